This design comes from an exercise in tuning for small area, a short achievable clock period and few clock cycles on the open sky130 flow, not from production work.
At most, simulation tests tie the RTL to the original design; equivalence was not proved.
Runs are listed by start time; runs that overlapped did not see each other's results, and the first one shown may already differ from the original design.
The series may have gaps, and a smaller design here may also do less where the tests do not look.
No functional check of the RTL was part of runs 3 to 5.

--- flow/run.sh ---
#!/bin/bash
# synth_recipe.tcl (not shown) runs the flow's synth.tcl, then flattens the netlist and writes it again
# the make line also repeats each setting of config.mk as NAME=value (left out here)
make -C /OpenROAD-flow-scripts/flow DESIGN_CONFIG=/design/flow/config.mk WORK_HOME=/design/flow/orfs CLKGATE_MAP_FILE= SYNTH_SCRIPT=/design/flow/synth_recipe.tcl finish
--- flow/config.mk ---
export PLATFORM = sky130hd
export DESIGN_NAME = SHA1_hash
export DESIGN_NICKNAME = SHA1_hash
export VERILOG_FILES = /design/flow/design.v
export SDC_FILE = /design/flow/constraint.sdc
export NUM_CORES = 4
export LEC_CHECK = 0
export CAP_MARGIN = 50
export CORE_MARGIN = 2
export CORE_UTILIZATION = 40
export SLEW_MARGIN = 50
--- flow/constraint.sdc ---
create_clock -name core_clock -period 8.0 [get_ports {clk}]
set_input_delay 1.6000 -clock core_clock [delete_from_list [all_inputs] [get_ports {clk}]]
set_output_delay 1.6000 -clock core_clock [all_outputs]
set_load 0.01 [all_outputs]
--- flow/design.v ---
module SHA1_hash (       
	clk, 		
	nreset, 	
	start_hash,  
	message_addr,	
	message_size, 	
	hash, 	
	done, 		
        port_A_data_out,
        port_A_addr
	);
input	clk;
input	nreset; 
input	start_hash; 
input 	[31:0] message_addr; 
input	[31:0] message_size; 
output	[159:0] hash; 
input   [31:0] port_A_data_out; 
output  [15:0] port_A_addr;
integer i;  
output	done;  
function [31:0] changeEndian;    
    input [31:0] value;
    changeEndian = {value[7:0], value[15:8], value[23:16], value[31:24]};
endfunction
function [31:0] f1;
	input [31:0] x, y, z;
	f1 = {(x & y) ^ (~x & z)};
endfunction
function [31:0] f2;
	input [31:0] x, y, z;
	f2 = {x ^ y ^ z};
endfunction
function [31:0] f3;
	input [31:0] x, y, z;
	f3 = {(x & y) ^ (x & z) ^ (y & z)};
endfunction
function [31:0] T;
	input [31:0] a, b, c, d;	
	T = {a[30:0],a[31]} ^ {b[30:0],b[31]} ^ {c[30:0],c[31]} ^ {d[30:0],d[31]};
endfunction
reg done;
reg [15:0] port_A_addr;
reg [159:0] hash ;
reg [15:0] addr;
reg [15:0] incr_mess;  
reg [16:0] size;  
reg [3:0] state;  
reg [31:0] A;
reg [31:0] B;
reg [31:0] C; 
reg [31:0] D;
reg [31:0] E;
reg [31:0] w[0:15];  
reg [7:0] count;
reg [1:0] padflag;
wire [31:0] x1,x2,x3,x4;
wire [31:0] hA = hash[159:128] + A;
wire [31:0] hB = hash[127:96] + B;
wire [31:0] hC = hash[95:64] + C;
wire [31:0] hD = hash[63:32] + D;
wire [31:0] hE = hash[31:0] + E;
assign x1 = w[15] + 32'h5a827999;
assign x2 = w[15] + 32'h6ed9eba1;
assign x3 = w[15] + 32'h8f1bbcdc;
assign x4 = w[15] + 32'hca62c1d6;
parameter IDLE=4'b0000, read=4'b0001, buffer=4'b0010, r1=4'b0011;
parameter c1=4'b0100, d1=4'b0101, pad0=4'b0111,pad1=4'b1000;
always @(posedge clk or negedge nreset)
begin
	if(!nreset) begin
		state <= IDLE;
		count <= 0;
		done <= 0;
	end else begin
		case(state)
			IDLE: begin
				if(start_hash) begin  
					incr_mess <= 16'b0;
					addr <= message_addr[15:0];
					port_A_addr <= message_addr[15:0];
					size <= {1'b0, message_size[15:0]};
					done <= 0;
					count <= 0;
					padflag <= 2'b00;
					hash[159:128] <= 32'h67452301;
					hash[127:96] <= 32'hEFCDAB89;
					hash[95:64] <= 32'h98BADCFE;
					hash[63:32] <= 32'h10325476;
					hash[31:0] <= 32'hC3D2E1F0;
					A <= 32'h67452301;
					B <= 32'hEFCDAB89;
					C <= 32'h98BADCFE;
					D <= 32'h10325476;
					E <= 32'hC3D2E1F0;
					state <= read;
				end
			end
			read: begin
				if (size == 0)begin
					count <= 0;
					state <= pad0;
				end	
				else begin	 
					port_A_addr <= addr + (incr_mess);
					incr_mess <= incr_mess + 4;
					count<=0;
					state <= buffer;
				end
			end
			buffer: begin
				state <= r1;
			end
			r1:begin		
				w[count[3:0]] <= changeEndian(port_A_data_out);
				if(count!=15 && ((size>>2) != count))begin
					port_A_addr <= addr + incr_mess;
					incr_mess <= incr_mess + 4;
				end
				if((size>>2) == count)begin
					state <= pad0;
				end else
					state <= c1;				
			end			
		c1:begin
				if (count < 16)
					A <= {A[26:0], A[31:27]} + w[count[3:0]] + f1(B,C,D) + 32'h5a827999 + E; 
				else if (count < 20)
					A <= {A[26:0], A[31:27]} + x1 + f1(B,C,D) + E;
				else if (count < 40)
					A <= {A[26:0], A[31:27]} + x2 + f2(B,C,D) + E; 
				else if (count < 60)
					A <= {A[26:0], A[31:27]} + x3 + f3(B,C,D) + E; 
				else 
					A <= {A[26:0], A[31:27]} + x4 + f2(B,C,D) + E; 
				B <= A;
				C <= {B[1:0], B[31:2]};
				D <= C;
				E <= D;								
				if(count < 15 && padflag==2'b00)begin
					count <= count + 1;
					state <= r1;
				end else if (count < 15 && padflag!=2'b00)begin
					count <= count + 1;
					state <= c1;
				end else if(count==79)begin
					state <= d1;				
				end else begin
					count <= count + 1;
					state <= c1;
					w[15] <= T(w[13],w[8],w[2],w[0]);
					w[14] <= w[15];
					w[13] <= w[14];
					w[12] <= w[13];
					w[11] <= w[12];
					w[10] <= w[11];
					w[9] <= w[10];
					w[8] <= w[9];
					w[7] <= w[8];
					w[6] <= w[7];
					w[5] <= w[6];
					w[4] <= w[5];
					w[3] <= w[4];
					w[2] <= w[3];
					w[1] <= w[2];
					w[0] <= w[1];
				end
			end
			d1:begin
				hash <= {hA, hB, hC, hD, hE};
				A <= hA;
				B <= hB;
				C <= hC;
				D <= hD;
				E <= hE;
				if(padflag == 2'b00)begin
					size <= size - 64;
					state <= read;
				end else if (padflag == 2'b10)begin
					state <= pad1;	
				end else begin
					done <=1;
					state <= IDLE;
				end
			end
			pad0: begin
				if(size[1:0]==1)begin
					w[count[3:0]] <= {w[count[3:0]][31:24] , 24'h800000};
				end else if (size[1:0]==2)begin
					w[count[3:0]] <= {w[count[3:0]][31:16] , 16'h8000};
				end else if (size[1:0]==3)
					w[count[3:0]] <= {w[count[3:0]][31:8] , 8'h80};
				else
					w[count[3:0]] <= 32'h80000000;
				for(i=1;i<14;i=i+1)begin
					if(i > count) 
						w[i] <= 32'h00000000;
				end			
				if(count < 14)begin
					w[14] <= 32'h00000000;
					w[15] <= {13'b0, message_size[15:0], 3'b000};
				end else	if(count == 14) 
					w[15] <= 32'h00000000;					
				if(size > 55)
					padflag <= 2'b10;
				else
					padflag <= 2'b01;
				state<=c1;			
			end	
			pad1: begin
				w[0] <= 32'h00000000;	
				w[1] <= 32'h00000000;
				w[2] <= 32'h00000000;
				w[3] <= 32'h00000000;
				w[4] <= 32'h00000000;
				w[5] <= 32'h00000000;
				w[6] <= 32'h00000000;
				w[7] <= 32'h00000000;
				w[8] <= 32'h00000000;
				w[9] <= 32'h00000000;
				w[10] <= 32'h00000000;
				w[11] <= 32'h00000000;
				w[12] <= 32'h00000000;
				w[13] <= 32'h00000000;
				w[14] <= 32'h00000000;
				w[15] <= {13'b0, message_size[15:0], 3'b000}; 
				count<=0;
				state <= c1;
				padflag <= 2'b11;
			end			
			default: begin
				state <= IDLE;
			end
			endcase
		end
	end
endmodule 
==> flow_summary.json, run 1 <==
{
  "crit_chain": "inv_1 > ha_1 > and3_1 > buf_12 > a22o_1 > a221oi_1 > nand4b_1 > o21ai_0 > fa_1 > inv_1 > ha_1 > ha_1 > inv_1 > fa_1 > nor2b_1 > o31a_1 > o311ai_1 > nand3_1 > o2111ai_1 > nand2_1 > a41oi_1 > xnor2_1 > o221ai_1 > o311ai_1",
  "grt_antenna_before_repair": 6,
  "drtPass1Iterations": 6,
  "yosys_most_used_dff": "edfxtp_1",
  "cts_hold_buf": 0,
  "cts_tree": "yes",
  "num_io_pins": 276,
  "die_x_um": 412,
  "fillers": 15300,
  "hold_viol": 0,
  "rsz0062_at_grt": "false",
  "num_antenna_cells": 0,
  "cts_buffer_depth": 3,
  "grt_usage_pct": 28.7,
  "r2r_end": "A[29]",
  "cts.sinks": 910,
  "path_class": "register to register",
  "synth_top_area_share_pct": 40.4,
  "die_area_um2": 170000,
  "synth-xor-area-share_pct": 5.22,
  "hold_end": "state[3]",
  "yosys.area.top_type": "edfxtp_1",
  "synthSimpleGateAreaFrac_pct": 9.89,
  "nets": 7341,
  "place_congestion": 0.958,
  "synth_area_um2": 66700,
  "r2r_start": "count[1]",
  "top_usage_layer": "met2",
  "use_met1_pct": 39.8,
  "cts_root_buf": "clkbuf_16",
  "core-area_um2": 165000,
  "grt_use_met2_pct": 44.0,
  "post-dp-hpwl_um": 182000,
  "slew_viol_final": 0,
  "rrSetupSlack_ns": 0.87,
  "yosys_warnings": 2,
  "cp_slowest_cell": "and3_1",
  "synth-compound-area-share_pct": 21.0,
  "min_path_cells": 1,
  "grt_use_met3_pct": 5.71,
  "final-setup-viol-count": 0,
  "synth_seq_cells": 910,
  "grt-ovfl-total": 0,
  "rows": 149,
  "die_height_um": 412,
  "worstPathArrival_ns": 7.67,
  "cts_setup_buffers": 0,
  "netlist_instances": 6328,
  "yosys-top-cells-count": "edfxtp_1, nand2_1, inv_1",
  "drive_above_1_share_pct": 7.38,
  "outcome": "finished clean",
  "place_ws_ns": 1.13,
  "required_ns": 8.54,
  "async_flop_share_pct": 1.43,
  "synth.distinct_cells": 93,
  "slew_headroom_pct": 47.1,
  "grt_pass1_wl_um": 359000,
  "crit_fanout": 20,
  "cp_num_buf_inv": 4,
  "clk_pin_slew_ns": 0.07,
  "viasPerCell": 6.31,
  "critical_path.top_delay_family": "compound AO/OA/AOI/OAI gates",
  "yosysMostFrequentCell": "edfxtp_1",
  "fmax_mhz": 140,
  "syn_to_final_growth_pct": 14.1,
  "wl_per_cell_um": 28.5,
  "hp-start": "padflag[0]",
  "worstMarginPinSlew_ns": 0.791,
  "muxShareOfSynthArea_pct": 0.815,
  "startpoint_type": "register",
  "synth_fa_ha_area_share_pct": 16.9,
  "initial_core_util_pct": 40.4,
  "vias": 55500,
  "slowest_delay_ns": 0.69,
  "synth_edf_count": 897,
  "path_depth": 24,
  "synthTopCellsByArea": "edfxtp_1, fa_1, ha_1, a221o_1, nand2_1",
  "fin_worst_skew_ns": 0.0840,
  "drcViolationCount": 0,
  "drv_cap": 0,
  "holdCritPathClass": "register to register",
  "cts_resized": 0,
  "endpoint_kind": "register",
  "drtAntennaViolNets": 0,
  "clk_latency_ns": 0.79,
  "synth_seq_area_share_pct": 40.8,
  "portBuffers": 243,
  "wl_um": 251000,
  "h-tree-depth": 3,
  "fin_ws_ns": 0.872,
  "fin_crit_ns": 7.13,
  "synth_top_family_by_area": "compound AO/OA/AOI/OAI gates",
  "cts_inserted_buffers": 106,
  "drtIter0Drc": 7773,
  "finalCritPeriodShare_pct": 89.1,
  "grt_pass1_vias": 53400,
  "reg2reg_depth": 24,
  "avgSynthCellArea_um2": 10.5,
  "grt_max_degree": 113
}
[routing by layer]
layer / routed length [um] / part of all wire [%] / vias to the layer above
met3: 27300 / 11 / 549
met4: 10600 / 4.2 / 4
met2: 110000 / 44 / 3449
li1: - / - / 23900
met5: 15 / 0.0060 / -
met1: 102000 / 41 / 27500
[metrics by stage]
stage	util, %	setup TNS, ns	instances	hold slack (ns)	instance area, um^2
5_1_grt	46.1	0	8790	0.506	76200
4_1_cts	46.0	0	8785	0.470	76100
3_3_place_gp	43.6	0	8570	0.451	72000
2_1_floorplan	-	-718.28	6328	0.437	66700
3_5_place_dp	43.9	0	8591	0.467	72600
6_report	46.1	0	8790	0.473	76200
[sequential cells by signal, summed over array words and instances (netlist names), 14 cells and up]
name / count
D: 32
port_A_addr: 16
w: 512
incr_mess: 14
C: 32
B: 32
E: 32
addr: 16
size: 17
hash: 160
A: 32
[cell families (layout without fill, tap and decap cells)]
kind of cell / after synthesis / in the layout
AND/OR/NAND/NOR: 1427 / 1427
buffers and inverters: 916 / 1189
flip-flops: 910 / 910
adder cells (fa/ha/maj): 727 / 727
XOR/XNOR: 398 / 398
AO/OA/AOI/OAI: 1899 / 1899
multiplexers: 51 / 51
[cell type report]
cell class / count / area [um^2] / share of cell area, %
multi-input combinational: 4502 / 36500 / 47.9
sequential: 910 / 27300 / 35.8
timing repair buffer: 417 / 4040 / 5.30
tap: 2189 / 2740 / 3.60
clock buffer: 123 / 2720 / 3.57
inverter: 578 / 2170 / 2.85
clock inverter: 71 / 773 / 1.01
[worst max path at each step]
stage,from,to,slack [ns]
after CTS,count[0],A[29],1.03
after global placement,count[0],A[29],1.02
after floorplan,start_hash,A[0],-2.24
after detailed placement,count[1],A[29],1.13
final,count[1],A[29],0.87
after global routing,count[0],A[29],0.72
[cell usage in the layout, fill, tap and decap left out, types with 23 or more instances in the layout]
cell type / count
o21a_1: 60
o211ai_1: 49
buf_4: 135
nand3_1: 80
nor2b_1: 30
a22o_1: 46
and3_1: 51
a31oi_1: 46
nor2_4: 25
ha_1: 434
a21o_1: 189
o22ai_1: 23
or3_1: 31
o21ai_0: 257
xnor2_1: 249
clkbuf_16: 106
nand4_1: 47
a21oi_1: 351
clkdlybuf4s50_1: 243
xor2_1: 149
o21bai_1: 36
nand2_1: 585
a211o_1: 46
a222oi_1: 25
and2_1: 75
mux2_2: 27
edfxtp_1: 897
a221oi_1: 59
a22oi_1: 116
a211oi_1: 36
inv_1: 577
nand2b_1: 52
o31ai_1: 31
mux2i_1: 23
nor2_1: 267
a221o_1: 363
nor3_1: 64
fa_1: 293
[worst reg2reg max path: cells and delay by family, from the launching register on]
family / cells / cell delay (ns)
XOR/XNOR: 1 / 0.16
buffers and inverters: 4 / 0.67
AO/OA/AOI/OAI: 9 / 2.37
flip-flops: 1 / 0.52
adder cells (fa/ha/maj): 5 / 1.80
AND/OR/NAND/NOR: 5 / 1.38
Testbench counts, summed over its fixed seeds: cycles 59,871.
Power of run 1 is not shown: the default activity estimate is doubtful for this run.
==> run 2, diff against run 1 <==
==> flow/design.v (replaced) <==
module SHA1_hash (
	clk,
	nreset,
	start_hash,
	message_addr,
	message_size,
	hash,
	done,
	port_A_data_out,
	port_A_addr
	);
input		clk;
input		nreset;
input		start_hash;
input	[31:0]	message_addr;
input	[31:0]	message_size;
output	[159:0]	hash;
output		done;
input	[31:0]	port_A_data_out;
output	[15:0]	port_A_addr;
localparam [31:0] IV0 = 32'h67452301;
localparam [31:0] IV1 = 32'hEFCDAB89;
localparam [31:0] IV2 = 32'h98BADCFE;
localparam [31:0] IV3 = 32'h10325476;
localparam [31:0] IV4 = 32'hC3D2E1F0;
reg		done;
reg		busy;
reg	[6:0]	tc;		 
reg		init;		 
reg		first;		 
reg		last;		 
reg		pad_done;	 
reg		pad14;		 
reg	[13:0]	dw;		 
reg	[13:0]	waddr;		 
reg	[31:0]	a, bq, cq, q, r;
reg	[31:0]	h0, h1, h2, h3, h4;
reg	[31:0]	w [0:15];
assign port_A_addr = {waddr, 2'b00};
assign hash = {h0, h1, h2, h3, h4};
wire	tc_wrap   = (tc == 7'd82);
wire	rd_word   = (tc >= 7'd79) || (tc <= 7'd11);	 
wire	cap_word  = (tc >= 7'd80) || (tc <= 7'd12);	 
wire	ring_add  = (tc >= 7'd76) && (tc <= 7'd80);
wire	ring_rot  = ring_add || (tc >= 7'd81) || (tc <= 7'd2);
wire	inj_b     = (tc >= 7'd79) && (tc <= 7'd81);
wire	inj_a     = (tc >= 7'd81);
wire	[31:0]	mem_be = {port_A_data_out[7:0], port_A_data_out[15:8],
			  port_A_data_out[23:16], port_A_data_out[31:24]};
wire		dw_zero = (dw == 14'd0);
wire		part  = !pad_done && dw_zero;	 
wire		full  = !pad_done && !dw_zero;
wire		lenw  = (tc == 7'd12) && pad14;	 
wire	[1:0]	rb = message_size[1:0];
wire	[3:0]	keep = full ? 4'b1111 :
		       part ? (rb == 2'd0 ? 4'b0000 : rb == 2'd1 ? 4'b1000 :
			       rb == 2'd2 ? 4'b1100 : 4'b1110) : 4'b0000;
wire	[3:0]	p80  = part ? (rb == 2'd0 ? 4'b1000 : rb == 2'd1 ? 4'b0100 :
			       rb == 2'd2 ? 4'b0010 : 4'b0001) : 4'b0000;
wire	[31:0]	kmask = {{8{keep[3]}}, {8{keep[2]}}, {8{keep[1]}}, {8{keep[0]}}};
wire	[31:0]	pbits = {p80[3], 7'd0, p80[2], 7'd0, p80[1], 7'd0, p80[0], 7'd0} |
			(lenw ? {13'd0, message_size[15:0], 3'd0} : 32'd0);
wire	[31:0]	wmem  = (mem_be & kmask) | pbits;
wire	[31:0]	wx    = w[13] ^ w[8] ^ w[2] ^ w[0];
wire	[31:0]	wnew  = cap_word ? wmem : {wx[30:0], wx[31]};
wire	[31:0]	kc = (tc <= 7'd17 || tc >= 7'd81) ? 32'h5A827999 :
		     (tc <= 7'd37) ? 32'h6ED9EBA1 :
		     (tc <= 7'd57) ? 32'h8F1BBCDC : 32'hCA62C1D6;
wire	f_ch  = (tc <= 7'd18) || (tc >= 7'd82);
wire	f_maj = (tc >= 7'd39) && (tc <= 7'd58);
wire	[31:0]	fb = a, fc = bq, fd = cq;
wire	[31:0]	fv = f_ch  ? ((fb & fc) | (~fb & fd)) :
		     f_maj ? ((fb & fc) | (fb & fd) | (fc & fd)) : (fb ^ fc ^ fd);
wire	[31:0]	r_next = cq + kc + w[15];
wire	[31:0]	q_next = fv + r;
wire	[31:0]	a_round = {a[26:0], a[31:27]} + q;
wire	[31:0]	x_ring = (tc == 7'd79 || tc == 7'd80) ? a :
			 ring_add ? {a[1:0], a[31:2]} : 32'd0;
wire	[31:0]	iv_t = (tc == 7'd76) ? IV4 : (tc == 7'd77) ? IV3 :
		       (tc == 7'd78) ? IV2 : (tc == 7'd79) ? IV1 : IV0;
wire	[31:0]	h_in = (first && ring_add) ? iv_t : h4;
wire	[31:0]	h_sum = h_in + x_ring;
wire	[31:0]	tap_b = init ? ((tc == 7'd79) ? IV4 : (tc == 7'd80) ? IV3 : IV2) : h2;
wire	[31:0]	tap_a = init ? ((tc == 7'd81) ? IV1 : IV0) : h1;
integer i;
always @(posedge clk) begin
	for (i = 0; i < 15; i = i + 1)
		w[i] <= w[i+1];
	w[15] <= wnew;
	r  <= r_next;
	q  <= q_next;
	a  <= inj_a ? tap_a : a_round;
	bq <= inj_b ? tap_b : {a[1:0], a[31:2]};
	cq <= bq;
	if (busy && ring_rot) begin
		h0 <= h_sum;
		h1 <= h0;
		h2 <= h1;
		h3 <= h2;
		h4 <= h3;
	end
end
always @(posedge clk or negedge nreset) begin
	if (!nreset) begin
		busy <= 1'b0;
		done <= 1'b0;
	end else if (!busy) begin
		if (start_hash) begin
			busy <= 1'b1;
			done <= 1'b0;
		end
	end else if (tc == 7'd80 && last && !init) begin
		busy <= 1'b0;
		done <= 1'b1;
	end
end
always @(posedge clk) begin
	if (!busy) begin
		if (start_hash) begin
			tc <= 7'd79;
			init <= 1'b1;
			first <= 1'b1;
			pad_done <= 1'b0;
			dw <= message_size[15:2];
			waddr <= message_addr[15:2];
		end
	end else begin
		tc <= tc_wrap ? 7'd0 : tc + 7'd1;
		if (tc_wrap) begin
			if (init)
				init <= 1'b0;
			else
				first <= 1'b0;
		end
		if (rd_word)
			waddr <= waddr + 14'd1;
		if (cap_word) begin
			dw <= dw - 14'd1;
			if (part)
				pad_done <= 1'b1;
		end
		if (tc == 7'd11)
			pad14 <= pad_done;
		if (tc == 7'd12)
			last <= pad14;
	end
end
endmodule
==> run 2 against run 1 <==
Die area down 51%. Maximum frequency rose by 27%. Sequential share of layout area grew 14 points. Clock skew fell by 0.050 ns. Design area fell by 48%. Routed wire length shrank 67%. Setup slack improved by 1.5 ns. Critical path depth is 6 lower. Register-to-register slack better by 1.5 ns.
==> flow_summary.json, run 2 <==
{
  "outcome": "finished clean",
  "synth-compound-area-share_pct": 13.4,
  "clk_latency_ns": 0.66,
  "vias": 21400,
  "synth_area_um2": 32700,
  "path_class": "register to register",
  "viasPerCell": 5.11,
  "synth_seq_cells": 874,
  "startpoint_type": "register",
  "grt_pass1_vias": 22000,
  "rsz0062_at_grt": "false",
  "synth-xor-area-share_pct": 6.53,
  "synth_top_area_share_pct": 41.1,
  "die_height_um": 290,
  "yosys-top-cells-count": "dfxtp_1, a21oi_1, edfxtp_1",
  "slowest_delay_ns": 0.63,
  "final_common_cell": "dfxtp_1",
  "drtAntennaViolNets": 0,
  "final_cell_mix": "dfxtp_1, clkdlybuf4s50_1, a21oi_1",
  "endpoint_kind": "register",
  "synth_seq_area_share_pct": 59.6,
  "cts_buffer_depth": 3,
  "synth.distinct_cells": 76,
  "required_ns": 8.56,
  "drtIter0Drc": 1142,
  "grt_usage_pct": 19.3,
  "async_flop_share_pct": 0.229,
  "netlist_instances": 2800,
  "die_area_um2": 84100,
  "initial_core_util_pct": 40.5,
  "synth_top_family_by_area": "compound AO/OA/AOI/OAI gates",
  "grt-ovfl-total": 0,
  "yosys_most_used_dff": "dfxtp_1",
  "portBuffers": 239,
  "cts_resized": 0,
  "grt_max_degree": 94,
  "synth_edf_count": 200,
  "drv_cap": 0,
  "grt_pass1_wl_um": 127000,
  "num_io_pins": 276,
  "slew_headroom_pct": 48.7,
  "die_x_um": 290,
  "drcViolationCount": 0,
  "fin_worst_skew_ns": 0.0341,
  "post-dp-hpwl_um": 60600,
  "drtPass1Iterations": 5,
  "synthTopCellsByArea": "dfxtp_1, edfxtp_1, ha_1, xnor2_1, a21oi_1",
  "yosys_warnings": 2,
  "cts.sinks": 874,
  "grt_use_met3_pct": 3.61,
  "worstMarginPinSlew_ns": 0.765,
  "worstPathArrival_ns": 6.17,
  "largest-register": "w",
  "slew_viol_final": 0,
  "drive_above_1_share_pct": 6.50,
  "h-tree-depth": 3,
  "grt_use_met2_pct": 31.5,
  "rows": 104,
  "syn_to_final_growth_pct": 20.7,
  "fmax_mhz": 178,
  "cts_hold_buf": 0,
  "wl_per_cell_um": 19.7,
  "final-setup-viol-count": 0,
  "holdCritPathClass": "register to register",
  "largest_reg_flops": 512,
  "yosysMostFrequentCell": "dfxtp_1",
  "place_congestion": 0.903,
  "fin_crit_ns": 5.62,
  "cp_slowest_cell": "nor2_1",
  "num_antenna_cells": 0,
  "cts_setup_buffers": 0,
  "core-area_um2": 80800,
  "cts_tree": "yes",
  "synth_fa_ha_area_share_pct": 8.95,
  "nets": 3367,
  "clk_pin_slew_ns": 0.06,
  "wl_um": 82700,
  "top_usage_layer": "met2",
  "crit_chain": "nor2_1 > nor2_1 > a211o_1 > nand2_1 > and2_1 > inv_1 > xnor2_1 > ha_1 > a21o_1 > ha_1 > a2111oi_4 > o21ai_2 > a41o_1 > a221oi_4 > nand3_2 > a2111oi_4 > nor3_2 > o311ai_2",
  "yosys.area.top_type": "dfxtp_1",
  "setup_tns_ns": 0,
  "avgSynthCellArea_um2": 11.7,
  "cts_inserted_buffers": 88,
  "finalCritPeriodShare_pct": 70.2,
  "hold_viol": 0,
  "grt_antenna_before_repair": 1,
  "crit_fanout": 12,
  "muxShareOfSynthArea_pct": 1.20,
  "use_met1_pct": 25.7,
  "cts_root_buf": "clkbuf_16",
  "synthSimpleGateAreaFrac_pct": 8.31
}
## run 2: changes by cell type in the layout (fill, tap and decap cells not counted), moves of 119 or more
cell	previous run	this run
edfxtp_1	897	200
dfxtp_1	0	672
inv_1	577	83
nand2_1	585	178
a221o_1	363	3
ha_1	434	151
fa_1	293	52
a21oi_1	351	217
a21o_1	189	60
buf_4	135	16
## run 2: worst max-delay path, delay by kind of cell, from the launching register on
kind                       cells  cell delay [ns]
AOI/OAI and AO/OA              8             2.37
xor gates and xnor gates       1             0.20
adders and majority gates      2             0.45
buffers and inverters          1             0.31
DFF                            1             0.57
and+or+nand+nor                6             1.62
## run 2: metal layers
metal  part of all wire [%]  wire (um)
met1                     46      37800
met2                     46      37800
met3                    5.0       4160
met4                    3.6       2960
met5                      0          0
## run 2: logic make-up after synthesis
kind of cell	after synthesis
other cells	1
flops	874
buf+inv	170
fa+ha+maj	203
xor+xnor	244
mux	39
compound gates	682
simple gates	587
## run 2: cell type report
cell class | count | area, um^2
Multi-Input combinational cell | 1757 | 12700
Tap cell | 1060 | 1330
Inverter | 85 | 319
Clock buffer | 122 | 2560
Clock inverter | 40 | 534
Sequential cell | 874 | 19500
Fill cell | 7140 | 41300
Timing Repair Buffer | 259 | 2580
## run 2: worst paths after layout
path	depth (start not counted)	slack, ns	from	end
worst min register to register	0	0.31	w[6][13]	w[5][13]
min in group asynchronous	1	1.10	nreset	done
worst min-delay path	0	0.31	w[6][13]	w[5][13]
max in group asynchronous	1	6.77	nreset	busy
worst max register to register	18	2.38	tc[1]	r[30]
worst max-delay path	18	2.38	tc[1]	r[30]
## run 2: through the flow
step | setup slack (ns) | util, % | cell area (um^2) | hold slack (ns) | std cells
2_1_floorplan | 1.12 | - | 32700 | 0.310 | 2801
3_3_place_gp | 2.65 | 45.0 | 36300 | 0.310 | 4033
3_5_place_dp | 2.41 | 45.1 | 36400 | 0.312 | 4035
6_report | 2.38 | 48.9 | 39500 | 0.305 | 4197
4_1_cts | 2.39 | 48.9 | 39500 | 0.304 | 4197
5_1_grt | 2.09 | 48.9 | 39500 | 0.300 | 4197
Testbench counts for the RTL of run 2, summed over its fixed seeds: cycles 51,953.
Power of run 2 is not shown: default switching activity piles up to over one toggle a cycle in this logic, so the estimate is an artifact.
==> run 3, diff against run 2 <==
==> flow/design.v (replaced) <==
module SHA1_hash (
	clk,
	nreset,
	start_hash,
	message_addr,
	message_size,
	hash,
	done,
	port_A_data_out,
	port_A_addr
	);
input		clk;
input		nreset;
input		start_hash;
input	[31:0]	message_addr;
input	[31:0]	message_size;
output	[159:0]	hash;
output		done;
input	[31:0]	port_A_data_out;
output	[15:0]	port_A_addr;
localparam [31:0] IV0 = 32'h67452301;
localparam [31:0] IV1 = 32'hEFCDAB89;
localparam [31:0] IV2 = 32'h98BADCFE;
localparam [31:0] IV3 = 32'h10325476;
localparam [31:0] IV4 = 32'hC3D2E1F0;
reg		done;
reg		busy;
reg	[6:0]	tc;		 
reg		init;		 
reg		first;		 
reg		last;		 
reg		pad_done;	 
reg	[13:0]	dw;		 
reg	[13:0]	waddr;		 
reg	[31:0]	a, bq, cq, q, r;
reg	[31:0]	h0, h1, h2, h3, h4;
reg	[31:0]	w [0:15];
reg		rd_r, cap_r, lenw_r;
reg		dwz_r;		 
reg		f_ch_r, f_maj_r;
reg	[1:0]	k_r;
reg	[4:0]	st_r;		 
reg		rot_r;		 
reg		xrot_r, xun_r;	 
reg	[4:0]	hiv_r;		 
reg		injb_r, inja_r;
reg	[2:0]	ivb_r;		 
reg	[1:0]	iva_r;		 
assign port_A_addr = {waddr, 2'b00};
assign hash = {h0, h1, h2, h3, h4};
wire	[6:0]	tcn = start_hash ? 7'd78 : (tc == 7'd81) ? 7'd0 : tc + 7'd1;
wire		initn = start_hash ? 1'b1 : (tc == 7'd81) ? 1'b0 : init;
wire		firstn = start_hash ? 1'b1 : (tc == 7'd81 && !init) ? 1'b0 : first;
always @(posedge clk) begin
	tc      <= tcn;
	init    <= initn;
	first   <= firstn;
	rd_r    <= (tcn >= 7'd78) || (tcn <= 7'd11);
	cap_r   <= (tcn >= 7'd79) || (tcn <= 7'd12);
	f_ch_r  <= (tcn <= 7'd18) || (tcn >= 7'd81);
	f_maj_r <= (tcn >= 7'd39) && (tcn <= 7'd58);
	k_r     <= (tcn <= 7'd17 || tcn >= 7'd80) ? 2'd0 :
		   (tcn <= 7'd37) ? 2'd1 : (tcn <= 7'd57) ? 2'd2 : 2'd3;
	st_r    <= {tcn == 7'd80, tcn == 7'd79, tcn == 7'd78, tcn == 7'd77, tcn == 7'd76};
	rot_r   <= (tcn >= 7'd76) || (tcn <= 7'd3);
	xrot_r  <= (tcn >= 7'd76) && (tcn <= 7'd78);
	xun_r   <= (tcn == 7'd79) || (tcn == 7'd80);
	hiv_r   <= firstn ? {tcn == 7'd80, tcn == 7'd79, tcn == 7'd78, tcn == 7'd77, tcn == 7'd76} : 5'd0;
	injb_r  <= (tcn >= 7'd78) && (tcn <= 7'd80);
	inja_r  <= (tcn >= 7'd80);
	ivb_r   <= initn ? {tcn == 7'd78, tcn == 7'd79, tcn == 7'd80} : 3'd0;
	iva_r   <= initn ? {tcn == 7'd80, tcn == 7'd81} : 2'd0;
end
wire	[31:0]	mem_be = {port_A_data_out[7:0], port_A_data_out[15:8],
			  port_A_data_out[23:16], port_A_data_out[31:24]};
wire		part  = !pad_done && dwz_r;	 
wire		full  = !pad_done && !dwz_r;
wire	[1:0]	rb = message_size[1:0];
wire	[3:0]	keep = full ? 4'b1111 :
		       part ? (rb == 2'd0 ? 4'b0000 : rb == 2'd1 ? 4'b1000 :
			       rb == 2'd2 ? 4'b1100 : 4'b1110) : 4'b0000;
wire	[3:0]	p80  = part ? (rb == 2'd0 ? 4'b1000 : rb == 2'd1 ? 4'b0100 :
			       rb == 2'd2 ? 4'b0010 : 4'b0001) : 4'b0000;
wire	[31:0]	kmask = {{8{keep[3]}}, {8{keep[2]}}, {8{keep[1]}}, {8{keep[0]}}};
wire	[31:0]	pbits = {p80[3], 7'd0, p80[2], 7'd0, p80[1], 7'd0, p80[0], 7'd0} |
			(lenw_r ? {13'd0, message_size[15:0], 3'd0} : 32'd0);
wire	[31:0]	wmem  = (mem_be & kmask) | pbits;
wire	[31:0]	wx    = w[13] ^ w[8] ^ w[2] ^ w[0];
wire	[31:0]	wnew  = cap_r ? wmem : {wx[30:0], wx[31]};
wire	[13:0]	dw_dec = dw - 14'd1;
wire	[13:0]	dwn = start_hash ? message_size[15:2] : cap_r ? dw_dec : dw;
always @(posedge clk) begin
	dw <= dwn;
	dwz_r <= (dwn == 14'd0);
	waddr <= start_hash ? message_addr[15:2] : rd_r ? waddr + 14'd1 : waddr;
	if (start_hash)
		pad_done <= 1'b0;
	else if (cap_r && part)
		pad_done <= 1'b1;
	lenw_r <= (tcn == 7'd12) && pad_done;
	if (start_hash)
		last <= 1'b0;
	else if (lenw_r)
		last <= 1'b1;
end
wire	[31:0]	kc = (k_r == 2'd0) ? 32'h5A827999 : (k_r == 2'd1) ? 32'h6ED9EBA1 :
		     (k_r == 2'd2) ? 32'h8F1BBCDC : 32'hCA62C1D6;
wire	[31:0]	fb = a, fc = bq, fd = cq;
wire	[31:0]	fv = f_ch_r  ? ((fb & fc) | (~fb & fd)) :
		     f_maj_r ? ((fb & fc) | (fb & fd) | (fc & fd)) : (fb ^ fc ^ fd);
wire	[31:0]	r_next = cq + kc + w[15];
wire	[31:0]	q_next = fv + r;
wire	[31:0]	a_round = {a[26:0], a[31:27]} + q;
wire	[31:0]	x_ring = ({32{xun_r}} & a) | ({32{xrot_r}} & {a[1:0], a[31:2]});
wire	[31:0]	h_in = hiv_r[0] ? IV4 : hiv_r[1] ? IV3 : hiv_r[2] ? IV2 :
		       hiv_r[3] ? IV1 : hiv_r[4] ? IV0 : h4;
wire	[31:0]	h_sum = h_in + x_ring;
wire	[31:0]	tap_b = ivb_r[2] ? IV4 : ivb_r[1] ? IV3 : ivb_r[0] ? IV2 : h1;
wire	[31:0]	tap_a = iva_r[1] ? IV1 : iva_r[0] ? IV0 : h0;
integer i;
always @(posedge clk) begin
	for (i = 0; i < 15; i = i + 1)
		w[i] <= w[i+1];
	w[15] <= wnew;
	r  <= r_next;
	q  <= q_next;
	a  <= inja_r ? tap_a : a_round;
	bq <= injb_r ? tap_b : {a[1:0], a[31:2]};
	cq <= bq;
	if (busy && rot_r) begin
		h0 <= h_sum;
		h1 <= h0;
		h2 <= h1;
		h3 <= h2;
		h4 <= h3;
	end
end
always @(posedge clk or negedge nreset) begin
	if (!nreset) begin
		busy <= 1'b0;
		done <= 1'b0;
	end else if (!busy) begin
		if (start_hash) begin
			busy <= 1'b1;
			done <= 1'b0;
		end
	end else if (st_r[4] && last && !init) begin
		busy <= 1'b0;
		done <= 1'b1;
	end
end
endmodule
==> run 3 against run 2 <==
Still clean on timing, DRC and antenna. Synthesized area about the same. Clock skew shrank 0.017 ns. Maximum frequency rose by 18%. Synthesized cell count fell by 1.6%. First-iteration DRC count up 12%. Setup slack better by 0.87 ns. Critical path depth shrank 3. Routed wire length fell by 3.9%. Critical path type unchanged.
==> flow_summary.json, run 3 <==
{
  "outcome": "finished clean",
  "drv_cap": 0,
  "rrSetupSlack_ns": 3.26,
  "portBuffers": 239,
  "synthTopCellsByArea": "dfxtp_1, edfxtp_1, ha_1, xnor2_1, fa_1",
  "rsz0062_at_grt": "false",
  "core-area_um2": 80800,
  "num_antenna_cells": 0,
  "async_flop_share_pct": 0.223,
  "final_cell_mix": "dfxtp_1, clkdlybuf4s50_1, a21oi_1",
  "syn_to_final_growth_pct": 20.4,
  "finalCritPeriodShare_pct": 59.3,
  "nets": 3336,
  "cts_setup_buffers": 0,
  "yosys.area.top_type": "dfxtp_1",
  "grt_pass1_vias": 20900,
  "worstMarginPinSlew_ns": 0.693,
  "startpoint_type": "register",
  "die_x_um": 290,
  "cp_slowest_cell": "dfxtp_1",
  "synth.distinct_cells": 86,
  "synth_top_family_by_area": "compound AO/OA/AOI/OAI gates",
  "slowest_delay_ns": 0.62,
  "die_area_um2": 84100,
  "slew_viol_final": 0,
  "hold_viol": 0,
  "grt-ovfl-total": 0,
  "r2r_start": "k_r[0]",
  "synth_area_um2": 32700,
  "cts_resized": 0,
  "largest-register": "w",
  "initial_core_util_pct": 40.5,
  "rows": 104,
  "cts_buffer_depth": 3,
  "largest_reg_flops": 512,
  "final_common_cell": "dfxtp_1",
  "clk_pin_slew_ns": 0.06,
  "drive_above_1_share_pct": 6.91,
  "synth-xor-area-share_pct": 6.42,
  "synth_seq_cells": 896,
  "viasPerCell": 5.02,
  "grt_antenna_before_repair": 1,
  "die_height_um": 290,
  "cp-startpoint": "k_r[0]",
  "h-tree-depth": 3,
  "crit_chain": "inv_1 > ha_1 > or2_2 > fa_1 > ha_1 > fa_1 > a211oi_1 > o21ai_0 > a31o_2 > a21o_1 > a211oi_1 > or3_1 > a21oi_1 > mux2i_1 > o311ai_0",
  "path_class": "register to register",
  "grt_max_degree": 65,
  "clk_latency_ns": 0.65,
  "drtAntennaViolNets": 0,
  "required_ns": 8.50,
  "vias": 20900,
  "critPathCapture": "r[31]",
  "slew_headroom_pct": 53.8,
  "yosys_warnings": 2,
  "fin_crit_ns": 4.74,
  "synth_edf_count": 174,
  "crit_fanout": 7,
  "drcViolationCount": 0,
  "fmax_mhz": 211,
  "grt_usage_pct": 18.6,
  "final-setup-viol-count": 0,
  "yosys-top-cells-count": "dfxtp_1, a21oi_1, xnor2_1",
  "yosys_most_used_dff": "dfxtp_1",
  "wl_per_cell_um": 19.1,
  "yosysMostFrequentCell": "dfxtp_1",
  "fin_worst_skew_ns": 0.0174,
  "reg2reg_depth": 15,
  "cts.sinks": 896,
  "synth_top_area_share_pct": 44.1,
  "wl_um": 79500,
  "holdCritPathClass": "register to register",
  "num_io_pins": 276,
  "grt_pass1_wl_um": 122000,
  "netlist_instances": 2755,
  "r2r_end": "r[31]",
  "synth_seq_area_share_pct": 60.2,
  "avgSynthCellArea_um2": 11.9,
  "synth_fa_ha_area_share_pct": 9.41,
  "place_congestion": 0.925,
  "post-dp-hpwl_um": 59100,
  "drtPass1Iterations": 6,
  "cts_inserted_buffers": 91,
  "setup_tns_ns": 0,
  "muxShareOfSynthArea_pct": 1.22,
  "synthSimpleGateAreaFrac_pct": 7.95,
  "endpoint_kind": "register",
  "cts_root_buf": "clkbuf_16",
  "cts_tree": "yes",
  "cts_hold_buf": 0,
  "worstPathArrival_ns": 5.24,
  "drtIter0Drc": 1276,
  "synth-compound-area-share_pct": 12.5
}
run 3: cell count changes after synthesis, sizes merged, moves of 13 or more:
cell | previous run | this run
o21a | 32 | 14
o21ai | 149 | 126
nand2b | 16 | 31
o22a | 0 | 16
nand3 | 65 | 35
or2 | 4 | 17
nor2 | 160 | 147
dfxtp | 672 | 720
edfxtp | 200 | 174
nand2 | 179 | 147
inv | 85 | 126
nor3 | 53 | 30
run 3: kinds of logic (layout without fill, tap and decap cells):
logic type               count (synthesis)  after routing
XOR/XNOR                               240            240
flip-flops                             896            896
other                                    1              2
multiplexers                            39             39
buffers and inverters                  201            544
adder cells (fa/ha/maj)                210            210
AO/OA/AOI/OAI                          634            634
AND/OR/NAND/NOR                        534            534
run 3: critical path: cells and delay by family (launching register included):
| kind | cells | cell delay (ns) |
|---|---|---|
| adder cells (fa/ha/maj) | 4 | 1.45 |
| AND/OR/NAND/NOR | 2 | 0.55 |
| multiplexers | 1 | 0.15 |
| AO/OA/AOI/OAI | 7 | 1.66 |
| buffers and inverters | 1 | 0.17 |
| flip-flops | 1 | 0.62 |
run 3: cell type report:
type | count | area (um^2)
fill | 7161 | 41400
clock inverter | 36 | 432
clock buffer | 129 | 2640
timing repair buffer | 253 | 2520
multi-input combinational | 1659 | 12300
sequential | 896 | 19700
inverter | 126 | 473
tap | 1060 | 1330
run 3: metal layers:
layer	up-vias	GRT usage (%)	share of wire [%]
met1	10100	25.2	46
met2	501	30.5	47
met4	2	5.59	2.6
met5	-	0	0.0088
met3	126	3.21	4.6
li1	10200	-	-
run 3: worst min-delay path by stage:
stage	slack, ns	startpoint	endpoint	cells past startpoint
after floorplan	0.31	w[1][0]	w[0][0]	0
after global placement	0.31	w[7][7]	w[6][7]	0
final	0.32	w[14][31]	w[13][31]	0
after CTS	0.32	w[9][4]	w[8][4]	0
after detailed placement	0.31	w[14][24]	w[13][24]	0
after global routing	0.32	w[1][0]	w[0][0]	0
run 3: through the flow:
| stage | hold slack, ns | utilization (%) | cells | worst slack [ns] | cell area (um^2) |
|---|---|---|---|---|---|
| floorplan | 0.310 | - | 2756 | 3.44 | 32700 |
| global placement | 0.311 | 44.9 | 3993 | 3.44 | 36200 |
| detailed placement | 0.312 | 44.9 | 3994 | 3.36 | 36300 |
| CTS | 0.322 | 48.7 | 4159 | 3.30 | 39400 |
| global route | 0.325 | 48.7 | 4159 | 2.98 | 39400 |
| finish | 0.319 | 48.7 | 4159 | 3.26 | 39400 |
Power of run 3 is not shown: the default activity estimate is doubtful for this run.
==> run 4, diff against run 3 <==
--- a/flow/config.mk
+++ b/flow/config.mk
@@ -9,3 +9,4 @@
 export CORE_MARGIN = 2
 export CORE_UTILIZATION = 40
+export SETUP_SLACK_MARGIN = 5
 export SLEW_MARGIN = 50
==> run 4 against run 3 <==
Still clean. Synthesized area stayed put. Clock skew up 0.011 ns. Maximum frequency increased by 29%. Design area rose by 10%. Sequential share of layout area is 4.5 points lower. Setup slack gained 1.1 ns. Clock-buffer cell count fell by 1. Critical path depth is 2 higher. Die area did not move. Core utilization grew 5.1 points. Register-to-register slack improved by 1.1 ns. Global-route usage grew 1.4 points. Critical endpoint is now q[30].
==> flow_summary.json, run 4 <==
{
  "post-dp-hpwl_um": 59100,
  "clk_latency_ns": 0.67,
  "drtIter0Drc": 1464,
  "fin_worst_skew_ns": 0.0282,
  "wl_per_cell_um": 19.7,
  "synth-xor-area-share_pct": 6.42,
  "grt_pass1_vias": 22600,
  "rrSetupSlack_ns": 4.32,
  "place_congestion": 0.883,
  "setup_tns_ns": 0,
  "synth_top_family_by_area": "compound AO/OA/AOI/OAI gates",
  "cts_root_buf": "clkbuf_16",
  "crit_fanout": 4,
  "largest-register": "w",
  "synth-compound-area-share_pct": 12.5,
  "viasPerCell": 5.03,
  "h-tree-depth": 3,
  "reg2reg_depth": 17,
  "initial_core_util_pct": 40.5,
  "fin_crit_ns": 3.68,
  "holdCritPathClass": "register to register",
  "cp-startpoint": "a[0]",
  "grt-ovfl-total": 0,
  "num_antenna_cells": 0,
  "synth.distinct_cells": 86,
  "avgSynthCellArea_um2": 11.9,
  "syn_to_final_growth_pct": 33.0,
  "yosys.area.top_type": "dfxtp_1",
  "synth_top_area_share_pct": 44.1,
  "num_io_pins": 276,
  "muxShareOfSynthArea_pct": 1.22,
  "min_path_cells": 0,
  "fmax_mhz": 271,
  "synth_fa_ha_area_share_pct": 9.41,
  "final_common_cell": "dfxtp_1",
  "drtPass1Iterations": 5,
  "synthTopCellsByArea": "dfxtp_1, edfxtp_1, ha_1, xnor2_1, fa_1",
  "cts_tree": "yes",
  "cts_inserted_buffers": 93,
  "wl_um": 87700,
  "synth_area_um2": 32700,
  "rows": 104,
  "hp-start": "w[11][29]",
  "drcViolationCount": 0,
  "slew_headroom_pct": 54.5,
  "hold_viol": 0,
  "worstMarginPinSlew_ns": 0.683,
  "grt_max_degree": 88,
  "final-setup-viol-count": 0,
  "cts_buffer_depth": 3,
  "netlist_instances": 2755,
  "drv_cap": 0,
  "r2r_end": "q[30]",
  "nets": 3611,
  "outcome": "finished clean",
  "cts_hold_buf": 0,
  "finalCritPeriodShare_pct": 46.1,
  "synth_seq_cells": 896,
  "vias": 22300,
  "synthSimpleGateAreaFrac_pct": 7.95,
  "die_x_um": 290,
  "yosysMostFrequentCell": "dfxtp_1",
  "grt_pass1_wl_um": 131000,
  "yosys_warnings": 2,
  "drtAntennaViolNets": 0,
  "slew_viol_final": 0,
  "synth_seq_area_share_pct": 60.2,
  "drive_above_1_share_pct": 22.7,
  "yosys-top-cells-count": "dfxtp_1, a21oi_1, xnor2_1",
  "worstPathArrival_ns": 4.28,
  "synth_edf_count": 174,
  "grt_usage_pct": 20.0,
  "core-area_um2": 80800,
  "async_flop_share_pct": 0.223,
  "yosys_most_used_dff": "dfxtp_1",
  "path_class": "register to register",
  "grt_antenna_before_repair": 0,
  "clk_pin_slew_ns": 0.06,
  "die_height_um": 290,
  "hold_end": "w[10][29]",
  "startpoint_type": "register",
  "die_area_um2": 84100,
  "endpoint_kind": "register",
  "largest_reg_flops": 512,
  "portBuffers": 239,
  "cts.sinks": 896,
  "final_cell_mix": "dfxtp_1, buf_4, edfxtp_1",
  "r2r_start": "a[0]",
  "rsz0062_at_grt": "true",
  "required_ns": 8.59
}
-- run 4: cell counts after synthesis --
No cell type changed its count.
-- run 4: kinds of logic (layout without fill, tap and decap cells) --
group | after synthesis | count (layout)
AOI/OAI and AO/OA | 634 | 634
xor gates and xnor gates | 240 | 240
adders and majority gates | 210 | 210
buffers and inverters | 201 | 825
DFF | 896 | 896
muxes | 39 | 39
other | 1 | 2
and+or+nand+nor | 534 | 534
-- run 4: stage by stage --
stage / setup WS [ns] / hold WS, ns / utilization (%) / instance area [um^2] / instances
4_1_cts: 4.34 / 0.321 / 52.1 / 42100 / 4365
5_1_grt: 4.18 / 0.319 / 53.8 / 43500 / 4440
6_report: 4.32 / 0.319 / 53.8 / 43500 / 4440
3_5_place_dp: 3.88 / 0.312 / 45.3 / 36600 / 3996
2_1_floorplan: 4.67 / 0.310 / - / 33000 / 2756
3_3_place_gp: 3.57 / 0.310 / 45.2 / 36500 / 3995
-- run 4: layout make-up --
cell class	instances	area, um^2
clock buffers	128	2640
clock inverters	45	561
fillers	6858	37300
inverters	126	488
multi-input cells	1659	13900
flip-flops and latches	896	19800
well taps	1060	1330
repair buffers	526	4820
-- run 4: metal layers --
metal	vias to the layer above	GRT usage [%]	wire length [um]
li1	10700	-	-
met1	11000	26.3	38700
met2	513	34.2	43200
met3	132	2.94	3730
met4	0	5.54	2030
met5	-	0	0
-- run 4: critical path: stages, from the launching register on --
cell	delay, ns
dfxtp_4	0.36
fa_1	0.52
nor2b_1	0.13
a211oi_1	0.05
a21oi_1	0.17
ha_2	0.21
inv_2	0.04
fa_2	0.35
nor2b_1	0.13
o21a_1	0.21
o21ai_4	0.09
a211oi_4	0.34
a221oi_4	0.14
o31ai_4	0.19
buf_6	0.16
a31oi_4	0.11
o31ai_2	0.23
xor2_1	0.17
-- run 4: how the worst max path moves through the flow --
stage                     slack [ns]  cells after the start      to
after floorplan                 4.67                     16   q[30]
after global placement          3.57                     12  h0[30]
after detailed placement        3.88                     12  h0[30]
after CTS                       4.34                     13   r[31]
after global routing            4.18                     17   q[30]
final                           4.32                     17   q[30]
-- run 4: repair_timing --
action | in CTS | in global routing
setup buffers | 194 | 72
cloned | 2 | 3
setup endpoints to repair | 263 | 123
resized for setup | 486 | 204
pin swaps | 121 | 147
Power of run 4 is not shown: the default activity estimate is doubtful for this run.
==> run 5, diff against run 4 <==
--- a/flow/config.mk
+++ b/flow/config.mk
@@ -8,5 +8,5 @@
 export CAP_MARGIN = 50
 export CORE_MARGIN = 2
-export CORE_UTILIZATION = 40
+export CORE_UTILIZATION = 65
 export SETUP_SLACK_MARGIN = 5
 export SLEW_MARGIN = 50
==> run 5 against run 4 <==
Still clean on timing, DRC and antenna. Sequential share of layout area increased by 0.89 points. First-iteration DRC count increased by 44%. Worst hold slack got worse by 0.0080 ns. Routed wire length increased by 8.1%.
==> flow_summary.json, run 5 <==
{
  "wl_um": 94700,
  "place_congestion": 0.964,
  "startpoint_type": "register",
  "crit_fanout": 5,
  "grt_pass1_wl_um": 136000,
  "finalCritPeriodShare_pct": 48.7,
  "core-area_um2": 50000,
  "cts_tree": "yes",
  "critical_path.top_delay_family": "adder cells",
  "drtIter0Drc": 2115,
  "slew_headroom_pct": 56.5,
  "rsz0062_at_grt": "true",
  "required_ns": 8.53,
  "die_height_um": 228,
  "worstPathArrival_ns": 4.43,
  "final_common_cell": "dfxtp_1",
  "hp-start": "w[10][8]",
  "slew_viol_final": 0,
  "drtAntennaViolNets": 0,
  "reg2reg_depth": 15,
  "synth.distinct_cells": 86,
  "avgSynthCellArea_um2": 11.9,
  "die_area_um2": 52100,
  "hold_viol": 0,
  "fillers": 2529,
  "slowest_delay_ns": 0.50,
  "h-tree-depth": 3,
  "clk_latency_ns": 0.67,
  "min_path_cells": 0,
  "synth_edf_count": 174,
  "worstMarginPinSlew_ns": 0.652,
  "largest_reg_flops": 512,
  "drive_above_1_share_pct": 21.5,
  "num_antenna_cells": 0,
  "viasPerCell": 5.93,
  "vias": 23900,
  "cts_hold_buf": 0,
  "fin_worst_skew_ns": 0.0375,
  "synth_seq_cells": 896,
  "synth_top_area_share_pct": 44.1,
  "grt_antenna_before_repair": 1,
  "path_class": "register to register",
  "grt_pass1_vias": 23800,
  "multiInputGateArea_um2": 13800,
  "grt_max_degree": 74,
  "die_x_um": 228,
  "rrSetupSlack_ns": 4.10,
  "whs_ns": 0.311,
  "cts.sinks": 896,
  "cp_slowest_cell": "fa_1",
  "r2r_end": "r[31]",
  "r2r_start": "k_r[0]",
  "cts_root_buf": "clkbuf_16",
  "yosys_warnings": 2,
  "cpMostUsedCell": "inv_1",
  "final_cell_mix": "dfxtp_1, buf_4, edfxtp_1",
  "final-setup-viol-count": 0,
  "cts_inserted_buffers": 86,
  "rows": 82,
  "largest-register": "w",
  "yosysMostFrequentCell": "dfxtp_1",
  "cts_buffer_depth": 3,
  "num_io_pins": 276,
  "async_flop_share_pct": 0.223,
  "setup_tns_ns": 0,
  "synthTopCellsByArea": "dfxtp_1, edfxtp_1, ha_1, xnor2_1, fa_1",
  "netlist_instances": 2755,
  "synth_area_um2": 32700,
  "drcViolationCount": 0,
  "drv_cap": 0,
  "hold_end": "w[9][8]",
  "post-dp-hpwl_um": 55800,
  "yosys_most_used_dff": "dfxtp_1",
  "fmax_mhz": 257,
  "outcome": "finished clean",
  "nets": 3585,
  "synth_seq_area_share_pct": 60.2,
  "grt-ovfl-total": 0,
  "final-seq-area_um2": 19800,
  "grt_usage_pct": 33.9,
  "syn_to_final_growth_pct": 30.4,
  "yosys.area.top_type": "dfxtp_1",
  "drtPass1Iterations": 6,
  "cp_num_buf_inv": 3,
  "clk_pin_slew_ns": 0.06,
  "endpoint_kind": "register",
  "wl_per_cell_um": 23.6,
  "portBuffers": 239,
  "fin_crit_ns": 3.90,
  "crit_chain": "inv_4 > ha_4 > inv_1 > fa_1 > inv_1 > ha_1 > nand2_1 > nor2_1 > a221oi_2 > o21bai_2 > a211oi_4 > or3_4 > a21oi_4 > mux2i_2 > o311ai_2",
  "initial_core_util_pct": 65.5,
  "yosys-top-cells-count": "dfxtp_1, a21oi_1, xnor2_1",
  "holdCritPathClass": "register to register"
}
[run 5: cell counts after synthesis]
Identical to the previous run, type by type.
[run 5: cell families (layout without fill, tap and decap cells)]
| kind of cell | Yosys count | in the layout | synth area share (%) |
|---|---|---|---|
| adders and majority gates | 210 | 210 | 9.41 |
| and+or+nand+nor | 534 | 534 | 7.95 |
| AOI/OAI and AO/OA | 634 | 634 | 12.5 |
| buffers and inverters | 201 | 794 | 2.35 |
| xor gates and xnor gates | 240 | 240 | 6.42 |
| muxes | 39 | 39 | 1.22 |
| other | 1 | 2 | 0.0115 |
| DFF | 896 | 896 | 60.2 |
[run 5: worst reg2reg max path: cells and delay by family, from the launching register on]
family	cells	cell delay, ns
flip-flops	1	0.43
AND/OR/NAND/NOR	3	0.78
buffers and inverters	3	0.22
multiplexers	1	0.25
adder cells (fa/ha/maj)	3	1.23
AO/OA/AOI/OAI	5	0.84
[run 5: through the flow]
stage,utilization (%),std cells,area [um^2],setup slack (ns)
after floorplan,-,2756,33000,4.67
after global placement,72.1,3602,36000,3.93
after detailed placement,72.1,3602,36000,4.05
after CTS,82.8,3946,41400,4.30
after global routing,85.4,4021,42700,4.02
final,85.4,4021,42700,4.10
[run 5: area by class of cell]
cell class	instances	share of cell area [%]
inverter	126	1.13
tap	672	1.97
clock inverter	52	1.92
clock buffer	109	5.50
multi-input combinational	1659	32.4
timing repair buffer	507	10.7
sequential	896	46.4
[run 5: repair_timing]
item | in CTS | in global routing
pin swaps | 131 | 91
resized for setup | 418 | 159
cloned | 1 | 2
endpoints found under the setup margin | 256 | 114
endpoints found under the hold margin | 0 | 0
setup buffers | 182 | 72
[run 5: how the worst max path moves through the flow]
stage / end / depth (start not counted) / slack [ns] / startpoint
floorplan: q[30] / 16 / 4.67 / a[0]
global placement: h0[29] / 11 / 3.93 / hiv_r[0]
detailed placement: q[30] / 16 / 4.05 / a[0]
CTS: r[31] / 13 / 4.30 / k_r[0]
global route: r[31] / 15 / 4.02 / k_r[0]
finish: r[31] / 15 / 4.10 / k_r[0]
[run 5: per-layer routing]
layer  wire (um)  track usage (%)  vias up  part of all wire (%)
met5           0                0        -                     0
met3        6870             5.81      341                   7.2
met4        4510             14.1        0                   4.8
met2       47300             58.7     1163                    50
met1       36100             42.3    11700                    38
li1            -                -    10600                     -
Power of run 5 is left out: the tool's default activity adds up to more than one toggle a clock period on the data nets, which glitch-free logic cannot reach.
==> run 6, diff against run 5 <==
--- a/flow/design.v
+++ b/flow/design.v
@@ -47,4 +47,20 @@
 reg	[2:0]	ivb_r;		 
 reg	[1:0]	iva_r;		 
+function [31:0] add32;
+	input [31:0] x, y;
+	reg [31:0] g, p, p0;
+	integer l, j;
+	begin
+		g = x & y;
+		p = x ^ y;
+		p0 = p;
+		for (l = 1; l < 32; l = l * 2)
+			for (j = 31; j >= l; j = j - 1) begin
+				g[j] = g[j] | (p[j] & g[j-l]);
+				p[j] = p[j] & p[j-l];
+			end
+		add32 = p0 ^ {g[30:0], 1'b0};
+	end
+endfunction
 assign port_A_addr = {waddr, 2'b00};
 assign hash = {h0, h1, h2, h3, h4};
@@ -109,11 +125,13 @@
 wire	[31:0]	fv = f_ch_r  ? ((fb & fc) | (~fb & fd)) :
 		     f_maj_r ? ((fb & fc) | (fb & fd) | (fc & fd)) : (fb ^ fc ^ fd);
-wire	[31:0]	r_next = cq + kc + w[15];
-wire	[31:0]	q_next = fv + r;
-wire	[31:0]	a_round = {a[26:0], a[31:27]} + q;
+wire	[31:0]	r_s = cq ^ kc ^ w[15];
+wire	[31:0]	r_c = (cq & kc) | (cq & w[15]) | (kc & w[15]);
+wire	[31:0]	r_next = add32(r_s, {r_c[30:0], 1'b0});
+wire	[31:0]	q_next = add32(fv, r);
+wire	[31:0]	a_round = add32({a[26:0], a[31:27]}, q);
 wire	[31:0]	x_ring = ({32{xun_r}} & a) | ({32{xrot_r}} & {a[1:0], a[31:2]});
 wire	[31:0]	h_in = hiv_r[0] ? IV4 : hiv_r[1] ? IV3 : hiv_r[2] ? IV2 :
 		       hiv_r[3] ? IV1 : hiv_r[4] ? IV0 : h4;
-wire	[31:0]	h_sum = h_in + x_ring;
+wire	[31:0]	h_sum = add32(h_in, x_ring);
 wire	[31:0]	tap_b = ivb_r[2] ? IV4 : ivb_r[1] ? IV3 : ivb_r[0] ? IV2 : h1;
 wire	[31:0]	tap_a = iva_r[1] ? IV1 : iva_r[0] ? IV0 : h0;
--- a/flow/config.mk
+++ b/flow/config.mk
@@ -8,5 +8,5 @@
 export CAP_MARGIN = 50
 export CORE_MARGIN = 2
-export CORE_UTILIZATION = 65
+export CORE_UTILIZATION = 40
 export SETUP_SLACK_MARGIN = 5
 export SLEW_MARGIN = 50
==> run 6 against run 5 <==
Still clean on timing, DRC and antenna. Routed wire length down 6.6%. Synthesized cell count up 1.7%. Sequential cell count unchanged. Core utilization down 33 points. Global-route usage down 13 points. Design area up 1.0%. Worst hold slack better by 0.0029 ns. Register-to-register slack better by 0.22 ns. First-iteration DRC count down 33%. Maximum frequency up 5.9%. Critical path type unchanged. Critical endpoint is now q[24].
==> flow_summary.json, run 6 <==
{
  "drtIter0Drc": 1407,
  "async_flop_share_pct": 0.223,
  "fin_crit_ns": 3.68,
  "crit_fanout": 4,
  "clk_latency_ns": 0.67,
  "portBuffers": 239,
  "synth_seq_area_share_pct": 59.9,
  "cts.sinks": 896,
  "drv_cap": 0,
  "drtAntennaViolNets": 0,
  "core-area_um2": 81700,
  "cts_tree": "yes",
  "rsz0062_at_grt": "true",
  "startpoint_type": "register",
  "grt_pass1_vias": 23200,
  "place_congestion": 0.904,
  "yosys_warnings": 2,
  "slew_headroom_pct": 56.2,
  "holdCritPathClass": "register to register",
  "h-tree-depth": 3,
  "min_path_cells": 0,
  "nets": 3621,
  "wl_per_cell_um": 19.8,
  "final_cell_mix": "dfxtp_1, buf_4, a21oi_1",
  "yosys.area.top_type": "dfxtp_1",
  "die_x_um": 291,
  "final-setup-viol-count": 0,
  "grt_usage_pct": 20.5,
  "path_class": "register to register",
  "fin_worst_skew_ns": 0.0619,
  "synthTopCellsByArea": "dfxtp_1, edfxtp_1, ha_1, xnor2_1, fa_1",
  "synth.distinct_cells": 80,
  "final_common_cell": "dfxtp_1",
  "cts_buffer_depth": 3,
  "cts_hold_buf": 0,
  "grt-ovfl-total": 0,
  "yosysMostFrequentCell": "dfxtp_1",
  "grt_max_degree": 65,
  "worstMarginPinSlew_ns": 0.655,
  "outcome": "finished clean",
  "rows": 105,
  "wl_um": 88500,
  "worstPathArrival_ns": 4.20,
  "synth_seq_cells": 896,
  "synth_edf_count": 174,
  "largest_reg_flops": 512,
  "num_io_pins": 276,
  "reg2reg_depth": 15,
  "viasPerCell": 5.07,
  "yosys_most_used_dff": "dfxtp_1",
  "cts_inserted_buffers": 91,
  "drcViolationCount": 0,
  "drtPass1Iterations": 5,
  "setup_tns_ns": 0,
  "grt_pass1_wl_um": 135000,
  "initial_core_util_pct": 40.2,
  "yosys-top-cells-count": "dfxtp_1, a21oi_1, xnor2_1",
  "largest-register": "w",
  "slew_viol_final": 0,
  "num_antenna_cells": 0,
  "fmax_mhz": 272,
  "netlist_instances": 2803,
  "post-dp-hpwl_um": 60200,
  "clk_pin_slew_ns": 0.07,
  "required_ns": 8.52,
  "avgSynthCellArea_um2": 11.7,
  "cts_root_buf": "clkbuf_16",
  "syn_to_final_growth_pct": 31.1,
  "stdcell_area_um2": 43100,
  "hold_viol": 0,
  "placedInstanceArea_um2": 36700,
  "drive_above_1_share_pct": 21.7,
  "grt_antenna_before_repair": 2,
  "synth_top_area_share_pct": 43.9,
  "endpoint_kind": "register",
  "vias": 22600,
  "synth_area_um2": 32900,
  "finalCritPeriodShare_pct": 46.0,
  "die_area_um2": 84500,
  "die_height_um": 291
}
-- run 6: cell types whose count changed after synthesis, moves of 6 or more --
cell,change
o21ai_0,+19
o21a_1,+8
a21o_1,-18
xnor2_1,+9
nor2_1,+7
inv_1,+19
a31oi_1,+6
maj3_1,+6
clkbuf_1,+8
nand3_1,+12
o21bai_1,-9
-- run 6: cells by family (layout without fill, tap and decap cells) --
| kind of cell | Yosys count | after routing | synth area share [%] |
|---|---|---|---|
| flops | 896 | 896 | 59.9 |
| compound gates | 634 | 634 | 12.4 |
| simple gates | 550 | 550 | 8.03 |
| xor+xnor | 249 | 249 | 6.64 |
| buf+inv | 227 | 813 | 2.65 |
| fa+ha+maj | 212 | 212 | 9.33 |
| mux | 34 | 34 | 1.05 |
| other cells | 1 | 2 | 0.0114 |
-- run 6: repair_timing --
action                                  CTS  global route
gates resized for setup                 445           227
pin swaps                                90           109
endpoints found under the setup margin  255           120
setup buffers                           176            67
hold endpoints to repair                  0             0
-- run 6: layout make-up --
type	count	area, um^2
Fill cell	6992	38600
Sequential cell	896	19800
Multi-Input combinational cell	1681	13800
Timing Repair Buffer	501	4430
Clock buffer	126	2640
Tap cell	1070	1340
Inverter	145	557
Clock inverter	41	510
-- run 6: per-stage QoR --
step	hold slack (ns)	util [%]	cells	setup slack [ns]
after global placement	0.310	44.9	4047	3.78
after CTS	0.317	51.1	4393	4.15
final	0.314	52.7	4460	4.32
after detailed placement	0.312	45.0	4050	3.97
after floorplan	0.310	-	2804	4.60
after global routing	0.325	52.7	4460	4.15
-- run 6: critical path: stages, from the launching register on --
cell       delay (ns)
dfxtp_4          0.36
fa_1             0.52
nor2b_1          0.19
a211oi_2         0.06
a21oi_2          0.16
ha_1             0.27
nor2b_2          0.16
o31a_1           0.26
o2111ai_1        0.19
nand3_1          0.15
o31a_1           0.33
a221oi_4         0.25
buf_6            0.17
a211oi_4         0.07
a31oi_1          0.23
xnor2_1          0.17
-- run 6: final timing paths --
path | from | to | slack [ns]
worst max-delay path | a[2] | q[24] | 4.32
worst min-delay path | w[10][2] | w[9][2] | 0.31
worst max register to register | a[2] | q[24] | 4.32
worst min register to register | w[10][2] | w[9][2] | 0.31
max in group asynchronous | nreset | done | 6.78
min in group asynchronous | nreset | busy | 1.10
-- run 6: routing by layer --
metal  global-route usage (%)  routed length (um)  vias up
met2                     33.9               41400      686
li1                         -                   -    10800
met5                        0                  12        -
met3                     3.39                4830      157
met4                     6.28                2770        2
met1                     27.5               39400    11000
Testbench counts for the RTL of run 6, summed over its fixed seeds: cycles 51,526.
Power of run 6 is left out for the same reason.
==> run 7, diff against run 6 <==
--- a/flow/config.mk
+++ b/flow/config.mk
@@ -9,4 +9,6 @@
 export CORE_MARGIN = 2
 export CORE_UTILIZATION = 40
+export CTS_CLUSTER_DIAMETER = 100
+export CTS_CLUSTER_SIZE = 30
 export SETUP_SLACK_MARGIN = 5
 export SLEW_MARGIN = 50
==> run 7 against run 6 <==
Sequential share of layout area increased by 2.2 points. Routed wire length shrank 2.0%. Sequential cell count unchanged. Design area decreased by 4.6%. Cell count decreased by 2.4%. Synthesized area did not move. Non-clock buffer count fell by 2. Core utilization is 2.4 points lower. Synthesized cell count did not move. Still clean. Critical path type unchanged. Critical path depth unchanged.
==> flow_summary.json, run 7 <==
{
  "outcome": "finished clean",
  "grt_pass1_vias": 22500,
  "wl_met1_um": 39600,
  "final_cell_mix": "dfxtp_1, buf_4, a21oi_1",
  "synth.distinct_cells": 80,
  "holdCritPathClass": "register to register",
  "cts_root_buf": "clkbuf_16",
  "synth_area_um2": 32900,
  "drive_above_1_share_pct": 18.4,
  "post-dp-hpwl_um": 60200,
  "grt_antenna_before_repair": 0,
  "top_layer_used": "met4",
  "finalCritPeriodShare_pct": 46.3,
  "path_class": "register to register",
  "hold_viol": 0,
  "yosys_most_used_dff": "dfxtp_1",
  "initial_core_util_pct": 40.2,
  "num_io_pins": 276,
  "cts_hold_buf": 0,
  "async_flop_share_pct": 0.223,
  "num_antenna_cells": 0,
  "portBuffers": 239,
  "crit_fanout": 4,
  "syn_to_final_growth_pct": 25.2,
  "drcViolationCount": 0,
  "die_height_um": 291,
  "clk_latency_ns": 0.64,
  "die_area_um2": 84500,
  "rows": 105,
  "clk_pin_slew_ns": 0.11,
  "synth_seq_cells": 896,
  "nets": 3568,
  "drv_cap": 0,
  "final_cells": 4351,
  "dpl.cell_count": 4050,
  "synth_edf_count": 174,
  "grt_usage_pct": 19.9,
  "yosys-top-cells-count": "dfxtp_1, a21oi_1, xnor2_1",
  "synth_top_area_share_pct": 43.9,
  "viasPerCell": 5.09,
  "cts.sinks": 896,
  "place_congestion": 0.904,
  "fin_crit_ns": 3.71,
  "grt_max_degree": 65,
  "vias": 22200,
  "netlist_instances": 2803,
  "endpoint_kind": "register",
  "grt-ovfl-total": 0,
  "avgSynthCellArea_um2": 11.7,
  "yosys_warnings": 2,
  "synth_seq_area_share_pct": 59.9,
  "largest_reg_flops": 512,
  "drtAntennaViolNets": 0,
  "h-tree-depth": 2,
  "yosysMostFrequentCell": "dfxtp_1",
  "synthTopCellsByArea": "dfxtp_1, edfxtp_1, ha_1, xnor2_1, fa_1",
  "dr_wl_met2_um": 40900,
  "slew_headroom_pct": 54.5,
  "grt_pass1_wl_um": 132000,
  "routed-wl-met3_um": 4010,
  "die_x_um": 291,
  "setup_tns_ns": 0,
  "cts_inserted_buffers": 40,
  "largest-register": "w",
  "worstPathArrival_ns": 4.20,
  "required_ns": 8.50,
  "fin_worst_skew_ns": 0.0375,
  "drtPass1Iterations": 5,
  "wl_um": 86700,
  "final_common_cell": "dfxtp_1",
  "cts_tree": "yes",
  "wl_per_cell_um": 19.9,
  "slew_viol_final": 0,
  "core-area_um2": 81700,
  "drtIter0Drc": 1408,
  "final-setup-viol-count": 0,
  "worstMarginPinSlew_ns": 0.679,
  "fmax_mhz": 270,
  "rsz0062_at_grt": "true",
  "startpoint_type": "register",
  "cts_buffer_depth": 3,
  "yosys.area.top_type": "dfxtp_1"
}
## run 7: cell counts after synthesis
Identical to the previous run, type by type.
## run 7: cell families (layout without fill, tap and decap cells)
kind of cell / after synthesis / count (layout) / synth area share [%]
adder cells (fa/ha/maj): 212 / 212 / 9.33
AND/OR/NAND/NOR: 550 / 550 / 8.03
flip-flops: 896 / 896 / 59.9
AO/OA/AOI/OAI: 634 / 634 / 12.4
other: 1 / 2 / 0.0114
XOR/XNOR: 249 / 249 / 6.64
multiplexers: 34 / 34 / 1.05
buffers and inverters: 227 / 704 / 2.65
## run 7: path summary, 6_finish.rpt
check,startpoint,slack [ns],endpoint,cells after the start
worst min-delay path,w[6][27],0.32,w[5][27],0
max in group asynchronous,nreset,6.75,busy,1
min in group asynchronous,nreset,1.14,done,1
worst max register to register,a[2],4.29,q[29],15
worst max-delay path,a[2],4.29,q[29],15
worst min register to register,w[6][27],0.32,w[5][27],0
## run 7: per-stage QoR
| stage | setup WS, ns | util [%] | instance area [um^2] | hold WS [ns] |
|---|---|---|---|---|
| after floorplan | 4.60 | - | 33200 | 0.310 |
| after global placement | 3.78 | 44.9 | 36700 | 0.310 |
| after detailed placement | 3.97 | 45.0 | 36700 | 0.312 |
| after CTS | 4.17 | 48.7 | 39800 | 0.318 |
| after global routing | 4.14 | 50.3 | 41100 | 0.314 |
| final | 4.29 | 50.3 | 41100 | 0.318 |
## run 7: area by class of cell
cell class                 count  area [um^2]
clock inverter                19          278
fill                        7225        40600
tap                         1070         1340
sequential                   896        19800
clock buffer                  41         1000
timing repair buffer         499         4470
inverter                     145          557
multi-input combinational   1681        13700
## run 7: worst max-delay path, stage by stage (launching register included)
cell,delay (ns)
dfxtp_4,0.38
fa_1,0.45
nor2b_2,0.17
a211oi_2,0.19
a21oi_2,0.07
ha_1,0.33
buf_4,0.16
o21ai_4,0.13
o21ai_2,0.10
a2111oi_4,0.47
o31ai_4,0.18
a22o_4,0.28
a211oi_4,0.29
buf_4,0.16
o21ai_2,0.06
xnor2_2,0.16
## run 7: what timing repair did
action                     CTS  global route
setup endpoints to repair  255           104
buffers inserted           169            72
pin swaps                   78           109
hold endpoints to repair     0             0
gates resized for setup    420           178
## run 7: per-layer routing
layer / vias up / track usage, %
met4: 0 / 5.07
met3: 115 / 2.65
met2: 606 / 33.5
li1: 10600 / -
met5: - / 0
met1: 10800 / 27.2
Power of run 7 is left out for the same reason.
==> run 8, diff against run 7 <==
--- a/flow/config.mk
+++ b/flow/config.mk
@@ -9,4 +9,5 @@
 export CORE_MARGIN = 2
 export CORE_UTILIZATION = 40
+export CTS_BUF_LIST = sky130_fd_sc_hd__clkbuf_8 sky130_fd_sc_hd__clkbuf_16
 export CTS_CLUSTER_DIAMETER = 100
 export CTS_CLUSTER_SIZE = 30
==> run 8 against run 7 <==
Synthesized cell count is the same. Critical endpoint unchanged. Sequential cell count is the same. Clock skew is essentially flat. Non-clock buffer count is the same. Clock-buffer cell count shrank 1. Cell count is the same.
==> flow_summary.json, run 8 <==
{
  "outcome": "finished clean",
  "vias": 22200,
  "largest_reg_flops": 512,
  "startpoint_type": "register",
  "r2r_start": "a[2]",
  "hold_viol": 0,
  "viasPerCell": 5.09,
  "required_ns": 8.50,
  "grt_antenna_before_repair": 0,
  "cp-startpoint": "a[2]",
  "synthTopCellsByArea": "dfxtp_1, edfxtp_1, ha_1, xnor2_1, fa_1",
  "routed-wl-met3_um": 4010,
  "r2r_end": "q[29]",
  "syn_to_final_growth_pct": 25.2,
  "slowest_delay_ns": 0.47,
  "core-area_um2": 81700,
  "yosys.area.top_type": "dfxtp_1",
  "rsz0062_at_grt": "true",
  "drtIter0Drc": 1408,
  "num_antenna_cells": 0,
  "crit_fanout": 4,
  "reg2reg_depth": 15,
  "netlist_instances": 2803,
  "cts_hold_buf": 0,
  "synth_seq_cells": 896,
  "crit_chain": "fa_1 > nor2b_2 > a211oi_2 > a21oi_2 > ha_1 > buf_4 > o21ai_4 > o21ai_2 > a2111oi_4 > o31ai_4 > a22o_4 > a211oi_4 > buf_4 > o21ai_2 > xnor2_2",
  "grt_max_degree": 65,
  "grt_usage_pct": 19.9,
  "top_layer_used": "met4",
  "slew_headroom_pct": 54.5,
  "yosys_most_used_dff": "dfxtp_1",
  "yosys_warnings": 2,
  "die_area_um2": 84500,
  "place_congestion": 0.904,
  "nets": 3568,
  "endpoint_kind": "register",
  "largest-register": "w",
  "cts.sinks": 896,
  "fmax_mhz": 270,
  "die_x_um": 291,
  "final_cell_mix": "dfxtp_1, buf_4, a21oi_1",
  "post-route-util_pct": 50.3,
  "grt_pass1_vias": 22500,
  "drcViolationCount": 0,
  "slew_viol_final": 0,
  "setup_tns_ns": 0,
  "synth_area_um2": 32900,
  "avgSynthCellArea_um2": 11.7,
  "rows": 105,
  "synth.distinct_cells": 80,
  "dpl.cell_count": 4050,
  "cts_tree": "yes",
  "die_height_um": 291,
  "final-setup-viol-count": 0,
  "drv_cap": 0,
  "clk_latency_ns": 0.64,
  "h-tree-depth": 2,
  "grt-ovfl-total": 0,
  "fillers": 7225,
  "fin_crit_ns": 3.71,
  "wl_met1_um": 39600,
  "final_cells": 4351,
  "path_class": "register to register",
  "drtAntennaViolNets": 0,
  "dr_wl_met2_um": 40900,
  "clk_pin_slew_ns": 0.11,
  "drive_above_1_share_pct": 18.4,
  "grt_pass1_wl_um": 132000,
  "rrSetupSlack_ns": 4.29,
  "holdCritPathClass": "register to register",
  "post-dp-hpwl_um": 60200,
  "cts_root_buf": "clkbuf_16",
  "finalCritPeriodShare_pct": 46.3,
  "worstMarginPinSlew_ns": 0.679,
  "num_io_pins": 276,
  "synth_edf_count": 174,
  "final_common_cell": "dfxtp_1",
  "cts_buffer_depth": 3,
  "critPathCapture": "q[29]",
  "fin_worst_skew_ns": 0.0375,
  "drtPass1Iterations": 5,
  "whs_ns": 0.318,
  "synth_top_area_share_pct": 43.9,
  "synth_seq_area_share_pct": 59.9,
  "cts_inserted_buffers": 40,
  "worstPathArrival_ns": 4.20,
  "initial_core_util_pct": 40.2,
  "async_flop_share_pct": 0.223,
  "yosysMostFrequentCell": "dfxtp_1",
  "yosys-top-cells-count": "dfxtp_1, a21oi_1, xnor2_1",
  "cp_slowest_cell": "a2111oi_4",
  "wl_um": 86700,
  "wl_per_cell_um": 19.9,
  "portBuffers": 239
}
==> run 8: cell counts after synthesis <==
Identical to the previous run, type by type.
==> run 8: kinds of logic (layout without fill, tap and decap cells) <==
family | count (synthesis) | after routing | synth area share, %
flops | 896 | 896 | 59.9
simple gates | 550 | 550 | 8.03
fa+ha+maj | 212 | 212 | 9.33
compound gates | 634 | 634 | 12.4
buf+inv | 227 | 704 | 2.65
other cells | 1 | 2 | 0.0114
xor+xnor | 249 | 249 | 6.64
mux | 34 | 34 | 1.05
==> run 8: worst min path at each step <==
| stage | start | to | slack, ns | depth (start not counted) |
|---|---|---|---|---|
| 2_1_floorplan | w[1][0] | w[0][0] | 0.31 | 0 |
| 3_3_place_gp | w[14][10] | w[13][10] | 0.31 | 0 |
| 3_5_place_dp | w[1][3] | w[0][3] | 0.31 | 0 |
| 4_1_cts | w[6][27] | w[5][27] | 0.32 | 0 |
| 5_1_grt | w[6][27] | w[5][27] | 0.31 | 0 |
| 6_report | w[6][27] | w[5][27] | 0.32 | 0 |
==> run 8: routing by layer <==
layer	up-vias	global-route usage, %
met5	-	0
met4	0	5.07
met3	115	2.65
met2	608	33.5
met1	10800	27.2
li1	10600	-
==> run 8: repair_timing <==
action / in CTS / in global routing
resized for setup: 420 / 178
setup buffers: 169 / 72
pin swaps: 78 / 109
setup endpoints to repair: 255 / 104
==> run 8: stage by stage <==
stage	instance area [um^2]	setup WS, ns
final	41100	4.29
after global placement	36700	3.78
after detailed placement	36700	3.97
after floorplan	33200	4.60
after global routing	41100	4.14
after CTS	39800	4.17
==> run 8: cell type report <==
class,count,area [um^2],share of cell area [%]
Clock buffer,40,1000,2.43
Clock inverter,20,282,0.684
Inverter,145,557,1.35
Multi-Input combinational cell,1681,13700,33.3
Sequential cell,896,19800,48.1
Tap cell,1070,1340,3.25
Timing Repair Buffer,499,4470,10.9
==> run 8: critical path, delay by kind of cell, from the launching register on <==
| kind | cells | cell delay (ns) |
|---|---|---|
| AO/OA/AOI/OAI | 9 | 1.77 |
| XOR/XNOR | 1 | 0.16 |
| adder cells (fa/ha/maj) | 2 | 0.78 |
| buffers and inverters | 2 | 0.32 |
| flip-flops | 1 | 0.38 |
| AND/OR/NAND/NOR | 1 | 0.17 |
Power of run 8 is left out for the same reason.
==> run 9, diff against run 8 <==
--- a/flow/config.mk
+++ b/flow/config.mk
@@ -9,7 +9,7 @@
 export CORE_MARGIN = 2
 export CORE_UTILIZATION = 40
-export CTS_BUF_LIST = sky130_fd_sc_hd__clkbuf_8 sky130_fd_sc_hd__clkbuf_16
-export CTS_CLUSTER_DIAMETER = 100
-export CTS_CLUSTER_SIZE = 30
+export CTS_BUF_LIST = sky130_fd_sc_hd__clkbuf_8
+export CTS_CLUSTER_DIAMETER = 60
+export CTS_CLUSTER_SIZE = 20
 export SETUP_SLACK_MARGIN = 5
 export SLEW_MARGIN = 50
==> run 9 against run 8 <==
Still clean on timing, DRC and antenna. Via count rose by 1.5%. Routed wire length grew 0.90%. Clock skew is 0.018 ns higher. Critical path type unchanged. Synthesized cell count is the same. Largest cell class unchanged.
==> flow_summary.json, run 9 <==
{
  "outcome": "finished clean",
  "cts_hold_buf": 0,
  "wl_per_cell_um": 19.7,
  "post-dp-hpwl_um": 60200,
  "drive_above_1_share_pct": 25.5,
  "netlist_instances": 2803,
  "synth_edf_count": 174,
  "holdCritPathClass": "register to register",
  "cts_tree": "yes",
  "fin_worst_skew_ns": 0.0554,
  "clk_latency_ns": 0.73,
  "cts_root_buf": "clkbuf_8",
  "core-area_um2": 81700,
  "yosys.area.top_type": "dfxtp_1",
  "final_common_cell": "dfxtp_1",
  "clk_pin_slew_ns": 0.12,
  "finalCritPeriodShare_pct": 46.2,
  "largest_reg_flops": 512,
  "yosys_warnings": 2,
  "place_congestion": 0.904,
  "avgSynthCellArea_um2": 11.7,
  "wl_um": 87500,
  "final-setup-viol-count": 0,
  "die_area_um2": 84500,
  "stdcell_area_um2": 41100,
  "syn_to_final_growth_pct": 24.9,
  "multiInputGateArea_um2": 13700,
  "drtIter0Drc": 1472,
  "path_class": "register to register",
  "synth_seq_cells": 896,
  "viasPerCell": 5.06,
  "placedInstanceArea_um2": 36700,
  "drtPass1Iterations": 5,
  "worstPathArrival_ns": 4.28,
  "drtAntennaViolNets": 0,
  "yosys_most_used_dff": "dfxtp_1",
  "slew_viol_final": 0,
  "synthTopCellsByArea": "dfxtp_1, edfxtp_1, ha_1, xnor2_1, fa_1",
  "required_ns": 8.58,
  "rsz0062_at_grt": "true",
  "fmax_mhz": 270,
  "num_io_pins": 276,
  "h-tree-depth": 3,
  "fin_crit_ns": 3.70,
  "grt_max_degree": 65,
  "cts_inserted_buffers": 73,
  "cts_buffer_depth": 3,
  "cts.sinks": 896,
  "synth_top_area_share_pct": 43.9,
  "rows": 105,
  "drv_cap": 0,
  "nets": 3628,
  "worstMarginPinSlew_ns": 0.663,
  "grt_usage_pct": 20.4,
  "initial_core_util_pct": 40.2,
  "die_height_um": 291,
  "hold_viol": 0,
  "grt_pass1_wl_um": 134000,
  "final_cell_mix": "dfxtp_1, buf_4, a21oi_1",
  "grt_pass1_vias": 23100,
  "die_x_um": 291,
  "fillers": 7237,
  "setup_tns_ns": 0,
  "drcViolationCount": 0,
  "synth_area_um2": 32900,
  "portBuffers": 239,
  "final-seq-area_um2": 19800,
  "synth_seq_area_share_pct": 59.9,
  "endpoint_kind": "register",
  "grt_antenna_before_repair": 1,
  "largest-register": "w",
  "yosys-top-cells-count": "dfxtp_1, a21oi_1, xnor2_1",
  "vias": 22500,
  "startpoint_type": "register",
  "synth.distinct_cells": 80,
  "slew_headroom_pct": 55.7,
  "crit_fanout": 3,
  "grt-ovfl-total": 0,
  "yosysMostFrequentCell": "dfxtp_1",
  "async_flop_share_pct": 0.223
}
-- run 9: cell families (layout without fill, tap and decap cells) --
kind of cell,count (synthesis),in the layout,synth area share [%]
compound gates,634,634,12.4
xor+xnor,249,249,6.64
fa+ha+maj,212,212,9.33
buf+inv,227,792,2.65
flops,896,896,59.9
mux,34,34,1.05
other cells,1,4,0.0114
simple gates,550,550,8.03
-- run 9: layout make-up --
class | instances | share of cell area [%]
antenna | 2 | 0.0122
clock buffer | 75 | 2.51
clock inverter | 46 | 1.58
inverter | 145 | 1.35
multi-input combinational | 1681 | 33.5
sequential | 896 | 48.2
tap | 1070 | 3.26
timing repair buffer | 526 | 9.59
-- run 9: repair_timing --
action,CTS,global route
setup buffers,216,52
endpoints found under the hold margin,0,0
resized for setup,872,135
setup endpoints to repair,255,121
pin swaps,99,89
-- run 9: per-stage QoR --
| stage | worst slack [ns] | hold WS [ns] | util, % | cells |
|---|---|---|---|---|
| final | 4.30 | 0.308 | 50.3 | 4441 |
| after global routing | 4.11 | 0.307 | 50.3 | 4440 |
| after CTS | 4.15 | 0.303 | 49.2 | 4387 |
| after detailed placement | 3.97 | 0.312 | 45.0 | 4050 |
| after global placement | 3.78 | 0.310 | 44.9 | 4047 |
| after floorplan | 4.60 | 0.310 | - | 2804 |
-- run 9: layer usage --
metal  global-route usage [%]  routed length [um]
met5                        0                   0
met4                     6.76                2760
met3                     3.17                4310
met2                     33.6               41000
met1                     27.4               39500
-- run 9: critical path, cell delays in order, from the launching register on --
cell and delay (ns):
dfxtp_4 0.38, fa_1 0.54, mux2i_1 0.08, o21ai_2 0.22, buf_4 0.15, ha_4 0.20
a211oi_4 0.29, o21ai_4 0.09, a2111oi_4 0.46, o31ai_4 0.18, a22o_4 0.28, a211oi_4 0.28
buf_4 0.17, o21ai_2 0.06, xnor2_2 0.17
-- run 9: final timing paths --
| kind | from | cells past startpoint | end | slack (ns) |
|---|---|---|---|---|
| min | w[4][23] | 0 | w[3][23] | 0.31 |
| max reg2reg | a[1] | 14 | q[29] | 4.30 |
| max | a[1] | 14 | q[29] | 4.30 |
| min in group asynchronous | nreset | 1 | busy | 1.05 |
| min reg2reg | w[4][23] | 0 | w[3][23] | 0.31 |
| max in group asynchronous | nreset | 1 | done | 6.82 |
Power of run 9 is left out for the same reason.
==> run 10, diff against run 9 <==
--- a/flow/config.mk
+++ b/flow/config.mk
@@ -11,5 +11,6 @@
 export CTS_BUF_LIST = sky130_fd_sc_hd__clkbuf_8
 export CTS_CLUSTER_DIAMETER = 60
-export CTS_CLUSTER_SIZE = 20
+export CTS_CLUSTER_SIZE = 16
+export PLACE_DENSITY = 0.75
 export SETUP_SLACK_MARGIN = 5
 export SLEW_MARGIN = 50
==> run 10 against run 9 <==
Still clean on timing, DRC and antenna. Sequential share of layout area increased by 1.0 points. Setup slack improved by 0.029 ns. Clock skew increased by 0.0085 ns. First-iteration DRC count increased by 18%. Synthesized area unchanged. Core utilization decreased by 1.1 points. Critical path type unchanged. Highest routed layer is now met5.
==> flow_summary.json, run 10 <==
{
  "outcome": "finished clean",
  "crit_fanout": 4,
  "fin_crit_ns": 3.67,
  "synth_seq_cells": 896,
  "largest_reg_flops": 512,
  "drcViolationCount": 0,
  "reg2reg_depth": 16,
  "rows": 105,
  "die_x_um": 291,
  "num_io_pins": 276,
  "drv_cap": 0,
  "grt-ovfl-total": 0,
  "final-setup-viol-count": 0,
  "cts_root_buf": "clkbuf_8",
  "yosys.area.top_type": "dfxtp_1",
  "cts_tree": "yes",
  "finalCritPeriodShare_pct": 45.9,
  "drive_above_1_share_pct": 23.0,
  "yosys_most_used_dff": "dfxtp_1",
  "initial_core_util_pct": 40.2,
  "post-route-util_pct": 49.2,
  "syn_to_final_growth_pct": 22.3,
  "async_flop_share_pct": 0.223,
  "final_common_cell": "dfxtp_1",
  "hp-start": "w[7][29]",
  "holdCritPathClass": "register to register",
  "yosys-top-cells-count": "dfxtp_1, a21oi_1, xnor2_1",
  "startpoint_type": "register",
  "worstPathArrival_ns": 4.24,
  "clk_pin_slew_ns": 0.10,
  "grt_usage_pct": 18.6,
  "die_area_um2": 84500,
  "synth_area_um2": 32900,
  "netlist_instances": 2803,
  "stdcell_area_um2": 40200,
  "fmax_mhz": 273,
  "cts_inserted_buffers": 72,
  "post-dp-hpwl_um": 55900,
  "grt_antenna_before_repair": 3,
  "grt_pass1_vias": 21600,
  "largest-register": "w",
  "slew_viol_final": 0,
  "rrSetupSlack_ns": 4.33,
  "core-area_um2": 81700,
  "viasPerCell": 5.09,
  "worstMarginPinSlew_ns": 0.710,
  "yosysMostFrequentCell": "dfxtp_1",
  "yosys_warnings": 2,
  "place_congestion": 0.920,
  "cts_hold_buf": 0,
  "nets": 3594,
  "required_ns": 8.57,
  "cp-startpoint": "a[0]",
  "wl_per_cell_um": 18.9,
  "fillers": 7114,
  "synth_seq_area_share_pct": 59.9,
  "grt_pass1_wl_um": 123000,
  "hold_end": "w[6][29]",
  "min_path_cells": 0,
  "portBuffers": 239,
  "placedInstanceArea_um2": 36700,
  "grt_max_degree": 70,
  "rsz0062_at_grt": "true",
  "final_cell_mix": "dfxtp_1, buf_4, a21oi_1",
  "vias": 22400,
  "wl_um": 82900,
  "synth_edf_count": 174,
  "fin_worst_skew_ns": 0.0639,
  "setup_tns_ns": 0,
  "r2r_start": "a[0]",
  "slew_headroom_pct": 52.5,
  "synth_top_area_share_pct": 43.9,
  "cts.sinks": 896,
  "drtIter0Drc": 1741,
  "die_height_um": 291,
  "clk_latency_ns": 0.74,
  "synth.distinct_cells": 80,
  "h-tree-depth": 3,
  "path_class": "register to register",
  "cts_buffer_depth": 3,
  "synthTopCellsByArea": "dfxtp_1, edfxtp_1, ha_1, xnor2_1, fa_1",
  "hold_viol": 0,
  "avgSynthCellArea_um2": 11.7,
  "drtPass1Iterations": 5,
  "endpoint_kind": "register",
  "r2r_end": "q[30]",
  "drtAntennaViolNets": 0
}
[run 10: worst max path at each step]
stage	to	slack, ns	cells after the start
4_1_cts	q[30]	4.24	16
5_1_grt	q[30]	4.19	16
6_report	q[30]	4.33	16
2_1_floorplan	h0[30]	4.60	15
3_3_place_gp	h0[30]	3.85	12
3_5_place_dp	h0[30]	4.03	12
[run 10: final cells by class]
type                            count  area, um^2  area share [%]
Antenna cell                        1        2.50         0.00622
Multi-Input combinational cell   1681       13500            33.6
Clock buffer                       74        1020            2.53
Tap cell                         1070        1340            3.33
Timing Repair Buffer              493        3680            9.16
Clock inverter                     34         269           0.669
Inverter                          145         563            1.40
Sequential cell                   896       19800            49.2
[run 10: kinds of logic (layout without fill, tap and decap cells)]
kind of cell,count (synthesis),count (layout),share of synthesized area (%)
DFF,896,896,59.9
other,1,3,0.0114
adders and majority gates,212,212,9.33
AOI/OAI and AO/OA,634,634,12.4
xor gates and xnor gates,249,249,6.64
buffers and inverters,227,746,2.65
muxes,34,34,1.05
and+or+nand+nor,550,550,8.03
[run 10: stage by stage]
step / hold slack (ns) / cells / worst slack (ns)
after floorplan: 0.310 / 2804 / 4.60
after global placement: 0.310 / 4042 / 3.85
after detailed placement: 0.312 / 4042 / 4.03
after CTS: 0.296 / 4346 / 4.24
after global routing: 0.311 / 4394 / 4.19
final: 0.293 / 4394 / 4.33
[run 10: critical path, cell delays in order, from the launching register on]
cell	delay (ns)
dfxtp_4	0.36
fa_1	0.49
nor2b_4	0.14
a211oi_2	0.18
a21oi_2	0.06
ha_2	0.21
inv_2	0.06
fa_2	0.21
nor2b_2	0.05
o31a_1	0.27
o2111ai_2	0.19
nand3_2	0.11
o31a_1	0.32
a221oi_4	0.41
a21bo_4	0.23
o41ai_4	0.09
xor2_1	0.15
[run 10: layer usage]
metal	global-route usage, %	share of wire (%)	wire [um]	up-vias
met3	3.37	6.0	4980	185
li1	-	-	-	10700
met1	23.4	41	34300	10800
met2	31.6	49	40600	711
met5	0	0.016	13	-
met4	7.78	3.7	3050	2
[run 10: repair_timing]
item,4_1_cts,5_1_grt
pin swaps,79,67
setup endpoints to repair,253,89
buffers inserted,196,47
resized for setup,839,121
Power of run 10 is not shown: the default activity estimate is doubtful for this run.
==> run 11, diff against run 10 <==
==> flow/flow/run.sh (new file) <==
#!/bin/bash
# Layout flow: the standard ORFS layout (standard.sh), unchanged except
# that the ports are buffered with sky130_fd_sc_hd__buf_1 cells (the repair
# steps may still resize them) instead of the buffer the flow picks itself.
# Each step's full output goes to a log file in the work folder.
set -euo pipefail
export BUFFER_PORTS_ARGS="-buffer_cell sky130_fd_sc_hd__buf_1"
bash standard.sh synth > synth.log 2>&1
bash standard.sh finish > layout.log 2>&1
test -f out/final.def
==> flow/standard.sh (new file) <==
#!/bin/bash
# synth_recipe.tcl (not shown) runs the flow's synth.tcl, then flattens the netlist and writes it again
# the make line also repeats each setting of config.mk as NAME=value (left out here)
make -C /OpenROAD-flow-scripts/flow DESIGN_CONFIG=/design/flow/config.mk WORK_HOME=/design/flow/orfs CLKGATE_MAP_FILE= SYNTH_SCRIPT=/design/flow/synth_recipe.tcl "${@:-finish}"
removed: flow/run.sh
==> run 11 against run 10 <==
Design area down 2.8%. Register-to-register slack better by 0.02 ns. Clock-buffer cell count unchanged. Clock skew down 0.020 ns. Global-route usage down 0.52 points. Synthesized cell count unchanged. Synthesized area unchanged. Critical path depth up 1. Cell count down 1.7%. Still clean on timing, DRC and antenna.
==> flow_summary.json, run 11 <==
{
  "outcome": "finished clean",
  "crit_fanout": 6,
  "setup_tns_ns": 0,
  "largest_reg_flops": 512,
  "holdCritPathClass": "register to register",
  "drcViolationCount": 0,
  "nets": 3522,
  "clk_pin_slew_ns": 0.10,
  "rsz0062_at_grt": "true",
  "yosysMostFrequentCell": "dfxtp_1",
  "synth.distinct_cells": 80,
  "slew_viol_final": 0,
  "r2r_start": "k_r[0]",
  "hp-start": "w[10][23]",
  "synth_top_area_share_pct": 43.9,
  "rrSetupSlack_ns": 4.35,
  "yosys.area.top_type": "dfxtp_1",
  "syn_to_final_growth_pct": 18.9,
  "final-setup-viol-count": 0,
  "synth_seq_area_share_pct": 59.9,
  "grt_usage_pct": 18.1,
  "vias": 22000,
  "rows": 105,
  "cts_hold_buf": 0,
  "path_class": "register to register",
  "yosys_most_used_dff": "dfxtp_1",
  "fin_worst_skew_ns": 0.0436,
  "cts_buffer_depth": 3,
  "netlist_instances": 2803,
  "final_cell_mix": "dfxtp_1, buf_1, a21oi_1",
  "grt_pass1_wl_um": 120000,
  "cts_inserted_buffers": 71,
  "worstMarginPinSlew_ns": 0.729,
  "drtPass1Iterations": 8,
  "grt-ovfl-total": 0,
  "cts_tree": "yes",
  "largest-register": "w",
  "drtIter0Drc": 1568,
  "cts_root_buf": "clkbuf_8",
  "place_congestion": 0.914,
  "drive_above_1_share_pct": 16.6,
  "die_x_um": 291,
  "fin_crit_ns": 3.65,
  "synth_edf_count": 174,
  "synthTopCellsByArea": "dfxtp_1, edfxtp_1, ha_1, xnor2_1, fa_1",
  "cts.sinks": 896,
  "grt_max_degree": 84,
  "yosys_warnings": 2,
  "num_antenna_cells": 0,
  "cp-startpoint": "k_r[0]",
  "startpoint_type": "register",
  "drtAntennaViolNets": 0,
  "avgSynthCellArea_um2": 11.7,
  "synth_seq_cells": 896,
  "endpoint_kind": "register",
  "fmax_mhz": 274,
  "wl_um": 80200,
  "post-dp-hpwl_um": 55400,
  "final_common_cell": "dfxtp_1",
  "wl_per_cell_um": 18.6,
  "synth_area_um2": 32900,
  "required_ns": 8.59,
  "grt_pass1_vias": 21200,
  "worstPathArrival_ns": 4.24,
  "hold_viol": 0,
  "grt_antenna_before_repair": 2,
  "die_area_um2": 84500,
  "clk_latency_ns": 0.72,
  "die_height_um": 291,
  "slew_headroom_pct": 51.2,
  "finalCritPeriodShare_pct": 45.6,
  "portBuffers": 239,
  "initial_core_util_pct": 40.2,
  "num_io_pins": 276,
  "yosys-top-cells-count": "dfxtp_1, a21oi_1, xnor2_1",
  "drv_cap": 0,
  "viasPerCell": 5.09,
  "h-tree-depth": 3,
  "async_flop_share_pct": 0.223,
  "core-area_um2": 81700
}
## run 11: cell counts after synthesis
No cell type changed its count.
## run 11: cell type report
| type | count | area [um^2] |
|---|---|---|
| Sequential cell | 896 | 19800 |
| Tap cell | 1070 | 1340 |
| Timing Repair Buffer | 422 | 2470 |
| Inverter | 145 | 561 |
| Clock buffer | 74 | 1020 |
| Fill cell | 7142 | 42600 |
| Clock inverter | 31 | 309 |
| Multi-Input combinational cell | 1681 | 13600 |
## run 11: final timing paths
| path | end | cells after the start |
|---|---|---|
| worst min register to register | w[9][23] | 0 |
| worst max-delay path | r[27] | 17 |
| worst max register to register | r[27] | 17 |
| min in group asynchronous | done | 1 |
| max in group asynchronous | busy | 1 |
| worst min-delay path | w[9][23] | 0 |
## run 11: logic make-up (layout without fill, tap and decap cells)
logic type               Yosys count  in the layout  share of synthesized area [%]
flip-flops                       896            896                           59.9
buffers and inverters            227            672                           2.65
XOR/XNOR                         249            249                           6.64
AND/OR/NAND/NOR                  550            550                           8.03
multiplexers                      34             34                           1.05
other                              1              2                         0.0114
AO/OA/AOI/OAI                    634            634                           12.4
adder cells (fa/ha/maj)          212            212                           9.33
## run 11: stage by stage
step / util, % / setup slack, ns / std cells / hold slack [ns] / cell area (um^2)
floorplan: - / 4.60 / 2804 / 0.310 / 33200
global placement: 43.0 / 3.81 / 4040 / 0.310 / 35100
detailed placement: 43.1 / 3.97 / 4042 / 0.312 / 35200
CTS: 46.6 / 4.29 / 4267 / 0.301 / 38100
global route: 47.8 / 4.23 / 4319 / 0.313 / 39100
finish: 47.8 / 4.35 / 4319 / 0.303 / 39100
## run 11: what timing repair did
action	CTS	global route
endpoints found under the setup margin	117	86
pin swaps	96	72
hold endpoints to repair	0	0
buffers inserted	120	51
gates resized for setup	172	123
## run 11: routing by layer
| layer | share of wire [%] | track usage [%] | wire [um] | up-vias |
|---|---|---|---|---|
| li1 | - | - | - | 10500 |
| met1 | 42 | 23.2 | 33900 | 10700 |
| met2 | 49 | 30.7 | 39300 | 657 |
| met3 | 5.4 | 3.18 | 4340 | 151 |
| met4 | 3.2 | 6.58 | 2570 | 4 |
| met5 | 0.034 | 0 | 27 | - |
## run 11: worst max-delay path, stage by stage, from the launching register on
cell and delay (ns):
dfxtp_4 0.46, inv_6 0.07, ha_4 0.17, nor2_4 0.21
buf_6 0.16, buf_4 0.16, xnor2_1 0.13, ha_1 0.29
nand2_1 0.12, nand2b_1 0.12, nor4_4 0.34, o41ai_4 0.12
a211o_1 0.39, a221oi_4 0.31, buf_4 0.17, o21bai_1 0.06
a21oi_1 0.17, xnor2_1 0.09
Power of run 11 is not shown: default switching activity piles up to over one toggle a cycle in this logic, so the estimate is an artifact.
==> run 12, diff against run 11 <==
--- a/flow/design.v
+++ b/flow/design.v
@@ -56,8 +56,9 @@
 		p0 = p;
 		for (l = 1; l < 32; l = l * 2)
-			for (j = 31; j >= l; j = j - 1) begin
-				g[j] = g[j] | (p[j] & g[j-l]);
-				p[j] = p[j] & p[j-l];
-			end
+			for (j = 0; j < 32; j = j + 1)
+				if (j & l) begin
+					g[j] = g[j] | (p[j] & g[(j & ~(2*l-1)) + l - 1]);
+					p[j] = p[j] & p[(j & ~(2*l-1)) + l - 1];
+				end
 		add32 = p0 ^ {g[30:0], 1'b0};
 	end
==> flow/run.sh (new file) <==
#!/bin/bash
# synth_recipe.tcl (not shown) runs the flow's synth.tcl, then flattens the netlist and writes it again
# the make line also repeats each setting of config.mk as NAME=value (left out here)
make -C /OpenROAD-flow-scripts/flow DESIGN_CONFIG=/design/flow/config.mk WORK_HOME=/design/flow/orfs CLKGATE_MAP_FILE= SYNTH_SCRIPT=/design/flow/synth_recipe.tcl finish
removed: flow/flow/run.sh
removed: flow/standard.sh
==> run 12 against run 11 <==
Sequential cell count did not move. Still clean. Synthesized area fell by 4.8%. Design area fell by 1.5%. Critical path depth fell by 1. First-iteration DRC count rose by 9.1%.
==> flow_summary.json, run 12 <==
{
  "synth_seq_cells": 896,
  "cts_hold_buf": 0,
  "die_x_um": 284,
  "whs_ns": 0.316,
  "drtIter0Drc": 1711,
  "wl_per_cell_um": 18.4,
  "wl_um": 75200,
  "die_area_um2": 80500,
  "synth_top_area_share_pct": 46.1,
  "yosys_warnings": 2,
  "cts_tree": "yes",
  "async_flop_share_pct": 0.223,
  "setup_tns_ns": 0,
  "drive_above_1_share_pct": 21.3,
  "synth_seq_area_share_pct": 62.9,
  "drtPass1Iterations": 5,
  "clk_pin_slew_ns": 0.11,
  "final-setup-viol-count": 0,
  "die_height_um": 284,
  "netlist_instances": 2529,
  "drv_cap": 0,
  "grt_antenna_before_repair": 3,
  "cts_buffer_depth": 3,
  "core-area_um2": 77500,
  "startpoint_type": "register",
  "place_congestion": 0.887,
  "synthTopCellsByArea": "dfxtp_1, edfxtp_1, ha_1, fa_1, xnor2_1",
  "slew_viol_final": 0,
  "required_ns": 8.61,
  "path_class": "register to register",
  "portBuffers": 239,
  "worstMarginPinSlew_ns": 0.711,
  "h-tree-depth": 3,
  "rsz0062_at_grt": "true",
  "initial_core_util_pct": 40.4,
  "slew_headroom_pct": 52.6,
  "yosys-top-cells-count": "dfxtp_1, edfxtp_1, a21oi_1",
  "holdCritPathClass": "register to register",
  "hold_viol": 0,
  "synth_area_um2": 31300,
  "grt-ovfl-total": 0,
  "rows": 102,
  "yosys_most_used_dff": "dfxtp_1",
  "final_common_cell": "dfxtp_1",
  "final_cell_mix": "dfxtp_1, buf_4, edfxtp_1",
  "worstPathArrival_ns": 4.12,
  "synth.distinct_cells": 68,
  "outcome": "finished clean",
  "finalCritPeriodShare_pct": 43.9,
  "grt_pass1_vias": 20000,
  "grt_max_degree": 77,
  "post-dp-hpwl_um": 51400,
  "vias": 20200,
  "nets": 3337,
  "fmax_mhz": 285,
  "crit_fanout": 4,
  "drcViolationCount": 0,
  "grt_pass1_wl_um": 112000,
  "cts_root_buf": "clkbuf_8",
  "num_io_pins": 276,
  "avgSynthCellArea_um2": 12.4,
  "synth_edf_count": 174,
  "endpoint_kind": "register",
  "grt_usage_pct": 17.8,
  "cts_inserted_buffers": 69,
  "clk_latency_ns": 0.69,
  "fillers": 6593,
  "fin_worst_skew_ns": 0.0416,
  "syn_to_final_growth_pct": 23.1,
  "largest-register": "w",
  "yosys.area.top_type": "dfxtp_1",
  "multiInputGateArea_um2": 11800,
  "cts.sinks": 896,
  "viasPerCell": 4.93,
  "drtAntennaViolNets": 0,
  "final-seq-area_um2": 19800,
  "yosysMostFrequentCell": "dfxtp_1",
  "largest_reg_flops": 512,
  "fin_crit_ns": 3.51
}
-- run 12: area by class of cell --
type | count | share of cell area [%]
Clock buffer | 73 | 2.61
Antenna cell | 3 | 0.0195
Inverter | 136 | 1.35
Multi-Input combinational cell | 1435 | 30.6
Sequential cell | 896 | 51.3
Tap cell | 1040 | 3.38
Timing Repair Buffer | 482 | 10.2
Clock inverter | 27 | 0.552
-- run 12: per-layer routing --
metal	global-route usage (%)	vias up	part of all wire [%]	wire, um
met3	3.04	154	5.7	4290
met2	31.1	640	50	37600
li1	-	9624	-	-
met1	22.6	9734	41	31000
met4	5.40	2	3.1	2310
met5	0	-	0.011	8
-- run 12: worst paths after layout --
path	end	from	slack (ns)	depth (start not counted)
setup / recovery	q[22]	a[0]	4.49	16
hold / removal	w[10][21]	w[11][21]	0.32	0
setup reg to reg	q[22]	a[0]	4.49	16
hold reg to reg	w[10][21]	w[11][21]	0.32	0
max in group asynchronous	done	nreset	6.79	1
min in group asynchronous	busy	nreset	1.09	1
-- run 12: per-stage QoR --
| stage | setup WS, ns | instance area, um^2 | utilization [%] | cells |
|---|---|---|---|---|
| after detailed placement | 4.20 | 35000 | 45.2 | 3762 |
| final | 4.49 | 38500 | 49.7 | 4092 |
| after global placement | 4.03 | 35000 | 45.2 | 3762 |
| after floorplan | 4.66 | 31500 | - | 2530 |
| after CTS | 4.53 | 37900 | 48.9 | 4038 |
| after global routing | 4.29 | 38500 | 49.7 | 4091 |
-- run 12: critical path, cell delays in order (launching register included) --
cell and delay [ns]:
dfxtp_4 0.37, fa_1 0.46, nor2b_2 0.16, a211oi_2 0.16
a21oi_1 0.06, ha_1 0.20, inv_1 0.08, fa_2 0.24
nor2b_4 0.06, o2111ai_4 0.21, a21oi_4 0.10, o21ai_4 0.24
buf_4 0.16, a21oi_2 0.06, or4_4 0.51, a31oi_2 0.21
xnor2_1 0.14
-- run 12: kinds of logic after synthesis --
| logic type | after synthesis | synth area share, % |
|---|---|---|
| compound gates | 485 | 9.73 |
| xor+xnor | 211 | 5.91 |
| fa+ha+maj | 218 | 10.6 |
| buf+inv | 199 | 2.41 |
| flops | 896 | 62.9 |
| mux | 36 | 1.18 |
| other cells | 1 | 0.0120 |
| simple gates | 483 | 7.23 |
-- run 12: what timing repair did --
item / 4_1_cts / 5_1_grt
setup buffers: 176 / 51
pin swaps: 90 / 76
hold endpoints to repair: 0 / 0
endpoints found under the setup margin: 260 / 139
gates resized for setup: 600 / 127
Testbench counts for the RTL of run 12, summed over its fixed seeds: cycles 51,526.
Power of run 12 is not shown: the default activity estimate is doubtful for this run.
==> run 13, diff against run 12 <==
==> flow/flow/run.sh (new file) <==
#!/bin/bash
# Layout flow: the standard ORFS layout (standard.sh), unchanged except
# that the ports are buffered with sky130_fd_sc_hd__buf_1 cells (the repair
# steps may still resize them) instead of the buffer the flow picks itself.
# Each step's full output goes to a log file in the work folder.
set -euo pipefail
export BUFFER_PORTS_ARGS="-buffer_cell sky130_fd_sc_hd__buf_1"
bash standard.sh synth > synth.log 2>&1
bash standard.sh finish > layout.log 2>&1
test -f out/final.def
==> flow/standard.sh (new file) <==
#!/bin/bash
# synth_recipe.tcl (not shown) runs the flow's synth.tcl, then flattens the netlist and writes it again
# the make line also repeats each setting of config.mk as NAME=value (left out here)
make -C /OpenROAD-flow-scripts/flow DESIGN_CONFIG=/design/flow/config.mk WORK_HOME=/design/flow/orfs CLKGATE_MAP_FILE= SYNTH_SCRIPT=/design/flow/synth_recipe.tcl "${@:-finish}"
removed: flow/run.sh
==> run 13 against run 12 <==
Still clean on timing, DRC and antenna. Clock-buffer cell count decreased by 1. Design area decreased by 4.8%. Sequential share of layout area increased by 2.6 points.
==> flow_summary.json, run 13 <==
{
  "reg2reg_depth": 12,
  "hold_viol": 0,
  "final_common_cell": "dfxtp_1",
  "fin_ws_ns": 4.43,
  "wl_um": 72200,
  "yosys-top-cells-count": "dfxtp_1, edfxtp_1, a21oi_1",
  "rows": 102,
  "fillers": 6803,
  "required_ns": 8.62,
  "hp-start": "w[7][16]",
  "yosys_most_used_dff": "dfxtp_1",
  "finalCritPeriodShare_pct": 44.6,
  "nets": 3234,
  "largest-register": "w",
  "initial_core_util_pct": 40.4,
  "final-setup-viol-count": 0,
  "crit_chain": "fa_1 > nor2b_1 > a211oi_1 > a21oi_1 > ha_1 > a21o_1 > o21ai_4 > buf_6 > a21oi_2 > or4_4 > a31oi_4 > xnor2_2",
  "core-area_um2": 77500,
  "holdCritPathClass": "register to register",
  "wl_per_cell_um": 18.1,
  "largest_reg_flops": 512,
  "grt_pass1_wl_um": 107000,
  "slew_viol_final": 0,
  "yosys.area.top_type": "dfxtp_1",
  "drtAntennaViolNets": 0,
  "cts_root_buf": "clkbuf_8",
  "endpoint_kind": "register",
  "die_height_um": 284,
  "outcome": "finished clean",
  "synth_seq_area_share_pct": 62.9,
  "avgSynthCellArea_um2": 12.4,
  "fmax_mhz": 280,
  "final_cell_mix": "dfxtp_1, buf_1, edfxtp_1",
  "drtPass1Iterations": 6,
  "clk_latency_ns": 0.71,
  "drv_cap": 0,
  "synth.distinct_cells": 68,
  "slowest_delay_ns": 0.63,
  "clk_pin_slew_ns": 0.10,
  "synth_edf_count": 174,
  "grt-ovfl-total": 0,
  "drive_above_1_share_pct": 14.6,
  "dpl.cell_count": 3765,
  "synth_seq_cells": 896,
  "crit_fanout": 7,
  "drcViolationCount": 0,
  "yosys_warnings": 2,
  "startpoint_type": "register",
  "cts_tree": "yes",
  "cp_slowest_cell": "dfxtp_1",
  "final_cells": 3988,
  "num_io_pins": 276,
  "synthTopCellsByArea": "dfxtp_1, edfxtp_1, ha_1, fa_1, xnor2_1",
  "cts_inserted_buffers": 70,
  "drtIter0Drc": 1421,
  "synth_area_um2": 31300,
  "place_ws_ns": 4.20,
  "synth_top_area_share_pct": 46.1,
  "fin_worst_skew_ns": 0.0383,
  "post-dp-hpwl_um": 50600,
  "path_class": "register to register",
  "worstPathArrival_ns": 4.19,
  "fin_crit_ns": 3.57,
  "slew_headroom_pct": 50.3,
  "min_path_cells": 0,
  "h-tree-depth": 3,
  "yosysMostFrequentCell": "dfxtp_1",
  "cts_hold_buf": 0,
  "syn_to_final_growth_pct": 17.2,
  "async_flop_share_pct": 0.223,
  "cts.sinks": 896,
  "grt_pass1_vias": 19000,
  "worstMarginPinSlew_ns": 0.742,
  "setup_tns_ns": 0,
  "grt_antenna_before_repair": 5,
  "grt_usage_pct": 17.1,
  "rsz0062_at_grt": "true",
  "die_area_um2": 80500,
  "path_depth": 12,
  "cts_buffer_depth": 3,
  "netlist_instances": 2529,
  "portBuffers": 239,
  "vias": 19700,
  "r2r_start": "a[7]",
  "cp-startpoint": "a[7]",
  "cp_num_buf_inv": 1,
  "critical_path.top_delay_family": "compound AO/OA/AOI/OAI gates",
  "grt_max_degree": 65,
  "viasPerCell": 4.94,
  "place_congestion": 0.918,
  "die_x_um": 284
}
run 13: cell types whose count changed in the layout (fill, tap and decap cells not counted), sizes merged:
cell           before  now
clkbuf            103   75
inv               156  157
clkdlybuf4s50      63    0
buf               300  375
clkdlybuf4s15      89    0
bufinv              2    1
clkinv              3    4
run 13: final timing paths:
check | endpoint | slack, ns
max | q[22] | 4.43
min | w[6][16] | 0.32
max reg2reg | q[22] | 4.43
min reg2reg | w[6][16] | 0.32
max in group asynchronous | done | 7.19
min in group asynchronous | busy | 0.68
run 13: kinds of logic (layout without fill, tap and decap cells):
group                      count (synthesis)  count (layout)  share of synthesized area (%)
and+or+nand+nor                          483             483                           7.23
DFF                                      896             896                           62.9
adders and majority gates                218             218                           10.6
buffers and inverters                    199             614                           2.41
other                                      1               5                         0.0120
AOI/OAI and AO/OA                        485             485                           9.73
muxes                                     36              36                           1.18
xor gates and xnor gates                 211             211                           5.91
run 13: final cells by class:
type	instances	area, um^2	share of cell area, %
flip-flops and latches	896	19800	53.9
inverters	136	520	1.42
well taps	1040	1300	3.55
clock buffers	72	991	2.70
multi-input cells	1435	11700	32.0
repair buffers	378	2150	5.88
diodes	3	7.51	0.0205
clock inverters	28	209	0.570
run 13: through the flow:
step	instance area, um^2	utilization [%]	hold WS, ns
final	36700	47.3	0.320
after CTS	36000	46.4	0.321
after global routing	36700	47.3	0.329
after floorplan	31500	-	0.310
after global placement	33500	43.3	0.310
after detailed placement	33600	43.4	0.312
run 13: repair_timing:
action / CTS / global route
setup buffers: 81 / 38
pin swaps: 72 / 56
endpoints found under the hold margin: 0 / 0
gates resized for setup: 130 / 97
cloned: 1 / 0
endpoints found under the setup margin: 106 / 111
run 13: layer usage:
layer,GRT usage [%],vias to the layer above,share of wire (%)
met1,22.0,9487,42
met2,29.0,634,49
met3,3.26,152,6.0
li1,-,9411,-
met4,5.45,2,3.1
met5,0,-,0.0097
Power of run 13 is not shown: the default activity estimate is doubtful for this run.
==> run 14, diff against run 13 <==
--- a/flow/config.mk
+++ b/flow/config.mk
@@ -10,6 +10,6 @@
 export CORE_UTILIZATION = 40
 export CTS_BUF_LIST = sky130_fd_sc_hd__clkbuf_8
-export CTS_CLUSTER_DIAMETER = 60
-export CTS_CLUSTER_SIZE = 16
+export CTS_CLUSTER_DIAMETER = 50
+export CTS_CLUSTER_SIZE = 14
 export PLACE_DENSITY = 0.75
 export SETUP_SLACK_MARGIN = 5
==> run 14 against run 13 <==
Die area stayed put. Setup slack got worse by 0.0036 ns. Routed wire length shrank 1.6%. Worst hold slack better by 0.0030 ns. Clock-buffer cell count rose by 18. Critical path type unchanged. Register-to-register slack hardly changed. Still clean. Sequential share of layout area grew 0.051 points. Non-clock buffer count fell by 28.
==> flow_summary.json, run 14 <==
{
  "synth_top_area_share_pct": 46.1,
  "cts_tree": "yes",
  "avgSynthCellArea_um2": 12.4,
  "multiInputGateArea_um2": 11700,
  "largest_reg_flops": 512,
  "synth_edf_count": 174,
  "yosys_warnings": 2,
  "reg2reg_depth": 17,
  "fin_worst_skew_ns": 0.0368,
  "drtAntennaViolNets": 0,
  "outcome": "finished clean",
  "cpMostUsedCell": "nor2b_4",
  "required_ns": 8.61,
  "drcViolationCount": 0,
  "grt_usage_pct": 16.9,
  "worstPathArrival_ns": 4.19,
  "syn_to_final_growth_pct": 17.1,
  "whs_ns": 0.323,
  "synth_area_um2": 31300,
  "yosys_most_used_dff": "dfxtp_1",
  "portBuffers": 239,
  "path_depth": 17,
  "holdCritPathClass": "register to register",
  "synthTopCellsByArea": "dfxtp_1, edfxtp_1, ha_1, fa_1, xnor2_1",
  "initial_core_util_pct": 40.4,
  "h-tree-depth": 3,
  "fin_crit_ns": 3.57,
  "die_area_um2": 80500,
  "cts.sinks": 896,
  "fillers": 6824,
  "yosys.area.top_type": "dfxtp_1",
  "drv_cap": 0,
  "vias": 19600,
  "min_path_cells": 0,
  "synth_seq_cells": 896,
  "die_x_um": 284,
  "grt_max_degree": 65,
  "clk_pin_slew_ns": 0.10,
  "r2r_start": "a[0]",
  "cts_root_buf": "clkbuf_8",
  "stdcell_area_um2": 36600,
  "finalCritPeriodShare_pct": 44.6,
  "netlist_instances": 2529,
  "yosysMostFrequentCell": "dfxtp_1",
  "rows": 102,
  "final_common_cell": "dfxtp_1",
  "crit_chain": "fa_1 > nor2b_4 > a211oi_2 > a21oi_1 > ha_2 > inv_2 > fa_2 > nor2b_4 > o2111ai_4 > a21oi_4 > o21ai_4 > buf_4 > buf_6 > a21oi_2 > or4_4 > a31oi_4 > xnor2_2",
  "hold_viol": 0,
  "setup_tns_ns": 0,
  "num_io_pins": 276,
  "path_class": "register to register",
  "crit_fanout": 4,
  "synth.distinct_cells": 68,
  "clk_latency_ns": 0.69,
  "cp_num_buf_inv": 3,
  "wl_um": 71000,
  "final_cells": 3979,
  "async_flop_share_pct": 0.223,
  "drtIter0Drc": 1404,
  "cp_slowest_cell": "fa_1",
  "slowest_delay_ns": 0.47,
  "slew_viol_final": 0,
  "rsz0062_at_grt": "true",
  "largest-register": "w",
  "drtPass1Iterations": 6,
  "grt-ovfl-total": 0,
  "cts_buffer_depth": 3,
  "fmax_mhz": 280,
  "final-setup-viol-count": 0,
  "synth_seq_area_share_pct": 62.9,
  "die_height_um": 284,
  "hp-start": "w[7][3]",
  "post-dp-hpwl_um": 50600,
  "worstMarginPinSlew_ns": 0.727,
  "cp-startpoint": "a[0]",
  "drive_above_1_share_pct": 14.3,
  "grt_pass1_vias": 19000,
  "grt_antenna_before_repair": 4,
  "placedInstanceArea_um2": 33600,
  "grt_pass1_wl_um": 106000,
  "wl_per_cell_um": 17.9,
  "nets": 3218,
  "final-seq-area_um2": 19800,
  "slew_headroom_pct": 51.3,
  "final_cell_mix": "dfxtp_1, buf_1, edfxtp_1",
  "cts_inserted_buffers": 81,
  "startpoint_type": "register",
  "viasPerCell": 4.93,
  "dpl.cell_count": 3765,
  "endpoint_kind": "register",
  "core-area_um2": 77500,
  "place_congestion": 0.918,
  "critical_path.top_delay_family": "compound AO/OA/AOI/OAI gates",
  "yosys-top-cells-count": "dfxtp_1, edfxtp_1, a21oi_1"
}
==> run 14: cell counts after synthesis <==
No cell type changed its count.
==> run 14: final cells by class <==
type                       count  share of cell area, %
tap                         1040                   3.55
multi-input combinational   1436                   31.9
inverter                     136                   1.41
timing repair buffer         350                   5.08
antenna                        2                 0.0137
clock inverter                29                  0.727
sequential                   896                   53.9
clock buffer                  90                   3.38
==> run 14: final timing paths <==
kind | to | slack [ns]
worst max-delay path | q[22] | 4.43
worst min-delay path | w[6][3] | 0.32
worst max register to register | q[22] | 4.43
worst min register to register | w[6][3] | 0.32
max in group asynchronous | done | 7.15
min in group asynchronous | busy | 0.71
==> run 14: repair_timing <==
| item | 4_1_cts | 5_1_grt |
|---|---|---|
| pin swaps | 73 | 52 |
| hold buffers | 0 | 0 |
| hold endpoints to repair | 0 | 0 |
| cloned | 1 | 0 |
| buffers inserted | 52 | 40 |
| resized for setup | 120 | 76 |
| setup endpoints to repair | 99 | 90 |
==> run 14: kinds of logic (layout without fill, tap and decap cells) <==
family                   count (synthesis)  after routing  share of synthesized area (%)
flip-flops                             896            896                           62.9
AO/OA/AOI/OAI                          485            485                           9.73
AND/OR/NAND/NOR                        483            484                           7.23
adder cells (fa/ha/maj)                218            218                           10.6
XOR/XNOR                               211            211                           5.91
buffers and inverters                  199            605                           2.41
multiplexers                            36             36                           1.18
other                                    1              4                         0.0120
==> run 14: per-layer routing <==
layer / track usage (%) / vias to the layer above / share of wire [%]
met5: 0 / - / 0.015
met4: 5.17 / 2 / 2.8
met3: 3.35 / 148 / 6.1
met2: 28.6 / 617 / 49
met1: 21.7 / 9450 / 42
li1: - / 9399 / -
==> run 14: through the flow <==
| stage | utilization, % | worst slack [ns] |
|---|---|---|
| 3_3_place_gp | 43.3 | 4.03 |
| 2_1_floorplan | - | 4.66 |
| 3_5_place_dp | 43.4 | 4.20 |
| 6_report | 47.3 | 4.43 |
| 5_1_grt | 47.3 | 4.21 |
| 4_1_cts | 46.4 | 4.47 |
Power of run 14 is not shown: the default activity estimate is doubtful for this run.
==> run 15, diff against run 14 <==
--- a/flow/config.mk
+++ b/flow/config.mk
@@ -10,6 +10,6 @@
 export CORE_UTILIZATION = 40
 export CTS_BUF_LIST = sky130_fd_sc_hd__clkbuf_8
-export CTS_CLUSTER_DIAMETER = 50
-export CTS_CLUSTER_SIZE = 14
+export CTS_CLUSTER_DIAMETER = 45
+export CTS_CLUSTER_SIZE = 12
 export PLACE_DENSITY = 0.75
 export SETUP_SLACK_MARGIN = 5
==> run 15 against run 14 <==
Worst hold slack lost 0.0019 ns. First-iteration DRC count increased by 7.1%. Routed wire length is 2.4% higher. Synthesized cell count unchanged. Synthesized area did not move. Design area grew 1.9%. Non-clock buffer count increased by 30. Clock-buffer cell count grew 10. Maximum frequency decreased by 1.6%. Still clean.
==> flow_summary.json, run 15 <==
{
  "final_common_cell": "dfxtp_1",
  "worstPathArrival_ns": 4.20,
  "yosys_most_used_dff": "dfxtp_1",
  "r2r_start": "cq[0]",
  "synth_area_um2": 31300,
  "wl_per_cell_um": 18.0,
  "path_class": "register to register",
  "synth_fa_ha_area_share_pct": 10.6,
  "drive_above_1_share_pct": 16.7,
  "cts_tree": "yes",
  "yosys_warnings": 2,
  "vias": 19900,
  "required_ns": 8.57,
  "outcome": "finished clean",
  "grt_antenna_before_repair": 4,
  "final-setup-viol-count": 0,
  "muxShareOfSynthArea_pct": 1.18,
  "fin_worst_skew_ns": 0.0352,
  "grt-ovfl-total": 0,
  "synth_top_family_by_area": "adder cells",
  "crit_fanout": 4,
  "endpoint_kind": "register",
  "synth_seq_cells": 896,
  "drtPass1Iterations": 6,
  "die_x_um": 284,
  "wl_um": 72700,
  "netlist_instances": 2529,
  "slew_viol_final": 0,
  "grt_pass1_wl_um": 107000,
  "cts_inserted_buffers": 94,
  "reg2reg_depth": 16,
  "synth.distinct_cells": 68,
  "hold_viol": 0,
  "cts.sinks": 896,
  "async_flop_share_pct": 0.223,
  "fillers": 6666,
  "drcViolationCount": 0,
  "clk_pin_slew_ns": 0.08,
  "yosys.area.top_type": "dfxtp_1",
  "slew_headroom_pct": 50.8,
  "rsz0062_at_grt": "true",
  "yosysMostFrequentCell": "dfxtp_1",
  "holdCritPathClass": "register to register",
  "drtIter0Drc": 1503,
  "final_cell_mix": "dfxtp_1, buf_1, edfxtp_1",
  "rrSetupSlack_ns": 4.37,
  "cp-startpoint": "cq[0]",
  "post-dp-hpwl_um": 50600,
  "nets": 3261,
  "synthSimpleGateAreaFrac_pct": 7.23,
  "synth-xor-area-share_pct": 5.91,
  "cts_hold_buf": 0,
  "grt_pass1_vias": 19100,
  "largest_reg_flops": 512,
  "rows": 102,
  "fmax_mhz": 275,
  "cts_buffer_depth": 3,
  "worstMarginPinSlew_ns": 0.736,
  "die_area_um2": 80500,
  "cts_root_buf": "clkbuf_8",
  "h-tree-depth": 3,
  "synthTopCellsByArea": "dfxtp_1, edfxtp_1, ha_1, fa_1, xnor2_1",
  "place_congestion": 0.918,
  "viasPerCell": 4.94,
  "drtAntennaViolNets": 0,
  "startpoint_type": "register",
  "synth_edf_count": 174,
  "synth_top_area_share_pct": 46.1,
  "setup_tns_ns": 0,
  "critPathCapture": "q[31]",
  "die_height_um": 284,
  "portBuffers": 239,
  "grt_max_degree": 65,
  "core-area_um2": 77500,
  "synth_seq_area_share_pct": 62.9,
  "yosys-top-cells-count": "dfxtp_1, edfxtp_1, a21oi_1",
  "grt_usage_pct": 17.0,
  "syn_to_final_growth_pct": 19.4,
  "largest-register": "w",
  "finalCritPeriodShare_pct": 45.4,
  "drv_cap": 0,
  "fin_crit_ns": 3.63,
  "r2r_end": "q[31]",
  "avgSynthCellArea_um2": 12.4,
  "num_io_pins": 276,
  "synth-compound-area-share_pct": 9.73,
  "initial_core_util_pct": 40.4,
  "clk_latency_ns": 0.71
}
[run 15: cell counts after synthesis]
Identical to the previous run, type by type.
[run 15: logic make-up after synthesis]
kind of cell	Yosys count
xor+xnor	211
buf+inv	199
mux	36
simple gates	483
fa+ha+maj	218
flops	896
other cells	1
compound gates	485
[run 15: layout make-up]
type / count / area (um^2) / share of cell area (%)
inverters: 136 / 520 / 1.39
clock buffers: 100 / 1380 / 3.69
multi-input cells: 1436 / 11900 / 31.8
repair buffers: 380 / 2130 / 5.70
clock inverters: 41 / 348 / 0.931
flip-flops and latches: 896 / 19800 / 53.0
well taps: 1040 / 1300 / 3.48
diodes: 2 / 5.00 / 0.0134
[run 15: layer usage]
layer,track usage [%],routed length (um),vias to the layer above
li1,-,-,9476
met1,21.9,30400,9626
met2,28.7,36000,623
met3,3.38,4100,167
met4,5.33,2200,2
met5,0,10,-
[run 15: per-stage QoR]
step | instance area (um^2) | utilization, % | setup slack [ns] | cells | hold WS (ns)
after floorplan | 31500 | - | 4.66 | 2530 | 0.310
after global placement | 33500 | 43.3 | 4.03 | 3763 | 0.310
after detailed placement | 33600 | 43.4 | 4.20 | 3765 | 0.312
after CTS | 36200 | 46.7 | 4.44 | 3965 | 0.325
after global routing | 37300 | 48.2 | 4.16 | 4031 | 0.327
final | 37300 | 48.2 | 4.37 | 4031 | 0.321
[run 15: worst min-delay path by stage]
| stage | slack (ns) | depth (start not counted) | to | startpoint |
|---|---|---|---|---|
| final | 0.32 | 0 | w[6][16] | w[7][16] |
| after global routing | 0.33 | 0 | w[0][17] | w[1][17] |
| after CTS | 0.32 | 0 | w[13][2] | w[14][2] |
| after detailed placement | 0.31 | 0 | w[4][23] | w[5][23] |
| after global placement | 0.31 | 0 | w[0][27] | w[1][27] |
| after floorplan | 0.31 | 0 | w[0][0] | w[1][0] |
[run 15: timing repair]
item | CTS | global route
setup buffers | 58 | 64
pin swaps | 68 | 109
endpoints found under the hold margin | 0 | 0
resized for setup | 112 | 145
cloned | 1 | 0
endpoints found under the setup margin | 105 | 90
[run 15: worst max-delay path, cell delays in order, from the launching register on]
cell and delay, ns:
dfxtp_4 0.36, fa_1 0.54, nor2b_4 0.15, a211oi_2 0.05, a21oi_1 0.18, ha_2 0.20
inv_2 0.04, fa_2 0.42, nor2b_4 0.16, o2111ai_4 0.16, a21oi_4 0.20, o21ai_4 0.11
a2111oi_4 0.41, o31ai_2 0.12, a21oi_2 0.20, a21oi_2 0.08, xnor2_1 0.13
Power of run 15 is not shown: the default activity estimate is doubtful for this run.
==> run 16, diff against run 15 <==
--- a/flow/config.mk
+++ b/flow/config.mk
@@ -10,7 +10,7 @@
 export CORE_UTILIZATION = 40
 export CTS_BUF_LIST = sky130_fd_sc_hd__clkbuf_8
-export CTS_CLUSTER_DIAMETER = 45
-export CTS_CLUSTER_SIZE = 12
-export PLACE_DENSITY = 0.75
+export CTS_CLUSTER_DIAMETER = 50
+export CTS_CLUSTER_SIZE = 14
+export PLACE_DENSITY = 0.8
 export SETUP_SLACK_MARGIN = 5
 export SLEW_MARGIN = 50
==> run 16 against run 15 <==
Routed wire length rose by 3.7%. Cell count fell by 0.17%. Synthesized area did not move. Highest routed layer is now met4.
==> flow_summary.json, run 16 <==
{
  "outcome": "finished clean",
  "yosys_most_used_dff": "dfxtp_1",
  "reg2reg_depth": 12,
  "cts_hold_buf": 0,
  "netlist_instances": 2529,
  "core-area_um2": 77500,
  "drv_cap": 0,
  "final-setup-viol-count": 0,
  "yosys.area.top_type": "dfxtp_1",
  "holdCritPathClass": "register to register",
  "grt_pass1_vias": 19900,
  "yosysMostFrequentCell": "dfxtp_1",
  "endpoint_kind": "register",
  "die_area_um2": 80500,
  "critical_path.top_delay_family": "compound AO/OA/AOI/OAI gates",
  "syn_to_final_growth_pct": 19.1,
  "synth.distinct_cells": 68,
  "h-tree-depth": 3,
  "rsz0062_at_grt": "true",
  "crit_chain": "fa_1 > mux2i_1 > o21ai_0 > ha_1 > a21o_1 > a21oi_2 > a21oi_4 > o21ai_4 > a21oi_4 > or4_4 > a31oi_4 > xnor2_1",
  "hold_end": "w[6][5]",
  "worstMarginPinSlew_ns": 0.682,
  "grt_max_degree": 81,
  "wl_per_cell_um": 18.7,
  "cts_tree": "yes",
  "startpoint_type": "register",
  "final-seq-area_um2": 19800,
  "r2r_end": "q[22]",
  "hp-start": "w[7][5]",
  "grt_usage_pct": 17.5,
  "cp_num_buf_inv": 0,
  "cts_buffer_depth": 3,
  "drtPass1Iterations": 5,
  "largest_reg_flops": 512,
  "viasPerCell": 5.05,
  "synth_top_area_share_pct": 46.1,
  "multiInputGateArea_um2": 11900,
  "cp_slowest_cell": "fa_1",
  "synthTopCellsByArea": "dfxtp_1, edfxtp_1, ha_1, fa_1, xnor2_1",
  "r2r_start": "a[4]",
  "drive_above_1_share_pct": 17.0,
  "cts.sinks": 896,
  "fillers": 6463,
  "slowest_delay_ns": 0.55,
  "die_height_um": 284,
  "wl_um": 75400,
  "path_class": "register to register",
  "grt-ovfl-total": 0,
  "synth_seq_area_share_pct": 62.9,
  "num_io_pins": 276,
  "fin_worst_skew_ns": 0.0566,
  "vias": 20300,
  "cpMostUsedCell": "a21oi_4",
  "fmax_mhz": 281,
  "rrSetupSlack_ns": 4.44,
  "crit_fanout": 6,
  "initial_core_util_pct": 40.4,
  "synth_edf_count": 174,
  "post-dp-hpwl_um": 51100,
  "place_congestion": 0.918,
  "synth_seq_cells": 896,
  "drcViolationCount": 0,
  "min_path_cells": 0,
  "async_flop_share_pct": 0.223,
  "yosys-top-cells-count": "dfxtp_1, edfxtp_1, a21oi_1",
  "rows": 102,
  "die_x_um": 284,
  "setup_tns_ns": 0,
  "grt_antenna_before_repair": 3,
  "slew_viol_final": 0,
  "portBuffers": 239,
  "avgSynthCellArea_um2": 12.4,
  "drtAntennaViolNets": 0,
  "hold_viol": 0,
  "nets": 3260,
  "final_cell_mix": "dfxtp_1, buf_1, edfxtp_1",
  "grt_pass1_wl_um": 109000,
  "drtIter0Drc": 1827,
  "yosys_warnings": 2,
  "synth_area_um2": 31300,
  "finalCritPeriodShare_pct": 44.5,
  "cts_root_buf": "clkbuf_8",
  "largest-register": "w",
  "final_common_cell": "dfxtp_1",
  "clk_pin_slew_ns": 0.10,
  "slew_headroom_pct": 54.6,
  "required_ns": 8.62,
  "clk_latency_ns": 0.73,
  "fin_crit_ns": 3.56,
  "cts_inserted_buffers": 80,
  "worstPathArrival_ns": 4.17
}
[run 16: changes by cell type in the layout (fill, tap and decap cells not counted), sizes merged]
cell | before | now
clkbuf | 106 | 88
buf | 374 | 391
bufinv | 4 | 1
clkinv | 11 | 9
clkinvlp | 3 | 1
diode | 2 | 4
nor2 | 159 | 158
[run 16: final cells by class]
class | count | share of cell area (%)
diodes | 4 | 0.0269
clock buffers | 85 | 3.14
clock inverters | 34 | 0.662
inverters | 136 | 1.39
multi-input cells | 1435 | 32.1
flip-flops and latches | 896 | 53.1
well taps | 1040 | 3.49
repair buffers | 394 | 6.08
[run 16: stage by stage]
step	utilization, %	worst slack [ns]	area, um^2	cells	hold slack, ns
global placement	43.2	4.03	33500	3759	0.310
finish	48.1	4.44	37300	4024	0.309
CTS	46.6	4.47	36100	3958	0.316
floorplan	-	4.66	31500	2530	0.310
global route	48.1	4.33	37300	4023	0.317
detailed placement	43.3	4.14	33600	3761	0.312
[run 16: repair_timing]
| item | 4_1_cts | 5_1_grt |
|---|---|---|
| gates resized for setup | 138 | 150 |
| pin swaps | 78 | 98 |
| buffers inserted | 78 | 62 |
| setup endpoints to repair | 115 | 104 |
| hold endpoints to repair | 0 | 0 |
[run 16: routing by layer]
layer  global-route usage [%]  vias to the layer above  part of all wire, %  wire length (um)
met5                        0                        -                    0                 0
met4                     7.99                        0                  4.4              3350
met3                     3.51                      242                  7.0              5250
met2                     29.2                      798                   49             37000
met1                     21.7                     9821                   40             29900
li1                         -                     9461                    -                 -
[run 16: worst max path at each step]
| stage | start | to | slack, ns | cells past startpoint |
|---|---|---|---|---|
| 2_1_floorplan | a[0] | q[31] | 4.66 | 16 |
| 3_5_place_dp | hiv_r[0] | h0[31] | 4.14 | 12 |
| 4_1_cts | a[0] | q[31] | 4.47 | 16 |
| 3_3_place_gp | hiv_r[0] | h0[31] | 4.03 | 12 |
| 6_report | a[4] | q[22] | 4.44 | 12 |
| 5_1_grt | a[0] | q[31] | 4.33 | 16 |
[run 16: cell families (layout without fill, tap and decap cells)]
family	Yosys count	in the layout	synth area share, %
buffers and inverters	199	649	2.41
adders and majority gates	218	218	10.6
xor gates and xnor gates	211	211	5.91
AOI/OAI and AO/OA	485	485	9.73
and+or+nand+nor	483	483	7.23
DFF	896	896	62.9
muxes	36	36	1.18
other	1	6	0.0120
Power of run 16 is left out: the tool's default activity adds up to more than one toggle a clock period on the data nets, which glitch-free logic cannot reach.
==> run 17, diff against run 16 <==
==> flow/run.sh (new file) <==
#!/bin/bash
# synth_recipe.tcl (not shown) runs the flow's synth.tcl, then flattens the netlist and writes it again
# the make line also repeats each setting of config.mk as NAME=value (left out here)
make -C /OpenROAD-flow-scripts/flow DESIGN_CONFIG=/design/flow/config.mk WORK_HOME=/design/flow/orfs CLKGATE_MAP_FILE= SYNTH_SCRIPT=/design/flow/synth_recipe.tcl finish
--- a/flow/config.mk
+++ b/flow/config.mk
@@ -12,5 +12,5 @@
 export CTS_CLUSTER_DIAMETER = 50
 export CTS_CLUSTER_SIZE = 14
-export PLACE_DENSITY = 0.8
+export PLACE_DENSITY = 0.75
 export SETUP_SLACK_MARGIN = 5
 export SLEW_MARGIN = 50
removed: flow/flow/run.sh
removed: flow/standard.sh
==> run 17 against run 16 <==
Worst hold slack is essentially flat. Die area is the same. Register-to-register slack lost 0.02 ns. Via count is essentially flat. Clock skew shrank 0.011 ns. Routed wire length grew 1.1%. Largest cell class unchanged. Setup slack lost 0.022 ns. Sequential cell count is the same.
==> flow_summary.json, run 17 <==
{
  "synth_area_um2": 31300,
  "wl_um": 76300,
  "fmax_mhz": 279,
  "cts_hold_buf": 0,
  "fin_worst_skew_ns": 0.0457,
  "synth_edf_count": 174,
  "yosys.area.top_type": "dfxtp_1",
  "core-area_um2": 77500,
  "grt_usage_pct": 18.0,
  "synth_seq_area_share_pct": 62.9,
  "critical_path.top_delay_family": "compound AO/OA/AOI/OAI gates",
  "cp_num_buf_inv": 2,
  "drtPass1Iterations": 5,
  "synth.distinct_cells": 68,
  "finalCritPeriodShare_pct": 44.8,
  "final-setup-viol-count": 0,
  "fin_crit_ns": 3.58,
  "synth_seq_cells": 896,
  "cts.sinks": 896,
  "post-dp-hpwl_um": 51400,
  "synth_top_area_share_pct": 46.1,
  "drv_cap": 0,
  "rows": 102,
  "drtIter0Drc": 1662,
  "drtAntennaViolNets": 0,
  "cts_tree": "yes",
  "netlist_instances": 2529,
  "hold_viol": 0,
  "dpl.cell_count": 3762,
  "initial_core_util_pct": 40.4,
  "place_ws_ns": 4.20,
  "largest-register": "w",
  "yosys-top-cells-count": "dfxtp_1, edfxtp_1, a21oi_1",
  "num_io_pins": 276,
  "synthTopCellsByArea": "dfxtp_1, edfxtp_1, ha_1, fa_1, xnor2_1",
  "worstMarginPinSlew_ns": 0.734,
  "grt_pass1_vias": 20100,
  "cts_root_buf": "clkbuf_8",
  "holdCritPathClass": "register to register",
  "largest_reg_flops": 512,
  "wl_per_cell_um": 18.5,
  "fin_ws_ns": 4.42,
  "die_x_um": 284,
  "setup_tns_ns": 0,
  "path_class": "register to register",
  "grt_pass1_wl_um": 113000,
  "fillers": 6550,
  "vias": 20300,
  "required_ns": 8.62,
  "place_congestion": 0.887,
  "portBuffers": 239,
  "grt_antenna_before_repair": 1,
  "die_height_um": 284,
  "nets": 3355,
  "slew_viol_final": 0,
  "endpoint_kind": "register",
  "rsz0062_at_grt": "true",
  "slowest_delay_ns": 0.53,
  "clk_latency_ns": 0.72,
  "viasPerCell": 4.93,
  "drcViolationCount": 0,
  "syn_to_final_growth_pct": 23.3,
  "slew_headroom_pct": 50.8,
  "outcome": "finished clean",
  "startpoint_type": "register",
  "crit_fanout": 4,
  "async_flop_share_pct": 0.223,
  "yosys_most_used_dff": "dfxtp_1",
  "worstPathArrival_ns": 4.20,
  "cts_inserted_buffers": 84,
  "final_cells": 4122,
  "crit_chain": "fa_1 > nor2b_2 > a211oi_2 > a21oi_1 > ha_1 > inv_1 > fa_2 > nor2b_4 > o2111ai_4 > a21oi_4 > o21ai_4 > a2111oi_4 > o31ai_2 > a21oi_2 > buf_4 > xor2_1",
  "drive_above_1_share_pct": 24.4,
  "cts_buffer_depth": 3,
  "h-tree-depth": 3,
  "clk_pin_slew_ns": 0.09,
  "yosysMostFrequentCell": "dfxtp_1",
  "avgSynthCellArea_um2": 12.4,
  "grt-ovfl-total": 0,
  "final_common_cell": "dfxtp_1",
  "die_area_um2": 80500,
  "yosys_warnings": 2,
  "grt_max_degree": 77,
  "cp_slowest_cell": "fa_1",
  "final_cell_mix": "dfxtp_1, buf_4, edfxtp_1"
}
==> run 17: changes by cell type in the layout (fill, tap and decap cells not counted), moves of 4 or more <==
cell / before / now
clkdlybuf4s50_1: 0 / 63
buf_2: 0 / 111
clkdlybuf4s15_2: 0 / 14
buf_4: 114 / 218
dfxtp_4: 20 / 15
clkdlybuf4s15_1: 0 / 16
buf_1: 238 / 0
a211oi_2: 11 / 5
clkinv_2: 5 / 9
ha_1: 122 / 131
ha_4: 13 / 6
buf_6: 35 / 26
a211oi_1: 27 / 33
clkbuf_2: 0 / 35
==> run 17: logic make-up after synthesis <==
kind of cell	count (synthesis)	synth area share [%]
AND/OR/NAND/NOR	483	7.23
adder cells (fa/ha/maj)	218	10.6
buffers and inverters	199	2.41
multiplexers	36	1.18
AO/OA/AOI/OAI	485	9.73
XOR/XNOR	211	5.91
other	1	0.0120
flip-flops	896	62.9
==> run 17: repair_timing <==
item                       in CTS  in global routing
gates resized for setup       695                158
setup endpoints to repair     260                152
buffers inserted              181                 49
pin swaps                      78                 76
==> run 17: metal layers <==
metal,GRT usage (%),vias to the layer above,share of wire (%)
li1,-,9663,-
met1,22.8,9832,41
met2,31.1,669,50
met3,3.08,170,6.1
met4,6.08,2,3.2
met5,0,-,0.014
==> run 17: final cells by class <==
| type | instances | area, um^2 | share of cell area [%] |
|---|---|---|---|
| inverter | 136 | 518 | 1.34 |
| tap | 1040 | 1300 | 3.37 |
| clock inverter | 42 | 347 | 0.898 |
| clock buffer | 87 | 1200 | 3.10 |
| multi-input combinational | 1435 | 11800 | 30.6 |
| timing repair buffer | 485 | 3640 | 9.44 |
| sequential | 896 | 19800 | 51.3 |
| antenna | 1 | 2.50 | 0.00649 |
==> run 17: final timing paths <==
check | startpoint | end | slack [ns] | depth (start not counted)
max | a[0] | q[30] | 4.42 | 16
min | w[14][6] | w[13][6] | 0.31 | 0
max reg2reg | a[0] | q[30] | 4.42 | 16
min reg2reg | w[14][6] | w[13][6] | 0.31 | 0
max in group asynchronous | nreset | done | 6.81 | 1
min in group asynchronous | nreset | busy | 1.06 | 1
==> run 17: through the flow <==
stage	area [um^2]	util [%]	hold slack, ns
2_1_floorplan	31500	-	0.310
3_3_place_gp	35000	45.2	0.310
3_5_place_dp	35000	45.2	0.312
4_1_cts	38000	49.1	0.305
5_1_grt	38600	49.8	0.317
6_report	38600	49.8	0.308
Power of run 17 is not shown: the default activity estimate is doubtful for this run.
==> run 18, diff against run 17 <==
==> flow/flow/run.sh (new file) <==
#!/bin/bash
# Layout flow: the standard ORFS layout (standard.sh), unchanged except
# that the ports are buffered with sky130_fd_sc_hd__buf_1 cells (the repair
# steps may still resize them) instead of the buffer the flow picks itself.
# Each step's full output goes to a log file in the work folder.
set -euo pipefail
export BUFFER_PORTS_ARGS="-buffer_cell sky130_fd_sc_hd__buf_1"
bash standard.sh synth > synth.log 2>&1
bash standard.sh finish > layout.log 2>&1
test -f out/final.def
==> flow/standard.sh (new file) <==
#!/bin/bash
# synth_recipe.tcl (not shown) runs the flow's synth.tcl, then flattens the netlist and writes it again
# the make line also repeats each setting of config.mk as NAME=value (left out here)
make -C /OpenROAD-flow-scripts/flow DESIGN_CONFIG=/design/flow/config.mk WORK_HOME=/design/flow/orfs CLKGATE_MAP_FILE= SYNTH_SCRIPT=/design/flow/synth_recipe.tcl "${@:-finish}"
--- a/flow/config.mk
+++ b/flow/config.mk
@@ -9,7 +9,7 @@
 export CORE_MARGIN = 2
 export CORE_UTILIZATION = 40
-export CTS_BUF_LIST = sky130_fd_sc_hd__clkbuf_8
-export CTS_CLUSTER_DIAMETER = 50
-export CTS_CLUSTER_SIZE = 14
+export CTS_BUF_LIST = sky130_fd_sc_hd__clkbuf_4 sky130_fd_sc_hd__clkbuf_8
+export CTS_CLUSTER_DIAMETER = 40
+export CTS_CLUSTER_SIZE = 10
 export PLACE_DENSITY = 0.75
 export SETUP_SLACK_MARGIN = 5
removed: flow/run.sh
==> run 18 against run 17 <==
Sequential share of layout area grew 0.45 points. Design area shrank 0.84%. Die area is the same. Routed wire length shrank 0.81%. Synthesized cell count is the same. Critical path type unchanged. Critical endpoint is now q[31].
==> flow_summary.json, run 18 <==
{
  "die_area_um2": 80500,
  "rsz0062_at_grt": "true",
  "fin_worst_skew_ns": 0.0430,
  "yosysMostFrequentCell": "dfxtp_1",
  "synth_seq_cells": 896,
  "grt-ovfl-total": 0,
  "synth_top_area_share_pct": 46.1,
  "final_cell_mix": "dfxtp_1, buf_1, edfxtp_1",
  "grt_usage_pct": 17.4,
  "initial_core_util_pct": 40.4,
  "startpoint_type": "register",
  "critical_path.top_delay_family": "compound AO/OA/AOI/OAI gates",
  "cts.sinks": 896,
  "die_x_um": 284,
  "cts_root_buf": "clkbuf_8",
  "whs_ns": 0.317,
  "endpoint_kind": "register",
  "slew_headroom_pct": 48.7,
  "drtPass1Iterations": 7,
  "post-dp-hpwl_um": 50600,
  "holdCritPathClass": "register to register",
  "fin_crit_ns": 3.60,
  "portBuffers": 239,
  "path_class": "register to register",
  "finalCritPeriodShare_pct": 44.9,
  "stdcell_area_um2": 38300,
  "h-tree-depth": 3,
  "vias": 20500,
  "avgSynthCellArea_um2": 12.4,
  "slowest_delay_ns": 0.54,
  "synth.distinct_cells": 68,
  "synth_area_um2": 31300,
  "viasPerCell": 5.00,
  "outcome": "finished clean",
  "cp_num_buf_inv": 1,
  "grt_pass1_wl_um": 110000,
  "syn_to_final_growth_pct": 22.3,
  "drcViolationCount": 0,
  "drtAntennaViolNets": 0,
  "place_congestion": 0.918,
  "cp_slowest_cell": "fa_1",
  "synth_edf_count": 174,
  "placedInstanceArea_um2": 33600,
  "yosys-top-cells-count": "dfxtp_1, edfxtp_1, a21oi_1",
  "clk_latency_ns": 0.75,
  "largest_reg_flops": 512,
  "grt_max_degree": 65,
  "yosys.area.top_type": "dfxtp_1",
  "die_height_um": 284,
  "grt_pass1_vias": 19700,
  "synth_seq_area_share_pct": 62.9,
  "fin_ws_ns": 4.40,
  "num_io_pins": 276,
  "hold_viol": 0,
  "fmax_mhz": 278,
  "cts_inserted_buffers": 114,
  "rows": 102,
  "yosys_warnings": 2,
  "synthTopCellsByArea": "dfxtp_1, edfxtp_1, ha_1, fa_1, xnor2_1",
  "core-area_um2": 77500,
  "largest-register": "w",
  "crit_chain": "fa_1 > nor2b_4 > a211oi_2 > a21oi_1 > ha_2 > inv_2 > fa_2 > nor2b_4 > o2111ai_4 > a21oi_4 > o21ai_4 > a2111oi_4 > o31ai_2 > a21oi_2 > a21oi_2 > xnor2_1",
  "required_ns": 8.61,
  "grt_antenna_before_repair": 4,
  "setup_tns_ns": 0,
  "netlist_instances": 2529,
  "yosys_most_used_dff": "dfxtp_1",
  "cts_hold_buf": 0,
  "wl_um": 75700,
  "worstPathArrival_ns": 4.20,
  "drtIter0Drc": 1569,
  "drive_above_1_share_pct": 19.4,
  "worstMarginPinSlew_ns": 0.766,
  "crit_fanout": 4,
  "cts_tree": "yes",
  "place_ws_ns": 4.20,
  "async_flop_share_pct": 0.223,
  "final_common_cell": "dfxtp_1",
  "clk_pin_slew_ns": 0.07,
  "slew_viol_final": 0,
  "final-setup-viol-count": 0,
  "cts_buffer_depth": 3,
  "drv_cap": 0,
  "nets": 3327,
  "wl_per_cell_um": 18.4
}
## run 18: cell counts after synthesis
No cell type changed its count.
## run 18: layout make-up
class	instances	area [um^2]
Clock buffer	137	1790
Fill cell	6509	39200
Sequential cell	896	19800
Tap cell	1040	1300
Multi-Input combinational cell	1436	11900
Antenna cell	3	7.51
Timing Repair Buffer	426	2470
Inverter	136	523
Clock inverter	36	499
## run 18: logic make-up (layout without fill, tap and decap cells)
family                   Yosys count  after routing  synth area share, %
multiplexers                      36             36                 1.18
buffers and inverters            199            735                 2.41
other                              1              5               0.0120
AND/OR/NAND/NOR                  483            484                 7.23
adder cells (fa/ha/maj)          218            218                 10.6
AO/OA/AOI/OAI                    485            485                 9.73
flip-flops                       896            896                 62.9
XOR/XNOR                         211            211                 5.91
## run 18: stage by stage
stage	cells	util, %
global placement	3763	43.3
detailed placement	3765	43.4
finish	4110	49.4
floorplan	2530	-
CTS	4040	47.9
global route	4109	49.4
## run 18: path summary, 6_finish.rpt
kind / from / to / slack (ns) / cells past startpoint
setup / recovery: cq[0] / q[31] / 4.40 / 16
hold reg to reg: w[6][1] / w[5][1] / 0.32 / 0
min in group asynchronous: nreset / busy / 0.67 / 1
hold / removal: w[6][1] / w[5][1] / 0.32 / 0
setup reg to reg: cq[0] / q[31] / 4.40 / 16
max in group asynchronous: nreset / done / 7.20 / 1
## run 18: per-layer routing
metal / vias up / GRT usage, % / wire, um
li1: 9620 / - / -
met1: 9894 / 22.0 / 30100
met2: 813 / 29.4 / 37300
met3: 212 / 3.67 / 5440
met4: 2 / 6.27 / 2820
met5: - / 0 / 12
## run 18: worst register-to-register path: stages, from the launching register on
cell	delay, ns
dfxtp_4	0.35
fa_1	0.54
nor2b_4	0.14
a211oi_2	0.04
a21oi_1	0.17
ha_2	0.19
inv_2	0.04
fa_2	0.42
nor2b_4	0.16
o2111ai_4	0.16
a21oi_4	0.20
o21ai_4	0.10
a2111oi_4	0.42
o31ai_2	0.13
a21oi_2	0.21
a21oi_2	0.08
xnor2_1	0.13
## run 18: timing repair
item | in CTS | in global routing
endpoints found under the setup margin | 139 | 118
cloned | 1 | 0
gates resized for setup | 109 | 151
pin swaps | 72 | 110
buffers inserted | 101 | 67
Power of run 18 is not shown: the default activity estimate is doubtful for this run.

[static timing again, ports no longer ideal]
Ports are ideal in the flow. The routed layouts listed here were re-timed in OpenROAD. Step 1 (the two cells are an assumption about what drives the block):
set clk [get_ports {clk}]
set_driving_cell -lib_cell sky130_fd_sc_hd__clkbuf_16 $clk
set_driving_cell -lib_cell sky130_fd_sc_hd__buf_2 [delete_from_list [all_inputs] $clk]
Step 2 moves the port delays by t, midway between the first and last clock arrival at a register: inputs arrive t later, outputs are due t later. That takes back most of the time a late clock gives input paths. Slacks: ideal / step 1 / step 2; pairs: ideal / step 1.
| run | t, ns | slack for setup (ns) | latest minus earliest clock arrival (ns) | slew at the worst register clock pin (ns) | cell pins on the clock port's net |
|---|---|---|---|---|---|
| run 1 | 0.823 | 0.872 / 0.872 / 0.872 | 0.086 / 0.087 | 0.07 / 0.07 | 1 |
| run 2 | 0.708 | 2.384 / 2.384 / 2.384 | 0.035 / 0.035 | 0.07 / 0.07 | 1 |
| run 3 | 0.698 | 3.256 / 3.256 / 3.256 | 0.023 / 0.024 | 0.06 / 0.06 | 1 |
| run 4 | 0.717 | 4.315 / 4.315 / 4.315 | 0.033 / 0.032 | 0.07 / 0.07 | 1 |
| run 5 | 0.718 | 4.103 / 4.103 / 4.103 | 0.039 / 0.039 | 0.07 / 0.07 | 1 |
| run 6 | 0.702 | 4.319 / 4.319 / 4.319 | 0.063 / 0.064 | 0.07 / 0.07 | 1 |
| run 7 | 0.672 | 4.293 / 4.293 / 4.293 | 0.061 / 0.061 | 0.12 / 0.12 | 1 |
| run 8 | 0.672 | 4.293 / 4.293 / 4.293 | 0.061 / 0.061 | 0.12 / 0.12 | 1 |
| run 9 | 0.761 | 4.302 / 4.302 / 4.302 | 0.059 / 0.058 | 0.12 / 0.12 | 1 |
| run 10 | 0.762 | 4.332 / 4.332 / 4.332 | 0.067 / 0.067 | 0.12 / 0.12 | 1 |
| run 11 | 0.746 | 4.349 / 4.349 / 4.349 | 0.064 / 0.064 | 0.11 / 0.11 | 1 |
| run 12 | 0.725 | 4.486 / 4.486 / 4.486 | 0.043 / 0.042 | 0.12 / 0.12 | 1 |
| run 13 | 0.736 | 4.432 / 4.432 / 4.399 | 0.049 / 0.049 | 0.12 / 0.12 | 1 |
| run 14 | 0.724 | 4.429 / 4.429 / 4.399 | 0.038 / 0.037 | 0.10 / 0.10 | 1 |
| run 15 | 0.748 | 4.370 / 4.370 / 4.370 | 0.036 / 0.035 | 0.09 / 0.09 | 1 |
| run 16 | 0.760 | 4.442 / 4.442 / 4.386 | 0.062 / 0.062 | 0.11 / 0.11 | 1 |
| run 17 | 0.752 | 4.420 / 4.420 / 4.420 | 0.046 / 0.046 | 0.09 / 0.09 | 1 |
| run 18 | 0.777 | 4.405 / 4.405 / 4.367 | 0.049 / 0.050 | 0.09 / 0.09 | 1 |
After both steps setup and hold are still met in every run listed. The setup slack of run 16, which loses most, moves by 0.000 ns with the drivers and by -0.056 ns with both steps.
